This is an optimization exercise on Yosys and OpenROAD, whose aim is small area and a short achievable clock period, not a production implementation. Where RTL was checked, it was by simulation tests only, not by an equivalence proof against the original. Runs are listed by start time; runs that overlapped did not see each other's results, and the first one shown may already differ from the original design. Some runs may be left out. An edit can pass the tests and still lose a function that they never use. The RTL of runs 5 to 10, 13, 14, 18, 19, 22 and 23 was laid out without a check of its function. No activity file was given, so power comes from the tool's default toggle rates.

File: flow/run.sh
#!/bin/bash
# synth_recipe.tcl (not shown) runs the flow's synth.tcl, then flattens the netlist and writes it again
# the make line also repeats each setting of config.mk as NAME=value (left out here)
make -C /OpenROAD-flow-scripts/flow DESIGN_CONFIG=/design/flow/config.mk WORK_HOME=/design/flow/orfs CLKGATE_MAP_FILE= SYNTH_SCRIPT=/design/flow/synth_recipe.tcl finish
File: flow/config.mk
export PLATFORM = sky130hd
export DESIGN_NAME = axi_stream_insert_header
export DESIGN_NICKNAME = axi_stream_insert_header
export VERILOG_FILES = /design/flow/design.v
export SDC_FILE = /design/flow/constraint.sdc
export NUM_CORES = 4
export LEC_CHECK = 0
export CAP_MARGIN = 20
export CORE_MARGIN = 2
export CORE_UTILIZATION = 30
export SLEW_MARGIN = 20
File: flow/constraint.sdc
create_clock -name core_clock -period 30.0 [get_ports {clk}]
set_input_delay 6.0000 -clock core_clock [delete_from_list [all_inputs] [get_ports {clk}]]
set_output_delay 6.0000 -clock core_clock [all_outputs]
set_load 0.01 [all_outputs]
File: flow/design.v
module axi_stream_insert_header #(
	parameter DATA_WD = 128,
	parameter DATA_BYTE_WD = DATA_WD / 8
) (
	input 							clk,
	input 							rst_n,
	input 							valid_in,
	input      [DATA_WD-1 : 0] 		data_in,
	input 	   [DATA_BYTE_WD-1 : 0] keep_in,
	input 							last_in,
	output reg 						ready_in,
	input 							valid_insert,
	input      [DATA_WD-1 : 0]		header_insert,
	input      [DATA_BYTE_WD-1 : 0] keep_insert,
	output reg 						ready_insert,
	output reg 						valid_out,
	output reg [DATA_WD-1 : 0] 		data_out,
	output reg [DATA_BYTE_WD-1 : 0] keep_out,
	output reg 						last_out,
	input 							ready_out
);
	reg   [DATA_WD-1 : 0] 		data_in_t;					 
	reg   [DATA_BYTE_WD-1 : 0] 	keep_in_t;					 
	reg 						ready_in_t;					 
	reg	  [DATA_BYTE_WD-1:0]	keep_in_count;				 
	reg	  [DATA_BYTE_WD-1:0]	keep_insert_count;			 
	reg   [DATA_BYTE_WD-1:0]	keep_insert_lock;			 
	wire 						ready_in_up; 				 
	wire						ready_in_down;				 
	wire  [DATA_WD*2-1:0]		header_data;				 
	wire  [DATA_WD*2-1:0]		data_2;						 
	integer 					i,j,k;
	assign ready_in_up   = ~ready_in_t && ready_in;    
	assign ready_in_down = ready_in_t && ~ready_in;	 
	assign header_data 	 = {header_insert, data_in};
	assign data_2 		 = {data_in_t, data_in};
	always @(keep_in_t) begin
		keep_in_count = 0;
		for (i = 0; i < DATA_BYTE_WD; i = i+1) begin
			if(keep_in_t[i])
               	keep_in_count = keep_in_count + 1;
		end
	end
	always @(keep_insert) begin
		keep_insert_count = 0;
		for (j = 0; j < DATA_BYTE_WD; j = j+1) begin
			if(keep_insert[j])
                keep_insert_count = keep_insert_count + 1;
		end
	end
	always @(posedge clk or negedge rst_n) begin 
		if(~rst_n) begin
			ready_in <= 0;
		end
		else if (last_in) begin
			ready_in <= 0;
		end
		else if (ready_out && valid_insert && valid_in) begin
			ready_in <= 1; 
		end
		else begin
			ready_in <= ready_in;
		end
	end
	always @(posedge clk or negedge rst_n) begin 
		if(~rst_n) begin
			ready_in_t <= 0;
		end
		else begin
			ready_in_t <= ready_in;
		end
	end
	always @(posedge clk or negedge rst_n) begin 
		if(~rst_n) begin
			ready_insert <= 0;
		end 
		else if (ready_in) begin
			ready_insert <= 0;
		end
		else if (ready_out && valid_insert && valid_in) begin
			ready_insert <= 1;
		end
		else begin
			ready_insert <= ready_insert;
		end
	end
	always @(posedge clk or negedge rst_n) begin 
		if(~rst_n) begin
			data_in_t <= 0;
			keep_in_t <= 0;
		end
		else if (ready_in) begin
			data_in_t <= data_in;
			keep_in_t <= keep_in;
		end
		else begin
			data_in_t <= data_in_t;
			keep_in_t <= keep_in_t;
		end
	end
	always @(posedge clk or negedge rst_n) begin 
		if(~rst_n) begin
			data_out  <= 0;
			keep_out  <= 0;
			last_out  <= 0;
			valid_out <= 0;
			keep_insert_lock <= 0;
		end
		else if (ready_in_up) begin
			data_out <= header_data[DATA_WD*2-1-((DATA_BYTE_WD-keep_insert_count)<<3) -: DATA_WD];
			valid_out <= 1;
			keep_out <= (1<<DATA_BYTE_WD)-1;
			last_out <= 0;
			keep_insert_lock <= keep_insert_count;
		end
		else if (ready_in) begin
			data_out <= data_2[DATA_WD*2-1-((DATA_BYTE_WD-keep_insert_lock)<<3) -: DATA_WD];
			valid_out <= 1;
			keep_out <= (1<<DATA_BYTE_WD)-1;
			last_out <= 0;
			keep_insert_lock <= keep_insert_lock;
		end
		else if (ready_in_down) begin
			data_out <= data_2[DATA_WD*2-1-((DATA_BYTE_WD-keep_insert_lock)<<3) -: DATA_WD];
			valid_out <= 1;
			for(k = 0;k < DATA_BYTE_WD;k=k+1)
				if(k < (DATA_BYTE_WD+DATA_BYTE_WD-keep_insert_lock-keep_in_count))
					keep_out[k] <= 0;
				else
					keep_out[k] <= 1; 
			last_out <= 1;
			keep_insert_lock <= keep_insert_lock;
		end
		else begin
			data_out <= data_out;
			keep_out <= keep_out;
			keep_insert_lock <= keep_insert_lock;
			last_out <= 0;
			valid_out <= 0;
		end
	end
endmodule
==> flow_summary.json, run 1 <==
{
  "areaGrowthSynthToFinish_pct": 19.3,
  "ys_seq_area_share_pct": 17.3,
  "die_x_um": 390,
  "cap_violations": 0,
  "hold_path.class": "reg2reg",
  "arrival_ps": 20030,
  "synth_area_leaders": "mux4_2 23%, dfrtp_1 17%, mux2i_1 9.7%",
  "floorplan.initialDensity_pct": 30.3,
  "drc_errors": 0,
  "clockBufferDepth": 3,
  "synth_area_um2": 44700,
  "drt_wl_total_um": 325000,
  "core_region_area_um2": 148000,
  "hpwl_um": 243000,
  "ys_types": 94,
  "ys_warn_count": 1,
  "cts_hold_buf": 0,
  "crit_type": "in2reg",
  "synth-xor-area-share_pct": 3.22,
  "hp-start": "keep_out[3]",
  "path_clk_slew_ps": 60,
  "synth_top_family_by_area": "multiplexers",
  "setup.worst_path.start_class": "primary input",
  "hold_viol_final": 0,
  "slowest_delay_ps": 860,
  "grt_pass1_vias": 48454,
  "grt_pass1_wl_um": 435000,
  "synth_edf_count": 0,
  "path_common_cell": "ha_1",
  "r2r_start": "keep_in_t[0]",
  "postCtsSetupRepairBufs": 0,
  "htreeDepth": 2,
  "synth_compound_area_share_pct": 19.4,
  "yosysMostFrequentCell": "nor2_1",
  "synth-simple-area-share_pct": 17.2,
  "syn_inst": 5213,
  "cts_resized": 0,
  "clk-insertion-delay-late_ps": 710,
  "min_path_cells": 2,
  "grt_max_degree": 165,
  "tns_ps": 0,
  "setup_viol": 0,
  "vias": 51863,
  "grt-ovfl-total": 0,
  "avgSynthCellArea_um2": 8.58,
  "dominantRegCellSynth": "dfrtp_1",
  "fill_cells": 15276,
  "cpMaxStageDelayCell": "mux2i_1",
  "status": "timing/DRC/antenna clean",
  "die_area_um2": 152000,
  "drtAntennaViolNets": 0,
  "fin_worst_skew_ps": 37.7,
  "drt-pass1-iter-count": 7,
  "ioPinCount": 442,
  "viasPerCell": 7.05,
  "relSlewSlack_pct": 8.24,
  "synthTopCellsByCount": "728 x nor2_1, 544 x nand2_1, 450 x mux4_2",
  "avgRoutedWirePerCell_um": 44.1,
  "gp_congestion": 1.06,
  "final.min_clock_period_ps": 19420,
  "fin_crit_sh_pct": 64.7,
  "yosys_register_bits": 309,
  "synth.mux.area_fraction_pct": 36.4,
  "io_buffers": 441,
  "cts_tree": "done",
  "cts_root_buf": "clkbuf_16",
  "max_freq_ghz": 0.0515,
  "cts_buffers": 48,
  "rsz0062_at_grt": "false",
  "drt_iter0_markers": 7995,
  "core.rowCount": 141,
  "clock_sinks": 309,
  "drive_gt1_share_pct": 18.4,
  "worst-path-max-fanout": 44,
  "rr_worst_depth": 58,
  "die_y_um": 390,
  "synth_top_cell_area_share_pct": 22.7,
  "hold_end": "keep_out[3]",
  "cp.required_ps": 30610,
  "slew_violations": 0,
  "end_kind": "register",
  "grt.total_usage_pct": 41.4,
  "yosys.area.top_type": "mux4_2",
  "r2r-end": "keep_out[6]",
  "synth_adder_area_share_pct": 1.49,
  "nNetsFinal": 5718,
  "async_flop_share_pct": 100,
  "tightest_slew_ps": 1380,
  "grt_antenna_before_repair": 54,
  "r2r_slack_ps": 17280
}
==> through the flow <==
| step | setup WS [ps] | hold WS (ps) | instances | util (%) | area, µm² |
|---|---|---|---|---|---|
| after detailed placement | 10290 | 491 | 7251 | 34.9 | 51600 |
| after global routing | 9590 | 536 | 7345 | 36.1 | 53300 |
| after CTS | 10930 | 504 | 7340 | 36.1 | 53300 |
| final | 10580 | 496 | 7357 | 36.1 | 53400 |
| after global placement | 10170 | 479 | 7248 | 34.9 | 51500 |
| after floorplan | 12620 | 464 | 5222 | - | 44800 |
==> worst max-delay path: cells and delay by family <==
family                     cells  cell delay [ps]
muxes                          6             2160
adders and majority gates     15             4550
buffers and inverters          9             2570
and+or+nand+nor               15             1680
xor gates and xnor gates       3              870
AOI/OAI and AO/OA             13             2020
==> placed cells by master (no fill, tap or decap), types with 39 or more instances in the layout <==
| cell type | n |
|---|---|
| a211oi_1 | 51 |
| a21oi_1 | 271 |
| a22oi_1 | 134 |
| a31oi_1 | 93 |
| and3_1 | 39 |
| buf_4 | 166 |
| clkbuf_16 | 49 |
| clkdlybuf4s50_1 | 440 |
| dfrtp_1 | 306 |
| ha_1 | 49 |
| inv_1 | 51 |
| mux2_2 | 161 |
| mux2i_1 | 432 |
| mux4_2 | 450 |
| nand2_1 | 540 |
| nand3_1 | 126 |
| nor2_1 | 714 |
| nor3_1 | 108 |
| o211ai_1 | 57 |
| o21ai_0 | 275 |
| o221ai_1 | 47 |
| o22ai_1 | 104 |
| or3_1 | 53 |
| xnor2_1 | 56 |
| xor2_1 | 41 |
==> how the worst max path moves through the flow <==
stage | start | end | slack [ps] | cells after the start
finish | keep_insert[0] | data_out[77] | 10580 | 61
global route | keep_insert[0] | data_out[77] | 9590 | 61
CTS | keep_insert[0] | data_out[77] | 10930 | 61
detailed placement | keep_insert[0] | data_out[77] | 10290 | 61
global placement | keep_insert[0] | data_out[77] | 10170 | 61
floorplan | keep_insert[0] | data_out[95] | 12620 | 58
==> cells by family (layout without fill, tap and decap cells) <==
family	Yosys count	in the layout
flops	309	309
buf+inv	579	768
other cells	1	26
xor+xnor	134	134
simple gates	1767	1767
fa+ha+maj	53	53
mux	1044	1044
compound gates	1326	1326
==> layer usage <==
layer  up-vias  global-route usage [%]  routed length, µm
met1     26176                    51.6             121000
met5         -                       0                579
met2      4210                    58.1             130000
met4        80                    30.4              29800
met3      1069                    15.5              43500
li1      20328                       -                  -
==> flip-flops by register name, summed over array words and instances, names as in the netlist <==
| name | count |
|---|---|
| last_out | 1 |
| ready_in | 1 |
| keep_out | 16 |
| ready_insert | 1 |
| ready_in_t | 1 |
| valid_out | 1 |
| keep_in_t | 16 |
| keep_insert_lock | 16 |
| data_out | 128 |
| data_in_t | 128 |
==> final cells by class <==
class | instances | area, µm² | share of cell area, %
clock buffers | 53 | 1260 | 2.36
well taps | 1930 | 2410 | 4.52
multi-input cells | 4334 | 35200 | 66.0
clock inverters | 36 | 472 | 0.884
inverters | 54 | 210 | 0.394
repair buffers | 625 | 6000 | 11.2
diodes | 16 | 40.0 | 0.0750
flip-flops and latches | 309 | 7740 | 14.5
Power of run 1 is left out: the tool's default activity adds up to more than one toggle a clock period on the data nets, which glitch-free logic cannot reach.
==> inputs of run 2 (changes only) <==
==> flow/design.v (replaced) <==
module aish_merge #(
	parameter NB = 16
) (
	input  [8*NB-1:0] a,
	input  [8*NB-1:0] b,
	input  [8*NB-1:0] c,
	input  [NB-1:0]   sa,
	input  [NB-1:0]   sb,
	input  [NB-1:0]   sc,
	output [8*NB-1:0] y
);
	genvar j;
	generate
		for (j = 0; j < NB; j = j + 1) begin : g_byte
			assign y[8*j +: 8] = ~((a[8*j +: 8] & {8{sa[j]}}) |
			                       (b[8*j +: 8] & {8{sb[j]}}) |
			                       (c[8*j +: 8] & {8{sc[j]}}));
		end
	endgenerate
endmodule
module aish_rot #(
	parameter NB  = 16,
	parameter SH  = 1,
	parameter INV = 1
) (
	input  [8*NB-1:0] a,
	input             s,
	output [8*NB-1:0] y
);
	wire [8*NB-1:0] r = {a[8*SH-1:0], a[8*NB-1:8*SH]};
	wire [8*NB-1:0] m = s ? r : a;
	assign y = INV ? ~m : m;
endmodule
module axi_stream_insert_header #(
	parameter DATA_WD = 128,
	parameter DATA_BYTE_WD = DATA_WD / 8
) (
	input                           clk,
	input                           rst_n,
	input                           valid_in,
	input      [DATA_WD-1 : 0]      data_in,
	input      [DATA_BYTE_WD-1 : 0] keep_in,
	input                           last_in,
	output reg                      ready_in,
	input                           valid_insert,
	input      [DATA_WD-1 : 0]      header_insert,
	input      [DATA_BYTE_WD-1 : 0] keep_insert,
	output reg                      ready_insert,
	output                          valid_out,
	output     [DATA_WD-1 : 0]      data_out,
	output     [DATA_BYTE_WD-1 : 0] keep_out,
	output                          last_out,
	input                           ready_out
);
	localparam NB = DATA_BYTE_WD;
	reg               rdy_prev;    
	reg               rdy_prev2;   
	reg [DATA_WD-1:0] data_d;      
	reg [DATA_WD-1:0] merged_n;    
	reg [4:0]         hdr_cnt;     
	reg [5:0]         end_cnt;     
	function [4:0] popcount;
		input [NB-1:0] x;
		integer n;
		begin
			popcount = 0;
			for (n = 0; n < NB; n = n + 1)
				popcount = popcount + x[n];
		end
	endfunction
	wire start = ready_out & valid_insert & valid_in;
	wire up    = ready_in & ~rdy_prev;
	wire [4:0] ins_cnt = popcount(keep_insert);
	wire [4:0] shift   = up ? ins_cnt : hdr_cnt;
	reg [NB-1:0] sel_in, sel_hdr, sel_prev;
	integer j;
	always @(*) begin
		for (j = 0; j < NB; j = j + 1) begin
			sel_in[j]   = (j >= shift);
			sel_hdr[j]  = (j < shift) & up;
			sel_prev[j] = (j < shift) & ~up;
		end
	end
	wire [DATA_WD-1:0] merged_n_d;
	aish_merge #(.NB(NB)) u_merge (
		.a(data_in), .b(header_insert), .c(data_d),
		.sa(sel_in), .sb(sel_hdr), .sc(sel_prev), .y(merged_n_d));
	wire [DATA_WD-1:0] r0, r1, r2;
	aish_rot #(.NB(NB), .SH(1), .INV(1)) u_rot0 (.a(merged_n), .s(hdr_cnt[0]), .y(r0));
	aish_rot #(.NB(NB), .SH(2), .INV(1)) u_rot1 (.a(r0),       .s(hdr_cnt[1]), .y(r1));
	aish_rot #(.NB(NB), .SH(4), .INV(1)) u_rot2 (.a(r1),       .s(hdr_cnt[2]), .y(r2));
	aish_rot #(.NB(NB), .SH(8), .INV(0)) u_rot3 (.a(r2),       .s(hdr_cnt[3]), .y(data_out));
	reg [NB-1:0] last_keep;
	integer k;
	always @(*) begin
		for (k = 0; k < NB; k = k + 1)
			last_keep[k] = (end_cnt >= 2 * NB - k);
	end
	assign valid_out = rdy_prev | rdy_prev2;
	assign last_out  = rdy_prev2 & ~rdy_prev;
	assign keep_out  = rdy_prev ? {NB{1'b1}} : last_keep;
	always @(posedge clk or negedge rst_n) begin
		if (~rst_n) begin
			ready_in     <= 1'b0;
			ready_insert <= 1'b0;
			rdy_prev     <= 1'b0;
			rdy_prev2    <= 1'b0;
		end else begin
			if (last_in)
				ready_in <= 1'b0;
			else if (start)
				ready_in <= 1'b1;
			if (ready_in)
				ready_insert <= 1'b0;
			else if (start)
				ready_insert <= 1'b1;
			rdy_prev  <= ready_in;
			rdy_prev2 <= rdy_prev;
		end
	end
	always @(posedge clk) begin
		data_d   <= data_in;
		merged_n <= merged_n_d;
		if (up)
			hdr_cnt <= ins_cnt;
		if (ready_in)
			end_cnt <= shift + popcount(keep_in);
	end
endmodule
--- a/flow/config.mk
+++ b/flow/config.mk
@@ -9,3 +9,4 @@
 export CORE_MARGIN = 2
 export CORE_UTILIZATION = 30
 export SLEW_MARGIN = 20
+export SYNTH_HIERARCHICAL = 1
==> flow_summary.json, run 2 <==
{
  "gp_congestion": 0.935,
  "relSlewSlack_pct": 25.0,
  "cp.required_ps": 30330,
  "hold_viol_final": 0,
  "vias": 12408,
  "path_clk_slew_ps": 60,
  "status": "timing/DRC/antenna clean",
  "avgRoutedWirePerCell_um": 26.8,
  "setup.worst_path.start_class": "primary input",
  "grt_pass1_vias": 12625,
  "yosys_register_bits": 271,
  "worst-path-max-fanout": 5,
  "grt-ovfl-total": 0,
  "synth_top_cell_area_share_pct": 34.8,
  "reg_top3": "data_d (128), merged_n (128), end_cnt (6)",
  "postCtsSetupRepairBufs": 0,
  "core_region_area_um2": 49800,
  "syn_inst": 1262,
  "viasPerCell": 5.29,
  "final_cell_mix": "441 x clkdlybuf4s50_1, 386 x mux2i_1, 257 x dfxtp_1, 128 x a222oi_1, 128 x mux2_2",
  "clock_sinks": 271,
  "synthTopCellsByCount": "386 x mux2i_1, 261 x dfxtp_1, 128 x a222oi_1, 128 x mux2_2, 62 x inv_1",
  "drive_gt1_share_pct": 13.0,
  "drt_iter0_markers": 1311,
  "yosys.area.top_type": "dfxtp_1",
  "tns_ps": 0,
  "dominantRegCellSynth": "dfxtp_1",
  "async_flop_share_pct": 1.48,
  "end_kind": "register",
  "drtAntennaViolNets": 0,
  "yosysMostFrequentCell": "mux2i_1",
  "setup_viol": 0,
  "ys_types": 57,
  "synth_area_leaders": "dfxtp_1 35%, mux2i_1 26%, mux2_2 9.6%",
  "drt-pass1-iter-count": 9,
  "clockBufferDepth": 3,
  "crit_type": "in2reg",
  "ys_seq_area_share_pct": 36.7,
  "die_area_um2": 51900,
  "cts_resized": 0,
  "cts_tree": "done",
  "fin_crit_sh_pct": 39.5,
  "io_buffers": 441,
  "grt.total_usage_pct": 23.3,
  "arrival_ps": 12160,
  "grt_max_degree": 95,
  "drc_errors": 0,
  "slew_violations": 0,
  "cap_violations": 0,
  "cts_root_buf": "clkbuf_16",
  "areaGrowthSynthToFinish_pct": 34.9,
  "rsz0062_at_grt": "false",
  "core.rowCount": 82,
  "fill_cells": 4830,
  "drt_wl_total_um": 62900,
  "layout_commonest_cell": "clkdlybuf4s50_1",
  "tightest_slew_ps": 1120,
  "cts_buffers": 31,
  "grt_pass1_wl_um": 88600,
  "htreeDepth": 1,
  "synth_area_um2": 15000,
  "fin_worst_skew_ps": 18.1,
  "cts_hold_buf": 0,
  "synth_edf_count": 6,
  "final.min_clock_period_ps": 11840,
  "max_freq_ghz": 0.0845,
  "hold_path.class": "reg2reg",
  "grt_antenna_before_repair": 6,
  "die_x_um": 228,
  "clk-insertion-delay-late_ps": 570,
  "avgSynthCellArea_um2": 11.9,
  "die_y_um": 228,
  "floorplan.initialDensity_pct": 30.2,
  "ioPinCount": 442,
  "ys_warn_count": 7,
  "nNetsFinal": 1977,
  "hpwl_um": 52800
}
[run 2: cell types whose count changed after synthesis, moves of 261 or more]
cell / before / now
clkbuf_1: 361 / 19
dfrtp_1: 309 / 4
dfxtp_1: 0 / 261
mux4_2: 450 / 0
nand2_1: 544 / 13
nor2_1: 728 / 26
o21ai_0: 278 / 16
[run 2: through the flow]
stage / utilization, % / hold slack, ps / setup slack [ps] / instance area [µm²] / instances
after floorplan: - / 393 / 18330 / 15000 / 1262
after global placement: 38.5 / 401 / 17650 / 19200 / 2286
after detailed placement: 38.5 / 402 / 17550 / 19200 / 2286
final: 40.7 / 411 / 18160 / 20300 / 2345
after CTS: 40.6 / 412 / 18160 / 20200 / 2342
after global routing: 40.7 / 417 / 17810 / 20300 / 2344
[run 2: metal layers]
| metal | global-route usage, % | wire length (µm) | vias to the layer above |
|---|---|---|---|
| li1 | - | - | 5619 |
| met1 | 31.4 | 27800 | 6125 |
| met2 | 38.9 | 29500 | 588 |
| met3 | 2.97 | 3930 | 76 |
| met4 | 6.66 | 1690 | 0 |
| met5 | 0 | 0 | - |
[run 2: cell type report]
cell class,instances,area (µm²),share of cell area [%]
clock buffer,45,920,4.54
timing repair buffer,451,4510,22.3
antenna,2,5.00,0.0247
sequential,271,5520,27.3
clock inverter,11,113,0.556
inverter,68,255,1.26
multi-input combinational,825,8090,39.9
tap,672,841,4.15
[run 2: cell families (layout without fill, tap and decap cells)]
family          Yosys count  count (layout)  share of synthesized area (%)
xor+xnor                  7               7                          0.458
flops                   271             271                           36.7
other cells               0               2                              0
mux                     515             515                           35.5
compound gates          199             199                           11.6
fa+ha+maj                35              35                           3.97
buf+inv                 166             575                           9.58
simple gates             69              69                           2.30
[run 2: worst max-delay path, stage by stage]
cell and delay (ps):
clkdlybuf4s50_1 450, inv_1 50, fa_1 550, fa_1 430, fa_1 530, fa_1 400, inv_1 60, ha_1 150
inv_1 60, fa_1 690, nor3b_1 100, a21oi_1 330, inv_2 120, ha_1 300, inv_1 40, fa_1 470
inv_1 50, fa_1 450, ha_1 280, a21o_1 150, a21oi_1 220, o21bai_1 90, a21o_1 170
[run 2: path summary, 6_finish.rpt]
path,startpoint,slack (ps),endpoint,depth (start not counted)
worst max-delay path,keep_insert[11],18160,end_cnt[5],23
worst min-delay path,data_d[33],410,merged_n[33],1
worst max register to register,ready_in,25190,end_cnt[4],13
worst min register to register,data_d[33],410,merged_n[33],1
max in group asynchronous,rst_n,24210,rdy_prev2,1
min in group asynchronous,rst_n,5630,ready_insert,1
Power of run 2 is not shown: the default activity estimate is doubtful for this run.
==> inputs of run 3 (changes only) <==
==> flow/flow/run.sh (new file) <==
#!/bin/bash
# Standard layout, with plain buf_1 cells as the port buffers and timing repair aiming well below the period.
set -euo pipefail
bash standard.sh 'BUFFER_PORTS_ARGS=-buffer_cell sky130_fd_sc_hd__buf_1' SETUP_SLACK_MARGIN=21 finish > make.log 2>&1
==> flow/standard.sh (new file) <==
#!/bin/bash
# synth_recipe.tcl (not shown) runs the flow's synth.tcl, then flattens the netlist and writes it again
# the make line also repeats each setting of config.mk as NAME=value (left out here)
make -C /OpenROAD-flow-scripts/flow DESIGN_CONFIG=/design/flow/config.mk WORK_HOME=/design/flow/orfs CLKGATE_MAP_FILE= SYNTH_SCRIPT=/design/flow/synth_recipe.tcl "${@:-finish}"
removed: flow/run.sh
==> flow_summary.json, run 3 <==
{
  "status": "timing/DRC/antenna clean",
  "relSlewSlack_pct": 28.3,
  "layout_commonest_cell": "buf_1",
  "hold_viol_final": 0,
  "synth_top_cell_area_share_pct": 34.8,
  "cap_violations": 0,
  "ys_types": 57,
  "cpMaxStageDelayCell": "fa_2",
  "drive_gt1_share_pct": 22.3,
  "die_x_um": 228,
  "die_area_um2": 51900,
  "fill_cells": 4883,
  "drt_wl_total_um": 65500,
  "grt_pass1_vias": 12713,
  "setup.worst_path.start_class": "primary input",
  "cp.required_ps": 30290,
  "synthTopCellsByCount": "386 x mux2i_1, 261 x dfxtp_1, 128 x a222oi_1, 128 x mux2_2, 62 x inv_1",
  "htreeDepth": 2,
  "io_buffers": 441,
  "hold_slack_ps": 407,
  "synth_edf_count": 6,
  "regArea_um2": 5520,
  "setup_viol": 0,
  "ys_warn_count": 7,
  "areaGrowthSynthToFinish_pct": 27.9,
  "viasPerCell": 5.29,
  "async_flop_share_pct": 1.48,
  "yosysMostFrequentCell": "mux2i_1",
  "avgRoutedWirePerCell_um": 26.9,
  "crit_type": "in2reg",
  "final.min_clock_period_ps": 11170,
  "end_kind": "register",
  "yosys.area.top_type": "dfxtp_1",
  "arrival_ps": 11460,
  "nNetsFinal": 2069,
  "floorplan.initialDensity_pct": 30.2,
  "ys_seq_area_share_pct": 36.7,
  "final_cell_mix": "440 x buf_1, 364 x mux2i_1, 257 x dfxtp_1, 128 x a222oi_1, 128 x mux2_2",
  "clockBufferDepth": 3,
  "ioPinCount": 442,
  "hpwl_um": 52300,
  "core_region_area_um2": 49800,
  "grt-ovfl-total": 0,
  "synth_area_leaders": "dfxtp_1 35%, mux2i_1 26%, mux2_2 9.6%",
  "cts_buffers": 34,
  "grt_max_degree": 93,
  "stdcell_count": 2439,
  "fin_worst_skew_ps": 19.5,
  "multi_input_area_um2": 8650,
  "tns_ps": 0,
  "hold_path.class": "reg2reg",
  "reg_top3": "data_d (128), merged_n (128), end_cnt (6)",
  "core.rowCount": 82,
  "die_y_um": 228,
  "clock_sinks": 271,
  "drtAntennaViolNets": 0,
  "grt_antenna_before_repair": 3,
  "path_common_cell": "fa_1",
  "drc_errors": 0,
  "cp_cell_sequence": "buf_1 -> inv_1 -> fa_1 -> fa_1 -> fa_1 -> fa_1 -> inv_2 -> ha_4 -> inv_2 -> fa_2 -> nor3b_2 -> a21oi_2 -> inv_2 -> ha_4 -> inv_2 -> fa_1 -> inv_1 -> fa_1 -> ha_1 -> a21o_1 -> a21oi_2 -> o21bai_1 -> a21o_1",
  "path_clk_slew_ps": 60,
  "syn_inst": 1262,
  "rsz0062_at_grt": "true",
  "slew_violations": 0,
  "max_freq_ghz": 0.0895,
  "fin_crit_sh_pct": 37.2,
  "cts_tree": "done",
  "gp_congestion": 0.934,
  "yosys_register_bits": 271,
  "dp.cells": 2287,
  "vias": 12905,
  "synth_area_um2": 15000,
  "drt_iter0_markers": 1454,
  "grt_pass1_wl_um": 90700,
  "tightest_slew_ps": 1080,
  "drt-pass1-iter-count": 9,
  "clk-insertion-delay-late_ps": 540,
  "worst-path-max-fanout": 2,
  "grt.total_usage_pct": 24.0,
  "dominantRegCellSynth": "dfxtp_1",
  "cts_root_buf": "clkbuf_16",
  "avgSynthCellArea_um2": 11.9,
  "slowest_delay_ps": 600
}
==> run 3: cell counts after synthesis <==
No cell type changed its count.
==> run 3: layer usage <==
layer	vias to the layer above	share of wire (%)	GRT usage, %	wire length [µm]
met5	-	0	0	0
met4	0	3.4	7.61	2250
met3	101	6.6	4.11	4300
met2	612	46	39.2	30100
met1	6375	44	32.2	28800
li1	5817	-	-	-
==> run 3: through the flow <==
stage                     area [µm²]  worst slack (ps)  util (%)
final                          19200             18830      38.6
after global routing           19200             18630      38.6
after CTS                      18900             18940      37.9
after detailed placement       16600             18050      33.3
after global placement         16600             18220      33.3
after floorplan                15200             18600         -
==> run 3: area by class of cell <==
class                           count  share of cell area, %
Multi-Input combinational cell    825                   45.0
Sequential cell                   271                   28.7
Timing Repair Buffer              540                   14.3
Clock buffer                       42                   4.85
Tap cell                          672                   4.38
Inverter                           68                   1.43
Clock inverter                     18                   1.18
Antenna cell                        3                 0.0391
==> run 3: worst paths after layout <==
| check | start | to | slack, ps | cells past startpoint |
|---|---|---|---|---|
| max reg2reg | ready_in | end_cnt[4] | 25300 | 15 |
| max | keep_insert[9] | end_cnt[5] | 18830 | 23 |
| min in group asynchronous | rst_n | ready_in | 5290 | 1 |
| max in group asynchronous | rst_n | rdy_prev | 24530 | 1 |
| min reg2reg | data_d[20] | merged_n[20] | 410 | 1 |
| min | data_d[20] | merged_n[20] | 410 | 1 |
==> run 3: what timing repair did <==
| item | in CTS | in global routing |
|---|---|---|
| hold endpoints to repair | 0 | 0 |
| gates cloned | 2 | 1 |
| pin swaps | 48 | 35 |
| endpoints found under the setup margin | 266 | 240 |
| setup buffers | 59 | 27 |
| resized for setup | 116 | 22 |
| hold buffers | 0 | 0 |
==> run 3: logic make-up (layout without fill, tap and decap cells) <==
group,count (synthesis),in the layout,synth area share [%]
buffers and inverters,166,668,9.58
other,0,3,0
DFF,271,271,36.7
and+or+nand+nor,69,69,2.30
muxes,515,515,35.5
AOI/OAI and AO/OA,199,199,11.6
xor gates and xnor gates,7,7,0.458
adders and majority gates,35,35,3.97
==> run 3: critical path: cells and delay by family <==
kind / cells / cell delay (ps)
compound gates: 5 / 820
fa+ha+maj: 10 / 4170
buf+inv: 7 / 410
simple gates: 1 / 70
Power of run 3 is not shown: the default activity estimate is doubtful for this run.
==> inputs of run 4 (changes only) <==
==> flow/flow/run.sh (replaced) <==
#!/bin/bash
# Standard layout, with plain buf_1 cells as the port buffers.
set -euo pipefail
bash standard.sh 'BUFFER_PORTS_ARGS=-buffer_cell sky130_fd_sc_hd__buf_1' finish > make.log 2>&1
==> flow_summary.json, run 4 <==
{
  "cts_resized": 0,
  "syn_inst": 1262,
  "htreeDepth": 2,
  "rsz0062_at_grt": "false",
  "cts_buffers": 34,
  "grt_pass1_wl_um": 88000,
  "core.rowCount": 82,
  "reg_top3": "data_d (128), merged_n (128), end_cnt (6)",
  "fin_worst_skew_ps": 24.3,
  "hp-start": "data_d[119]",
  "hold_path.class": "reg2reg",
  "die_y_um": 228,
  "ys_types": 57,
  "synthTopCellsByCount": "386 x mux2i_1, 261 x dfxtp_1, 128 x a222oi_1, 128 x mux2_2, 62 x inv_1",
  "hold_slack_ps": 405,
  "clockBufferDepth": 3,
  "cts_hold_buf": 0,
  "grt_antenna_before_repair": 8,
  "core_region_area_um2": 49800,
  "synth_top_cell_area_share_pct": 34.8,
  "postCtsSetupRepairBufs": 0,
  "clk-insertion-delay-late_ps": 540,
  "io_buffers": 441,
  "slew_violations": 0,
  "final_cell_mix": "441 x buf_1, 386 x mux2i_1, 257 x dfxtp_1, 128 x a222oi_1, 128 x mux2_2",
  "nNetsFinal": 1978,
  "crit_path_start": "keep_insert[11]",
  "gp_congestion": 0.940,
  "layout_commonest_cell": "buf_1",
  "yosys.area.top_type": "dfxtp_1",
  "grt-ovfl-total": 0,
  "grt_max_degree": 84,
  "setup_viol": 0,
  "path_clk_slew_ps": 60,
  "avgRoutedWirePerCell_um": 26.8,
  "vias": 12472,
  "cts_tree": "done",
  "ys_warn_count": 7,
  "ioPinCount": 442,
  "max_freq_ghz": 0.0865,
  "crit_type": "in2reg",
  "yosys_register_bits": 271,
  "arrival_ps": 11850,
  "grt.total_usage_pct": 23.4,
  "relSlewSlack_pct": 27.0,
  "floorplan.initialDensity_pct": 30.2,
  "drc_errors": 0,
  "drt_wl_total_um": 63000,
  "drt_iter0_markers": 1633,
  "hold_viol_final": 0,
  "cp.required_ps": 30280,
  "ys_seq_area_share_pct": 36.7,
  "synth_edf_count": 6,
  "die_x_um": 228,
  "end_kind": "register",
  "dominantRegCellSynth": "dfxtp_1",
  "drive_gt1_share_pct": 13.2,
  "status": "timing/DRC/antenna clean",
  "tightest_slew_ps": 1090,
  "yosysMostFrequentCell": "mux2i_1",
  "async_flop_share_pct": 1.48,
  "hpwl_um": 52600,
  "final.min_clock_period_ps": 11560,
  "tns_ps": 0,
  "grt_pass1_vias": 12462,
  "drt-pass1-iter-count": 9,
  "cts_root_buf": "clkbuf_16",
  "synth_area_um2": 15000,
  "synth_area_leaders": "dfxtp_1 35%, mux2i_1 26%, mux2_2 9.6%",
  "avgSynthCellArea_um2": 11.9,
  "fin_crit_sh_pct": 38.5,
  "worst-path-max-fanout": 5,
  "clock_sinks": 271,
  "die_area_um2": 51900,
  "r2r_start": "ready_in",
  "setup.worst_path.start_class": "primary input",
  "cap_violations": 0,
  "viasPerCell": 5.31,
  "drtAntennaViolNets": 0,
  "areaGrowthSynthToFinish_pct": 16.9
}
-- run 4: cell families (layout without fill, tap and decap cells) --
family	Yosys count	count (layout)	synth area share, %
compound gates	199	199	11.6
xor+xnor	7	7	0.458
fa+ha+maj	35	35	3.97
buf+inv	166	575	9.58
flops	271	271	36.7
mux	515	515	35.5
other cells	0	7	0
simple gates	69	69	2.30
-- run 4: area by class of cell --
class                           instances  area, µm²
Multi-Input combinational cell        825       8090
Sequential cell                       271       5520
Inverter                               68        255
Clock inverter                         15        180
Tap cell                              672        841
Clock buffer                           43        946
Fill cell                            5075      32200
Timing Repair Buffer                  449       1720
Antenna cell                            7       17.5
-- run 4: per-layer routing --
layer / wire length [µm] / global-route usage, % / part of all wire (%)
met5: 0 / 0 / 0
met4: 2180 / 8.86 / 3.5
met3: 3640 / 3.43 / 5.8
met2: 28600 / 37.8 / 45
met1: 28600 / 31.6 / 45
-- run 4: critical path, stage by stage --
cell	delay, ps
buf_1	70
inv_1	50
fa_1	550
fa_1	430
fa_1	530
fa_1	410
inv_1	70
ha_1	160
inv_1	60
fa_1	690
nor3b_1	110
a21oi_1	330
inv_2	120
ha_1	290
inv_1	40
fa_1	470
inv_1	50
fa_1	460
ha_1	310
a21o_1	170
a21oi_1	210
o21bai_1	90
a21o_1	170
-- run 4: final timing paths --
path / end / slack, ps / depth (start not counted)
max: end_cnt[5] / 18440 / 23
min: merged_n[119] / 410 / 1
max reg2reg: end_cnt[4] / 25220 / 13
min reg2reg: merged_n[119] / 410 / 1
max in group asynchronous: ready_insert / 24530 / 1
min in group asynchronous: rdy_prev2 / 5290 / 1
-- run 4: stage by stage --
step | cells | worst slack [ps] | instance area [µm²] | utilization [%]
floorplan | 1262 | 18330 | 15000 | -
global placement | 2285 | 18030 | 16400 | 33.0
detailed placement | 2285 | 17910 | 16400 | 33.0
CTS | 2343 | 18490 | 17500 | 35.2
global route | 2348 | 18130 | 17600 | 35.3
finish | 2350 | 18440 | 17600 | 35.3
Power of run 4 is not shown: the default activity estimate is doubtful for this run.
==> inputs of run 5 (changes only) <==
--- a/flow/design.v
+++ b/flow/design.v
@@ -31,6 +31,59 @@
 	wire [8*NB-1:0] m = s ? r : a;
 	assign y = INV ? ~m : m;
 endmodule
+module aish_thermo16 (
+	input  [15:0] x,
+	output [15:0] t
+);
+	function [3:0] sort4;
+		input [3:0] v;
+		begin
+			sort4[0] = |v;
+			sort4[1] = (v[0] & v[1]) | (v[0] & v[2]) | (v[0] & v[3]) |
+			           (v[1] & v[2]) | (v[1] & v[3]) | (v[2] & v[3]);
+			sort4[2] = (v[0] & v[1] & v[2]) | (v[0] & v[1] & v[3]) |
+			           (v[0] & v[2] & v[3]) | (v[1] & v[2] & v[3]);
+			sort4[3] = &v;
+		end
+	endfunction
+	function [7:0] add44;
+		input [3:0] a;
+		input [3:0] b;
+		integer m, i;
+		reg [4:0] ae, be;
+		begin
+			ae = {a, 1'b1};
+			be = {b, 1'b1};
+			for (m = 1; m <= 8; m = m + 1) begin
+				add44[m-1] = 1'b0;
+				for (i = 0; i <= 4; i = i + 1)
+					if (m - i >= 0 && m - i <= 4 && i <= 4)
+						add44[m-1] = add44[m-1] | (ae[i] & be[m-i]);
+			end
+		end
+	endfunction
+	function [15:0] add88;
+		input [7:0] a;
+		input [7:0] b;
+		integer m, i;
+		reg [8:0] ae, be;
+		begin
+			ae = {a, 1'b1};
+			be = {b, 1'b1};
+			for (m = 1; m <= 16; m = m + 1) begin
+				add88[m-1] = 1'b0;
+				for (i = 0; i <= 8; i = i + 1)
+					if (m - i >= 0 && m - i <= 8)
+						add88[m-1] = add88[m-1] | (ae[i] & be[m-i]);
+			end
+		end
+	endfunction
+	wire [3:0] n0 = sort4(x[3:0]);
+	wire [3:0] n1 = sort4(x[7:4]);
+	wire [3:0] n2 = sort4(x[11:8]);
+	wire [3:0] n3 = sort4(x[15:12]);
+	assign t = add88(add44(n0, n1), add44(n2, n3));
+endmodule
 module axi_stream_insert_header #(
 	parameter DATA_WD = 128,
 	parameter DATA_BYTE_WD = DATA_WD / 8
@@ -58,27 +111,29 @@
 	reg [DATA_WD-1:0] data_d;      
 	reg [DATA_WD-1:0] merged_n;    
 	reg [4:0]         hdr_cnt;     
-	reg [5:0]         end_cnt;     
-	function [4:0] popcount;
-		input [NB-1:0] x;
-		integer n;
-		begin
-			popcount = 0;
-			for (n = 0; n < NB; n = n + 1)
-				popcount = popcount + x[n];
-		end
-	endfunction
+	reg [4:0]         keep_cnt;    
 	wire start = ready_out & valid_insert & valid_in;
 	wire up    = ready_in & ~rdy_prev;
-	wire [4:0] ins_cnt = popcount(keep_insert);
-	wire [4:0] shift   = up ? ins_cnt : hdr_cnt;
-	reg [NB-1:0] sel_in, sel_hdr, sel_prev;
+	wire [15:0] ins_t;
+	aish_thermo16 u_ins_t (.x(keep_insert), .t(ins_t));
+	wire [4:0] ins_cnt;
+	assign ins_cnt[4] = ins_t[15];
+	assign ins_cnt[3] = ins_t[7] & ~ins_t[15];
+	assign ins_cnt[2] = (ins_t[3] & ~ins_t[7]) | (ins_t[11] & ~ins_t[15]);
+	assign ins_cnt[1] = (ins_t[1] & ~ins_t[3]) | (ins_t[5] & ~ins_t[7]) |
+	                    (ins_t[9] & ~ins_t[11]) | (ins_t[13] & ~ins_t[15]);
+	assign ins_cnt[0] = (ins_t[0] & ~ins_t[1]) | (ins_t[2] & ~ins_t[3]) |
+	                    (ins_t[4] & ~ins_t[5]) | (ins_t[6] & ~ins_t[7]) |
+	                    (ins_t[8] & ~ins_t[9]) | (ins_t[10] & ~ins_t[11]) |
+	                    (ins_t[12] & ~ins_t[13]) | (ins_t[14] & ~ins_t[15]);
+	reg [NB-1:0] low, sel_in, sel_hdr, sel_prev;
 	integer j;
 	always @(*) begin
 		for (j = 0; j < NB; j = j + 1) begin
-			sel_in[j]   = (j >= shift);
-			sel_hdr[j]  = (j < shift) & up;
-			sel_prev[j] = (j < shift) & ~up;
+			low[j]      = up ? ins_t[j] : (hdr_cnt > j);
+			sel_in[j]   = ~low[j];
+			sel_hdr[j]  = low[j] & up;
+			sel_prev[j] = low[j] & ~up;
 		end
 	end
 	wire [DATA_WD-1:0] merged_n_d;
@@ -90,6 +145,7 @@
 	aish_rot #(.NB(NB), .SH(2), .INV(1)) u_rot1 (.a(r0),       .s(hdr_cnt[1]), .y(r1));
 	aish_rot #(.NB(NB), .SH(4), .INV(1)) u_rot2 (.a(r1),       .s(hdr_cnt[2]), .y(r2));
 	aish_rot #(.NB(NB), .SH(8), .INV(0)) u_rot3 (.a(r2),       .s(hdr_cnt[3]), .y(data_out));
+	wire [5:0] end_cnt = hdr_cnt + keep_cnt;
 	reg [NB-1:0] last_keep;
 	integer k;
 	always @(*) begin
@@ -124,6 +180,6 @@
 		if (up)
 			hdr_cnt <= ins_cnt;
 		if (ready_in)
-			end_cnt <= shift + popcount(keep_in);
+			keep_cnt <= $countones(keep_in);
 	end
 endmodule
==> flow_summary.json, run 5 <==
{
  "yosysMostFrequentCell": "mux2i_1",
  "path_clk_slew_ps": 60,
  "yosys.area.top_type": "dfxtp_1",
  "grt.total_usage_pct": 22.8,
  "avgRoutedWirePerCell_um": 26.4,
  "tns_ps": 0,
  "dpl-instance-area_um2": 16900,
  "cap_violations": 0,
  "max_freq_ghz": 0.0947,
  "die_area_um2": 53400,
  "synthTopCellsByCount": "384 x mux2i_1, 256 x dfxtp_1, 137 x a222oi_1",
  "r2r_start": "hdr_cnt[3]",
  "end_kind": "primary output",
  "cp.required_ps": 24000,
  "clockBufferDepth": 3,
  "worst-path-max-fanout": 68,
  "synth_top_cell_area_share_pct": 33.2,
  "fin_worst_skew_ps": 26.2,
  "die_x_um": 231,
  "cts_resized": 0,
  "grt_max_degree": 139,
  "synth_area_leaders": "dfxtp_1 33%, mux2i_1 25%, mux2_2 9.4%",
  "vias": 13121,
  "crit_type": "reg2out",
  "nNetsFinal": 2027,
  "grt_pass1_wl_um": 88500,
  "viasPerCell": 5.43,
  "cp-endpoint": "data_out[59]",
  "core_region_area_um2": 51100,
  "drt-pass1-iter-count": 8,
  "relSlewSlack_pct": 26.7,
  "rsz0062_at_grt": "false",
  "clk-insertion-delay-late_ps": 580,
  "final.min_clock_period_ps": 10550,
  "p_clk_share_pct": 35.1,
  "htreeDepth": 1,
  "arrival_ps": 4550,
  "r2r_slack_ps": 25850,
  "power_frac_seq_pct": 36.1,
  "tightest_slew_ps": 1100,
  "drtAntennaViolNets": 0,
  "postCtsSetupRepairBufs": 0,
  "grt_pass1_vias": 12798,
  "hpwl_um": 52400,
  "leakagePower_nw": 7.59,
  "gp_congestion": 0.942,
  "ioPinCount": 442,
  "combinationalPowerShare_pct": 28.9,
  "die_y_um": 231,
  "status": "timing/DRC/antenna clean",
  "hold_viol_final": 0,
  "drt_iter0_markers": 1668,
  "cts_tree": "done",
  "drc_errors": 0,
  "switching_share_pct": 33.7,
  "clock_sinks": 270,
  "ir_worst_vdd_v": 0.0000392,
  "ys_types": 64,
  "r2r-end": "merged_n[96]",
  "core.rowCount": 83,
  "io_buffers": 441,
  "cts_root_buf": "clkbuf_16",
  "grt-ovfl-total": 0,
  "ys_seq_area_share_pct": 35.7,
  "ys_warn_count": 8,
  "areaGrowthSynthToFinish_pct": 16.4,
  "power_density_nw_per_um2": 64.9,
  "grt_antenna_before_repair": 4,
  "final_area_um2": 18000,
  "crit_path_start": "hdr_cnt[0]",
  "setup.worst_path.start_class": "register",
  "syn_inst": 1328,
  "internal_power_w": 0.000774,
  "dominantRegCellSynth": "dfxtp_1",
  "rr_worst_depth": 6,
  "hold_path.class": "reg2reg",
  "async_flop_share_pct": 1.48,
  "cts_buffers": 31,
  "drt_wl_total_um": 63900,
  "final_cell_mix": "441 x buf_1, 384 x mux2i_1, 256 x dfxtp_1, 137 x a222oi_1, 129 x mux2_2",
  "synth_edf_count": 10,
  "yosys_register_bits": 270,
  "cts_hold_buf": 0,
  "layout_commonest_cell": "buf_1",
  "floorplan.initialDensity_pct": 30.3,
  "avgSynthCellArea_um2": 11.6,
  "fin_crit_sh_pct": 35.2,
  "drive_gt1_share_pct": 12.6,
  "setup_viol": 0,
  "slew_violations": 0,
  "reg_top3": "data_d (128), merged_n (128)",
  "switchingPower_w": 0.000393,
  "synth_area_um2": 15500
}
run 5: cell types whose count changed after synthesis, sizes merged, moves of 6 or more:
cell	delta
and2	+13
o211ai	+15
nand2	+6
a21oi	-12
nand3	+6
nor2	+9
inv	-24
nand4	+9
a22oi	+14
o21a	+6
a222oi	+9
fa	-10
run 5: cell families (layout without fill, tap and decap cells):
kind of cell / after synthesis / count (layout) / share of synthesized area [%]
flip-flops: 270 / 270 / 35.7
buffers and inverters: 149 / 556 / 9.00
adder cells (fa/ha/maj): 25 / 25 / 2.51
other: 0 / 1 / 0
multiplexers: 513 / 513 / 34.3
AND/OR/NAND/NOR: 121 / 121 / 4.32
AO/OA/AOI/OAI: 247 / 247 / 14.0
XOR/XNOR: 3 / 3 / 0.170
run 5: stage by stage:
step / utilization, % / power, W / cells / worst slack [ps] / hold WS (ps)
after floorplan: - / 0.000635 / 1328 / 20990 / 393
final: 35.2 / 0.00117 / 2416 / 19450 / 407
after global routing: 35.2 / 0.00122 / 2415 / 19210 / 416
after detailed placement: 33.0 / 0.000761 / 2358 / 20050 / 402
after global placement: 33.0 / 0.000756 / 2358 / 20090 / 402
after CTS: 35.2 / 0.00117 / 2414 / 19460 / 407
run 5: how the worst min path moves through the flow:
stage | startpoint | endpoint | slack, ps | cells past startpoint
final | data_d[120] | merged_n[120] | 410 | 1
after global routing | data_d[108] | merged_n[108] | 420 | 1
after CTS | data_d[120] | merged_n[120] | 410 | 1
after detailed placement | data_d[91] | merged_n[91] | 400 | 1
after global placement | data_d[104] | merged_n[104] | 400 | 1
after floorplan | data_d[0] | merged_n[0] | 390 | 1
run 5: per-layer routing:
layer | up-vias | track usage (%) | wire length, µm
met2 | 573 | 40.4 | 31600
met4 | 4 | 7.88 | 2110
met3 | 86 | 3.32 | 3550
li1 | 6001 | - | -
met1 | 6457 | 28.2 | 26600
met5 | - | 0 | 27
run 5: worst max-delay path, cell delays in order, from the launching register on:
cell	delay [ps]
edfxtp_1	620
buf_4	910
buf_4	920
mux2i_1	240
mux2i_1	590
mux2i_1	210
mux2_2	310
buf_1	130
run 5: modules after synthesis (local to each module, per instance), excerpt:
module / flip-flops and latches / cells / times used / cell area, µm²
aish_thermo16: 0 / 131 / 1 / 951
axi_stream_insert_header: 270 / 469 / 1 / 6810
run 5: power by group through the flow:
stage	logic [W]	clock network [W]	registers, W
2_1_floorplan	0.000224	0	0.000411
3_3_place_gp	0.000328	0	0.000428
3_5_place_dp	0.000332	0	0.000428
4_1_cts	0.000335	0.000419	0.000420
5_1_grt	0.000362	0.000432	0.000422
6_report	0.000337	0.000409	0.000421
run 5: cell type report:
class                           instances  area [µm²]
Antenna cell                            1        2.50
Clock buffer                           38         873
Clock inverter                         18         238
Fill cell                            5190       33100
Inverter                               44         165
Multi-Input combinational cell        909        8550
Sequential cell                       270        5530
Tap cell                              680         851
Timing Repair Buffer                  456        1780
==> inputs of run 6 (changes only) <==
==> flow/flow/run.sh (replaced) <==
#!/bin/bash
# Standard layout, with plain buf_1 cells as the port buffers and timing repair aiming well below the period.
set -euo pipefail
bash standard.sh 'BUFFER_PORTS_ARGS=-buffer_cell sky130_fd_sc_hd__buf_1' SETUP_SLACK_MARGIN=20 finish > make.log 2>&1
==> flow_summary.json, run 6 <==
{
  "cts_buffers": 31,
  "die_x_um": 231,
  "async_flop_share_pct": 1.48,
  "yosys.area.top_type": "dfxtp_1",
  "postCtsSetupRepairBufs": 0,
  "cts_tree": "done",
  "drc_errors": 0,
  "drt_iter0_markers": 1723,
  "rr_worst_depth": 6,
  "fin_worst_skew_ps": 27.0,
  "final_cell_mix": "441 x buf_1, 384 x mux2i_1, 256 x dfxtp_1, 137 x a222oi_1, 129 x mux2_2",
  "reg_top3": "data_d (128), merged_n (128)",
  "grt-ovfl-total": 0,
  "end_kind": "primary output",
  "avgRoutedWirePerCell_um": 26.7,
  "clockBufferDepth": 3,
  "ys_warn_count": 8,
  "die_y_um": 231,
  "power_frac_seq_pct": 36.0,
  "power_density_nw_per_um2": 64.8,
  "avgSynthCellArea_um2": 11.6,
  "r2r_slack_ps": 25830,
  "drive_gt1_share_pct": 12.7,
  "fin_crit_sh_pct": 32.3,
  "combinationalPowerShare_pct": 28.9,
  "grt_max_degree": 139,
  "final.min_clock_period_ps": 9700,
  "relSlewSlack_pct": 26.1,
  "cts_root_buf": "clkbuf_16",
  "ir_worst_vdd_v": 0.0000392,
  "hold_viol_final": 0,
  "switching_share_pct": 33.8,
  "hp-start": "data_d[120]",
  "max_freq_ghz": 0.103,
  "ys_types": 64,
  "core_region_area_um2": 51100,
  "drt_wl_total_um": 64700,
  "synth_area_um2": 15500,
  "io_buffers": 441,
  "rsz0062_at_grt": "false",
  "ys_seq_area_share_pct": 35.7,
  "syn_inst": 1328,
  "cp_cell_sequence": "clkbuf_16 -> inv_1 -> fa_1 -> nand2b_1 -> a21oi_1 -> nand3_1 -> a31oi_1 -> o21ai_0 -> buf_1",
  "hold_path.class": "reg2reg",
  "status": "timing/DRC/antenna clean",
  "grt_pass1_vias": 12797,
  "layout_commonest_cell": "buf_1",
  "floorplan.initialDensity_pct": 30.3,
  "cap_violations": 0,
  "hold_slack_ps": 406,
  "clk-insertion-delay-late_ps": 580,
  "slew_violations": 0,
  "synth_top_cell_area_share_pct": 33.2,
  "leakagePower_nw": 7.61,
  "min_path_cells": 1,
  "synth_area_leaders": "dfxtp_1 33%, mux2i_1 25%, mux2_2 9.4%",
  "vias": 13166,
  "p_clk_share_pct": 35.1,
  "synthTopCellsByCount": "384 x mux2i_1, 256 x dfxtp_1, 137 x a222oi_1",
  "dominantRegCellSynth": "dfxtp_1",
  "htreeDepth": 1,
  "cpMaxStageDelayCell": "edfxtp_1",
  "gp_congestion": 0.942,
  "hpwl_um": 52400,
  "arrival_ps": 3700,
  "die_area_um2": 53400,
  "synth_edf_count": 10,
  "grt_antenna_before_repair": 4,
  "hold_end": "merged_n[120]",
  "setup_viol": 0,
  "tns_ps": 0,
  "cp.required_ps": 24000,
  "setup.worst_path.start_class": "register",
  "r2r-end": "merged_n[96]",
  "r2r_start": "hdr_cnt[3]",
  "crit_type": "reg2out",
  "path_clk_slew_ps": 60,
  "areaGrowthSynthToFinish_pct": 16.7,
  "clock_sinks": 270,
  "grt.total_usage_pct": 22.8,
  "nNetsFinal": 2029,
  "drt-pass1-iter-count": 11,
  "core.rowCount": 83,
  "yosysMostFrequentCell": "mux2i_1",
  "internal_power_w": 0.000774,
  "tightest_slew_ps": 1110,
  "slowest_delay_ps": 590,
  "worst-path-max-fanout": 35,
  "drtAntennaViolNets": 0,
  "switchingPower_w": 0.000394,
  "grt_pass1_wl_um": 88500,
  "viasPerCell": 5.44,
  "yosys_register_bits": 270,
  "ioPinCount": 442
}
[run 6: cell counts after synthesis]
Identical to the previous run, type by type.
[run 6: logic make-up after synthesis]
family                     after synthesis  share of synthesized area [%]
AOI/OAI and AO/OA                      247                           14.0
xor gates and xnor gates                 3                          0.170
adders and majority gates               25                           2.51
buffers and inverters                  149                           9.00
DFF                                    270                           35.7
muxes                                  513                           34.3
and+or+nand+nor                        121                           4.32
[run 6: how the worst max path moves through the flow]
| stage | startpoint | to | slack, ps | depth (start not counted) |
|---|---|---|---|---|
| floorplan | keep_in[11] | keep_cnt[2] | 20990 | 10 |
| global placement | hdr_cnt[0] | data_out[27] | 20090 | 7 |
| detailed placement | hdr_cnt[0] | data_out[27] | 20050 | 7 |
| CTS | hdr_cnt[1] | keep_out[15] | 20020 | 9 |
| global route | hdr_cnt[1] | keep_out[13] | 20000 | 9 |
| finish | hdr_cnt[1] | keep_out[15] | 20300 | 9 |
[run 6: power groups by stage]
stage / Sequential (W) / Combinational [W] / Clock (W)
6_report: 0.000421 / 0.000338 / 0.000410
5_1_grt: 0.000423 / 0.000363 / 0.000432
4_1_cts: 0.000420 / 0.000335 / 0.000419
3_5_place_dp: 0.000428 / 0.000332 / 0
3_3_place_gp: 0.000428 / 0.000328 / 0
2_1_floorplan: 0.000411 / 0.000224 / 0
[run 6: metal layers]
metal / track usage (%) / up-vias / wire, µm
li1: - / 6004 / -
met1: 28.2 / 6468 / 26900
met2: 40.4 / 596 / 31800
met3: 3.32 / 94 / 3680
met4: 7.88 / 4 / 2220
met5: 0 / - / 32
[run 6: modules after synthesis (local to each module, per instance), a selection]
module                    cell area [µm²]  copies in the design
axi_stream_insert_header             6810                     1
aish_thermo16                         951                     1
[run 6: through the flow]
| stage | cell area, µm² | power (W) | worst slack, ps | std cells | util, % |
|---|---|---|---|---|---|
| final | 18000 | 0.00117 | 20300 | 2418 | 35.3 |
| after global routing | 18000 | 0.00122 | 20000 | 2417 | 35.3 |
| after CTS | 18000 | 0.00117 | 20020 | 2414 | 35.2 |
| after detailed placement | 16900 | 0.000761 | 20050 | 2358 | 33.0 |
| after global placement | 16900 | 0.000756 | 20090 | 2358 | 33.0 |
| after floorplan | 15500 | 0.000635 | 20990 | 1328 | - |
[run 6: worst max-delay path: cells and delay by family, from the launching register on]
| kind | cells | cell delay [ps] |
|---|---|---|
| AOI/OAI and AO/OA | 3 | 980 |
| adders and majority gates | 1 | 470 |
| buffers and inverters | 3 | 750 |
| DFF | 1 | 590 |
| and+or+nand+nor | 2 | 360 |
[run 6: timing repair]
action / in CTS / in global routing
cloned: 0 / 2
hold buffers: 0 / 0
endpoints found under the hold margin: 0 / 0
gates resized for setup: 3 / 5
endpoints found under the setup margin: 96 / 27
[run 6: final cells by class]
type                            count  area (µm²)
Antenna cell                        1        2.50
Clock buffer                       38         873
Clock inverter                     18         238
Fill cell                        5189       33100
Inverter                           44         165
Multi-Input combinational cell    909        8550
Sequential cell                   270        5530
Tap cell                          680         851
Timing Repair Buffer              458        1830
==> inputs of run 7 (changes only) <==
--- a/flow/design.v
+++ b/flow/design.v
@@ -112,8 +112,10 @@
 	reg [DATA_WD-1:0] merged_n;    
 	reg [4:0]         hdr_cnt;     
 	reg [4:0]         keep_cnt;    
+	reg [3:0]         rot;         
 	wire start = ready_out & valid_insert & valid_in;
 	wire up    = ready_in & ~rdy_prev;
+	wire [4:0] shift;
 	wire [15:0] ins_t;
 	aish_thermo16 u_ins_t (.x(keep_insert), .t(ins_t));
 	wire [4:0] ins_cnt;
@@ -126,6 +128,7 @@
 	                    (ins_t[4] & ~ins_t[5]) | (ins_t[6] & ~ins_t[7]) |
 	                    (ins_t[8] & ~ins_t[9]) | (ins_t[10] & ~ins_t[11]) |
 	                    (ins_t[12] & ~ins_t[13]) | (ins_t[14] & ~ins_t[15]);
+	assign shift = up ? ins_cnt : hdr_cnt;
 	reg [NB-1:0] low, sel_in, sel_hdr, sel_prev;
 	integer j;
 	always @(*) begin
@@ -141,10 +144,10 @@
 		.a(data_in), .b(header_insert), .c(data_d),
 		.sa(sel_in), .sb(sel_hdr), .sc(sel_prev), .y(merged_n_d));
 	wire [DATA_WD-1:0] r0, r1, r2;
-	aish_rot #(.NB(NB), .SH(1), .INV(1)) u_rot0 (.a(merged_n), .s(hdr_cnt[0]), .y(r0));
-	aish_rot #(.NB(NB), .SH(2), .INV(1)) u_rot1 (.a(r0),       .s(hdr_cnt[1]), .y(r1));
-	aish_rot #(.NB(NB), .SH(4), .INV(1)) u_rot2 (.a(r1),       .s(hdr_cnt[2]), .y(r2));
-	aish_rot #(.NB(NB), .SH(8), .INV(0)) u_rot3 (.a(r2),       .s(hdr_cnt[3]), .y(data_out));
+	aish_rot #(.NB(NB), .SH(1), .INV(1)) u_rot0 (.a(merged_n), .s(rot[0]), .y(r0));
+	aish_rot #(.NB(NB), .SH(2), .INV(1)) u_rot1 (.a(r0),       .s(rot[1]), .y(r1));
+	aish_rot #(.NB(NB), .SH(4), .INV(1)) u_rot2 (.a(r1),       .s(rot[2]), .y(r2));
+	aish_rot #(.NB(NB), .SH(8), .INV(0)) u_rot3 (.a(r2),       .s(rot[3]), .y(data_out));
 	wire [5:0] end_cnt = hdr_cnt + keep_cnt;
 	reg [NB-1:0] last_keep;
 	integer k;
@@ -177,6 +180,7 @@
 	always @(posedge clk) begin
 		data_d   <= data_in;
 		merged_n <= merged_n_d;
+		rot      <= shift[3:0];
 		if (up)
 			hdr_cnt <= ins_cnt;
 		if (ready_in)
==> flow/flow/run.sh (replaced) <==
#!/bin/bash
# Standard layout, with plain buf_1 cells as the port buffers and timing repair aiming well below the period.
set -euo pipefail
bash standard.sh 'BUFFER_PORTS_ARGS=-buffer_cell sky130_fd_sc_hd__buf_1' SETUP_SLACK_MARGIN=22 finish > make.log 2>&1
--- a/flow/config.mk
+++ b/flow/config.mk
@@ -7,6 +7,6 @@
 export LEC_CHECK = 0
 export CAP_MARGIN = 20
 export CORE_MARGIN = 2
-export CORE_UTILIZATION = 30
+export CORE_UTILIZATION = 50
 export SLEW_MARGIN = 20
 export SYNTH_HIERARCHICAL = 1
==> flow_summary.json, run 7 <==
{
  "rsz0062_at_grt": "true",
  "gp_congestion": 0.972,
  "setup_ws_ps": 21100,
  "r2r_start": "ready_in",
  "clockBufferDepth": 3,
  "power_density_nw_per_um2": 55.1,
  "ys_types": 67,
  "switching_share_pct": 33.7,
  "core.rowCount": 64,
  "yosys.area.top_type": "dfxtp_1",
  "io_buffers": 441,
  "die_x_um": 180,
  "ioPinCount": 442,
  "drt_iter0_markers": 2022,
  "grt_antenna_before_repair": 2,
  "final.min_clock_period_ps": 8910,
  "grt.total_usage_pct": 34.0,
  "syn_inst": 1332,
  "async_flop_share_pct": 1.48,
  "leakagePower_nw": 9.02,
  "multi_input_area_um2": 11000,
  "internal_power_w": 0.000791,
  "avgSynthCellArea_um2": 11.6,
  "drt-pass1-iter-count": 9,
  "crit_type": "reg2out",
  "drive_gt1_share_pct": 42.1,
  "drc_errors": 0,
  "regArea_um2": 5530,
  "arrival_ps": 2900,
  "vias": 14469,
  "diodes": 0,
  "clk-insertion-delay-late_ps": 550,
  "fin_worst_skew_ps": 9.67,
  "status": "timing/DRC/antenna clean",
  "tns_ps": 0,
  "relSlewSlack_pct": 19.4,
  "die_area_um2": 32400,
  "rr_worst_depth": 7,
  "yosysMostFrequentCell": "mux2i_1",
  "hold_slack_ps": 407,
  "ys_seq_area_share_pct": 35.7,
  "ys_warn_count": 8,
  "hpwl_um": 43200,
  "cts_buffers": 28,
  "areaGrowthSynthToFinish_pct": 40.0,
  "place_ws_ps": 20620,
  "htreeDepth": 1,
  "drtAntennaViolNets": 0,
  "reg_top3": "data_d (128), merged_n (128), keep_cnt (5)",
  "grt_pass1_vias": 13503,
  "core_region_area_um2": 30500,
  "cp.required_ps": 24000,
  "p_total_w": 0.00119,
  "grt_max_degree": 78,
  "end_kind": "primary output",
  "layout_commonest_cell": "buf_1",
  "fill_cells": 2205,
  "hold_path.class": "reg2reg",
  "final_cell_mix": "304 x buf_1, 256 x dfxtp_1, 190 x mux2i_1, 137 x a222oi_1, 117 x mux2i_2",
  "cap_violations": 0,
  "nNetsFinal": 2138,
  "cts_root_buf": "clkbuf_16",
  "viasPerCell": 6.46,
  "synthTopCellsByCount": "384 x mux2i_1, 256 x dfxtp_1, 137 x a222oi_1",
  "tightest_slew_ps": 1210,
  "synth_area_leaders": "dfxtp_1 33%, mux2i_1 25%, mux2_2 9.4%",
  "clock_sinks": 270,
  "ir_worst_vdd_v": 0.0000444,
  "power_frac_seq_pct": 36.0,
  "path_clk_slew_ps": 60,
  "drt_wl_total_um": 62200,
  "cts_tree": "done",
  "slew_violations": 0,
  "synth_top_cell_area_share_pct": 33.1,
  "crit_path_start": "rot[0]",
  "worst-path-max-fanout": 8,
  "die_y_um": 180,
  "min_path_cells": 1,
  "switchingPower_w": 0.000402,
  "setup.worst_path.start_class": "register",
  "dominantRegCellSynth": "dfxtp_1",
  "hold_viol_final": 0,
  "setup_viol": 0,
  "grt-ovfl-total": 0,
  "avgRoutedWirePerCell_um": 27.7,
  "yosys_register_bits": 270,
  "max_freq_ghz": 0.112,
  "synth_edf_count": 10,
  "fin_crit_sh_pct": 29.7,
  "grt_pass1_wl_um": 83800,
  "cts_hold_buf": 0,
  "p_clk_share_pct": 29.7,
  "combinationalPowerShare_pct": 34.3,
  "floorplan.initialDensity_pct": 50.7,
  "hp-start": "data_d[124]",
  "synth_area_um2": 15500
}
==> run 7: cell count changes after synthesis, sizes merged, moves of 4 or more <==
cell   change
a22oi      -5
and2       -5
nor2       +7
o22ai      +4
==> run 7: worst paths after layout <==
kind,to,slack [ps]
max reg2reg,merged_n[33],26140
max,data_out[25],21100
min in group asynchronous,rdy_prev2,5270
max in group asynchronous,ready_insert,24550
min,merged_n[124],410
min reg2reg,merged_n[124],410
==> run 7: layout make-up <==
| cell class | instances | area share [%] |
|---|---|---|
| Sequential cell | 270 | 25.5 |
| Timing Repair Buffer | 562 | 16.1 |
| Multi-Input combinational cell | 916 | 50.9 |
| Clock buffer | 38 | 3.74 |
| Clock inverter | 14 | 0.711 |
| Tap cell | 396 | 2.29 |
| Inverter | 45 | 0.815 |
==> run 7: critical path, cell delays in order, from the launching register on <==
cell	delay, ps
edfxtp_1	420
buf_4	160
buf_6	140
buf_12	160
buf_16	170
mux2i_2	180
mux2i_2	450
mux2i_1	230
mux2_2	310
clkbuf_2	130
==> run 7: cell families after synthesis <==
| family | Yosys count | share of synthesized area (%) |
|---|---|---|
| multiplexers | 513 | 34.2 |
| flip-flops | 270 | 35.7 |
| AO/OA/AOI/OAI | 247 | 13.9 |
| buffers and inverters | 151 | 9.04 |
| AND/OR/NAND/NOR | 123 | 4.37 |
| adder cells (fa/ha/maj) | 25 | 2.51 |
| XOR/XNOR | 3 | 0.170 |
==> run 7: modules after synthesis, one instance, submodules excluded, a selection <==
module,flops+latches,cells
axi_stream_insert_header,270,473
aish_thermo16,0,131
==> run 7: stage by stage <==
| stage | utilization [%] | std cells | cell area (µm²) |
|---|---|---|---|
| after floorplan | - | 1332 | 15900 |
| after global placement | 55.1 | 2071 | 16800 |
| after detailed placement | 55.1 | 2071 | 16800 |
| after CTS | 64.8 | 2188 | 19800 |
| after global routing | 71.0 | 2241 | 21700 |
| final | 71.0 | 2241 | 21700 |
==> run 7: timing repair <==
item                                    4_1_cts  5_1_grt
pin swaps                                    55       89
buffers inserted                             51       42
cloned                                       14       11
endpoints found under the setup margin      267      270
gates resized for setup                     277      406
==> run 7: per-layer routing <==
metal	part of all wire, %	global-route usage (%)	vias up
met1	38	42.9	6942
li1	-	-	6298
met3	8.8	4.48	234
met2	47	57.1	991
met4	6.2	17.4	4
met5	0.042	0	-
==> run 7: power groups by stage <==
stage               Clock (W)  Sequential (W)  Combinational [W]
floorplan                   0        0.000410           0.000214
global placement            0        0.000423           0.000302
detailed placement          0        0.000423           0.000305
CTS                  0.000357        0.000422           0.000346
global route         0.000372        0.000430           0.000429
finish               0.000354        0.000429           0.000410
==> inputs of run 8 (changes only) <==
--- a/flow/config.mk
+++ b/flow/config.mk
@@ -8,5 +8,6 @@
 export CAP_MARGIN = 20
 export CORE_MARGIN = 2
 export CORE_UTILIZATION = 50
+export CTS_BUF_LIST = sky130_fd_sc_hd__clkbuf_4
 export SLEW_MARGIN = 20
 export SYNTH_HIERARCHICAL = 1
==> flow_summary.json, run 8 <==
{
  "synthTopCellsByCount": "384 x mux2i_1, 256 x dfxtp_1, 137 x a222oi_1",
  "dominantRegCellSynth": "dfxtp_1",
  "layout_commonest_cell": "buf_1",
  "die_x_um": 180,
  "viasPerCell": 6.34,
  "path_clk_slew_ps": 80,
  "path_common_cell": "buf_12",
  "slowest_delay_ps": 430,
  "reg_top3": "data_d (128), merged_n (128), keep_cnt (5)",
  "synth_area_leaders": "dfxtp_1 33%, mux2i_1 25%, mux2_2 9.4%",
  "grt-ovfl-total": 0,
  "relSlewSlack_pct": 18.0,
  "io_buffers": 441,
  "hp-start": "data_d[127]",
  "grt_max_degree": 78,
  "cts_root_buf": "clkbuf_4",
  "hold_end": "merged_n[127]",
  "ys_types": 67,
  "drtAntennaViolNets": 0,
  "synth_top_cell_area_share_pct": 33.1,
  "tightest_slew_ps": 1230,
  "wl_met2_um": 29000,
  "setup_ws_ps": 20960,
  "yosysMostFrequentCell": "mux2i_1",
  "combinationalPowerShare_pct": 34.5,
  "async_flop_share_pct": 1.48,
  "drt_wl_total_um": 61300,
  "cts_buffers": 71,
  "drive_gt1_share_pct": 39.2,
  "switching_share_pct": 35.5,
  "leakagePower_nw": 8.68,
  "floorplan.initialDensity_pct": 50.7,
  "yosys.area.top_type": "dfxtp_1",
  "clockBufferDepth": 3,
  "drt_iter0_markers": 2042,
  "gp_congestion": 0.972,
  "final_cell_mix": "320 x buf_1, 256 x dfxtp_1, 211 x mux2i_1, 137 x a222oi_1, 107 x mux2i_2",
  "cts_tree": "done",
  "switchingPower_w": 0.000404,
  "synth_area_um2": 15500,
  "yosys_register_bits": 270,
  "place_ws_ps": 20620,
  "worst-path-max-fanout": 8,
  "clock_sinks": 270,
  "drt-pass1-iter-count": 11,
  "core_region_area_um2": 30500,
  "grt_antenna_before_repair": 3,
  "setup.worst_path.start_class": "register",
  "cp.required_ps": 24000,
  "status": "timing/DRC/antenna clean",
  "arrival_ps": 3040,
  "tns_ps": 0,
  "synth_edf_count": 10,
  "p_clk_share_pct": 28.0,
  "max_freq_ghz": 0.111,
  "die_area_um2": 32400,
  "min_path_cells": 1,
  "cp_cell_sequence": "buf_4 -> buf_6 -> buf_12 -> buf_12 -> buf_16 -> mux2i_4 -> mux2i_2 -> mux2i_1 -> mux2_2 -> clkbuf_2",
  "ys_seq_area_share_pct": 35.7,
  "drc_errors": 0,
  "clk-insertion-delay-late_ps": 730,
  "r2r-end": "merged_n[33]",
  "areaGrowthSynthToFinish_pct": 33.6,
  "syn_inst": 1332,
  "rsz0062_at_grt": "true",
  "cap_violations": 0,
  "end_kind": "primary output",
  "nNetsFinal": 2130,
  "avgSynthCellArea_um2": 11.6,
  "r2r_slack_ps": 26240,
  "vias": 14340,
  "final.min_clock_period_ps": 9040,
  "power_density_nw_per_um2": 55.0,
  "grt.total_usage_pct": 34.0,
  "ir_worst_vdd_v": 0.0000423,
  "cpMaxStageDelayCell": "edfxtp_1",
  "met3_length_um": 5950,
  "setup_viol": 0,
  "ioPinCount": 442,
  "core.rowCount": 64,
  "met1_length_um": 22700,
  "power_frac_seq_pct": 37.6,
  "r2r_start": "ready_in",
  "slew_violations": 0,
  "fin_worst_skew_ps": 70.0,
  "rr_worst_depth": 7,
  "htreeDepth": 3,
  "fin_crit_sh_pct": 30.1,
  "grt_pass1_wl_um": 83100,
  "highest_layer": "met5",
  "hpwl_um": 43200,
  "internal_power_w": 0.000733,
  "hold_viol_final": 0,
  "hold_path.class": "reg2reg",
  "ys_warn_count": 8,
  "grt_pass1_vias": 13625,
  "avgRoutedWirePerCell_um": 27.1,
  "crit_type": "reg2out",
  "die_y_um": 180
}
## run 8: cell count changes in the layout (fill, tap and decap cells not counted), moves of 12 or more
cell       change
clkbuf_16     -29
clkbuf_4      +99
buf_1         +16
buf_6         -16
clkbuf_2      -12
mux2i_1       +21
buf_4         -30
clkinv_1      +14
## run 8: timing repair
item,CTS,global route
gates resized for setup,182,378
setup buffers,24,22
hold buffers,0,0
setup endpoints to repair,251,268
pin swaps,31,51
gates cloned,11,10
## run 8: power by group through the flow
stage               Clock [W]  Combinational, W  Sequential [W]
finish               0.000318          0.000392        0.000428
global placement            0          0.000302        0.000423
detailed placement          0          0.000305        0.000423
CTS                  0.000322          0.000333        0.000420
global route         0.000342          0.000411        0.000428
floorplan                   0          0.000214        0.000410
## run 8: area by class of cell
type | instances | area (µm²)
inverter | 45 | 176
fill | 2410 | 9840
timing repair buffer | 512 | 2920
tap | 396 | 495
sequential | 270 | 5530
clock buffer | 100 | 751
clock inverter | 23 | 128
multi-input combinational | 915 | 10700
antenna | 2 | 5.00
## run 8: worst max-delay path: cells and delay by family, from the launching register on
kind | cells | cell delay (ps)
multiplexers | 4 | 1030
buffers and inverters | 6 | 900
flip-flops | 1 | 430
## run 8: per-layer routing
| metal | global-route usage (%) | vias to the layer above |
|---|---|---|
| met5 | 0 | - |
| met4 | 20.3 | 2 |
| met3 | 5.23 | 228 |
| met2 | 55.7 | 1060 |
| met1 | 42.4 | 6742 |
| li1 | - | 6308 |
## run 8: stage by stage
step           util, %  total power (W)  hold WS (ps)  instances  cell area, µm²
6_report          67.7          0.00114           368       2263           20700
5_1_grt           67.7          0.00118           375       2263           20700
4_1_cts           62.2          0.00108           373       2229           19000
3_5_place_dp      55.1         0.000728           397       2071           16800
3_3_place_gp      55.1         0.000725           396       2071           16800
2_1_floorplan        -         0.000624           393       1332           15900
## run 8: modules after synthesis (local to each module, per instance), a selection
module	cells inside	area, µm²
aish_thermo16	131	951
axi_stream_insert_header	473	6820
## run 8: worst max path at each step
stage                    start       endpoint  slack [ps]  depth (start not counted)
floorplan           keep_in[2]    keep_cnt[1]       20940                         12
CTS                     rot[0]    keep_out[7]       21070                         10
global route            rot[0]  data_out[116]       20940                         10
finish                  rot[0]   data_out[37]       20960                         10
detailed placement  keep_in[2]    keep_cnt[1]       20620                         13
global placement    keep_in[2]    keep_cnt[1]       20640                         13
## run 8: logic make-up after synthesis
kind of cell             after synthesis  share of synthesized area [%]
AO/OA/AOI/OAI                        247                           13.9
multiplexers                         513                           34.2
buffers and inverters                151                           9.04
adder cells (fa/ha/maj)               25                           2.51
AND/OR/NAND/NOR                      123                           4.37
flip-flops                           270                           35.7
XOR/XNOR                               3                          0.170
==> inputs of run 9 (changes only) <==
--- a/flow/design.v
+++ b/flow/design.v
@@ -109,10 +109,10 @@
 	reg               rdy_prev;    
 	reg               rdy_prev2;   
 	reg [DATA_WD-1:0] data_d;      
-	reg [DATA_WD-1:0] merged_n;    
+	reg [DATA_WD-1:0] merged;      
 	reg [4:0]         hdr_cnt;     
 	reg [4:0]         keep_cnt;    
-	reg [3:0]         rot;         
+	reg [2:0]         rot;         
 	wire start = ready_out & valid_insert & valid_in;
 	wire up    = ready_in & ~rdy_prev;
 	wire [4:0] shift;
@@ -139,15 +139,15 @@
 			sel_prev[j] = low[j] & ~up;
 		end
 	end
-	wire [DATA_WD-1:0] merged_n_d;
+	wire [DATA_WD-1:0] merged_n_d, merged_d;
 	aish_merge #(.NB(NB)) u_merge (
 		.a(data_in), .b(header_insert), .c(data_d),
 		.sa(sel_in), .sb(sel_hdr), .sc(sel_prev), .y(merged_n_d));
-	wire [DATA_WD-1:0] r0, r1, r2;
-	aish_rot #(.NB(NB), .SH(1), .INV(1)) u_rot0 (.a(merged_n), .s(rot[0]), .y(r0));
-	aish_rot #(.NB(NB), .SH(2), .INV(1)) u_rot1 (.a(r0),       .s(rot[1]), .y(r1));
-	aish_rot #(.NB(NB), .SH(4), .INV(1)) u_rot2 (.a(r1),       .s(rot[2]), .y(r2));
-	aish_rot #(.NB(NB), .SH(8), .INV(0)) u_rot3 (.a(r2),       .s(rot[3]), .y(data_out));
+	aish_rot #(.NB(NB), .SH(8), .INV(1)) u_rot3 (.a(merged_n_d), .s(shift[3]), .y(merged_d));
+	wire [DATA_WD-1:0] r0, r1;
+	aish_rot #(.NB(NB), .SH(1), .INV(1)) u_rot0 (.a(merged), .s(rot[0]), .y(r0));
+	aish_rot #(.NB(NB), .SH(2), .INV(1)) u_rot1 (.a(r0),     .s(rot[1]), .y(r1));
+	aish_rot #(.NB(NB), .SH(4), .INV(0)) u_rot2 (.a(r1),     .s(rot[2]), .y(data_out));
 	wire [5:0] end_cnt = hdr_cnt + keep_cnt;
 	reg [NB-1:0] last_keep;
 	integer k;
@@ -179,8 +179,8 @@
 	end
 	always @(posedge clk) begin
 		data_d   <= data_in;
-		merged_n <= merged_n_d;
-		rot      <= shift[3:0];
+		merged   <= merged_d;
+		rot      <= shift[2:0];
 		if (up)
 			hdr_cnt <= ins_cnt;
 		if (ready_in)
==> flow/flow/run.sh (replaced) <==
#!/bin/bash
# Standard layout, with plain buf_1 cells as the port buffers and timing repair aiming well below the period.
set -euo pipefail
bash standard.sh 'BUFFER_PORTS_ARGS=-buffer_cell sky130_fd_sc_hd__buf_1' SETUP_SLACK_MARGIN=20 finish > make.log 2>&1
--- a/flow/config.mk
+++ b/flow/config.mk
@@ -7,7 +7,6 @@
 export LEC_CHECK = 0
 export CAP_MARGIN = 20
 export CORE_MARGIN = 2
-export CORE_UTILIZATION = 50
-export CTS_BUF_LIST = sky130_fd_sc_hd__clkbuf_4
+export CORE_UTILIZATION = 30
 export SLEW_MARGIN = 20
 export SYNTH_HIERARCHICAL = 1
==> flow_summary.json, run 9 <==
{
  "status": "timing/DRC/antenna clean",
  "synth_area_um2": 15500,
  "syn_inst": 1338,
  "setup_viol": 0,
  "drc_errors": 0,
  "postCtsSetupRepairBufs": 0,
  "hold_viol_final": 0,
  "viasPerCell": 5.40,
  "rr_worst_depth": 8,
  "leakagePower_nw": 7.67,
  "synth_edf_count": 9,
  "worst-path-max-fanout": 139,
  "cts_buffers": 34,
  "fin_crit_sh_pct": 32.2,
  "fin_worst_skew_ps": 14.0,
  "ir_worst_vdd_v": 0.0000282,
  "yosys_register_bits": 270,
  "hp-start": "rdy_prev",
  "grt_antenna_before_repair": 10,
  "tns_ps": 0,
  "dominantRegCellSynth": "dfxtp_1",
  "rsz0062_at_grt": "false",
  "hold_path.class": "reg2reg",
  "synth_area_leaders": "dfxtp_1 33%, mux2i_1 25%, mux2_2 9.3%",
  "synth-xor-area-share_pct": 0.283,
  "crit_type": "reg2out",
  "cp.required_ps": 24000,
  "hold_end": "rdy_prev2",
  "max_freq_ghz": 0.103,
  "tightest_slew_ps": 1180,
  "dp.cells": 2381,
  "path_clk_slew_ps": 60,
  "min_path_cells": 0,
  "synth_compound_area_share_pct": 14.1,
  "grt_max_degree": 140,
  "cts_tree": "done",
  "avgSynthCellArea_um2": 11.6,
  "hpwl_um": 51000,
  "cts_resized": 0,
  "cts_root_buf": "clkbuf_16",
  "clk-insertion-delay-late_ps": 540,
  "drtAntennaViolNets": 0,
  "ys_types": 64,
  "cap_violations": 0,
  "clockBufferDepth": 3,
  "setup.worst_path.start_class": "register",
  "synth_adder_area_share_pct": 2.51,
  "synth.mux.area_fraction_pct": 34.2,
  "synthTopCellsByCount": "384 x mux2i_1, 257 x dfxtp_1, 137 x a222oi_1",
  "core_region_area_um2": 51100,
  "synth_top_family_by_area": "multiplexers",
  "drive_gt1_share_pct": 13.0,
  "dpl-instance-area_um2": 17000,
  "areaGrowthSynthToFinish_pct": 17.2,
  "ys_warn_count": 8,
  "layout_commonest_cell": "buf_1",
  "end_kind": "primary output",
  "drt_iter0_markers": 1600,
  "stdcell_count": 2447,
  "htreeDepth": 2,
  "ioPinCount": 442,
  "grt.total_usage_pct": 22.7,
  "core.rowCount": 83,
  "yosysMostFrequentCell": "mux2i_1",
  "vias": 13215,
  "final_cell_mix": "441 x buf_1, 384 x mux2i_1, 257 x dfxtp_1, 137 x a222oi_1, 128 x mux2_2",
  "cts_hold_buf": 0,
  "async_flop_share_pct": 1.48,
  "grt_pass1_vias": 13149,
  "synth_top_cell_area_share_pct": 33.3,
  "final_area_um2": 18100,
  "io_buffers": 441,
  "reg_top3": "data_d (128), merged (128), keep_cnt (5)",
  "die_x_um": 231,
  "die_y_um": 231,
  "nNetsFinal": 2053,
  "grt-ovfl-total": 0,
  "grt_pass1_wl_um": 88700,
  "drt_wl_total_um": 62800,
  "arrival_ps": 3660,
  "yosys.area.top_type": "dfxtp_1",
  "r2r_start": "ready_in",
  "floorplan.initialDensity_pct": 30.3,
  "slew_violations": 0,
  "gp_congestion": 0.908,
  "clock_sinks": 270,
  "utilization_pct": 35.5,
  "relSlewSlack_pct": 21.0,
  "final.min_clock_period_ps": 9660,
  "avgRoutedWirePerCell_um": 25.7,
  "ys_seq_area_share_pct": 35.7,
  "power_density_nw_per_um2": 75.4,
  "synth-simple-area-share_pct": 4.26,
  "r2r_slack_ps": 26640,
  "die_area_um2": 53400,
  "drt-pass1-iter-count": 10,
  "r2r-end": "merged[32]"
}
run 9: cell count changes in the layout (fill, tap and decap cells not counted), moves of 19 or more:
cell / change
mux2_2: +52
mux2i_4: -66
clkbuf_4: -100
nor2_1: +24
clkbuf_16: +28
mux2_4: -53
buf_1: +121
mux2i_2: -107
mux2i_1: +173
clkbuf_2: -91
buf_2: -19
run 9: stage by stage:
step / setup slack, ps / power (W) / hold WS, ps
CTS: 20160 / 0.00138 / 494
detailed placement: 20230 / 0.000959 / 491
floorplan: 20900 / 0.000785 / 400
global route: 20060 / 0.00143 / 506
global placement: 20230 / 0.000952 / 479
finish: 20340 / 0.00137 / 486
run 9: layer usage:
metal  wire length, µm  vias to the layer above  GRT usage [%]
met5                68                        -              0
met4              2460                       10           9.48
met3              5000                      114           5.02
met2             29700                      634           38.4
met1             25600                     6376           27.9
li1                  -                     6081              -
run 9: cell families after synthesis:
family | after synthesis
adder cells (fa/ha/maj) | 25
flip-flops | 270
XOR/XNOR | 5
AND/OR/NAND/NOR | 126
buffers and inverters | 148
AO/OA/AOI/OAI | 252
multiplexers | 512
run 9: how the worst max path moves through the flow:
stage                          startpoint          end  slack, ps  cells after the start
after global placement    keep_insert[13]   merged[47]      20230                     11
after global routing               rot[1]  keep_out[9]      20060                      9
after floorplan                keep_in[2]  keep_cnt[2]      20900                     12
final                              rot[1]  keep_out[9]      20340                      9
after detailed placement  keep_insert[13]   merged[47]      20230                     11
after CTS                          rot[1]  keep_out[9]      20160                      9
run 9: Yosys stat by module (local to each module, per instance), excerpt:
module / cell area, µm² / times used / cells inside
aish_thermo16: 951 / 1 / 131
axi_stream_insert_header: 6810 / 1 / 479
run 9: report_power, final:
part           internal, W  switching (W)
combinational     0.000193       0.000285
clock             0.000247       0.000166
sequential        0.000421      0.0000548
run 9: area by class of cell:
type,count,area (µm²)
diodes,4,10.0
clock buffers,48,985
clock inverters,13,128
fillers,5180,33000
inverters,43,161
multi-input cells,920,8580
flip-flops and latches,270,5520
well taps,680,851
repair buffers,469,1900
run 9: worst max-delay path: stages, from the launching register on:
cell,delay (ps)
edfxtp_1,370
buf_12,420
inv_1,260
fa_1,540
nand2b_1,170
a21o_1,210
or3_4,360
a31oi_2,290
o21ai_0,190
buf_1,160
==> inputs of run 10 (changes only) <==
==> flow/flow/run.sh (replaced) <==
#!/bin/bash
# Standard layout, with plain buf_1 cells as the port buffers and timing repair aiming well below the period.
set -euo pipefail
bash standard.sh 'BUFFER_PORTS_ARGS=-buffer_cell sky130_fd_sc_hd__buf_1' SETUP_SLACK_MARGIN=21 finish > make.log 2>&1
==> flow_summary.json, run 10 <==
{
  "yosys.area.top_type": "dfxtp_1",
  "relSlewSlack_pct": 28.7,
  "viasPerCell": 5.44,
  "cp_cell_sequence": "buf_1 -> maj3_1 -> o21ai_1 -> o221ai_2 -> a222oi_1 -> nand3_1 -> inv_1 -> nor2_1 -> buf_4 -> a222oi_1 -> mux2i_1",
  "nNetsFinal": 2104,
  "io_buffers": 441,
  "hp-start": "rdy_prev",
  "path_common_cell": "a222oi_1",
  "avgSynthCellArea_um2": 11.6,
  "core.rowCount": 83,
  "p_clk_share_pct": 30.9,
  "path_clk_slew_ps": 60,
  "yosys_register_bits": 270,
  "fin_crit_sh_pct": 29.7,
  "arrival_ps": 9270,
  "layout_commonest_cell": "buf_1",
  "cts_buffers": 34,
  "slew_violations": 0,
  "clk-insertion-delay-late_ps": 550,
  "dominantRegCellSynth": "dfxtp_1",
  "drtAntennaViolNets": 0,
  "combinationalPowerShare_pct": 35.9,
  "yosysMostFrequentCell": "mux2i_1",
  "synth_area_leaders": "dfxtp_1 33%, mux2i_1 25%, mux2_2 9.3%",
  "crit_path_start": "keep_insert[15]",
  "grt-ovfl-total": 0,
  "clock_sinks": 270,
  "ys_warn_count": 8,
  "die_y_um": 231,
  "end_kind": "register",
  "areaGrowthSynthToFinish_pct": 22.0,
  "status": "timing/DRC/antenna clean",
  "setup_viol": 0,
  "r2r_start": "hdr_cnt[4]",
  "max_freq_ghz": 0.112,
  "leakagePower_nw": 8.01,
  "tightest_slew_ps": 1070,
  "slowest_delay_ps": 560,
  "synthTopCellsByCount": "384 x mux2i_1, 257 x dfxtp_1, 137 x a222oi_1",
  "grt.total_usage_pct": 23.4,
  "syn_inst": 1338,
  "cts_hold_buf": 0,
  "rsz0062_at_grt": "false",
  "drive_gt1_share_pct": 17.3,
  "floorplan.initialDensity_pct": 30.3,
  "synth_top_cell_area_share_pct": 33.3,
  "gp_congestion": 0.947,
  "die_x_um": 231,
  "final.min_clock_period_ps": 8920,
  "switching_share_pct": 36.6,
  "internal_power_w": 0.000891,
  "ys_types": 64,
  "cpMaxStageDelayCell": "a222oi_1",
  "grt_pass1_vias": 13379,
  "core_region_area_um2": 51100,
  "worst-path-max-fanout": 9,
  "critPathTopFamily": "compound AO/OA/AOI/OAI gates",
  "ioPinCount": 442,
  "fin_worst_skew_ps": 15.7,
  "synth_area_um2": 15500,
  "synth_edf_count": 9,
  "final_cell_mix": "440 x buf_1, 384 x mux2i_1, 257 x dfxtp_1, 137 x a222oi_1, 128 x mux2_2",
  "die_area_um2": 53400,
  "hold_path.class": "reg2reg",
  "cts_root_buf": "clkbuf_16",
  "ys_seq_area_share_pct": 35.7,
  "power_frac_seq_pct": 33.2,
  "switchingPower_w": 0.000514,
  "drt-pass1-iter-count": 10,
  "drt_wl_total_um": 65200,
  "r2r_slack_ps": 26190,
  "drt_iter0_markers": 1396,
  "hold_viol_final": 0,
  "hpwl_um": 51400,
  "grt_max_degree": 83,
  "cts_tree": "done",
  "fill_cells": 5168,
  "crit_type": "in2reg",
  "ir_worst_vdd_v": 0.0000312,
  "async_flop_share_pct": 1.48,
  "cp.required_ps": 30340,
  "tns_ps": 0,
  "hold_slack_ps": 502,
  "grt_antenna_before_repair": 2,
  "power_density_nw_per_um2": 74.5,
  "htreeDepth": 2,
  "crit_buf_inv": 3,
  "clockBufferDepth": 3,
  "drc_errors": 0,
  "grt_pass1_wl_um": 91200,
  "setup.worst_path.start_class": "primary input",
  "cap_violations": 0,
  "reg_top3": "data_d (128), merged (128), keep_cnt (5)",
  "avgRoutedWirePerCell_um": 26.2,
  "diodes": 0,
  "vias": 13577
}
[run 10: cell types whose count changed in the layout (fill, tap and decap cells not counted), sizes merged]
cell,change
clkinv,-1
bufbuf,+3
bufinv,+1
clkbuf,+1
inv,+1
diode,-4
buf,+46
[run 10: routing by layer]
layer	track usage [%]	share of wire, %	vias to the layer above
li1	-	-	6185
met1	29.3	42	6693
met2	40.3	48	606
met3	4.22	6.7	89
met4	7.68	3.2	4
met5	0	0.046	-
[run 10: final timing paths]
kind,cells after the start,endpoint
setup / recovery,11,merged[127]
hold / removal,0,rdy_prev2
setup reg to reg,6,merged[68]
hold reg to reg,0,rdy_prev2
max in group asynchronous,1,rdy_prev
min in group asynchronous,1,rdy_prev2
[run 10: worst reg2reg max path: cells and delay by family (launching register included)]
family / cells / cell delay, ps
mux: 1 / 220
flops: 1 / 670
compound gates: 3 / 2230
simple gates: 2 / 500
[run 10: logic make-up (layout without fill, tap and decap cells)]
kind of cell	after synthesis	count (layout)	synth area share (%)
adder cells (fa/ha/maj)	25	25	2.51
XOR/XNOR	5	5	0.283
flip-flops	270	270	35.7
AND/OR/NAND/NOR	126	126	4.26
buffers and inverters	148	624	8.97
multiplexers	512	512	34.2
AO/OA/AOI/OAI	252	252	14.1
[run 10: timing repair]
action	in CTS	in global routing
resized for setup	30	23
pin swaps	25	20
gates cloned	3	1
buffers inserted	30	18
endpoints found under the setup margin	179	119
[run 10: modules after synthesis (local to each module, per instance), a selection]
| module | cells | cell area (µm²) |
|---|---|---|
| aish_thermo16 | 131 | 951 |
| axi_stream_insert_header | 479 | 6810 |
[run 10: cell type report]
| cell class | instances | area (µm²) | area share [%] |
|---|---|---|---|
| clock buffer | 47 | 1020 | 5.43 |
| clock inverter | 14 | 161 | 0.855 |
| inverter | 43 | 169 | 0.895 |
| multi-input combinational | 920 | 8740 | 46.3 |
| sequential | 270 | 5520 | 29.2 |
| tap | 680 | 851 | 4.51 |
| timing repair buffer | 520 | 2410 | 12.8 |
[run 10: stage by stage]
step	cell area, µm²	power [W]	cells	utilization, %	worst slack (ps)
3_5_place_dp	17000	0.000956	2381	33.3	19580
4_1_cts	18600	0.00141	2475	36.5	20950
3_3_place_gp	17000	0.000948	2381	33.3	19710
2_1_floorplan	15500	0.000786	1338	-	20920
5_1_grt	18900	0.00147	2494	36.9	21000
6_report	18900	0.00141	2494	36.9	21080
[run 10: power groups by stage]
stage	Sequential (W)	Clock, W	Combinational, W
finish	0.000466	0.000435	0.000504
global route	0.000471	0.000458	0.000541
CTS	0.000466	0.000445	0.000496
detailed placement	0.000474	0	0.000482
global placement	0.000475	0	0.000474
floorplan	0.000447	0	0.000338
==> inputs of run 11 (changes only) <==
--- a/flow/design.v
+++ b/flow/design.v
@@ -113,6 +113,22 @@
 	reg [4:0]         hdr_cnt;     
 	reg [4:0]         keep_cnt;    
 	reg [2:0]         rot;         
+	wire [1:0] in_c2 [0:7];
+	wire [2:0] in_c4 [0:3];
+	wire [3:0] in_c8 [0:1];
+	genvar g;
+	generate
+		for (g = 0; g < 8; g = g + 1) begin : g_c2
+			assign in_c2[g] = keep_in[2*g] + keep_in[2*g+1];
+		end
+		for (g = 0; g < 4; g = g + 1) begin : g_c4
+			assign in_c4[g] = in_c2[2*g] + in_c2[2*g+1];
+		end
+		for (g = 0; g < 2; g = g + 1) begin : g_c8
+			assign in_c8[g] = in_c4[2*g] + in_c4[2*g+1];
+		end
+	endgenerate
+	wire [4:0] in_cnt = in_c8[0] + in_c8[1];
 	wire start = ready_out & valid_insert & valid_in;
 	wire up    = ready_in & ~rdy_prev;
 	wire [4:0] shift;
@@ -184,6 +200,6 @@
 		if (up)
 			hdr_cnt <= ins_cnt;
 		if (ready_in)
-			keep_cnt <= $countones(keep_in);
-	end
-endmodule
+			keep_cnt <= in_cnt;
+	end
+endmodule
==> flow_summary.json, run 11 <==
{
  "ys_types": 65,
  "tightest_slew_ps": 996,
  "arrival_ps": 2880,
  "grt_max_degree": 134,
  "max_freq_ghz": 0.113,
  "setup.worst_path.start_class": "register",
  "avgRoutedWirePerCell_um": 25.7,
  "cts_root_buf": "clkbuf_16",
  "status": "timing/DRC/antenna clean",
  "ys_seq_area_share_pct": 35.6,
  "drt-pass1-iter-count": 9,
  "ys_warn_count": 8,
  "internal_power_w": 0.000870,
  "cp.required_ps": 24000,
  "path_clk_slew_ps": 60,
  "setup_ws_ps": 21120,
  "yosys.area.top_type": "dfxtp_1",
  "cts_tree": "done",
  "vias": 13390,
  "clockBufferDepth": 3,
  "nNetsFinal": 2087,
  "drc_errors": 0,
  "switching_share_pct": 37.5,
  "r2r_start": "hdr_cnt[2]",
  "hold_path.class": "reg2reg",
  "rsz0062_at_grt": "true",
  "worst-path-max-fanout": 133,
  "relSlewSlack_pct": 33.6,
  "final_area_um2": 18600,
  "hold_slack_ps": 506,
  "die_area_um2": 53500,
  "core.rowCount": 83,
  "tns_ps": 0,
  "cap_violations": 0,
  "grt_pass1_vias": 13394,
  "grt-ovfl-total": 0,
  "grt.total_usage_pct": 22.9,
  "cts_buffers": 35,
  "combinationalPowerShare_pct": 36.0,
  "fin_crit_sh_pct": 29.6,
  "hold_viol_final": 0,
  "synthTopCellsByCount": "384 x mux2i_1, 257 x dfxtp_1, 137 x a222oi_1",
  "slew_violations": 0,
  "drive_gt1_share_pct": 16.2,
  "switchingPower_w": 0.000522,
  "drtAntennaViolNets": 0,
  "ioPinCount": 442,
  "async_flop_share_pct": 1.48,
  "gp_congestion": 0.954,
  "grt_antenna_before_repair": 4,
  "synth_edf_count": 9,
  "p_clk_share_pct": 29.6,
  "synth_area_um2": 15500,
  "place_ws_ps": 20170,
  "io_buffers": 441,
  "fin_worst_skew_ps": 24.2,
  "drt_wl_total_um": 63800,
  "reg_top3": "data_d (128), merged (128), keep_cnt (5)",
  "power_frac_seq_pct": 34.4,
  "dominantRegCellSynth": "dfxtp_1",
  "leakagePower_nw": 7.84,
  "yosysMostFrequentCell": "mux2i_1",
  "grt_pass1_wl_um": 89500,
  "avgSynthCellArea_um2": 11.5,
  "viasPerCell": 5.40,
  "die_x_um": 231,
  "crit_type": "reg2out",
  "end_kind": "primary output",
  "areaGrowthSynthToFinish_pct": 19.9,
  "hp-start": "ready_insert",
  "synth_top_cell_area_share_pct": 33.2,
  "syn_inst": 1342,
  "final.min_clock_period_ps": 8880,
  "clock_sinks": 270,
  "htreeDepth": 2,
  "hpwl_um": 51900,
  "synth_area_leaders": "dfxtp_1 33%, mux2i_1 25%, mux2_2 9.3%",
  "clk-insertion-delay-late_ps": 550,
  "power_density_nw_per_um2": 75.0,
  "core_region_area_um2": 51200,
  "final_cell_mix": "440 x buf_1, 384 x mux2i_1, 256 x dfxtp_1, 137 x a222oi_1, 128 x mux2_2",
  "setup_viol": 0,
  "layout_commonest_cell": "buf_1",
  "dpl-instance-area_um2": 17100,
  "ir_worst_vdd_v": 0.0000436,
  "floorplan.initialDensity_pct": 30.3,
  "crit_path_start": "rot[0]",
  "die_y_um": 231,
  "drt_iter0_markers": 1540,
  "yosys_register_bits": 270
}
## run 11: changes by cell type after synthesis, moves of 3 or more
| cell | delta |
|---|---|
| a21boi_2 | +3 |
| a21o_1 | -3 |
| a21oi_1 | +3 |
| buf_2 | +3 |
| clkbuf_1 | -3 |
| o21ai_0 | -7 |
| o21ai_1 | +4 |
| o21bai_1 | -3 |
## run 11: per-layer routing
layer / wire (µm) / track usage [%]
met4: 2500 / 9.94
met3: 4430 / 4.58
met5: 13 / 0
met2: 30300 / 38.2
met1: 26600 / 28.6
## run 11: repair_timing
action                                  in CTS  in global routing
gates cloned                                 1                  0
pin swaps                                   11                 15
buffers inserted                            13                 13
hold endpoints to repair                     0                  0
endpoints found under the setup margin     129                132
resized for setup                           11                 30
hold buffers                                 0                  0
## run 11: cells by family (layout without fill, tap and decap cells)
family | after synthesis | count (layout) | synth area share [%]
AO/OA/AOI/OAI | 250 | 250 | 14.1
flip-flops | 270 | 270 | 35.6
adder cells (fa/ha/maj) | 25 | 25 | 2.50
AND/OR/NAND/NOR | 130 | 130 | 4.39
multiplexers | 512 | 512 | 34.1
XOR/XNOR | 7 | 7 | 0.396
other | 0 | 2 | 0
buffers and inverters | 148 | 604 | 8.97
## run 11: worst paths after layout
kind | slack [ps] | end | cells after the start
worst max-delay path | 21120 | data_out[84] | 5
max in group asynchronous | 24530 | rdy_prev2 | 1
worst max register to register | 26430 | merged[79] | 6
worst min-delay path | 510 | ready_insert | 2
worst min register to register | 510 | ready_insert | 2
min in group asynchronous | 5290 | rdy_prev | 1
## run 11: worst max-delay path, stage by stage (launching register included)
cell and delay, ps:
edfxtp_1 450, buf_12 570, mux2i_1 450, mux2i_1 170, mux2_2 310, buf_1 130
## run 11: final cells by class
type / instances / area, µm²
Antenna cell: 2 / 5.00
Clock buffer: 50 / 1010
Clock inverter: 13 / 123
Fill cell: 5204 / 32600
Inverter: 42 / 161
Multi-Input combinational cell: 924 / 8740
Sequential cell: 270 / 5520
Tap cell: 680 / 851
Timing Repair Buffer: 499 / 2170
## run 11: through the flow
step | cells | utilization, % | power (W)
2_1_floorplan | 1342 | - | 0.000791
3_3_place_gp | 2387 | 33.3 | 0.000962
3_5_place_dp | 2388 | 33.3 | 0.000969
4_1_cts | 2465 | 35.9 | 0.00140
5_1_grt | 2478 | 36.3 | 0.00146
6_report | 2480 | 36.3 | 0.00139
## run 11: modules after synthesis, one instance, submodules excluded, a selection
module                    flops+latches  cell area (µm²)  copies in the design  cells
aish_thermo16                         0              951                     1    131
axi_stream_insert_header            270             6850                     1    483
## run 11: power by group through the flow
stage | clock (W) | combinational, W | sequential [W]
after CTS | 0.000425 | 0.000491 | 0.000480
after floorplan | 0 | 0.000343 | 0.000448
after detailed placement | 0 | 0.000481 | 0.000488
final | 0.000413 | 0.000501 | 0.000479
after global placement | 0 | 0.000475 | 0.000488
after global routing | 0.000436 | 0.000538 | 0.000483
==> inputs of run 12 (changes only) <==
--- a/flow/config.mk
+++ b/flow/config.mk
@@ -8,5 +8,7 @@
 export CAP_MARGIN = 20
 export CORE_MARGIN = 2
 export CORE_UTILIZATION = 30
+export CTS_CLUSTER_DIAMETER = 90
+export CTS_CLUSTER_SIZE = 24
 export SLEW_MARGIN = 20
 export SYNTH_HIERARCHICAL = 1
==> flow_summary.json, run 12 <==
{
  "drtAntennaViolNets": 0,
  "cp_cell_sequence": "buf_4 -> buf_12 -> ha_1 -> a21o_1 -> a211oi_4 -> buf_4 -> nor3b_2 -> a2bb2oi_1 -> o21ai_1 -> buf_1",
  "reg_top3": "data_d (128), merged (128), keep_cnt (5)",
  "slowest_delay_ps": 400,
  "die_x_um": 231,
  "tns_ps": 0,
  "ioPinCount": 442,
  "path_clk_slew_ps": 100,
  "ys_seq_area_share_pct": 35.6,
  "arrival_ps": 2880,
  "synth_area_um2": 15500,
  "ys_types": 65,
  "gp_congestion": 0.954,
  "final.min_clock_period_ps": 8880,
  "cp.required_ps": 24000,
  "core.rowCount": 83,
  "avgSynthCellArea_um2": 11.5,
  "io_buffers": 441,
  "fin_crit_sh_pct": 29.6,
  "grt_pass1_wl_um": 89100,
  "async_flop_share_pct": 1.48,
  "fill_cells": 5238,
  "status": "timing/DRC/antenna clean",
  "synth_top_cell_area_share_pct": 33.2,
  "drt-pass1-iter-count": 8,
  "hold_path.class": "reg2reg",
  "die_y_um": 231,
  "switching_share_pct": 40.3,
  "synth_area_leaders": "dfxtp_1 33%, mux2i_1 25%, mux2_2 9.3%",
  "die_area_um2": 53500,
  "viasPerCell": 5.47,
  "synthTopCellsByCount": "384 x mux2i_1, 257 x dfxtp_1, 137 x a222oi_1",
  "drc_errors": 0,
  "areaGrowthSynthToFinish_pct": 16.1,
  "dp.cells": 2388,
  "clock_sinks": 270,
  "clockBufferDepth": 3,
  "switchingPower_w": 0.000496,
  "setup_viol": 0,
  "htreeDepth": 1,
  "crit_type": "reg2out",
  "grt_pass1_vias": 13113,
  "dominantRegCellSynth": "dfxtp_1",
  "syn_inst": 1342,
  "tightest_slew_ps": 1010,
  "final_cell_mix": "438 x buf_1, 384 x mux2i_1, 256 x dfxtp_1, 137 x a222oi_1, 128 x mux2_2",
  "drt_iter0_markers": 1466,
  "stdcell_count": 2447,
  "nNetsFinal": 2071,
  "slew_violations": 0,
  "vias": 13375,
  "cts_buffers": 17,
  "place_ws_ps": 20170,
  "path_common_cell": "buf_4",
  "drive_gt1_share_pct": 15.2,
  "rsz0062_at_grt": "true",
  "cap_violations": 0,
  "cts_tree": "done",
  "core_region_area_um2": 51200,
  "relSlewSlack_pct": 32.8,
  "drt_wl_total_um": 63900,
  "hold_viol_final": 0,
  "cts_hold_buf": 0,
  "ir_worst_vdd_v": 0.0000334,
  "power_frac_seq_pct": 38.8,
  "synth_edf_count": 9,
  "avgRoutedWirePerCell_um": 26.1,
  "grt.total_usage_pct": 22.6,
  "p_total_w": 0.00123,
  "cts_root_buf": "clkbuf_16",
  "hpwl_um": 51900,
  "crit_path_start": "rot[1]",
  "internal_power_w": 0.000735,
  "grt_antenna_before_repair": 2,
  "worst-path-max-fanout": 19,
  "r2r_start": "hdr_cnt[2]",
  "ys_warn_count": 8,
  "layout_commonest_cell": "buf_1",
  "fin_worst_skew_ps": 27.7,
  "floorplan.initialDensity_pct": 30.3,
  "setup_ws_ps": 21120,
  "power_density_nw_per_um2": 68.4,
  "max_freq_ghz": 0.113,
  "p_clk_share_pct": 20.3,
  "combinationalPowerShare_pct": 40.9,
  "clk-insertion-delay-late_ps": 530,
  "setup.worst_path.start_class": "register",
  "end_kind": "primary output",
  "grt-ovfl-total": 0,
  "yosys_register_bits": 270,
  "hp-start": "rdy_prev",
  "cpMaxStageDelayCell": "edfxtp_1",
  "leakagePower_nw": 7.56,
  "yosysMostFrequentCell": "mux2i_1",
  "grt_max_degree": 134,
  "yosys.area.top_type": "dfxtp_1"
}
run 12: power groups by stage:
stage          Clock, W  Combinational (W)  Sequential, W
2_1_floorplan         0           0.000343       0.000448
3_3_place_gp          0           0.000475       0.000488
3_5_place_dp          0           0.000481       0.000488
4_1_cts        0.000258           0.000491       0.000479
5_1_grt        0.000272           0.000540       0.000482
6_report       0.000250           0.000503       0.000478
run 12: worst paths after layout:
path / cells after the start / slack, ps / end
min in group asynchronous: 1 / 5300 / rdy_prev
worst max register to register: 6 / 26350 / merged[8]
worst min-delay path: 0 / 500 / rdy_prev2
worst min register to register: 0 / 500 / rdy_prev2
worst max-delay path: 10 / 21120 / keep_out[14]
max in group asynchronous: 1 / 24520 / rdy_prev2
run 12: critical path, delay by kind of cell (launching register included):
kind                       cells  cell delay [ps]
DFF                            1              400
AOI/OAI and AO/OA              4              750
buffers and inverters          4              700
and+or+nand+nor                1              190
adders and majority gates      1              320
run 12: timing repair:
action,CTS,global route
cloned,1,1
endpoints found under the setup margin,128,111
endpoints found under the hold margin,0,0
gates resized for setup,13,29
setup buffers,14,13
pin swaps,12,14
run 12: through the flow:
stage                     cell area, µm²  hold WS [ps]  util [%]
final                              18000           497      35.1
after global routing               18000           547      35.1
after CTS                          17800           517      34.7
after detailed placement           17100           499      33.3
after global placement             17000           484      33.3
after floorplan                    15500           400         -
run 12: cell families after synthesis:
group	Yosys count	share of synthesized area [%]
muxes	512	34.1
DFF	270	35.6
AOI/OAI and AO/OA	250	14.1
buffers and inverters	148	8.97
and+or+nand+nor	130	4.39
adders and majority gates	25	2.50
xor gates and xnor gates	7	0.396
run 12: per-module statistics from Yosys, one instance, submodules excluded, a selection:
module	cells	times used
aish_thermo16	131	1
axi_stream_insert_header	483	1
run 12: metal layers:
| metal | vias up | track usage, % | wire length, µm |
|---|---|---|---|
| li1 | 6099 | - | - |
| met1 | 6663 | 29.6 | 27700 |
| met3 | 53 | 2.33 | 3360 |
| met2 | 560 | 39.8 | 31600 |
| met4 | 0 | 5.28 | 1280 |
| met5 | - | 0 | 0 |
run 12: area by class of cell:
| cell class | count | area [µm²] | area share, % |
|---|---|---|---|
| timing repair buffer | 501 | 2190 | 12.1 |
| multi-input combinational | 924 | 8740 | 48.6 |
| clock inverter | 8 | 85.1 | 0.473 |
| sequential | 270 | 5520 | 30.7 |
| antenna | 2 | 5.00 | 0.0278 |
| tap | 680 | 851 | 4.73 |
| inverter | 42 | 161 | 0.897 |
| clock buffer | 20 | 447 | 2.48 |
==> inputs of run 13 (changes only) <==
--- a/flow/design.v
+++ b/flow/design.v
@@ -21,14 +21,15 @@
 module aish_rot #(
 	parameter NB  = 16,
 	parameter SH  = 1,
-	parameter INV = 1
+	parameter INV = 1,
+	parameter SN  = 0
 ) (
 	input  [8*NB-1:0] a,
 	input             s,
 	output [8*NB-1:0] y
 );
 	wire [8*NB-1:0] r = {a[8*SH-1:0], a[8*NB-1:8*SH]};
-	wire [8*NB-1:0] m = s ? r : a;
+	wire [8*NB-1:0] m = (SN ? ~s : s) ? r : a;
 	assign y = INV ? ~m : m;
 endmodule
 module aish_thermo16 (
@@ -112,7 +113,8 @@
 	reg [DATA_WD-1:0] merged;      
 	reg [4:0]         hdr_cnt;     
 	reg [4:0]         keep_cnt;    
-	reg [2:0]         rot;         
+	reg [5:0]         end_cnt;     
+	reg [2:0]         rot_n;       
 	wire [1:0] in_c2 [0:7];
 	wire [2:0] in_c4 [0:3];
 	wire [3:0] in_c8 [0:1];
@@ -161,10 +163,9 @@
 		.sa(sel_in), .sb(sel_hdr), .sc(sel_prev), .y(merged_n_d));
 	aish_rot #(.NB(NB), .SH(8), .INV(1)) u_rot3 (.a(merged_n_d), .s(shift[3]), .y(merged_d));
 	wire [DATA_WD-1:0] r0, r1;
-	aish_rot #(.NB(NB), .SH(1), .INV(1)) u_rot0 (.a(merged), .s(rot[0]), .y(r0));
-	aish_rot #(.NB(NB), .SH(2), .INV(1)) u_rot1 (.a(r0),     .s(rot[1]), .y(r1));
-	aish_rot #(.NB(NB), .SH(4), .INV(0)) u_rot2 (.a(r1),     .s(rot[2]), .y(data_out));
-	wire [5:0] end_cnt = hdr_cnt + keep_cnt;
+	aish_rot #(.NB(NB), .SH(1), .INV(1), .SN(1)) u_rot0 (.a(merged), .s(rot_n[0]), .y(r0));
+	aish_rot #(.NB(NB), .SH(2), .INV(1), .SN(1)) u_rot1 (.a(r0),     .s(rot_n[1]), .y(r1));
+	aish_rot #(.NB(NB), .SH(4), .INV(0), .SN(1)) u_rot2 (.a(r1),     .s(rot_n[2]), .y(data_out));
 	reg [NB-1:0] last_keep;
 	integer k;
 	always @(*) begin
@@ -196,10 +197,10 @@
 	always @(posedge clk) begin
 		data_d   <= data_in;
 		merged   <= merged_d;
-		rot      <= shift[2:0];
+		rot_n    <= ~shift[2:0];
 		if (up)
 			hdr_cnt <= ins_cnt;
-		if (ready_in)
-			keep_cnt <= in_cnt;
-	end
-endmodule
+		keep_cnt <= in_cnt;
+		end_cnt  <= hdr_cnt + keep_cnt;
+	end
+endmodule
--- a/flow/config.mk
+++ b/flow/config.mk
@@ -7,7 +7,7 @@
 export LEC_CHECK = 0
 export CAP_MARGIN = 20
 export CORE_MARGIN = 2
-export CORE_UTILIZATION = 30
+export CORE_UTILIZATION = 45
 export CTS_CLUSTER_DIAMETER = 90
 export CTS_CLUSTER_SIZE = 24
 export SLEW_MARGIN = 20
==> flow_summary.json, run 13 <==
{
  "grt_antenna_before_repair": 1,
  "r2r_start": "rdy_prev",
  "fill_cells": 3300,
  "core.rowCount": 68,
  "hpwl_um": 43500,
  "crit_path_start": "rot_n[0]",
  "diodes": 0,
  "hp-start": "keep_cnt[0]",
  "vias": 13104,
  "core_region_area_um2": 34500,
  "fin_worst_skew_ps": 19.1,
  "yosysMostFrequentCell": "mux2i_1",
  "areaGrowthSynthToFinish_pct": 11.4,
  "final_cell_mix": "441 x buf_1, 384 x mux2i_1, 271 x dfxtp_1, 137 x a222oi_1, 128 x mux2_2",
  "clk-insertion-delay-late_ps": 520,
  "yosys_register_bits": 279,
  "yosys.area.top_type": "dfxtp_1",
  "synthTopCellsByCount": "384 x mux2i_1, 274 x dfxtp_1, 137 x a222oi_1",
  "leakagePower_nw": 7.13,
  "layout_commonest_cell": "buf_1",
  "arrival_ps": 2890,
  "cts_tree": "done",
  "hold_viol_final": 0,
  "syn_inst": 1369,
  "grt_pass1_wl_um": 77500,
  "nNetsFinal": 2059,
  "async_flop_share_pct": 1.43,
  "place_ws_ps": 20210,
  "max_freq_ghz": 0.112,
  "p_total_w": 0.00168,
  "fin_crit_sh_pct": 29.6,
  "utilization_pct": 50.7,
  "path_common_cell": "mux2i_1",
  "power_density_nw_per_um2": 96.4,
  "setup_ws_ps": 21110,
  "multi_input_area_um2": 8680,
  "htreeDepth": 1,
  "setup.worst_path.start_class": "register",
  "grt-ovfl-total": 0,
  "hold_path.class": "reg2reg",
  "gp_congestion": 0.910,
  "synth_area_leaders": "dfxtp_1 35%, mux2i_1 25%, mux2_2 9.2%",
  "drt_iter0_markers": 1509,
  "drt_wl_total_um": 54800,
  "dominantRegCellSynth": "dfxtp_1",
  "floorplan.initialDensity_pct": 45.5,
  "ys_seq_area_share_pct": 35.8,
  "critPathTopFamily": "multiplexers",
  "tns_ps": 0,
  "ir_worst_vdd_v": 0.0000631,
  "regArea_um2": 5630,
  "drc_errors": 0,
  "grt.total_usage_pct": 28.4,
  "avgRoutedWirePerCell_um": 24.8,
  "clockBufferDepth": 3,
  "setup_viol": 0,
  "slew_violations": 0,
  "grt_pass1_vias": 12715,
  "synth-xor-area-share_pct": 0.223,
  "rsz0062_at_grt": "true",
  "cts_root_buf": "clkbuf_16",
  "viasPerCell": 5.94,
  "avgSynthCellArea_um2": 11.5,
  "worst-path-max-fanout": 64,
  "relSlewSlack_pct": 26.3,
  "synth.mux.area_fraction_pct": 33.7,
  "drtAntennaViolNets": 0,
  "final.min_clock_period_ps": 8890,
  "grt_max_degree": 130,
  "path_clk_slew_ps": 90,
  "reg_top3": "data_d (128), merged (128), end_cnt (6)",
  "cap_violations": 0,
  "cts_buffers": 16,
  "ys_warn_count": 8,
  "synth_top_family_by_area": "multiplexers",
  "synth_adder_area_share_pct": 2.47,
  "cp.required_ps": 24000,
  "synth_compound_area_share_pct": 14.1,
  "die_area_um2": 36400,
  "end_kind": "primary output",
  "synth_area_um2": 15700,
  "synth-simple-area-share_pct": 4.33,
  "die_y_um": 191,
  "io_buffers": 441,
  "hold_slack_ps": 456,
  "synth_edf_count": 1,
  "drt-pass1-iter-count": 10,
  "ys_types": 66,
  "die_x_um": 191,
  "cts_hold_buf": 0,
  "crit_buf_inv": 2,
  "ioPinCount": 442,
  "drive_gt1_share_pct": 12.2,
  "cpMaxStageDelayCell": "dfxtp_4",
  "synth_top_cell_area_share_pct": 35.0,
  "slowest_delay_ps": 760,
  "tightest_slew_ps": 1100,
  "clock_sinks": 279,
  "crit_type": "reg2out",
  "status": "timing/DRC/antenna clean",
  "cp_cell_sequence": "buf_8 -> mux2i_1 -> mux2i_1 -> mux2_2 -> buf_1"
}
[run 13: cell count changes in the layout (fill, tap and decap cells not counted), sizes merged, moves of 7 or more]
cell,change
buf,-27
dfxtp,+17
edfxtp,-8
nand2,+10
nor2,-7
o21ai,+14
[run 13: cell families (layout without fill, tap and decap cells)]
logic type      after synthesis  after routing
mux                         512            512
flops                       279            279
compound gates              261            261
buf+inv                     158            539
simple gates                130            130
fa+ha+maj                    25             25
xor+xnor                      4              4
[run 13: what timing repair did]
action / 4_1_cts / 5_1_grt
setup buffers: 3 / 14
pin swaps: 1 / 15
gates cloned: 0 / 1
gates resized for setup: 5 / 14
setup endpoints to repair: 107 / 162
[run 13: power by group]
group / total, W / internal, W / switching (W) / leakage [nW]
clock: 0.000243 / 0.000115 / 0.000129 / 0.241
sequential: 0.000533 / 0.000443 / 0.0000896 / 2.37
combinational: 0.000908 / 0.000392 / 0.000516 / 4.52
[run 13: final timing paths]
kind	slack (ps)	endpoint	cells past startpoint
worst max-delay path	21110	data_out[100]	5
max in group asynchronous	24490	rdy_prev2	1
worst min-delay path	460	end_cnt[0]	1
worst max register to register	26290	merged[6]	8
worst min register to register	460	end_cnt[0]	1
min in group asynchronous	5300	rdy_prev	1
[run 13: cell type report]
| type | instances | area share, % |
|---|---|---|
| clock buffer | 20 | 2.50 |
| sequential | 279 | 32.2 |
| tap | 455 | 3.26 |
| inverter | 45 | 0.967 |
| clock inverter | 4 | 0.379 |
| timing repair buffer | 470 | 11.0 |
| multi-input combinational | 932 | 49.7 |
[run 13: metrics by stage]
stage / std cells / instance area [µm²]
after floorplan: 1369 / 15700
after global placement: 2162 / 16700
after detailed placement: 2162 / 16700
after CTS: 2189 / 17300
after global routing: 2205 / 17500
final: 2205 / 17500
[run 13: per-module statistics from Yosys, one instance, submodules excluded, excerpt]
| module | cell area (µm²) | cells | flip-flops and latches | copies in the design |
|---|---|---|---|---|
| aish_thermo16 | 951 | 131 | 0 | 1 |
| axi_stream_insert_header | 7030 | 510 | 279 | 1 |
[run 13: metal layers]
metal / wire [µm] / up-vias / part of all wire, % / GRT usage (%)
met1: 22900 / 6319 / 42 / 36.5
li1: - / 6095 / - / -
met3: 4630 / 73 / 8.5 / 6.16
met5: 0 / - / 0 / 0
met2: 25700 / 617 / 47 / 47.5
met4: 1580 / 0 / 2.9 / 8.50
==> inputs of run 14 (changes only) <==
--- a/flow/config.mk
+++ b/flow/config.mk
@@ -7,7 +7,7 @@
 export LEC_CHECK = 0
 export CAP_MARGIN = 20
 export CORE_MARGIN = 2
-export CORE_UTILIZATION = 45
+export CORE_UTILIZATION = 30
 export CTS_CLUSTER_DIAMETER = 90
 export CTS_CLUSTER_SIZE = 24
 export SLEW_MARGIN = 20
==> flow_summary.json, run 14 <==
{
  "status": "timing/DRC/antenna clean",
  "setup_viol": 0,
  "floorplan.initialDensity_pct": 30.4,
  "synth_edf_count": 1,
  "clk-insertion-delay-late_ps": 560,
  "hold_path.class": "reg2reg",
  "final_cell_mix": "441 x buf_1, 384 x mux2i_1, 271 x dfxtp_1, 137 x a222oi_1, 128 x mux2_2",
  "yosys.area.top_type": "dfxtp_1",
  "arrival_ps": 9300,
  "hpwl_um": 51300,
  "path_clk_slew_ps": 80,
  "die_y_um": 233,
  "synthTopCellsByCount": "384 x mux2i_1, 274 x dfxtp_1, 137 x a222oi_1",
  "async_flop_share_pct": 1.43,
  "power_density_nw_per_um2": 99.0,
  "cap_violations": 0,
  "fin_worst_skew_ps": 24.7,
  "viasPerCell": 5.43,
  "grt_antenna_before_repair": 6,
  "ys_seq_area_share_pct": 35.8,
  "slew_violations": 0,
  "p_total_w": 0.00177,
  "cpMaxStageDelayCell": "a222oi_1",
  "die_area_um2": 54100,
  "io_buffers": 441,
  "clockBufferDepth": 3,
  "drive_gt1_share_pct": 12.4,
  "leakagePower_nw": 7.17,
  "hold_viol_final": 0,
  "cts_hold_buf": 0,
  "grt_max_degree": 130,
  "cp.required_ps": 30380,
  "cts_buffers": 20,
  "avgSynthCellArea_um2": 11.5,
  "areaGrowthSynthToFinish_pct": 14.0,
  "crit_type": "in2reg",
  "reg_top3": "data_d (128), merged (128), end_cnt (6)",
  "grt.total_usage_pct": 21.9,
  "synth_top_cell_area_share_pct": 35.0,
  "slowest_delay_ps": 620,
  "cts_tree": "done",
  "drtAntennaViolNets": 0,
  "worst-path-max-fanout": 9,
  "ys_types": 66,
  "path_common_cell": "a222oi_1",
  "tns_ps": 0,
  "fin_crit_sh_pct": 29.7,
  "tightest_slew_ps": 1060,
  "vias": 13226,
  "nNetsFinal": 2053,
  "grt_pass1_vias": 12724,
  "die_x_um": 233,
  "drc_errors": 0,
  "gp_congestion": 0.947,
  "syn_inst": 1369,
  "setup.worst_path.start_class": "primary input",
  "cp_cell_sequence": "buf_1 -> maj3_2 -> o21ai_0 -> o211ai_1 -> a222oi_1 -> nand3_1 -> and2_1 -> a222oi_1 -> mux2i_1",
  "synth_area_leaders": "dfxtp_1 35%, mux2i_1 25%, mux2_2 9.2%",
  "relSlewSlack_pct": 28.7,
  "rr_worst_depth": 8,
  "ir_worst_vdd_v": 0.0000471,
  "drt_iter0_markers": 1493,
  "ys_warn_count": 8,
  "rsz0062_at_grt": "false",
  "yosys_register_bits": 279,
  "grt-ovfl-total": 0,
  "synth_area_um2": 15700,
  "min_path_cells": 1,
  "yosysMostFrequentCell": "mux2i_1",
  "end_kind": "register",
  "grt_pass1_wl_um": 86300,
  "fill_cells": 5326,
  "final.min_clock_period_ps": 8920,
  "layout_commonest_cell": "buf_1",
  "max_freq_ghz": 0.112,
  "clock_sinks": 279,
  "htreeDepth": 1,
  "dominantRegCellSynth": "dfxtp_1",
  "avgRoutedWirePerCell_um": 26.0,
  "drt-pass1-iter-count": 10,
  "core_region_area_um2": 51500,
  "ioPinCount": 442,
  "hold_slack_ps": 455,
  "cts_root_buf": "clkbuf_16",
  "drt_wl_total_um": 63400,
  "core.rowCount": 83
}
run 14: cell families after synthesis:
| logic type | count (synthesis) | share of synthesized area, % |
|---|---|---|
| flops | 279 | 35.8 |
| xor+xnor | 4 | 0.223 |
| compound gates | 261 | 14.1 |
| simple gates | 130 | 4.33 |
| mux | 512 | 33.7 |
| fa+ha+maj | 25 | 2.47 |
| buf+inv | 158 | 9.32 |
run 14: per-stage QoR:
stage | util (%) | instances | cell area (µm²) | worst slack (ps)
2_1_floorplan | - | 1369 | 15700 | 21010
3_3_place_gp | 33.0 | 2387 | 17000 | 20130
3_5_place_dp | 33.0 | 2387 | 17000 | 20100
4_1_cts | 34.5 | 2422 | 17800 | 21010
5_1_grt | 34.7 | 2435 | 17900 | 21010
6_report | 34.7 | 2435 | 17900 | 21080
run 14: cell type report:
cell class              instances  area (µm²)  area share (%)
diodes                          6        15.0          0.0840
clock buffers                  21         504            2.82
clock inverters                12         163           0.910
inverters                      45         169           0.945
multi-input cells             932        8680            48.5
flip-flops and latches        279        5630            31.5
well taps                     680         851            4.76
repair buffers                460        1870            10.4
run 14: what timing repair did:
item,CTS,global route
resized for setup,10,14
setup endpoints to repair,116,111
pin swaps,0,6
cloned,0,1
buffers inserted,2,6
run 14: Yosys stat by module (local to each module, per instance), excerpt:
module,copies in the design,area [µm²],cells,flip-flops and latches
axi_stream_insert_header,1,7030,510,279
aish_thermo16,1,951,131,0
run 14: worst paths after layout:
check	from	end	slack, ps
worst max-delay path	keep_insert[2]	merged[75]	21080
worst min-delay path	keep_cnt[0]	end_cnt[0]	450
worst max register to register	rdy_prev	merged[69]	26190
worst min register to register	keep_cnt[0]	end_cnt[0]	450
max in group asynchronous	rst_n	ready_in	24540
min in group asynchronous	rst_n	rdy_prev2	5280
run 14: power by group:
part | internal (W) | total [W] | switching (W)
Sequential | 0.000443 | 0.000549 | 0.000106
Clock | 0.000133 | 0.000293 | 0.000160
Combinational | 0.000391 | 0.000927 | 0.000536
Total | 0.000968 | 0.00177 | 0.000802
run 14: layer usage:
layer  vias up  track usage (%)  share of wire, %
met1      6489             28.7                44
met3        66             3.19               6.2
met2       573             36.6                47
li1       6098                -                 -
met4         0             7.30               2.9
met5         -                0                 0
run 14: worst max-delay path, delay by kind of cell:
kind / cells / cell delay [ps]
AO/OA/AOI/OAI: 4 / 1850
buffers and inverters: 1 / 150
AND/OR/NAND/NOR: 2 / 740
multiplexers: 1 / 200
adder cells (fa/ha/maj): 1 / 360
==> inputs of run 15 (changes only) <==
--- a/flow/design.v
+++ b/flow/design.v
@@ -32,58 +32,67 @@
 	wire [8*NB-1:0] m = (SN ? ~s : s) ? r : a;
 	assign y = INV ? ~m : m;
 endmodule
+module aish_sort4 (
+	input  [3:0] v,
+	output [3:0] t
+);
+	assign t[0] = |v;
+	assign t[1] = (v[0] & v[1]) | (v[0] & v[2]) | (v[0] & v[3]) |
+	              (v[1] & v[2]) | (v[1] & v[3]) | (v[2] & v[3]);
+	assign t[2] = (v[0] & v[1] & v[2]) | (v[0] & v[1] & v[3]) |
+	              (v[0] & v[2] & v[3]) | (v[1] & v[2] & v[3]);
+	assign t[3] = &v;
+endmodule
+module aish_tadd #(
+	parameter N = 4
+) (
+	input  [N-1:0]   a,
+	input  [N-1:0]   b,
+	output [2*N-1:0] c
+);
+	wire [N:0] ae = {a, 1'b1};
+	wire [N:0] be = {b, 1'b1};
+	genvar m, i;
+	generate
+		for (m = 1; m <= 2 * N; m = m + 1) begin : g_m
+			wire [N:0] term;
+			for (i = 0; i <= N; i = i + 1) begin : g_i
+				if (m - i >= 0 && m - i <= N)
+					assign term[i] = ae[i] & be[m-i];
+				else
+					assign term[i] = 1'b0;
+			end
+			assign c[m-1] = |term;
+		end
+	endgenerate
+endmodule
 module aish_thermo16 (
 	input  [15:0] x,
 	output [15:0] t
 );
-	function [3:0] sort4;
-		input [3:0] v;
-		begin
-			sort4[0] = |v;
-			sort4[1] = (v[0] & v[1]) | (v[0] & v[2]) | (v[0] & v[3]) |
-			           (v[1] & v[2]) | (v[1] & v[3]) | (v[2] & v[3]);
-			sort4[2] = (v[0] & v[1] & v[2]) | (v[0] & v[1] & v[3]) |
-			           (v[0] & v[2] & v[3]) | (v[1] & v[2] & v[3]);
-			sort4[3] = &v;
-		end
-	endfunction
-	function [7:0] add44;
-		input [3:0] a;
-		input [3:0] b;
-		integer m, i;
-		reg [4:0] ae, be;
-		begin
-			ae = {a, 1'b1};
-			be = {b, 1'b1};
-			for (m = 1; m <= 8; m = m + 1) begin
-				add44[m-1] = 1'b0;
-				for (i = 0; i <= 4; i = i + 1)
-					if (m - i >= 0 && m - i <= 4 && i <= 4)
-						add44[m-1] = add44[m-1] | (ae[i] & be[m-i]);
-			end
-		end
-	endfunction
-	function [15:0] add88;
-		input [7:0] a;
-		input [7:0] b;
-		integer m, i;
-		reg [8:0] ae, be;
-		begin
-			ae = {a, 1'b1};
-			be = {b, 1'b1};
-			for (m = 1; m <= 16; m = m + 1) begin
-				add88[m-1] = 1'b0;
-				for (i = 0; i <= 8; i = i + 1)
-					if (m - i >= 0 && m - i <= 8)
-						add88[m-1] = add88[m-1] | (ae[i] & be[m-i]);
-			end
-		end
-	endfunction
-	wire [3:0] n0 = sort4(x[3:0]);
-	wire [3:0] n1 = sort4(x[7:4]);
-	wire [3:0] n2 = sort4(x[11:8]);
-	wire [3:0] n3 = sort4(x[15:12]);
-	assign t = add88(add44(n0, n1), add44(n2, n3));
+	wire [3:0] n0, n1, n2, n3;
+	wire [7:0] h0, h1;
+	aish_sort4 u_n0 (.v(x[3:0]),   .t(n0));
+	aish_sort4 u_n1 (.v(x[7:4]),   .t(n1));
+	aish_sort4 u_n2 (.v(x[11:8]),  .t(n2));
+	aish_sort4 u_n3 (.v(x[15:12]), .t(n3));
+	aish_tadd #(.N(4)) u_h0 (.a(n0), .b(n1), .c(h0));
+	aish_tadd #(.N(4)) u_h1 (.a(n2), .b(n3), .c(h1));
+	aish_tadd #(.N(8)) u_t  (.a(h0), .b(h1), .c(t));
+endmodule
+module aish_sel #(
+	parameter NB = 16
+) (
+	input  [NB-1:0] t,
+	input  [NB-1:0] h,
+	input           up,
+	output [NB-1:0] sa,
+	output [NB-1:0] sb,
+	output [NB-1:0] sc
+);
+	assign sa = up ? ~t : ~h;
+	assign sb = {NB{up}} & t;
+	assign sc = {NB{~up}} & h;
 endmodule
 module axi_stream_insert_header #(
 	parameter DATA_WD = 128,
@@ -147,16 +156,16 @@
 	                    (ins_t[8] & ~ins_t[9]) | (ins_t[10] & ~ins_t[11]) |
 	                    (ins_t[12] & ~ins_t[13]) | (ins_t[14] & ~ins_t[15]);
 	assign shift = up ? ins_cnt : hdr_cnt;
-	reg [NB-1:0] low, sel_in, sel_hdr, sel_prev;
+	reg [NB-1:0] hdr_low;
 	integer j;
 	always @(*) begin
-		for (j = 0; j < NB; j = j + 1) begin
-			low[j]      = up ? ins_t[j] : (hdr_cnt > j);
-			sel_in[j]   = ~low[j];
-			sel_hdr[j]  = low[j] & up;
-			sel_prev[j] = low[j] & ~up;
-		end
-	end
+		for (j = 0; j < NB; j = j + 1)
+			hdr_low[j] = (hdr_cnt > j);
+	end
+	wire [NB-1:0] sel_in, sel_hdr, sel_prev;
+	aish_sel #(.NB(NB)) u_sel (
+		.t(ins_t), .h(hdr_low), .up(up),
+		.sa(sel_in), .sb(sel_hdr), .sc(sel_prev));
 	wire [DATA_WD-1:0] merged_n_d, merged_d;
 	aish_merge #(.NB(NB)) u_merge (
 		.a(data_in), .b(header_insert), .c(data_d),
==> flow_summary.json, run 15 <==
{
  "drtAntennaViolNets": 0,
  "utilization_pct": 34.5,
  "drt_iter0_markers": 1513,
  "relSlewSlack_pct": 27.0,
  "synth_area_um2": 15700,
  "cts_tree": "done",
  "end_kind": "primary output",
  "clockBufferDepth": 3,
  "tightest_slew_ps": 1090,
  "dominantRegCellSynth": "dfxtp_1",
  "crit_type": "reg2out",
  "stdcell_count": 2410,
  "synth_area_leaders": "dfxtp_1 35%, mux2i_1 26%, mux2_2 9.2%",
  "grt_antenna_before_repair": 0,
  "diodes": 0,
  "hpwl_um": 50100,
  "rr_worst_depth": 6,
  "floorplan.initialDensity_pct": 30.4,
  "tns_ps": 0,
  "reg_top3": "data_d (128), merged (128), end_cnt (6)",
  "vias": 13002,
  "grt_max_degree": 130,
  "met3_usage_pct": 3.32,
  "max_freq_ghz": 0.113,
  "drt-pass1-iter-count": 10,
  "cts_hold_buf": 0,
  "clk-insertion-delay-late_ps": 550,
  "drt_wl_total_um": 61300,
  "drc_errors": 0,
  "cts_root_buf": "clkbuf_16",
  "layout_commonest_cell": "buf_1",
  "hold_path.class": "reg2reg",
  "slew_violations": 0,
  "fin_worst_skew_ps": 21.4,
  "nNetsFinal": 2032,
  "die_x_um": 233,
  "viasPerCell": 5.40,
  "drive_gt1_share_pct": 11.4,
  "min_path_cells": 0,
  "avgRoutedWirePerCell_um": 25.4,
  "path_clk_slew_ps": 80,
  "cap_violations": 0,
  "die_area_um2": 54100,
  "yosysMostFrequentCell": "mux2i_1",
  "cp.required_ps": 24000,
  "final_cell_mix": "441 x buf_1, 397 x mux2i_1, 271 x dfxtp_1, 135 x a222oi_1, 128 x mux2_2",
  "grtUsageMet1_pct": 27.8,
  "setup.worst_path.start_class": "register",
  "ys_seq_area_share_pct": 35.8,
  "ioPinCount": 442,
  "ir_worst_vdd_v": 0.0000512,
  "areaGrowthSynthToFinish_pct": 13.3,
  "synth_edf_count": 1,
  "worst-path-max-fanout": 76,
  "top_usage_layer": "met2",
  "hold_viol_final": 0,
  "synth_top_cell_area_share_pct": 35.0,
  "arrival_ps": 2870,
  "avgSynthCellArea_um2": 11.5,
  "ys_warn_count": 7,
  "fin_crit_sh_pct": 29.6,
  "grt_pass1_wl_um": 86000,
  "setup_viol": 0,
  "grt_pass1_vias": 12775,
  "htreeDepth": 1,
  "grt_util_met2_pct": 38.1,
  "cts_buffers": 20,
  "clock_sinks": 279,
  "status": "timing/DRC/antenna clean",
  "gp_congestion": 0.948,
  "synthTopCellsByCount": "400 x mux2i_1, 274 x dfxtp_1, 135 x a222oi_1",
  "dp.cells": 2371,
  "core_region_area_um2": 51500,
  "core.rowCount": 83,
  "die_y_um": 233,
  "io_buffers": 441,
  "ys_types": 47,
  "final.min_clock_period_ps": 8870,
  "yosys_register_bits": 279,
  "yosys.area.top_type": "dfxtp_1",
  "grt.total_usage_pct": 21.6,
  "async_flop_share_pct": 1.43,
  "grt-ovfl-total": 0,
  "rsz0062_at_grt": "false",
  "syn_inst": 1358,
  "leakagePower_nw": 7.83,
  "power_density_nw_per_um2": 99.5
}
run 15: cell count changes after synthesis, moves of 12 or more:
cell and delta:
nor2b_1 +16, mux2i_1 +16, a22oi_1 +20, a211oi_1 +13, a21oi_1 -12, nor2_1 -25
run 15: metrics by stage:
step                power, W  setup WS, ps  hold slack (ps)  cell area [µm²]
finish               0.00177         21130              458            17800
global route         0.00187         21000              487            17800
CTS                  0.00177         21070              463            17700
detailed placement   0.00145         20570              443            17000
global placement     0.00144         20590              425            17000
floorplan            0.00120         21010              400            15700
run 15: per-module statistics from Yosys, one instance, submodules excluded, excerpt:
module / cell area, µm² / copies in the design
aish_sort4: 55.1 / 4
axi_stream_insert_header: 6730 / 1
run 15: cell families (layout without fill, tap and decap cells):
logic type / Yosys count / in the layout / share of synthesized area [%]
muxes: 528 / 528 / 34.7
xor gates and xnor gates: 4 / 4 / 0.223
adders and majority gates: 21 / 21 / 2.20
AOI/OAI and AO/OA: 240 / 240 / 13.3
buffers and inverters: 165 / 537 / 9.62
and+or+nand+nor: 121 / 121 / 4.16
DFF: 279 / 279 / 35.8
run 15: cell type report:
type	instances	area (µm²)
tap	680	851
timing repair buffer	456	1810
inverter	46	173
clock inverter	13	185
clock buffer	22	529
sequential	279	5630
multi-input combinational	914	8580
fill	5265	33700
run 15: final timing paths:
kind | slack [ps] | startpoint | end
worst max register to register | 26370 | rdy_prev | merged[93]
min in group asynchronous | 5280 | rst_n | ready_insert
worst max-delay path | 21130 | rot_n[2] | data_out[33]
worst min-delay path | 460 | rdy_prev | rdy_prev2
max in group asynchronous | 24500 | rst_n | ready_in
worst min register to register | 460 | rdy_prev | rdy_prev2
run 15: worst max-delay path, cell delays in order (launching register included):
cell and delay, ps:
dfxtp_4 790, buf_4 810, mux2_2 440, buf_1 190
run 15: power breakdown:
group	leakage (nW)	total [W]	internal, W	switching [W]
combinational	5.11	0.000927	0.000385	0.000541
sequential	2.37	0.000536	0.000444	0.0000919
clock	0.345	0.000305	0.000146	0.000159
run 15: timing repair:
item / in CTS / in global routing
resized for setup: 3 / 3
buffers inserted: 1 / 3
pin swaps: 0 / 3
setup endpoints to repair: 103 / 72
run 15: metal layers:
metal  vias up  routed length (µm)
li1       5992                   -
met1      6337               26000
met2       616               30000
met3        57                4360
met4         0                 973
met5         -                   0
==> inputs of run 16 (changes only) <==
--- a/flow/design.v
+++ b/flow/design.v
@@ -79,6 +79,21 @@
 	aish_tadd #(.N(4)) u_h0 (.a(n0), .b(n1), .c(h0));
 	aish_tadd #(.N(4)) u_h1 (.a(n2), .b(n3), .c(h1));
 	aish_tadd #(.N(8)) u_t  (.a(h0), .b(h1), .c(t));
+endmodule
+module aish_rot2 #(
+	parameter NB  = 16,
+	parameter SH  = 1,
+	parameter INV = 1
+) (
+	input  [8*NB-1:0] a,
+	input             s_n,
+	input             s_p,
+	output [8*NB-1:0] y
+);
+	localparam HB = 4 * NB;
+	wire [8*NB-1:0] r = {a[8*SH-1:0], a[8*NB-1:8*SH]};
+	wire [8*NB-1:0] m = {s_p ? r[8*NB-1:HB] : a[8*NB-1:HB], ~s_n ? r[HB-1:0] : a[HB-1:0]};
+	assign y = INV ? ~m : m;
 endmodule
 module aish_sel #(
 	parameter NB = 16
@@ -119,11 +134,12 @@
 	reg               rdy_prev;    
 	reg               rdy_prev2;   
 	reg [DATA_WD-1:0] data_d;      
-	reg [DATA_WD-1:0] merged;      
+	reg [DATA_WD-1:0] merged_n;    
 	reg [4:0]         hdr_cnt;     
 	reg [4:0]         keep_cnt;    
 	reg [5:0]         end_cnt;     
 	reg [2:0]         rot_n;       
+	reg [2:0]         rot_p;       
 	wire [1:0] in_c2 [0:7];
 	wire [2:0] in_c4 [0:3];
 	wire [3:0] in_c8 [0:1];
@@ -166,15 +182,15 @@
 	aish_sel #(.NB(NB)) u_sel (
 		.t(ins_t), .h(hdr_low), .up(up),
 		.sa(sel_in), .sb(sel_hdr), .sc(sel_prev));
-	wire [DATA_WD-1:0] merged_n_d, merged_d;
+	wire [DATA_WD-1:0] merged_n_d, merged_n_d8;
 	aish_merge #(.NB(NB)) u_merge (
 		.a(data_in), .b(header_insert), .c(data_d),
 		.sa(sel_in), .sb(sel_hdr), .sc(sel_prev), .y(merged_n_d));
-	aish_rot #(.NB(NB), .SH(8), .INV(1)) u_rot3 (.a(merged_n_d), .s(shift[3]), .y(merged_d));
+	aish_rot #(.NB(NB), .SH(8), .INV(0)) u_rot3 (.a(merged_n_d), .s(shift[3]), .y(merged_n_d8));
 	wire [DATA_WD-1:0] r0, r1;
-	aish_rot #(.NB(NB), .SH(1), .INV(1), .SN(1)) u_rot0 (.a(merged), .s(rot_n[0]), .y(r0));
-	aish_rot #(.NB(NB), .SH(2), .INV(1), .SN(1)) u_rot1 (.a(r0),     .s(rot_n[1]), .y(r1));
-	aish_rot #(.NB(NB), .SH(4), .INV(0), .SN(1)) u_rot2 (.a(r1),     .s(rot_n[2]), .y(data_out));
+	aish_rot2 #(.NB(NB), .SH(1), .INV(1)) u_rot0 (.a(merged_n), .s_n(rot_n[0]), .s_p(rot_p[0]), .y(r0));
+	aish_rot2 #(.NB(NB), .SH(2), .INV(1)) u_rot1 (.a(r0),       .s_n(rot_n[1]), .s_p(rot_p[1]), .y(r1));
+	aish_rot2 #(.NB(NB), .SH(4), .INV(1)) u_rot2 (.a(r1),       .s_n(rot_n[2]), .s_p(rot_p[2]), .y(data_out));
 	reg [NB-1:0] last_keep;
 	integer k;
 	always @(*) begin
@@ -205,8 +221,9 @@
 	end
 	always @(posedge clk) begin
 		data_d   <= data_in;
-		merged   <= merged_d;
+		merged_n <= merged_n_d8;
 		rot_n    <= ~shift[2:0];
+		rot_p    <= shift[2:0];
 		if (up)
 			hdr_cnt <= ins_cnt;
 		keep_cnt <= in_cnt;
--- a/flow/config.mk
+++ b/flow/config.mk
@@ -7,7 +7,7 @@
 export LEC_CHECK = 0
 export CAP_MARGIN = 20
 export CORE_MARGIN = 2
-export CORE_UTILIZATION = 30
+export CORE_UTILIZATION = 45
 export CTS_CLUSTER_DIAMETER = 90
 export CTS_CLUSTER_SIZE = 24
 export SLEW_MARGIN = 20
==> flow_summary.json, run 16 <==
{
  "leakagePower_nw": 7.35,
  "areaGrowthSynthToFinish_pct": 11.0,
  "drt_iter0_markers": 1488,
  "synth_edf_count": 1,
  "yosysMostFrequentCell": "mux2i_1",
  "rsz0062_at_grt": "false",
  "arrival_ps": 9410,
  "rr_worst_depth": 6,
  "yosys.area.top_type": "dfxtp_1",
  "nNetsFinal": 2015,
  "status": "timing/DRC/antenna clean",
  "fin_crit_sh_pct": 29.9,
  "drt-pass1-iter-count": 9,
  "setup_viol": 0,
  "cts_hold_buf": 0,
  "vias": 12904,
  "cpMaxStageDelayCell": "a222oi_1",
  "tns_ps": 0,
  "grt-ovfl-total": 0,
  "tightest_slew_ps": 1140,
  "grt_pass1_vias": 12458,
  "fill_cells": 3196,
  "synth_area_um2": 15500,
  "die_area_um2": 35900,
  "io_buffers": 441,
  "slew_violations": 0,
  "power_density_nw_per_um2": 95.4,
  "floorplan.initialDensity_pct": 45.9,
  "setup.worst_path.start_class": "primary input",
  "cp_cell_sequence": "buf_1 -> or4_1 -> a211oi_1 -> nand2_1 -> a22oi_1 -> nand4_1 -> and2_1 -> a222oi_1 -> mux2_2",
  "hold_viol_final": 0,
  "fin_worst_skew_ps": 21.3,
  "gp_congestion": 0.955,
  "async_flop_share_pct": 1.43,
  "critPathTopFamily": "compound AO/OA/AOI/OAI gates",
  "path_clk_slew_ps": 90,
  "clockBufferDepth": 3,
  "reg_top3": "data_d (128), merged_n (128), end_cnt (6)",
  "final_cell_mix": "441 x buf_1, 396 x mux2i_1, 268 x dfxtp_1, 135 x a222oi_1, 128 x mux2_2",
  "ioPinCount": 442,
  "layout_commonest_cell": "buf_1",
  "cap_violations": 0,
  "drc_errors": 0,
  "relSlewSlack_pct": 24.1,
  "cts_buffers": 16,
  "synthTopCellsByCount": "400 x mux2i_1, 274 x dfxtp_1, 135 x a222oi_1",
  "ys_seq_area_share_pct": 36.3,
  "htreeDepth": 1,
  "ir_worst_vdd_v": 0.0000492,
  "grt_max_degree": 96,
  "final.min_clock_period_ps": 8960,
  "dpl-instance-area_um2": 16600,
  "cp.depth": 9,
  "regArea_um2": 5640,
  "syn_inst": 1352,
  "drtAntennaViolNets": 0,
  "die_y_um": 189,
  "utilization_pct": 51.0,
  "yosys_register_bits": 279,
  "max_freq_ghz": 0.112,
  "final_area_um2": 17200,
  "worst-path-max-fanout": 9,
  "core.rowCount": 67,
  "multi_input_area_um2": 8580,
  "viasPerCell": 5.99,
  "crit_buf_inv": 1,
  "clk-insertion-delay-late_ps": 510,
  "end_kind": "register",
  "grt_antenna_before_repair": 4,
  "ys_types": 50,
  "ys_warn_count": 7,
  "avgSynthCellArea_um2": 11.4,
  "hold_path.class": "reg2reg",
  "grt_pass1_wl_um": 78400,
  "core_region_area_um2": 33700,
  "clock_sinks": 279,
  "drt_wl_total_um": 54300,
  "synth_area_leaders": "dfxtp_1 35%, mux2i_1 26%, mux2_2 9.3%",
  "hpwl_um": 43600,
  "avgRoutedWirePerCell_um": 25.2,
  "synth_top_cell_area_share_pct": 35.5,
  "cts_tree": "done",
  "grt.total_usage_pct": 28.9,
  "cp.required_ps": 30460,
  "dominantRegCellSynth": "dfxtp_1",
  "drive_gt1_share_pct": 10.7,
  "cts_root_buf": "clkbuf_16",
  "die_x_um": 189,
  "min_path_cells": 1,
  "slowest_delay_ps": 980,
  "crit_type": "in2reg"
}
==> run 16: cell families after synthesis <==
group	Yosys count	share of synthesized area, %
simple gates	114	3.99
buf+inv	163	8.44
mux	528	35.2
xor+xnor	4	0.226
flops	279	36.3
fa+ha+maj	21	2.23
compound gates	243	13.6
==> run 16: worst register-to-register path, delay by kind of cell, from the launching register on <==
kind                   cells  cell delay, ps
buffers and inverters      2            1100
AO/OA/AOI/OAI              1            1060
multiplexers               2             660
flip-flops                 1             440
AND/OR/NAND/NOR            1             390
==> run 16: path summary, 6_finish.rpt <==
kind / startpoint / to / slack, ps
max: keep_insert[9] / merged_n[4] / 21040
min: keep_cnt[0] / end_cnt[0] / 450
max reg2reg: rdy_prev / merged_n[36] / 26300
min reg2reg: keep_cnt[0] / end_cnt[0] / 450
max in group asynchronous: rst_n / ready_in / 24470
min in group asynchronous: rst_n / rdy_prev2 / 5330
==> run 16: routing by layer <==
layer  routed length [µm]  up-vias  global-route usage [%]
met5                   27        -                       0
met4                 1900        4                    10.3
met3                 4120       83                    3.67
met2                24800      673                    47.0
met1                23500     6208                    39.4
li1                     -     5936                       -
==> run 16: modules after synthesis (local to each module, per instance), a selection <==
module / flip-flops and latches / cell area, µm²
aish_sort4: 0 / 55.1
axi_stream_insert_header: 279 / 6720
==> run 16: report_power, final <==
part	total, W	switching, W	internal (W)	leakage, nW
sequential	0.000559	0.000115	0.000443	2.37
combinational	0.000841	0.000494	0.000347	4.73
clock	0.000239	0.000127	0.000112	0.247
==> run 16: through the flow <==
step                hold slack (ps)  total power (W)  cells  setup slack [ps]
finish                          448          0.00164   2154             21040
global route                    471          0.00173   2153             21020
CTS                             453          0.00164   2151             21010
detailed placement              433          0.00140   2129             20580
global placement                436          0.00139   2129             20610
floorplan                       400          0.00114   1352             21010
==> run 16: layout make-up <==
| class | instances | area share [%] |
|---|---|---|
| multi-input combinational | 910 | 50.0 |
| sequential | 279 | 32.8 |
| timing repair buffer | 448 | 10.0 |
| tap | 448 | 3.26 |
| clock buffer | 19 | 2.70 |
| inverter | 45 | 0.984 |
| clock inverter | 3 | 0.219 |
| antenna | 2 | 0.0291 |
==> run 16: timing repair <==
action,CTS,global route
setup endpoints to repair,0,44
buffers inserted,0,1
gates resized for setup,0,5
==> inputs of run 17 (changes only) <==
==> flow/design.v: back to that of run 15 <==
==> flow/flow/run.sh (replaced) <==
#!/bin/bash
# Standard layout, with plain buf_1 cells as the port buffers and timing repair aiming well below the period.
set -euo pipefail
bash standard.sh 'BUFFER_PORTS_ARGS=-buffer_cell sky130_fd_sc_hd__buf_1' SETUP_SLACK_MARGIN=21.5 finish > make.log 2>&1
==> flow_summary.json, run 17 <==
{
  "fill_cells": 3248,
  "core.rowCount": 68,
  "cts_buffers": 17,
  "final.min_clock_period_ps": 8540,
  "synth_top_family_by_area": "multiplexers",
  "synth-simple-area-share_pct": 4.16,
  "dominantRegCellSynth": "dfxtp_1",
  "drt_wl_total_um": 54600,
  "relSlewSlack_pct": 33.5,
  "drt_iter0_markers": 1599,
  "power_frac_seq_pct": 29.9,
  "reg_top3": "data_d (128), merged (128), end_cnt (6)",
  "setup_viol": 0,
  "final_area_um2": 18100,
  "nNetsFinal": 2091,
  "synth_area_um2": 15700,
  "areaGrowthSynthToFinish_pct": 15.5,
  "avgSynthCellArea_um2": 11.5,
  "setup.worst_path.start_class": "primary input",
  "die_area_um2": 36400,
  "ys_types": 47,
  "synth_area_leaders": "dfxtp_1 35%, mux2i_1 26%, mux2_2 9.2%",
  "gp_congestion": 0.928,
  "switchingPower_w": 0.000752,
  "grt_max_degree": 81,
  "yosys_register_bits": 279,
  "ioPinCount": 442,
  "syn_inst": 1358,
  "synth.mux.area_fraction_pct": 34.7,
  "yosysMostFrequentCell": "mux2i_1",
  "yosys.area.top_type": "dfxtp_1",
  "synth_compound_area_share_pct": 13.3,
  "cts_tree": "done",
  "final_cell_mix": "439 x buf_1, 387 x mux2i_1, 271 x dfxtp_1, 135 x a222oi_1, 128 x mux2_2",
  "hpwl_um": 43000,
  "tns_ps": 0,
  "grt.total_usage_pct": 28.3,
  "avgRoutedWirePerCell_um": 24.4,
  "drive_gt1_share_pct": 16.5,
  "grt_antenna_before_repair": 1,
  "grt-ovfl-total": 0,
  "clock_sinks": 279,
  "arrival_ps": 8980,
  "die_x_um": 191,
  "io_buffers": 441,
  "synthTopCellsByCount": "400 x mux2i_1, 274 x dfxtp_1, 135 x a222oi_1",
  "cp.required_ps": 30440,
  "end_kind": "register",
  "diodes": 0,
  "crit_type": "in2reg",
  "fin_worst_skew_ps": 30.8,
  "power_density_nw_per_um2": 95.6,
  "switching_share_pct": 43.5,
  "async_flop_share_pct": 1.43,
  "clk-insertion-delay-late_ps": 520,
  "worst-path-max-fanout": 2,
  "clockBufferDepth": 3,
  "ir_worst_vdd_v": 0.0000542,
  "synth_top_cell_area_share_pct": 35.0,
  "slew_violations": 0,
  "synth_adder_area_share_pct": 2.20,
  "rsz0062_at_grt": "true",
  "drtAntennaViolNets": 0,
  "dpl-instance-area_um2": 16700,
  "fin_crit_sh_pct": 28.5,
  "grt_pass1_wl_um": 77200,
  "hold_path.class": "reg2reg",
  "die_y_um": 191,
  "max_freq_ghz": 0.117,
  "ys_warn_count": 7,
  "ys_seq_area_share_pct": 35.8,
  "layout_commonest_cell": "buf_1",
  "drc_errors": 0,
  "core_region_area_um2": 34500,
  "cap_violations": 0,
  "hold_viol_final": 0,
  "cts_root_buf": "clkbuf_16",
  "viasPerCell": 5.88,
  "grt_pass1_vias": 12605,
  "path_clk_slew_ps": 70,
  "floorplan.initialDensity_pct": 45.5,
  "p_clk_share_pct": 14.7,
  "vias": 13166,
  "combinationalPowerShare_pct": 55.4,
  "tightest_slew_ps": 998,
  "drt-pass1-iter-count": 10,
  "internal_power_w": 0.000979,
  "leakagePower_nw": 8.13,
  "synth-xor-area-share_pct": 0.223,
  "htreeDepth": 1,
  "status": "timing/DRC/antenna clean",
  "synth_edf_count": 1
}
[run 17: power by group through the flow]
stage	Clock, W	Combinational (W)	Sequential [W]
floorplan	0	0.000725	0.000477
global placement	0	0.000862	0.000549
detailed placement	0	0.000871	0.000549
CTS	0.000259	0.000927	0.000522
global route	0.000273	0.00103	0.000524
finish	0.000254	0.000959	0.000518
[run 17: kinds of logic (layout without fill, tap and decap cells)]
family,after synthesis,after routing
mux,528,528
flops,279,279
compound gates,240,240
buf+inv,165,590
simple gates,121,121
fa+ha+maj,21,21
xor+xnor,4,4
[run 17: worst max-delay path, stage by stage]
cell and delay (ps):
buf_1 90, inv_2 40, fa_1 530, inv_2 50, fa_2 540, fa_1 400
inv_1 80, fa_2 430, inv_2 70, ha_4 130, inv_2 30, fa_2 340
nor2b_1 130, o21a_1 120
[run 17: repair_timing]
action | in CTS | in global routing
hold buffers | 0 | 0
pin swaps | 35 | 47
buffers inserted | 32 | 35
gates resized for setup | 26 | 48
gates cloned | 1 | 0
endpoints found under the setup margin | 222 | 205
[run 17: layout make-up]
class	count	area, µm²	share of cell area, %
multi-input combinational	914	8770	48.4
sequential	279	5630	31.1
clock inverter	6	98.8	0.546
inverter	46	180	0.995
timing repair buffer	518	2430	13.4
clock buffer	20	437	2.41
tap	455	569	3.14
[run 17: per-module statistics from Yosys, one instance, submodules excluded, excerpt]
module                    area (µm²)  times used  cells
axi_stream_insert_header        6730           1    452
aish_sort4                      55.1           4      8
[run 17: worst paths after layout]
check | cells past startpoint | startpoint | slack, ps | endpoint
hold reg to reg | 1 | keep_cnt[0] | 450 | end_cnt[0]
max in group asynchronous | 1 | rst_n | 24520 | rdy_prev
min in group asynchronous | 1 | rst_n | 5290 | rdy_prev2
setup reg to reg | 6 | rdy_prev | 26210 | merged[127]
setup / recovery | 14 | keep_in[1] | 21460 | keep_cnt[4]
hold / removal | 1 | keep_cnt[0] | 450 | end_cnt[0]
[run 17: metal layers]
metal  GRT usage, %  vias up  part of all wire, %
li1               -     6104                    -
met1           36.4     6366                   42
met2           46.3      597                   46
met3           5.94       99                  8.3
met4           11.1        0                  4.0
met5              0        -                    0
[run 17: metrics by stage]
step                power [W]  worst slack, ps  hold slack, ps  util (%)  instances
finish                0.00173            21460             451      52.6       2238
global route          0.00183            21320             494      52.6       2238
CTS                   0.00171            21380             462      51.2       2202
detailed placement    0.00142            20600             444      48.4       2143
global placement      0.00141            20620             435      48.4       2143
floorplan             0.00120            21060             400         -       1358
==> inputs of run 18 (changes only) <==
--- a/flow/design.v
+++ b/flow/design.v
@@ -79,6 +79,21 @@
 	aish_tadd #(.N(4)) u_h0 (.a(n0), .b(n1), .c(h0));
 	aish_tadd #(.N(4)) u_h1 (.a(n2), .b(n3), .c(h1));
 	aish_tadd #(.N(8)) u_t  (.a(h0), .b(h1), .c(t));
+endmodule
+module aish_rot2 #(
+	parameter NB  = 16,
+	parameter SH  = 1,
+	parameter INV = 1
+) (
+	input  [8*NB-1:0] a,
+	input             s_n,
+	input             s_p,
+	output [8*NB-1:0] y
+);
+	localparam HB = 4 * NB;
+	wire [8*NB-1:0] r = {a[8*SH-1:0], a[8*NB-1:8*SH]};
+	wire [8*NB-1:0] m = {s_p ? r[8*NB-1:HB] : a[8*NB-1:HB], ~s_n ? r[HB-1:0] : a[HB-1:0]};
+	assign y = INV ? ~m : m;
 endmodule
 module aish_sel #(
 	parameter NB = 16
@@ -119,11 +134,12 @@
 	reg               rdy_prev;    
 	reg               rdy_prev2;   
 	reg [DATA_WD-1:0] data_d;      
-	reg [DATA_WD-1:0] merged;      
+	reg [DATA_WD-1:0] merged_n;    
 	reg [4:0]         hdr_cnt;     
 	reg [4:0]         keep_cnt;    
 	reg [5:0]         end_cnt;     
 	reg [2:0]         rot_n;       
+	reg [2:0]         rot_p;       
 	wire [1:0] in_c2 [0:7];
 	wire [2:0] in_c4 [0:3];
 	wire [3:0] in_c8 [0:1];
@@ -166,15 +182,15 @@
 	aish_sel #(.NB(NB)) u_sel (
 		.t(ins_t), .h(hdr_low), .up(up),
 		.sa(sel_in), .sb(sel_hdr), .sc(sel_prev));
-	wire [DATA_WD-1:0] merged_n_d, merged_d;
+	wire [DATA_WD-1:0] merged_n_d, merged_n_d8;
 	aish_merge #(.NB(NB)) u_merge (
 		.a(data_in), .b(header_insert), .c(data_d),
 		.sa(sel_in), .sb(sel_hdr), .sc(sel_prev), .y(merged_n_d));
-	aish_rot #(.NB(NB), .SH(8), .INV(1)) u_rot3 (.a(merged_n_d), .s(shift[3]), .y(merged_d));
+	aish_rot #(.NB(NB), .SH(1), .INV(0)) u_rot0 (.a(merged_n_d), .s(shift[0]), .y(merged_n_d8));
 	wire [DATA_WD-1:0] r0, r1;
-	aish_rot #(.NB(NB), .SH(1), .INV(1), .SN(1)) u_rot0 (.a(merged), .s(rot_n[0]), .y(r0));
-	aish_rot #(.NB(NB), .SH(2), .INV(1), .SN(1)) u_rot1 (.a(r0),     .s(rot_n[1]), .y(r1));
-	aish_rot #(.NB(NB), .SH(4), .INV(0), .SN(1)) u_rot2 (.a(r1),     .s(rot_n[2]), .y(data_out));
+	aish_rot2 #(.NB(NB), .SH(2), .INV(1)) u_rot1 (.a(merged_n), .s_n(rot_n[0]), .s_p(rot_p[0]), .y(r0));
+	aish_rot2 #(.NB(NB), .SH(4), .INV(1)) u_rot2 (.a(r0),       .s_n(rot_n[1]), .s_p(rot_p[1]), .y(r1));
+	aish_rot2 #(.NB(NB), .SH(8), .INV(1)) u_rot3 (.a(r1),       .s_n(rot_n[2]), .s_p(rot_p[2]), .y(data_out));
 	reg [NB-1:0] last_keep;
 	integer k;
 	always @(*) begin
@@ -205,8 +221,9 @@
 	end
 	always @(posedge clk) begin
 		data_d   <= data_in;
-		merged   <= merged_d;
-		rot_n    <= ~shift[2:0];
+		merged_n <= merged_n_d8;
+		rot_n    <= ~shift[3:1];
+		rot_p    <= shift[3:1];
 		if (up)
 			hdr_cnt <= ins_cnt;
 		keep_cnt <= in_cnt;
==> flow/flow/run.sh (replaced) <==
#!/bin/bash
# Standard layout, with plain buf_1 cells as the port buffers and timing repair aiming well below the period.
set -euo pipefail
bash standard.sh 'BUFFER_PORTS_ARGS=-buffer_cell sky130_fd_sc_hd__buf_1' SETUP_SLACK_MARGIN=21 finish > make.log 2>&1
==> flow_summary.json, run 18 <==
{
  "dominantRegCellSynth": "dfxtp_1",
  "avgSynthCellArea_um2": 11.4,
  "p_total_w": 0.00171,
  "grt_pass1_vias": 12483,
  "yosysMostFrequentCell": "mux2i_1",
  "clk-insertion-delay-late_ps": 520,
  "fin_crit_sh_pct": 29.9,
  "end_kind": "register",
  "setup_viol": 0,
  "max_freq_ghz": 0.111,
  "ys_types": 48,
  "diodes": 0,
  "grt-ovfl-total": 0,
  "hold_end": "end_cnt[0]",
  "crit_type": "in2reg",
  "rsz0062_at_grt": "false",
  "min_path_cells": 1,
  "cap_violations": 0,
  "rr_worst_depth": 6,
  "tns_ps": 0,
  "power_density_nw_per_um2": 98.2,
  "gp_congestion": 0.935,
  "hp-start": "keep_cnt[0]",
  "floorplan.initialDensity_pct": 45.9,
  "die_x_um": 189,
  "ys_warn_count": 7,
  "status": "timing/DRC/antenna clean",
  "nNetsFinal": 2028,
  "relSlewSlack_pct": 20.3,
  "die_y_um": 189,
  "slowest_delay_ps": 840,
  "cp.required_ps": 30400,
  "grt.total_usage_pct": 30.3,
  "fill_cells": 3157,
  "worst-path-max-fanout": 9,
  "async_flop_share_pct": 1.43,
  "drive_gt1_share_pct": 11.4,
  "stdcell_count": 2167,
  "cts_buffers": 16,
  "drtAntennaViolNets": 0,
  "cpMaxStageDelayCell": "mux2i_1",
  "r2r_slack_ps": 26270,
  "synth_top_cell_area_share_pct": 35.5,
  "cts_tree": "done",
  "leakagePower_nw": 7.50,
  "core.rowCount": 67,
  "io_buffers": 441,
  "path_clk_slew_ps": 100,
  "core_region_area_um2": 33700,
  "tightest_slew_ps": 1190,
  "r2r-end": "merged_n[38]",
  "ys_seq_area_share_pct": 36.3,
  "r2r_start": "rdy_prev",
  "arrival_ps": 9370,
  "grt_max_degree": 65,
  "dp.cells": 2133,
  "clockBufferDepth": 3,
  "ioPinCount": 442,
  "grt_antenna_before_repair": 5,
  "final.min_clock_period_ps": 8970,
  "vias": 13306,
  "htreeDepth": 1,
  "areaGrowthSynthToFinish_pct": 12.5,
  "syn_inst": 1352,
  "yosys_register_bits": 279,
  "synth_area_leaders": "dfxtp_1 35%, mux2i_1 26%, mux2_2 9.3%",
  "hold_path.class": "reg2reg",
  "ir_worst_vdd_v": 0.0000539,
  "path_common_cell": "nand2_1",
  "avgRoutedWirePerCell_um": 26.6,
  "die_area_um2": 35900,
  "drc_errors": 0,
  "drt_wl_total_um": 57700,
  "synth_edf_count": 1,
  "hpwl_um": 45600,
  "cp_cell_sequence": "buf_1 -> or4_1 -> a211oi_1 -> nand2_1 -> a22oi_1 -> nand2_1 -> mux2i_1 -> a222oi_1 -> mux2_2",
  "setup.worst_path.start_class": "primary input",
  "reg_top3": "data_d (128), merged_n (128), end_cnt (6)",
  "viasPerCell": 6.14,
  "hold_viol_final": 0,
  "final_cell_mix": "441 x buf_1, 396 x mux2i_1, 268 x dfxtp_1, 135 x a222oi_1, 128 x mux2_2",
  "clock_sinks": 279,
  "layout_commonest_cell": "buf_1",
  "synth_area_um2": 15500,
  "synthTopCellsByCount": "400 x mux2i_1, 274 x dfxtp_1, 135 x a222oi_1",
  "crit_buf_inv": 1,
  "drt-pass1-iter-count": 10,
  "yosys.area.top_type": "dfxtp_1",
  "cts_root_buf": "clkbuf_16",
  "slew_violations": 0,
  "critPathTopFamily": "multiplexers",
  "cts_hold_buf": 0,
  "fin_worst_skew_ps": 24.6,
  "grt_pass1_wl_um": 81500,
  "drt_iter0_markers": 1764
}
-- run 18: changes by cell type after synthesis, sizes merged, moves of 2 or more --
cell | before | now
o21bai | 0 | 3
nor2 | 17 | 13
a22oi | 30 | 28
o31ai | 2 | 0
clkbuf | 45 | 42
buf | 74 | 76
-- run 18: layout make-up --
type,instances,area [µm²],area share [%]
sequential,279,5640,32.4
tap,448,561,3.22
clock inverter,2,36.3,0.209
timing repair buffer,461,1940,11.1
multi-input combinational,909,8600,49.4
inverter,46,173,0.993
clock buffer,22,454,2.61
-- run 18: how the worst max path moves through the flow --
stage,start,end,cells after the start
CTS,rot_p[0],data_out[50],5
global route,keep_insert[1],merged_n[124],12
finish,keep_insert[9],merged_n[16],9
global placement,keep_insert[1],merged_n[63],12
detailed placement,keep_insert[1],merged_n[108],12
floorplan,keep_in[11],keep_cnt[4],13
-- run 18: timing repair --
action                                  4_1_cts  5_1_grt
cloned                                        1        4
pin swaps                                     0        6
gates resized for setup                      10        8
endpoints found under the hold margin         0        0
buffers inserted                              0        5
endpoints found under the setup margin       88      102
-- run 18: cell families after synthesis --
group / after synthesis / share of synthesized area [%]
xor+xnor: 4 / 0.226
simple gates: 114 / 4.00
fa+ha+maj: 21 / 2.23
flops: 279 / 36.3
buf+inv: 164 / 8.42
compound gates: 242 / 13.6
mux: 528 / 35.2
-- run 18: per-module statistics from Yosys (local to each module, per instance), excerpt --
module                    cell area, µm²  copies in the design  cells  flops+latches
axi_stream_insert_header            6720                     1    446            279
aish_sort4                          55.1                     4      8              0
-- run 18: where the power goes --
group / internal (W) / total [W] / leakage (nW) / switching (W)
Sequential: 0.000452 / 0.000544 / 2.37 / 0.0000923
Clock: 0.000109 / 0.000242 / 0.238 / 0.000132
Combinational: 0.000374 / 0.000921 / 4.88 / 0.000547
-- run 18: metrics by stage --
stage	area, µm²	setup slack, ps	util [%]	hold WS, ps
detailed placement	16700	19650	49.5	419
finish	17400	21030	51.6	437
global route	17400	20990	51.6	444
CTS	17200	21010	51.1	442
global placement	16700	19780	49.5	417
floorplan	15500	21010	-	394
-- run 18: layer usage --
layer | up-vias | GRT usage [%] | routed length, µm
met4 | 4 | 6.77 | 1270
li1 | 5981 | - | -
met3 | 84 | 3.80 | 4880
met1 | 6527 | 41.0 | 23800
met2 | 710 | 51.5 | 27700
met5 | - | 0 | 23
==> inputs of run 19 (changes only) <==
--- a/flow/config.mk
+++ b/flow/config.mk
@@ -7,7 +7,7 @@
 export LEC_CHECK = 0
 export CAP_MARGIN = 20
 export CORE_MARGIN = 2
-export CORE_UTILIZATION = 45
+export CORE_UTILIZATION = 60
 export CTS_CLUSTER_DIAMETER = 90
 export CTS_CLUSTER_SIZE = 24
 export SLEW_MARGIN = 20
==> flow_summary.json, run 19 <==
{
  "status": "timing/DRC/antenna clean",
  "avgRoutedWirePerCell_um": 25.7,
  "path_clk_slew_ps": 90,
  "setup_ws_ps": 21110,
  "synthTopCellsByCount": "400 x mux2i_1, 274 x dfxtp_1, 135 x a222oi_1",
  "max_freq_ghz": 0.113,
  "grt_max_degree": 68,
  "internal_power_w": 0.000926,
  "nNetsFinal": 2022,
  "drc_errors": 0,
  "viasPerCell": 6.49,
  "leakagePower_nw": 7.46,
  "regArea_um2": 5640,
  "slew_violations": 0,
  "layout_commonest_cell": "buf_1",
  "synth-xor-area-share_pct": 0.227,
  "die_y_um": 165,
  "dp.cells": 2011,
  "cts_buffers": 15,
  "avgSynthCellArea_um2": 11.4,
  "yosys.area.top_type": "dfxtp_1",
  "setup_viol": 0,
  "floorplan.initialDensity_pct": 61.2,
  "hpwl_um": 41700,
  "dominantRegCellSynth": "dfxtp_1",
  "synth_adder_area_share_pct": 2.23,
  "clock_sinks": 279,
  "htreeDepth": 1,
  "relSlewSlack_pct": 22.7,
  "synth_area_leaders": "dfxtp_1 35%, mux2i_1 26%, mux2_2 9.3%",
  "synth.mux.area_fraction_pct": 35.2,
  "drt-pass1-iter-count": 13,
  "diodes": 0,
  "worst-path-max-fanout": 37,
  "gp_congestion": 0.980,
  "clockBufferDepth": 3,
  "drive_gt1_share_pct": 11.6,
  "ir_worst_vdd_v": 0.0000573,
  "drtAntennaViolNets": 0,
  "final_cell_mix": "441 x buf_1, 396 x mux2i_1, 268 x dfxtp_1, 135 x a222oi_1, 128 x mux2_2",
  "grt_antenna_before_repair": 1,
  "tns_ps": 0,
  "power_density_nw_per_um2": 97.3,
  "yosysMostFrequentCell": "mux2i_1",
  "fin_worst_skew_ps": 24.4,
  "cts_hold_buf": 0,
  "yosys_register_bits": 279,
  "core_region_area_um2": 25300,
  "crit_type": "in2reg",
  "synth_top_family_by_area": "multiplexers",
  "syn_inst": 1352,
  "die_area_um2": 27100,
  "grt-ovfl-total": 0,
  "hold_viol_final": 0,
  "async_flop_share_pct": 1.43,
  "ys_warn_count": 7,
  "final.min_clock_period_ps": 8890,
  "areaGrowthSynthToFinish_pct": 10.9,
  "grt_pass1_vias": 12327,
  "setup.worst_path.start_class": "primary input",
  "drt_iter0_markers": 1952,
  "place_ws_ps": 19640,
  "synth-simple-area-share_pct": 4.00,
  "switching_share_pct": 44.5,
  "die_x_um": 165,
  "fin_crit_sh_pct": 29.6,
  "grt.total_usage_pct": 37.0,
  "synth_area_um2": 15500,
  "synth_compound_area_share_pct": 13.6,
  "switchingPower_w": 0.000743,
  "cp.required_ps": 30410,
  "synth_edf_count": 1,
  "core.rowCount": 58,
  "ys_seq_area_share_pct": 36.3,
  "vias": 13237,
  "combinationalPowerShare_pct": 52.1,
  "fill_cells": 2086,
  "tightest_slew_ps": 1160,
  "cts_root_buf": "clkbuf_16",
  "io_buffers": 441,
  "rsz0062_at_grt": "false",
  "hold_path.class": "reg2reg",
  "arrival_ps": 9300,
  "p_clk_share_pct": 13.1,
  "cts_tree": "done",
  "drt_wl_total_um": 52400,
  "clk-insertion-delay-late_ps": 520,
  "grt_pass1_wl_um": 74700,
  "multi_input_area_um2": 8630,
  "ioPinCount": 442,
  "reg_top3": "data_d (128), merged_n (128), end_cnt (6)",
  "cap_violations": 0,
  "power_frac_seq_pct": 34.7,
  "ys_types": 48,
  "synth_top_cell_area_share_pct": 35.5,
  "end_kind": "register",
  "stdcell_count": 2040
}
[run 19: cell counts after synthesis]
Identical to the previous run, type by type.
[run 19: area by class of cell]
class                           instances  share of cell area [%]
Multi-Input combinational cell        909                    50.3
Timing Repair Buffer                  456                    11.0
Tap cell                              330                    2.41
Inverter                               46                    1.01
Clock inverter                          2                  0.0875
Clock buffer                           18                    2.38
Sequential cell                       279                    32.9
[run 19: critical path, cell delays in order]
cell and delay, ps:
buf_1 130, or4_1 630, a22oi_1 260, nand2_2 170
a222oi_1 430, nand3_2 250, a22oi_1 340, a41oi_4 190
buf_12 250, bufbuf_16 330, mux2_2 290
[run 19: path summary, 6_finish.rpt]
path	cells after the start	to	from	slack, ps
setup reg to reg	6	merged_n[28]	rdy_prev	26320
max in group asynchronous	1	rdy_prev	rst_n	24510
hold reg to reg	0	rdy_prev2	rdy_prev	460
hold / removal	0	rdy_prev2	rdy_prev	460
setup / recovery	11	merged_n[108]	keep_insert[5]	21110
min in group asynchronous	1	ready_insert	rst_n	5310
[run 19: Yosys stat by module (local to each module, per instance), a selection]
| module | area, µm² | flops+latches | cells inside | times used |
|---|---|---|---|---|
| aish_sort4 | 55.1 | 0 | 8 | 4 |
| axi_stream_insert_header | 6720 | 279 | 446 | 1 |
[run 19: layer usage]
layer  routed length (µm)  up-vias  global-route usage (%)
met5                    0        -                       0
met4                 2450        0                    15.5
met3                 4810      100                    6.65
met2                23600      806                    58.9
met1                21500     6380                    49.7
li1                     -     5951                       -
[run 19: stage by stage]
stage	hold WS, ps	util (%)	instance area [µm²]	power, W
4_1_cts	442	67.5	17100	0.00165
3_3_place_gp	424	65.3	16500	0.00140
3_5_place_dp	424	65.3	16500	0.00141
2_1_floorplan	394	-	15500	0.00117
6_report	455	67.9	17200	0.00167
5_1_grt	482	67.9	17200	0.00175
[run 19: logic make-up after synthesis]
group | Yosys count
XOR/XNOR | 4
flip-flops | 279
buffers and inverters | 164
AO/OA/AOI/OAI | 242
multiplexers | 528
adder cells (fa/ha/maj) | 21
AND/OR/NAND/NOR | 114
[run 19: power by group through the flow]
stage / registers (W) / logic (W) / clock network (W)
after floorplan: 0.000487 / 0.000679 / 0
after global placement: 0.000582 / 0.000819 / 0
after detailed placement: 0.000583 / 0.000831 / 0
after global routing: 0.000584 / 0.000935 / 0.000233
after CTS: 0.000574 / 0.000855 / 0.000220
final: 0.000579 / 0.000870 / 0.000219
[run 19: timing repair]
action	4_1_cts	5_1_grt
pin swaps	2	5
gates resized for setup	9	16
setup buffers	0	6
gates cloned	3	0
endpoints found under the setup margin	124	146
==> inputs of run 20 (changes only) <==
--- a/flow/design.v
+++ b/flow/design.v
@@ -186,11 +186,11 @@
 	aish_merge #(.NB(NB)) u_merge (
 		.a(data_in), .b(header_insert), .c(data_d),
 		.sa(sel_in), .sb(sel_hdr), .sc(sel_prev), .y(merged_n_d));
-	aish_rot #(.NB(NB), .SH(1), .INV(0)) u_rot0 (.a(merged_n_d), .s(shift[0]), .y(merged_n_d8));
+	aish_rot #(.NB(NB), .SH(8), .INV(0)) u_rot3 (.a(merged_n_d), .s(shift[3]), .y(merged_n_d8));
 	wire [DATA_WD-1:0] r0, r1;
-	aish_rot2 #(.NB(NB), .SH(2), .INV(1)) u_rot1 (.a(merged_n), .s_n(rot_n[0]), .s_p(rot_p[0]), .y(r0));
-	aish_rot2 #(.NB(NB), .SH(4), .INV(1)) u_rot2 (.a(r0),       .s_n(rot_n[1]), .s_p(rot_p[1]), .y(r1));
-	aish_rot2 #(.NB(NB), .SH(8), .INV(1)) u_rot3 (.a(r1),       .s_n(rot_n[2]), .s_p(rot_p[2]), .y(data_out));
+	aish_rot2 #(.NB(NB), .SH(1), .INV(1)) u_rot0 (.a(merged_n), .s_n(rot_n[0]), .s_p(rot_p[0]), .y(r0));
+	aish_rot2 #(.NB(NB), .SH(2), .INV(1)) u_rot1 (.a(r0),       .s_n(rot_n[1]), .s_p(rot_p[1]), .y(r1));
+	aish_rot2 #(.NB(NB), .SH(4), .INV(1)) u_rot2 (.a(r1),       .s_n(rot_n[2]), .s_p(rot_p[2]), .y(data_out));
 	reg [NB-1:0] last_keep;
 	integer k;
 	always @(*) begin
@@ -222,8 +222,8 @@
 	always @(posedge clk) begin
 		data_d   <= data_in;
 		merged_n <= merged_n_d8;
-		rot_n    <= ~shift[3:1];
-		rot_p    <= shift[3:1];
+		rot_n    <= ~shift[2:0];
+		rot_p    <= shift[2:0];
 		if (up)
 			hdr_cnt <= ins_cnt;
 		keep_cnt <= in_cnt;
==> flow/flow/run.sh (replaced) <==
#!/bin/bash
# Standard layout, with plain buf_1 cells as the port buffers and timing repair aiming well below the period.
set -euo pipefail
bash standard.sh 'BUFFER_PORTS_ARGS=-buffer_cell sky130_fd_sc_hd__buf_1' SETUP_SLACK_MARGIN=21.5 finish > make.log 2>&1
--- a/flow/config.mk
+++ b/flow/config.mk
@@ -7,7 +7,7 @@
 export LEC_CHECK = 0
 export CAP_MARGIN = 20
 export CORE_MARGIN = 2
-export CORE_UTILIZATION = 60
+export CORE_UTILIZATION = 45
 export CTS_CLUSTER_DIAMETER = 90
 export CTS_CLUSTER_SIZE = 24
 export SLEW_MARGIN = 20
==> flow_summary.json, run 20 <==
{
  "hold_path.class": "reg2reg",
  "grt.total_usage_pct": 29.3,
  "synth_top_family_by_area": "multiplexers",
  "end_kind": "register",
  "crit_type": "in2reg",
  "utilization_pct": 53.3,
  "grt_max_degree": 81,
  "hp-start": "ready_in",
  "clock_sinks": 279,
  "hold_end": "rdy_prev",
  "p_total_w": 0.00169,
  "final_cell_mix": "440 x buf_1, 385 x mux2i_1, 268 x dfxtp_1, 135 x a222oi_1, 128 x mux2_2",
  "tightest_slew_ps": 958,
  "grt_pass1_wl_um": 79200,
  "synth-xor-area-share_pct": 0.226,
  "status": "timing/DRC/antenna clean",
  "switching_share_pct": 44.9,
  "yosys_register_bits": 279,
  "synth_edf_count": 1,
  "drtAntennaViolNets": 0,
  "setup_ws_ps": 21470,
  "avgRoutedWirePerCell_um": 25.3,
  "ir_worst_vdd_v": 0.0000442,
  "relSlewSlack_pct": 36.1,
  "synthTopCellsByCount": "400 x mux2i_1, 274 x dfxtp_1, 135 x a222oi_1",
  "setup.worst_path.start_class": "primary input",
  "combinationalPowerShare_pct": 53.7,
  "slowest_delay_ps": 530,
  "fin_worst_skew_ps": 29.1,
  "grt_antenna_before_repair": 0,
  "drt_iter0_markers": 1728,
  "yosys.area.top_type": "dfxtp_1",
  "core_region_area_um2": 33700,
  "die_x_um": 189,
  "yosysMostFrequentCell": "mux2i_1",
  "cap_violations": 0,
  "max_freq_ghz": 0.117,
  "vias": 13241,
  "die_area_um2": 35900,
  "areaGrowthSynthToFinish_pct": 16.2,
  "p_clk_share_pct": 14.9,
  "async_flop_share_pct": 1.43,
  "dp.cells": 2129,
  "crit_buf_inv": 6,
  "switchingPower_w": 0.000761,
  "drt_wl_total_um": 55900,
  "ys_warn_count": 7,
  "cts_buffers": 17,
  "ys_types": 50,
  "syn_inst": 1352,
  "place_ws_ps": 20620,
  "min_path_cells": 0,
  "cts_tree": "done",
  "synth_compound_area_share_pct": 13.6,
  "synth_adder_area_share_pct": 2.23,
  "cp.required_ps": 30440,
  "drc_errors": 0,
  "hold_viol_final": 0,
  "r2r_start": "rdy_prev",
  "clk-insertion-delay-late_ps": 520,
  "drt-pass1-iter-count": 10,
  "synth.mux.area_fraction_pct": 35.2,
  "ys_seq_area_share_pct": 36.3,
  "floorplan.initialDensity_pct": 45.9,
  "htreeDepth": 1,
  "slew_violations": 0,
  "cpMaxStageDelayCell": "fa_2",
  "grt_pass1_vias": 12633,
  "worst-path-max-fanout": 2,
  "setup_viol": 0,
  "drive_gt1_share_pct": 15.8,
  "r2r_slack_ps": 26670,
  "tns_ps": 0,
  "synth_top_cell_area_share_pct": 35.5,
  "internal_power_w": 0.000933,
  "grt-ovfl-total": 0,
  "synth_area_leaders": "dfxtp_1 35%, mux2i_1 26%, mux2_2 9.3%",
  "gp_congestion": 0.968,
  "viasPerCell": 5.99,
  "arrival_ps": 8970,
  "critPathTopFamily": "adder cells",
  "cts_root_buf": "clkbuf_16",
  "synth-simple-area-share_pct": 3.99,
  "path_clk_slew_ps": 90,
  "io_buffers": 441,
  "power_frac_seq_pct": 31.4,
  "power_density_nw_per_um2": 94.3,
  "dominantRegCellSynth": "dfxtp_1",
  "hpwl_um": 43200,
  "die_y_um": 189,
  "fill_cells": 3103,
  "rr_worst_depth": 6,
  "fin_crit_sh_pct": 28.4,
  "final.min_clock_period_ps": 8530,
  "synth_area_um2": 15500,
  "reg_top3": "data_d (128), merged_n (128), end_cnt (6)",
  "avgSynthCellArea_um2": 11.4,
  "layout_commonest_cell": "buf_1",
  "leakagePower_nw": 7.69,
  "r2r-end": "merged_n[60]",
  "cp_cell_sequence": "buf_1 -> inv_1 -> fa_1 -> inv_1 -> fa_2 -> fa_1 -> inv_2 -> fa_1 -> inv_1 -> ha_2 -> inv_2 -> fa_2 -> nor2b_1 -> o21a_1",
  "stdcell_count": 2210,
  "rsz0062_at_grt": "true",
  "core.rowCount": 67,
  "ioPinCount": 442,
  "nNetsFinal": 2067,
  "clockBufferDepth": 3
}
## run 20: metal layers
layer	track usage [%]	share of wire, %
met5	0	0
met1	39.0	42
met3	3.69	7.8
met2	48.9	47
met4	10.4	3.5
## run 20: logic make-up (layout without fill, tap and decap cells)
group,count (synthesis),after routing
AOI/OAI and AO/OA,243,243
xor gates and xnor gates,4,4
adders and majority gates,21,21
buffers and inverters,163,570
DFF,279,279
muxes,528,528
other,0,3
and+or+nand+nor,114,114
## run 20: how the worst max path moves through the flow
stage	startpoint	to	slack [ps]	cells after the start
after floorplan	keep_in[11]	keep_cnt[1]	21060	12
after global placement	keep_insert[9]	merged_n[83]	20740	9
after detailed placement	keep_insert[9]	merged_n[83]	20620	9
after CTS	keep_insert[9]	merged_n[4]	21380	9
after global routing	keep_in[0]	keep_cnt[4]	21310	14
final	keep_in[0]	keep_cnt[4]	21470	14
## run 20: repair_timing
action | in CTS | in global routing
setup endpoints to repair | 256 | 146
hold buffers | 0 | 0
resized for setup | 23 | 51
gates cloned | 0 | 1
pin swaps | 27 | 37
setup buffers | 24 | 26
## run 20: area by class of cell
| cell class | count | area [µm²] | area share, % |
|---|---|---|---|
| diodes | 3 | 7.51 | 0.0418 |
| clock buffers | 21 | 472 | 2.62 |
| clock inverters | 5 | 67.6 | 0.376 |
| inverters | 45 | 176 | 0.981 |
| multi-input cells | 910 | 8800 | 49.0 |
| flip-flops and latches | 279 | 5640 | 31.4 |
| well taps | 448 | 561 | 3.12 |
| repair buffers | 499 | 2250 | 12.5 |
## run 20: per-stage QoR
step	hold WS (ps)	area (µm²)
after floorplan	400	15500
after global placement	427	16700
after detailed placement	434	16700
after CTS	445	17500
after global routing	470	18000
final	448	18000
## run 20: modules after synthesis (local to each module, per instance), a selection
module	cell area (µm²)	times used	flops+latches	cells inside
aish_sort4	55.1	4	0	8
axi_stream_insert_header	6720	1	279	446
## run 20: power groups by stage
stage	Sequential, W	Combinational, W	Clock [W]
6_report	0.000532	0.000909	0.000253
5_1_grt	0.000538	0.000970	0.000271
4_1_cts	0.000540	0.000868	0.000257
3_5_place_dp	0.000568	0.000824	0
3_3_place_gp	0.000567	0.000815	0
2_1_floorplan	0.000475	0.000665	0
==> inputs of run 21 (changes only) <==
--- a/flow/config.mk
+++ b/flow/config.mk
@@ -7,7 +7,7 @@
 export LEC_CHECK = 0
 export CAP_MARGIN = 20
 export CORE_MARGIN = 2
-export CORE_UTILIZATION = 45
+export CORE_UTILIZATION = 60
 export CTS_CLUSTER_DIAMETER = 90
 export CTS_CLUSTER_SIZE = 24
 export SLEW_MARGIN = 20
==> flow_summary.json, run 21 <==
{
  "cts_root_buf": "clkbuf_16",
  "core_region_area_um2": 25300,
  "die_x_um": 165,
  "synth_edf_count": 1,
  "yosysMostFrequentCell": "mux2i_1",
  "drtAntennaViolNets": 0,
  "die_y_um": 165,
  "viasPerCell": 6.50,
  "drive_gt1_share_pct": 14.9,
  "r2r-end": "merged_n[126]",
  "path_clk_slew_ps": 90,
  "ys_seq_area_share_pct": 36.3,
  "fin_crit_sh_pct": 28.7,
  "status": "timing/DRC/antenna clean",
  "synth_top_family_by_area": "multiplexers",
  "hold_viol_final": 0,
  "tns_ps": 0,
  "fill_cells": 1997,
  "hold_path.class": "reg2reg",
  "synth_area_leaders": "dfxtp_1 35%, mux2i_1 26%, mux2_2 9.3%",
  "final_cell_mix": "440 x buf_1, 386 x mux2i_1, 268 x dfxtp_1, 135 x a222oi_1, 127 x mux2_2",
  "clockBufferDepth": 3,
  "async_flop_share_pct": 1.43,
  "vias": 13417,
  "ioPinCount": 442,
  "die_area_um2": 27100,
  "grt_pass1_wl_um": 73800,
  "grt.total_usage_pct": 36.1,
  "drt-pass1-iter-count": 10,
  "cts_hold_buf": 0,
  "synth_adder_area_share_pct": 2.23,
  "leakagePower_nw": 7.56,
  "power_density_nw_per_um2": 94.5,
  "grt_antenna_before_repair": 3,
  "setup_viol": 0,
  "core.rowCount": 58,
  "r2r_slack_ps": 26780,
  "grt_max_degree": 70,
  "drt_wl_total_um": 52500,
  "setup_ws_ps": 21380,
  "slew_violations": 0,
  "cp-endpoint": "keep_cnt[4]",
  "synth-simple-area-share_pct": 3.99,
  "grt-ovfl-total": 0,
  "io_buffers": 441,
  "end_kind": "register",
  "synthTopCellsByCount": "400 x mux2i_1, 274 x dfxtp_1, 135 x a222oi_1",
  "synth_compound_area_share_pct": 13.6,
  "cts_buffers": 16,
  "cp.required_ps": 30450,
  "setup.worst_path.start_class": "primary input",
  "dp.cells": 2011,
  "synth_area_um2": 15500,
  "htreeDepth": 1,
  "yosys_register_bits": 279,
  "crit_path_start": "keep_in[0]",
  "synth.mux.area_fraction_pct": 35.2,
  "floorplan.initialDensity_pct": 61.3,
  "relSlewSlack_pct": 22.4,
  "clock_sinks": 279,
  "max_freq_ghz": 0.116,
  "worst-path-max-fanout": 2,
  "ir_worst_vdd_v": 0.0000569,
  "avgSynthCellArea_um2": 11.4,
  "rr_worst_depth": 6,
  "rsz0062_at_grt": "true",
  "cts_tree": "done",
  "drt_iter0_markers": 2013,
  "r2r_start": "rdy_prev",
  "ys_warn_count": 7,
  "hold_slack_ps": 455,
  "grt_pass1_vias": 12635,
  "dominantRegCellSynth": "dfxtp_1",
  "cap_violations": 0,
  "hpwl_um": 40200,
  "clk-insertion-delay-late_ps": 520,
  "drc_errors": 0,
  "synth_top_cell_area_share_pct": 35.5,
  "diodes": 0,
  "avgRoutedWirePerCell_um": 25.4,
  "yosys.area.top_type": "dfxtp_1",
  "nNetsFinal": 2046,
  "arrival_ps": 9070,
  "fin_worst_skew_ps": 37.1,
  "place_ws_ps": 20730,
  "gp_congestion": 0.964,
  "stdcell_count": 2065,
  "final.min_clock_period_ps": 8620,
  "layout_commonest_cell": "buf_1",
  "areaGrowthSynthToFinish_pct": 13.6,
  "syn_inst": 1352,
  "tightest_slew_ps": 1160,
  "crit_type": "in2reg",
  "reg_top3": "data_d (128), merged_n (128), end_cnt (6)",
  "synth-xor-area-share_pct": 0.226,
  "ys_types": 50
}
## run 21: cell counts after synthesis
Identical to the previous run, type by type.
## run 21: kinds of logic after synthesis
kind of cell,Yosys count
adder cells (fa/ha/maj),21
buffers and inverters,163
AO/OA/AOI/OAI,243
XOR/XNOR,4
AND/OR/NAND/NOR,114
flip-flops,279
multiplexers,528
## run 21: worst min path at each step
stage | from | endpoint | slack (ps) | cells after the start
CTS | keep_cnt[0] | end_cnt[0] | 460 | 1
detailed placement | keep_cnt[0] | end_cnt[0] | 440 | 1
floorplan | rdy_prev | rdy_prev2 | 400 | 0
finish | keep_cnt[0] | end_cnt[0] | 460 | 1
global placement | rdy_prev | rdy_prev2 | 420 | 0
global route | keep_cnt[0] | end_cnt[0] | 460 | 1
## run 21: power breakdown
part           total [W]  leakage (nW)  internal [W]  switching (W)
registers       0.000543          2.37      0.000443      0.0000999
logic           0.000886          4.95      0.000369       0.000517
clock network   0.000233         0.231      0.000106       0.000127
## run 21: layout make-up
| class | count | area, µm² | area share (%) |
|---|---|---|---|
| clock buffer | 20 | 437 | 2.48 |
| clock inverter | 2 | 46.3 | 0.263 |
| inverter | 45 | 176 | 1.00 |
| multi-input combinational | 911 | 8800 | 50.1 |
| sequential | 279 | 5640 | 32.1 |
| tap | 330 | 413 | 2.35 |
| timing repair buffer | 478 | 2070 | 11.8 |
## run 21: critical path, stage by stage
cell     delay [ps]
buf_1            80
inv_2            40
fa_1            540
inv_2            40
fa_2            540
fa_1            430
inv_2            80
fa_2            440
inv_2            60
ha_2            180
inv_2            40
fa_2            350
nor2b_1         120
o21a_1          140
## run 21: timing repair
action	in CTS	in global routing
endpoints found under the setup margin	254	218
gates resized for setup	25	53
cloned	0	3
setup buffers	8	21
pin swaps	14	35
## run 21: layer usage
layer	up-vias	track usage, %	part of all wire, %
met5	-	0	0
met4	0	14.3	4.8
met3	115	5.80	9.2
met2	825	60.6	46
met1	6462	46.5	40
li1	6015	-	-
## run 21: Yosys stat by module (local to each module, per instance), excerpt
module / flops+latches / cell area, µm² / cells inside
aish_sort4: 0 / 55.1 / 8
axi_stream_insert_header: 279 / 6720 / 446
## run 21: stage by stage
stage	utilization, %	total power (W)	cell area, µm²
floorplan	-	0.00114	15500
global placement	65.3	0.00136	16500
detailed placement	65.3	0.00138	16500
CTS	67.9	0.00161	17200
global route	69.6	0.00174	17600
finish	69.6	0.00166	17600
==> inputs of run 22 (changes only) <==
--- a/flow/design.v
+++ b/flow/design.v
@@ -186,11 +186,11 @@
 	aish_merge #(.NB(NB)) u_merge (
 		.a(data_in), .b(header_insert), .c(data_d),
 		.sa(sel_in), .sb(sel_hdr), .sc(sel_prev), .y(merged_n_d));
-	aish_rot #(.NB(NB), .SH(8), .INV(0)) u_rot3 (.a(merged_n_d), .s(shift[3]), .y(merged_n_d8));
+	aish_rot #(.NB(NB), .SH(1), .INV(0)) u_rot0 (.a(merged_n_d), .s(shift[0]), .y(merged_n_d8));
 	wire [DATA_WD-1:0] r0, r1;
-	aish_rot2 #(.NB(NB), .SH(1), .INV(1)) u_rot0 (.a(merged_n), .s_n(rot_n[0]), .s_p(rot_p[0]), .y(r0));
-	aish_rot2 #(.NB(NB), .SH(2), .INV(1)) u_rot1 (.a(r0),       .s_n(rot_n[1]), .s_p(rot_p[1]), .y(r1));
-	aish_rot2 #(.NB(NB), .SH(4), .INV(1)) u_rot2 (.a(r1),       .s_n(rot_n[2]), .s_p(rot_p[2]), .y(data_out));
+	aish_rot2 #(.NB(NB), .SH(2), .INV(1)) u_rot1 (.a(merged_n), .s_n(rot_n[0]), .s_p(rot_p[0]), .y(r0));
+	aish_rot2 #(.NB(NB), .SH(4), .INV(1)) u_rot2 (.a(r0),       .s_n(rot_n[1]), .s_p(rot_p[1]), .y(r1));
+	aish_rot2 #(.NB(NB), .SH(8), .INV(1)) u_rot3 (.a(r1),       .s_n(rot_n[2]), .s_p(rot_p[2]), .y(data_out));
 	reg [NB-1:0] last_keep;
 	integer k;
 	always @(*) begin
@@ -222,8 +222,8 @@
 	always @(posedge clk) begin
 		data_d   <= data_in;
 		merged_n <= merged_n_d8;
-		rot_n    <= ~shift[2:0];
-		rot_p    <= shift[2:0];
+		rot_n    <= ~shift[3:1];
+		rot_p    <= shift[3:1];
 		if (up)
 			hdr_cnt <= ins_cnt;
 		keep_cnt <= in_cnt;
==> flow_summary.json, run 22 <==
{
  "status": "timing/DRC/antenna clean",
  "place_ws_ps": 19300,
  "reg_top3": "data_d (128), merged_n (128), end_cnt (6)",
  "tightest_slew_ps": 1150,
  "hold_viol_final": 0,
  "rsz0062_at_grt": "true",
  "grt-ovfl-total": 0,
  "async_flop_share_pct": 1.43,
  "synthTopCellsByCount": "400 x mux2i_1, 274 x dfxtp_1, 135 x a222oi_1",
  "ys_seq_area_share_pct": 36.3,
  "relSlewSlack_pct": 23.5,
  "utilization_pct": 74.3,
  "layout_commonest_cell": "buf_1",
  "core_region_area_um2": 25300,
  "fin_crit_sh_pct": 28.9,
  "grt.total_usage_pct": 40.5,
  "min_path_cells": 0,
  "grt_pass1_vias": 13107,
  "fill_cells": 1832,
  "hold_path.class": "reg2reg",
  "ir_worst_vdd_v": 0.0000641,
  "setup_ws_ps": 21330,
  "arrival_ps": 9120,
  "r2r_slack_ps": 26850,
  "grt_pass1_wl_um": 80900,
  "vias": 14079,
  "power_density_nw_per_um2": 97.7,
  "fin_worst_skew_ps": 10.2,
  "setup.worst_path.start_class": "primary input",
  "cts_root_buf": "clkbuf_16",
  "dpl-instance-area_um2": 17000,
  "cts_tree": "done",
  "slew_violations": 0,
  "gp_congestion": 1.08,
  "drive_gt1_share_pct": 17.9,
  "drc_errors": 0,
  "yosysMostFrequentCell": "mux2i_1",
  "die_x_um": 165,
  "clockBufferDepth": 3,
  "end_kind": "register",
  "ys_types": 48,
  "cts_hold_buf": 0,
  "areaGrowthSynthToFinish_pct": 21.3,
  "htreeDepth": 1,
  "dp.cells": 2012,
  "drt_wl_total_um": 59200,
  "synth_top_cell_area_share_pct": 35.5,
  "final_cell_mix": "433 x buf_1, 379 x mux2i_1, 268 x dfxtp_1, 135 x a222oi_1, 120 x mux2_4",
  "yosys_register_bits": 279,
  "syn_inst": 1352,
  "io_buffers": 441,
  "die_area_um2": 27100,
  "avgSynthCellArea_um2": 11.4,
  "yosys.area.top_type": "dfxtp_1",
  "cp.required_ps": 30440,
  "final.min_clock_period_ps": 8670,
  "synth_area_um2": 15500,
  "worst-path-max-fanout": 8,
  "final_area_um2": 18800,
  "grt_antenna_before_repair": 1,
  "rr_worst_depth": 6,
  "floorplan.initialDensity_pct": 61.2,
  "synth_edf_count": 1,
  "dominantRegCellSynth": "dfxtp_1",
  "avgRoutedWirePerCell_um": 28.1,
  "crit_type": "in2reg",
  "synth_area_leaders": "dfxtp_1 35%, mux2i_1 26%, mux2_2 9.3%",
  "hpwl_um": 43100,
  "cap_violations": 0,
  "path_clk_slew_ps": 100,
  "leakagePower_nw": 8.54,
  "grt_max_degree": 66,
  "cts_buffers": 15,
  "nNetsFinal": 2087,
  "setup_viol": 0,
  "tns_ps": 0,
  "viasPerCell": 6.69,
  "drt_iter0_markers": 2224,
  "drtAntennaViolNets": 0,
  "stdcell_count": 2106,
  "core.rowCount": 58,
  "max_freq_ghz": 0.115,
  "clk-insertion-delay-late_ps": 500,
  "die_y_um": 165,
  "ys_warn_count": 7,
  "drt-pass1-iter-count": 12,
  "clock_sinks": 279,
  "ioPinCount": 442
}
run 22: changes by cell type in the layout (fill, tap and decap cells not counted), moves of 9 or more:
cell	previous run	this run
mux2_2	127	8
mux2_4	1	120
buf_4	27	42
mux2i_2	4	18
a22oi_1	29	18
buf_16	2	12
a22oi_2	1	10
run 22: final cells by class:
cell class              count  area, µm²  area share [%]
well taps                 330        413            2.20
clock inverters             1       8.76          0.0467
clock buffers              18        397            2.12
repair buffers            518       2790            14.9
flip-flops and latches    279       5640            30.1
diodes                      2       5.00          0.0267
repair inverters            1       5.00          0.0267
inverters                  46        180           0.961
multi-input cells         911       9320            49.7
run 22: worst paths after layout:
kind | from | endpoint
max in group asynchronous | rst_n | rdy_prev
max reg2reg | rdy_prev | merged_n[4]
max | keep_insert[9] | merged_n[82]
min in group asynchronous | rst_n | ready_in
min reg2reg | rdy_prev | rdy_prev2
min | rdy_prev | rdy_prev2
run 22: per-stage QoR:
step	hold WS, ps	total power, W
floorplan	394	0.00123
global route	474	0.00190
finish	442	0.00183
CTS	449	0.00176
global placement	426	0.00146
detailed placement	429	0.00148
run 22: cells by family (layout without fill, tap and decap cells):
| logic type | after synthesis | count (layout) | synth area share, % |
|---|---|---|---|
| muxes | 528 | 528 | 35.2 |
| xor gates and xnor gates | 4 | 4 | 0.226 |
| other | 0 | 2 | 0 |
| and+or+nand+nor | 114 | 115 | 4.00 |
| AOI/OAI and AO/OA | 242 | 243 | 13.6 |
| adders and majority gates | 21 | 21 | 2.23 |
| DFF | 279 | 279 | 36.3 |
| buffers and inverters | 164 | 584 | 8.42 |
run 22: what timing repair did:
item,CTS,global route
gates resized for setup,79,33
setup buffers,41,13
setup endpoints to repair,261,156
gates cloned,11,8
pin swaps,40,17
run 22: modules after synthesis (local to each module, per instance), a selection:
module	area [µm²]	flops+latches	copies in the design
axi_stream_insert_header	6720	279	1
aish_sort4	55.1	0	4
run 22: critical path, stage by stage:
cell	delay, ps
buf_8	100
or4_4	600
a22oi_2	220
nand2_2	140
buf_6	150
buf_4	120
a22oi_1	140
nand3_1	230
and2_1	330
a222oi_1	770
mux2_4	310
run 22: report_power, final:
part           total, W  internal [W]  switching, W
Clock          0.000215     0.0000947      0.000120
Combinational   0.00107      0.000470      0.000602
Sequential     0.000545      0.000452     0.0000928
run 22: layer usage:
| layer | wire length (µm) | GRT usage (%) |
|---|---|---|
| met1 | 22200 | 50.9 |
| met2 | 27500 | 66.0 |
| met3 | 5730 | 6.71 |
| met4 | 3820 | 23.1 |
| met5 | 0 | 0 |
==> inputs of run 23 (changes only) <==
==> flow/flow/run.sh (replaced) <==
#!/bin/bash
# Standard layout, with plain buf_1 cells as the port buffers and timing repair aiming well below the period.
set -euo pipefail
bash standard.sh 'BUFFER_PORTS_ARGS=-buffer_cell sky130_fd_sc_hd__buf_1' SETUP_SLACK_MARGIN=22 finish > make.log 2>&1
==> flow_summary.json, run 23 <==
{
  "status": "timing/DRC/antenna clean",
  "die_x_um": 165,
  "cp.required_ps": 30460,
  "fin_crit_sh_pct": 29.2,
  "drive_gt1_share_pct": 40.4,
  "gp_congestion": 0.966,
  "viasPerCell": 7.64,
  "r2r_slack_ps": 26480,
  "synth_top_cell_area_share_pct": 35.5,
  "synth_area_leaders": "dfxtp_1 35%, mux2i_1 26%, mux2_2 9.3%",
  "tightest_slew_ps": 1070,
  "io_buffers": 441,
  "end_kind": "register",
  "fill_cells": 1125,
  "slew_violations": 0,
  "max_freq_ghz": 0.114,
  "synth_adder_area_share_pct": 2.23,
  "syn_inst": 1352,
  "utilization_pct": 87.6,
  "core_region_area_um2": 25300,
  "die_area_um2": 27100,
  "rr_worst_depth": 6,
  "reg_top3": "data_d (128), merged_n (128), end_cnt (6)",
  "drt-pass1-iter-count": 17,
  "grt_max_degree": 64,
  "synth_edf_count": 1,
  "synth.mux.area_fraction_pct": 35.2,
  "yosysMostFrequentCell": "mux2i_1",
  "drc_errors": 0,
  "drt_iter0_markers": 3999,
  "ys_seq_area_share_pct": 36.3,
  "layout_commonest_cell": "buf_1",
  "grt_pass1_wl_um": 88700,
  "floorplan.initialDensity_pct": 61.2,
  "power_density_nw_per_um2": 109,
  "clockBufferDepth": 3,
  "final_cell_mix": "301 x buf_1, 268 x dfxtp_1, 190 x mux2i_1, 135 x a222oi_1, 128 x mux2_4",
  "regArea_um2": 5640,
  "rsz0062_at_grt": "true",
  "worst-path-max-fanout": 8,
  "final.min_clock_period_ps": 8770,
  "setup.worst_path.start_class": "primary input",
  "synthTopCellsByCount": "400 x mux2i_1, 274 x dfxtp_1, 135 x a222oi_1",
  "hold_slack_ps": 452,
  "core.rowCount": 58,
  "avgSynthCellArea_um2": 11.4,
  "ys_warn_count": 7,
  "crit_path_start": "keep_insert[5]",
  "grt_pass1_vias": 14020,
  "multi_input_area_um2": 11200,
  "hold_viol_final": 0,
  "cts_root_buf": "clkbuf_16",
  "htreeDepth": 1,
  "cts_buffers": 15,
  "cts_tree": "done",
  "yosys.area.top_type": "dfxtp_1",
  "path_clk_slew_ps": 110,
  "r2r_start": "rdy_prev",
  "cp_cell_sequence": "buf_6 -> or4_4 -> a211o_4 -> a22oi_2 -> nand4_1 -> buf_4 -> buf_4 -> and2_1 -> a222oi_1 -> mux2_4",
  "synth_compound_area_share_pct": 13.6,
  "yosys_register_bits": 279,
  "clock_sinks": 279,
  "synth_top_family_by_area": "multiplexers",
  "async_flop_share_pct": 1.43,
  "hold_path.class": "reg2reg",
  "die_y_um": 165,
  "cap_violations": 0,
  "grtUsageMet1_pct": 53.0,
  "synth-simple-area-share_pct": 4.00,
  "dominantRegCellSynth": "dfxtp_1",
  "top_usage_layer": "met2",
  "avgRoutedWirePerCell_um": 36.5,
  "areaGrowthSynthToFinish_pct": 43.0,
  "synth_area_um2": 15500,
  "grt-ovfl-total": 0,
  "cts_hold_buf": 0,
  "arrival_ps": 9230,
  "nNetsFinal": 2179,
  "tns_ps": 0,
  "clk-insertion-delay-late_ps": 530,
  "cp-endpoint": "merged_n[66]",
  "relSlewSlack_pct": 28.6,
  "grt_antenna_before_repair": 10,
  "path_common_cell": "buf_4",
  "crit_type": "in2reg",
  "hpwl_um": 42100,
  "fin_worst_skew_ps": 33.2,
  "drt_wl_total_um": 80500,
  "cpMaxStageDelayCell": "a222oi_1",
  "r2r-end": "merged_n[127]",
  "ioPinCount": 442,
  "leakagePower_nw": 9.44,
  "slowest_delay_ps": 780,
  "setup_viol": 0,
  "grt_util_met2_pct": 69.6,
  "vias": 16830,
  "ys_types": 48,
  "grt.total_usage_pct": 44.8,
  "ir_worst_vdd_v": 0.0000735,
  "met3_usage_pct": 13.7,
  "drtAntennaViolNets": 0,
  "synth-xor-area-share_pct": 0.227
}
[run 23: cell counts after synthesis]
No cell type changed its count.
[run 23: area by class of cell]
cell class,instances,area share [%]
clock buffers,16,1.71
multi-input cells,911,50.4
clock inverters,2,0.0622
flip-flops and latches,279,25.5
diodes,9,0.102
well taps,330,1.87
repair buffers,611,19.5
inverters,46,0.814
[run 23: worst max-delay path: cells and delay by family]
kind / cells / cell delay, ps
buffers and inverters: 3 / 440
AND/OR/NAND/NOR: 3 / 1100
multiplexers: 1 / 290
AO/OA/AOI/OAI: 3 / 1390
[run 23: repair_timing]
action	in CTS	in global routing
gates cloned	28	4
gates resized for setup	266	460
endpoints found under the hold margin	0	0
endpoints found under the setup margin	264	265
buffers inserted	87	48
pin swaps	59	62
[run 23: worst min-delay path by stage]
stage	from	endpoint	slack (ps)	depth (start not counted)
4_1_cts	keep_cnt[0]	end_cnt[0]	460	1
3_3_place_gp	keep_cnt[0]	end_cnt[0]	440	1
6_report	keep_cnt[0]	end_cnt[0]	450	1
5_1_grt	keep_cnt[0]	end_cnt[0]	490	1
2_1_floorplan	rdy_prev	rdy_prev2	390	0
3_5_place_dp	keep_cnt[0]	end_cnt[0]	430	1
[run 23: stage by stage]
stage | setup WS (ps) | total power (W) | instances | instance area [µm²]
final | 21230 | 0.00241 | 2204 | 22100
after detailed placement | 20470 | 0.00147 | 2010 | 17000
after floorplan | 21080 | 0.00123 | 1352 | 16100
after CTS | 21450 | 0.00194 | 2143 | 20000
after global routing | 21190 | 0.00242 | 2197 | 22100
after global placement | 20530 | 0.00146 | 2010 | 17000
[run 23: routing by layer]
layer,up-vias,routed length [µm]
met2,2016,32500
met1,7742,24700
met5,-,301
met4,10,9010
met3,762,14000
li1,6300,-
[run 23: where the power goes]
part	switching, W	internal, W	total, W
Clock	0.000127	0.0000918	0.000219
Sequential	0.000178	0.000452	0.000630
Combinational	0.000821	0.000741	0.00156
[run 23: cell families (layout without fill, tap and decap cells)]
family | count (synthesis) | count (layout)
flip-flops | 279 | 279
AO/OA/AOI/OAI | 242 | 242
other | 0 | 9
AND/OR/NAND/NOR | 114 | 116
adder cells (fa/ha/maj) | 21 | 21
multiplexers | 528 | 528
buffers and inverters | 164 | 675
XOR/XNOR | 4 | 4
[run 23: Yosys stat by module, one instance, submodules excluded, a selection]
module | cells | copies in the design | flops+latches
axi_stream_insert_header | 446 | 1 | 279
aish_sort4 | 8 | 4 | 0
==> inputs of run 24 (changes only) <==
--- a/flow/design.v
+++ b/flow/design.v
@@ -186,11 +186,11 @@
 	aish_merge #(.NB(NB)) u_merge (
 		.a(data_in), .b(header_insert), .c(data_d),
 		.sa(sel_in), .sb(sel_hdr), .sc(sel_prev), .y(merged_n_d));
-	aish_rot #(.NB(NB), .SH(1), .INV(0)) u_rot0 (.a(merged_n_d), .s(shift[0]), .y(merged_n_d8));
+	aish_rot #(.NB(NB), .SH(8), .INV(0)) u_rot3 (.a(merged_n_d), .s(shift[3]), .y(merged_n_d8));
 	wire [DATA_WD-1:0] r0, r1;
-	aish_rot2 #(.NB(NB), .SH(2), .INV(1)) u_rot1 (.a(merged_n), .s_n(rot_n[0]), .s_p(rot_p[0]), .y(r0));
-	aish_rot2 #(.NB(NB), .SH(4), .INV(1)) u_rot2 (.a(r0),       .s_n(rot_n[1]), .s_p(rot_p[1]), .y(r1));
-	aish_rot2 #(.NB(NB), .SH(8), .INV(1)) u_rot3 (.a(r1),       .s_n(rot_n[2]), .s_p(rot_p[2]), .y(data_out));
+	aish_rot2 #(.NB(NB), .SH(1), .INV(1)) u_rot0 (.a(merged_n), .s_n(rot_n[0]), .s_p(rot_p[0]), .y(r0));
+	aish_rot2 #(.NB(NB), .SH(2), .INV(1)) u_rot1 (.a(r0),       .s_n(rot_n[1]), .s_p(rot_p[1]), .y(r1));
+	aish_rot2 #(.NB(NB), .SH(4), .INV(1)) u_rot2 (.a(r1),       .s_n(rot_n[2]), .s_p(rot_p[2]), .y(data_out));
 	reg [NB-1:0] last_keep;
 	integer k;
 	always @(*) begin
@@ -222,8 +222,8 @@
 	always @(posedge clk) begin
 		data_d   <= data_in;
 		merged_n <= merged_n_d8;
-		rot_n    <= ~shift[3:1];
-		rot_p    <= shift[3:1];
+		rot_n    <= ~shift[2:0];
+		rot_p    <= shift[2:0];
 		if (up)
 			hdr_cnt <= ins_cnt;
 		keep_cnt <= in_cnt;
==> flow/flow/run.sh (replaced) <==
#!/bin/bash
# Standard layout, with plain buf_1 cells as the port buffers and timing repair aiming well below the period.
set -euo pipefail
bash standard.sh 'BUFFER_PORTS_ARGS=-buffer_cell sky130_fd_sc_hd__buf_1' SETUP_SLACK_MARGIN=21.5 finish > make.log 2>&1
--- a/flow/config.mk
+++ b/flow/config.mk
@@ -8,7 +8,8 @@
 export CAP_MARGIN = 20
 export CORE_MARGIN = 2
 export CORE_UTILIZATION = 60
-export CTS_CLUSTER_DIAMETER = 90
-export CTS_CLUSTER_SIZE = 24
+export CTS_BUF_LIST = sky130_fd_sc_hd__clkbuf_8
+export CTS_CLUSTER_DIAMETER = 60
+export CTS_CLUSTER_SIZE = 12
 export SLEW_MARGIN = 20
 export SYNTH_HIERARCHICAL = 1
==> flow_summary.json, run 24 <==
{
  "status": "timing/DRC/antenna clean",
  "crit_type": "in2reg",
  "cts_root_buf": "clkbuf_8",
  "layout_commonest_cell": "buf_1",
  "grt_pass1_wl_um": 74200,
  "io_buffers": 441,
  "gp_congestion": 0.964,
  "tightest_slew_ps": 1140,
  "syn_inst": 1352,
  "floorplan.initialDensity_pct": 61.3,
  "areaGrowthSynthToFinish_pct": 13.2,
  "grt_pass1_vias": 12744,
  "slowest_delay_ps": 540,
  "final.min_clock_period_ps": 8520,
  "hold_end": "end_cnt[0]",
  "cts_buffers": 28,
  "met3_length_um": 4910,
  "cp_cell_sequence": "buf_1 -> inv_1 -> fa_1 -> inv_2 -> fa_1 -> fa_1 -> inv_2 -> fa_1 -> inv_1 -> ha_2 -> inv_2 -> fa_2 -> nor2b_1 -> o21a_1",
  "ys_seq_area_share_pct": 36.3,
  "drive_gt1_share_pct": 14.9,
  "relSlewSlack_pct": 23.7,
  "cap_violations": 0,
  "yosys.area.top_type": "dfxtp_1",
  "setup_viol": 0,
  "fin_crit_sh_pct": 28.4,
  "die_y_um": 165,
  "combinationalPowerShare_pct": 53.5,
  "ir_worst_vdd_v": 0.0000604,
  "r2r-end": "merged_n[126]",
  "synth_area_leaders": "dfxtp_1 35%, mux2i_1 26%, mux2_2 9.3%",
  "yosys_register_bits": 279,
  "rr_worst_depth": 6,
  "r2r_slack_ps": 26850,
  "yosysMostFrequentCell": "mux2i_1",
  "hold_path.class": "reg2reg",
  "path_clk_slew_ps": 80,
  "viasPerCell": 6.43,
  "cts_tree": "done",
  "clk-insertion-delay-late_ps": 580,
  "grt_max_degree": 70,
  "setup.worst_path.start_class": "primary input",
  "met1_length_um": 20600,
  "switchingPower_w": 0.000738,
  "setup_ws_ps": 21480,
  "fin_worst_skew_ps": 16.8,
  "hp-start": "keep_cnt[0]",
  "tns_ps": 0,
  "min_path_cells": 1,
  "fill_cells": 2025,
  "core.rowCount": 58,
  "core_region_area_um2": 25300,
  "internal_power_w": 0.000903,
  "ioPinCount": 442,
  "ys_warn_count": 7,
  "arrival_ps": 9040,
  "worst-path-max-fanout": 2,
  "reg_top3": "data_d (128), merged_n (128), end_cnt (6)",
  "slew_violations": 0,
  "end_kind": "register",
  "grt_antenna_before_repair": 4,
  "cpMaxStageDelayCell": "fa_1",
  "async_flop_share_pct": 1.43,
  "diodes": 0,
  "drtAntennaViolNets": 0,
  "synth_top_cell_area_share_pct": 35.5,
  "leakagePower_nw": 7.57,
  "grt.total_usage_pct": 36.3,
  "final_cell_mix": "440 x buf_1, 386 x mux2i_1, 268 x dfxtp_1, 135 x a222oi_1, 128 x mux2_2",
  "synth_area_um2": 15500,
  "drc_errors": 0,
  "grt-ovfl-total": 0,
  "highest_layer": "met4",
  "vias": 13371,
  "cp.required_ps": 30520,
  "ys_types": 50,
  "die_area_um2": 27100,
  "synth_edf_count": 1,
  "rsz0062_at_grt": "true",
  "avgSynthCellArea_um2": 11.4,
  "p_clk_share_pct": 13.4,
  "drt_iter0_markers": 1999,
  "max_freq_ghz": 0.117,
  "drt-pass1-iter-count": 9,
  "cts_hold_buf": 0,
  "hpwl_um": 40200,
  "switching_share_pct": 45.0,
  "p_total_w": 0.00164,
  "path_common_cell": "fa_1",
  "place_ws_ps": 20730,
  "drt_wl_total_um": 52100,
  "power_frac_seq_pct": 33.2,
  "avgRoutedWirePerCell_um": 25.0,
  "clockBufferDepth": 3,
  "r2r_start": "rdy_prev",
  "dominantRegCellSynth": "dfxtp_1",
  "clock_sinks": 279,
  "nNetsFinal": 2055,
  "synthTopCellsByCount": "400 x mux2i_1, 274 x dfxtp_1, 135 x a222oi_1",
  "power_density_nw_per_um2": 93.7,
  "die_x_um": 165,
  "hold_viol_final": 0,
  "htreeDepth": 1,
  "wl_met2_um": 24000
}
[run 24: changes by cell type after synthesis, moves of 2 or more]
cell      change
o21bai_1      +2
inv_1         -2
nor2_1        -2
buf_2         -2
a22oi_1       +2
[run 24: worst max-delay path: cells and delay by family]
family	cells	cell delay, ps
adders and majority gates	6	2470
buffers and inverters	6	310
AOI/OAI and AO/OA	1	140
and+or+nand+nor	1	130
[run 24: worst max path at each step]
stage                    from           end  slack, ps
3_3_place_gp   keep_insert[1]  merged_n[12]      20780
3_5_place_dp      keep_in[11]   keep_cnt[4]      20730
2_1_floorplan     keep_in[11]   keep_cnt[1]      21060
4_1_cts            keep_in[0]   keep_cnt[4]      21490
6_report          keep_in[15]   keep_cnt[4]      21480
5_1_grt            keep_in[0]   keep_cnt[4]      21380
[run 24: metrics by stage]
stage	area (µm²)	util, %	instances	hold slack [ps]
CTS	17100	67.7	2053	450
detailed placement	16500	65.3	2011	436
floorplan	15500	-	1352	400
global placement	16500	65.3	2011	416
global route	17500	69.3	2079	458
finish	17500	69.3	2079	445
[run 24: power groups by stage]
stage | sequential [W] | combinational [W] | clock, W
2_1_floorplan | 0.000475 | 0.000665 | 0
6_report | 0.000544 | 0.000877 | 0.000219
3_3_place_gp | 0.000562 | 0.000802 | 0
5_1_grt | 0.000547 | 0.000940 | 0.000235
4_1_cts | 0.000539 | 0.000844 | 0.000221
3_5_place_dp | 0.000563 | 0.000814 | 0
[run 24: layout make-up]
cell class / instances / area [µm²] / area share (%)
Sequential cell: 279 / 5640 / 32.2
Clock buffer: 31 / 427 / 2.44
Multi-Input combinational cell: 910 / 8770 / 50.1
Inverter: 45 / 176 / 1.01
Tap cell: 330 / 413 / 2.36
Clock inverter: 8 / 40.0 / 0.229
Timing Repair Buffer: 476 / 2050 / 11.7
[run 24: Yosys stat by module, one instance, submodules excluded, excerpt]
module	flops+latches	cells	copies in the design	cell area (µm²)
aish_sort4	0	8	4	55.1
axi_stream_insert_header	279	446	1	6720
[run 24: cells by family after synthesis]
| group | count (synthesis) | share of synthesized area (%) |
|---|---|---|
| mux | 528 | 35.2 |
| buf+inv | 163 | 8.44 |
| xor+xnor | 4 | 0.226 |
| simple gates | 114 | 3.99 |
| flops | 279 | 36.3 |
| fa+ha+maj | 21 | 2.23 |
| compound gates | 243 | 13.6 |
[run 24: routing by layer]
| metal | up-vias | GRT usage [%] |
|---|---|---|
| met2 | 826 | 60.7 |
| met3 | 116 | 5.47 |
| met1 | 6395 | 47.1 |
| met4 | 0 | 14.7 |
| li1 | 6034 | - |
| met5 | - | 0 |
[run 24: what timing repair did]
action                     CTS  global route
cloned                       0             2
gates resized for setup     18            48
buffers inserted             3            24
pin swaps                    5            44
setup endpoints to repair  237           136
==> inputs of run 25 (changes only) <==
--- a/flow/config.mk
+++ b/flow/config.mk
@@ -8,8 +8,8 @@
 export CAP_MARGIN = 20
 export CORE_MARGIN = 2
 export CORE_UTILIZATION = 60
-export CTS_BUF_LIST = sky130_fd_sc_hd__clkbuf_8
-export CTS_CLUSTER_DIAMETER = 60
-export CTS_CLUSTER_SIZE = 12
+export CTS_CLUSTER_DIAMETER = 90
+export CTS_CLUSTER_SIZE = 24
+export PLACE_DENSITY = 0.8
 export SLEW_MARGIN = 20
 export SYNTH_HIERARCHICAL = 1
==> flow_summary.json, run 25 <==
{
  "status": "timing/DRC/antenna clean",
  "regArea_um2": 5640,
  "diodes": 0,
  "gp_congestion": 0.932,
  "stdcell_count": 2090,
  "crit_type": "in2reg",
  "rr_worst_depth": 6,
  "async_flop_share_pct": 1.43,
  "cts_tree": "done",
  "ir_worst_vdd_v": 0.0000525,
  "clk-insertion-delay-late_ps": 490,
  "r2r_start": "rdy_prev",
  "areaGrowthSynthToFinish_pct": 15.1,
  "core_region_area_um2": 25300,
  "drc_errors": 0,
  "grt.total_usage_pct": 36.1,
  "yosysMostFrequentCell": "mux2i_1",
  "ys_seq_area_share_pct": 36.3,
  "cts_hold_buf": 0,
  "synthTopCellsByCount": "400 x mux2i_1, 274 x dfxtp_1, 135 x a222oi_1",
  "max_freq_ghz": 0.117,
  "ys_types": 50,
  "floorplan.initialDensity_pct": 61.3,
  "drt-pass1-iter-count": 10,
  "io_buffers": 441,
  "viasPerCell": 6.58,
  "r2r_slack_ps": 26090,
  "ys_warn_count": 7,
  "multi_input_area_um2": 8860,
  "yosys.area.top_type": "dfxtp_1",
  "hold_viol_final": 0,
  "crit_buf_inv": 7,
  "grt-ovfl-total": 0,
  "arrival_ps": 8960,
  "drt_wl_total_um": 53400,
  "final_cell_mix": "440 x buf_1, 386 x mux2i_1, 268 x dfxtp_1, 135 x a222oi_1, 128 x mux2_2",
  "die_y_um": 165,
  "r2r-end": "merged_n[52]",
  "cts_root_buf": "clkbuf_16",
  "drt_iter0_markers": 2153,
  "nNetsFinal": 2072,
  "worst-path-max-fanout": 2,
  "avgRoutedWirePerCell_um": 25.6,
  "reg_top3": "data_d (128), merged_n (128), end_cnt (6)",
  "synth_edf_count": 1,
  "power_density_nw_per_um2": 93.6,
  "synth_top_cell_area_share_pct": 35.5,
  "hold_end": "rdy_prev2",
  "fill_cells": 1970,
  "path_common_cell": "inv_2",
  "grt_pass1_vias": 12814,
  "die_area_um2": 27100,
  "relSlewSlack_pct": 24.2,
  "layout_commonest_cell": "buf_1",
  "cts_buffers": 15,
  "clockBufferDepth": 3,
  "ioPinCount": 442,
  "setup_viol": 0,
  "tns_ps": 0,
  "htreeDepth": 1,
  "min_path_cells": 0,
  "synth_area_um2": 15500,
  "cp.required_ps": 30400,
  "grt_antenna_before_repair": 1,
  "drive_gt1_share_pct": 16.6,
  "end_kind": "register",
  "slew_violations": 0,
  "core.rowCount": 58,
  "rsz0062_at_grt": "true",
  "hpwl_um": 40300,
  "fin_crit_sh_pct": 28.5,
  "utilization_pct": 70.5,
  "leakagePower_nw": 7.67,
  "slowest_delay_ps": 530,
  "grt_max_degree": 77,
  "cp_cell_sequence": "buf_1 -> inv_2 -> fa_1 -> inv_1 -> fa_2 -> fa_1 -> inv_2 -> fa_2 -> inv_2 -> ha_4 -> inv_2 -> fa_2 -> inv_1",
  "final.min_clock_period_ps": 8560,
  "syn_inst": 1352,
  "synth_area_leaders": "dfxtp_1 35%, mux2i_1 26%, mux2_2 9.3%",
  "critPathTopFamily": "adder cells",
  "tightest_slew_ps": 1140,
  "fin_worst_skew_ps": 11.8,
  "drtAntennaViolNets": 0,
  "setup.worst_path.start_class": "primary input",
  "avgSynthCellArea_um2": 11.4,
  "hp-start": "rdy_prev",
  "crit_path_start": "keep_in[0]",
  "clock_sinks": 279,
  "dominantRegCellSynth": "dfxtp_1",
  "die_x_um": 165,
  "dp.cells": 2011,
  "cap_violations": 0,
  "grt_pass1_wl_um": 74000,
  "hold_path.class": "reg2reg",
  "vias": 13743,
  "path_clk_slew_ps": 90,
  "yosys_register_bits": 279,
  "cpMaxStageDelayCell": "fa_1"
}
## run 25: cell counts after synthesis
No cell type changed its count.
## run 25: modules after synthesis (local to each module, per instance), a selection
module	cell area, µm²	cells
aish_sort4	55.1	8
axi_stream_insert_header	6720	446
## run 25: what timing repair did
item,CTS,global route
cloned,0,2
endpoints found under the setup margin,254,216
gates resized for setup,30,56
pin swaps,31,40
setup buffers,28,29
endpoints found under the hold margin,0,0
## run 25: area by class of cell
| cell class | count | area share (%) |
|---|---|---|
| repair buffers | 505 | 12.8 |
| inverters | 45 | 0.991 |
| clock inverters | 2 | 0.337 |
| well taps | 330 | 2.32 |
| clock buffers | 18 | 2.17 |
| multi-input cells | 911 | 49.8 |
| flip-flops and latches | 279 | 31.7 |
## run 25: per-layer routing
| layer | routed length, µm | global-route usage, % |
|---|---|---|
| met1 | 20700 | 46.7 |
| met5 | 0 | 0 |
| met3 | 5430 | 5.68 |
| met2 | 24700 | 60.6 |
| met4 | 2610 | 14.5 |
## run 25: cell families (layout without fill, tap and decap cells)
group           after synthesis  after routing  synth area share [%]
xor+xnor                      4              4                 0.226
mux                         528            528                  35.2
fa+ha+maj                    21             21                  2.23
buf+inv                     163            570                  8.44
simple gates                114            115                  3.99
compound gates              243            243                  13.6
flops                       279            279                  36.3
## run 25: power breakdown
part           leakage [nW]  internal, W  switching (W)  total (W)
registers              2.37     0.000443      0.0000834   0.000527
logic                  5.08     0.000376       0.000535   0.000911
clock network         0.217     0.000109       0.000120   0.000229
total                  7.67     0.000929       0.000738    0.00167
## run 25: worst max-delay path by stage
stage / end / cells after the start
final: keep_cnt[1] / 13
after global placement: merged_n[108] / 12
after floorplan: keep_cnt[1] / 12
after global routing: keep_cnt[4] / 14
after detailed placement: merged_n[117] / 12
after CTS: keep_cnt[1] / 13
## run 25: per-stage QoR
stage	worst slack [ps]	power, W	area (µm²)	hold WS [ps]
2_1_floorplan	21060	0.00114	15500	400
3_3_place_gp	20560	0.00136	16500	425
3_5_place_dp	20360	0.00137	16500	422
4_1_cts	21440	0.00162	17300	443
5_1_grt	21360	0.00174	17800	497
6_report	21440	0.00167	17800	443
==> inputs of run 26 (changes only) <==
--- a/flow/config.mk
+++ b/flow/config.mk
@@ -7,9 +7,9 @@
 export LEC_CHECK = 0
 export CAP_MARGIN = 20
 export CORE_MARGIN = 2
-export CORE_UTILIZATION = 60
-export CTS_CLUSTER_DIAMETER = 90
-export CTS_CLUSTER_SIZE = 24
-export PLACE_DENSITY = 0.8
+export CORE_UTILIZATION = 70
+export CTS_BUF_LIST = sky130_fd_sc_hd__clkbuf_8
+export CTS_CLUSTER_DIAMETER = 60
+export CTS_CLUSTER_SIZE = 12
 export SLEW_MARGIN = 20
 export SYNTH_HIERARCHICAL = 1
==> flow_summary.json, run 26 <==
{
  "clockBufferDepth": 3,
  "clock_sinks": 279,
  "status": "timing/DRC/antenna clean",
  "syn_inst": 1352,
  "viasPerCell": 6.72,
  "drt_iter0_markers": 2224,
  "path_clk_slew_ps": 80,
  "end_kind": "register",
  "cts_tree": "done",
  "drc_errors": 0,
  "synth_top_cell_area_share_pct": 35.5,
  "cts_buffers": 28,
  "synth_edf_count": 1,
  "cap_violations": 0,
  "fin_crit_sh_pct": 28.4,
  "htreeDepth": 1,
  "final_cell_mix": "440 x buf_1, 387 x mux2i_1, 268 x dfxtp_1, 135 x a222oi_1, 128 x mux2_2",
  "ys_types": 50,
  "grt-ovfl-total": 0,
  "min_path_cells": 0,
  "worst-path-max-fanout": 9,
  "cts_root_buf": "clkbuf_8",
  "vias": 13622,
  "tightest_slew_ps": 1130,
  "yosys_register_bits": 279,
  "setup_viol": 0,
  "avgRoutedWirePerCell_um": 25.2,
  "grt_max_degree": 66,
  "ir_worst_vdd_v": 0.0000486,
  "drtAntennaViolNets": 0,
  "grt_pass1_vias": 13079,
  "leakagePower_nw": 7.55,
  "yosysMostFrequentCell": "mux2i_1",
  "relSlewSlack_pct": 24.4,
  "areaGrowthSynthToFinish_pct": 12.6,
  "rsz0062_at_grt": "true",
  "cp_cell_sequence": "buf_1 -> or4_1 -> a22oi_1 -> nand2_2 -> a222oi_1 -> nand2_2 -> and2_2 -> a222oi_1 -> mux2_2",
  "dominantRegCellSynth": "dfxtp_1",
  "clk-insertion-delay-late_ps": 580,
  "io_buffers": 441,
  "hp-start": "rdy_prev",
  "r2r-end": "merged_n[125]",
  "die_area_um2": 23300,
  "arrival_ps": 9040,
  "drt_wl_total_um": 51200,
  "floorplan.initialDensity_pct": 71.1,
  "ys_warn_count": 7,
  "crit_buf_inv": 1,
  "grt_pass1_wl_um": 75400,
  "slowest_delay_ps": 650,
  "hpwl_um": 38600,
  "hold_end": "rdy_prev2",
  "hold_viol_final": 0,
  "ioPinCount": 442,
  "tns_ps": 0,
  "drt-pass1-iter-count": 10,
  "r2r_slack_ps": 26930,
  "synthTopCellsByCount": "400 x mux2i_1, 274 x dfxtp_1, 135 x a222oi_1",
  "synth_area_leaders": "dfxtp_1 35%, mux2i_1 26%, mux2_2 9.3%",
  "hold_path.class": "reg2reg",
  "crit_type": "in2reg",
  "core_region_area_um2": 21800,
  "r2r_start": "rdy_prev",
  "drive_gt1_share_pct": 14.9,
  "grt.total_usage_pct": 41.2,
  "setup.worst_path.start_class": "primary input",
  "fin_worst_skew_ps": 21.3,
  "critPathTopFamily": "simple AND/OR/NAND/NOR gates",
  "ys_seq_area_share_pct": 36.3,
  "layout_commonest_cell": "buf_1",
  "core.rowCount": 54,
  "cts_hold_buf": 0,
  "diodes": 0,
  "die_y_um": 153,
  "cp.required_ps": 30500,
  "gp_congestion": 0.986,
  "yosys.area.top_type": "dfxtp_1",
  "die_x_um": 153,
  "grt_antenna_before_repair": 2,
  "final.min_clock_period_ps": 8530,
  "cpMaxStageDelayCell": "or4_1",
  "nNetsFinal": 2057,
  "slew_violations": 0,
  "async_flop_share_pct": 1.43,
  "avgSynthCellArea_um2": 11.4,
  "synth_area_um2": 15500,
  "max_freq_ghz": 0.117,
  "rr_worst_depth": 6,
  "reg_top3": "data_d (128), merged_n (128), end_cnt (6)",
  "power_density_nw_per_um2": 94.0,
  "p_total_w": 0.00164
}
## run 26: cell count changes in the layout (fill, tap and decap cells not counted), moves of 6 or more
cell       delta
buf_4        -28
clkbuf_16    -16
clkbuf_8     +29
inv_1         +9
inv_2         -6
## run 26: area by class of cell
type,count,area [µm²]
clock inverters,7,41.3
clock buffers,29,399
repair buffers,478,2070
flip-flops and latches,279,5640
inverters,45,176
multi-input cells,910,8740
well taps,280,350
fillers,1468,4340
## run 26: logic make-up (layout without fill, tap and decap cells)
family | count (synthesis) | after routing | synth area share [%]
AO/OA/AOI/OAI | 243 | 243 | 13.6
XOR/XNOR | 4 | 4 | 0.226
adder cells (fa/ha/maj) | 21 | 21 | 2.23
buffers and inverters | 163 | 559 | 8.44
flip-flops | 279 | 279 | 36.3
multiplexers | 528 | 528 | 35.2
AND/OR/NAND/NOR | 114 | 114 | 3.99
## run 26: metal layers
| metal | vias up | global-route usage, % | part of all wire (%) |
|---|---|---|---|
| met4 | 0 | 22.1 | 6.7 |
| met1 | 6447 | 52.1 | 38 |
| met5 | - | 0 | 0 |
| met2 | 960 | 67.1 | 46 |
| li1 | 6035 | - | - |
| met3 | 180 | 7.45 | 10 |
## run 26: where the power goes
part / switching [W] / internal, W / total [W]
Clock: 0.000126 / 0.0000880 / 0.000214
Combinational: 0.000504 / 0.000367 / 0.000871
Sequential: 0.000108 / 0.000443 / 0.000552
Total: 0.000738 / 0.000898 / 0.00164
## run 26: Yosys stat by module, one instance, submodules excluded, a selection
| module | copies in the design | flops+latches | cells |
|---|---|---|---|
| aish_sort4 | 4 | 0 | 8 |
| axi_stream_insert_header | 1 | 279 | 446 |
## run 26: how the worst max path moves through the flow
| stage | start | to | slack [ps] | depth (start not counted) |
|---|---|---|---|---|
| 2_1_floorplan | keep_in[11] | keep_cnt[1] | 21060 | 12 |
| 3_3_place_gp | keep_insert[6] | merged_n[13] | 20570 | 12 |
| 3_5_place_dp | keep_insert[12] | merged_n[92] | 20370 | 12 |
| 4_1_cts | keep_in[0] | keep_cnt[4] | 21490 | 14 |
| 5_1_grt | keep_in[0] | keep_cnt[4] | 21370 | 14 |
| 6_report | keep_insert[9] | merged_n[90] | 21470 | 9 |
## run 26: what timing repair did
action | CTS | global route
hold endpoints to repair | 0 | 0
pin swaps | 9 | 38
gates resized for setup | 20 | 34
buffers inserted | 10 | 22
setup endpoints to repair | 237 | 189
cloned | 0 | 1
## run 26: through the flow
| step | instances | hold WS, ps | setup WS (ps) | util (%) | area [µm²] |
|---|---|---|---|---|---|
| final | 2028 | 446 | 21470 | 80.0 | 17400 |
| after CTS | 2005 | 451 | 21490 | 78.5 | 17100 |
| after detailed placement | 1959 | 439 | 20370 | 75.5 | 16400 |
| after floorplan | 1352 | 400 | 21060 | - | 15500 |
| after global placement | 1959 | 440 | 20570 | 75.5 | 16400 |
| after global routing | 2028 | 473 | 21370 | 80.0 | 17400 |
==> inputs of run 27 (changes only) <==
==> flow/flow/run.sh (replaced) <==
#!/bin/bash
# Standard layout, with plain buf_1 cells as the port buffers and timing repair aiming well below the period.
set -euo pipefail
bash standard.sh 'BUFFER_PORTS_ARGS=-buffer_cell sky130_fd_sc_hd__buf_1' SETUP_SLACK_MARGIN=21.8 finish > make.log 2>&1
--- a/flow/config.mk
+++ b/flow/config.mk
@@ -7,7 +7,7 @@
 export LEC_CHECK = 0
 export CAP_MARGIN = 20
 export CORE_MARGIN = 2
-export CORE_UTILIZATION = 70
+export CORE_UTILIZATION = 60
 export CTS_BUF_LIST = sky130_fd_sc_hd__clkbuf_8
 export CTS_CLUSTER_DIAMETER = 60
 export CTS_CLUSTER_SIZE = 12
==> flow_summary.json, run 27 <==
{
  "status": "timing/DRC/antenna clean",
  "synth_top_family_by_area": "multiplexers",
  "drt_iter0_markers": 2767,
  "ioPinCount": 442,
  "ys_seq_area_share_pct": 36.3,
  "setup.worst_path.start_class": "primary input",
  "yosys_register_bits": 279,
  "async_flop_share_pct": 1.43,
  "leakagePower_nw": 8.83,
  "fin_worst_skew_ps": 17.3,
  "cts_buffers": 28,
  "clk-insertion-delay-late_ps": 580,
  "min_path_cells": 0,
  "slew_violations": 0,
  "synth_adder_area_share_pct": 2.23,
  "fill_cells": 1712,
  "r2r_slack_ps": 26280,
  "grt_antenna_before_repair": 2,
  "yosys.area.top_type": "dfxtp_1",
  "drt_wl_total_um": 58800,
  "utilization_pct": 78.9,
  "end_kind": "register",
  "ys_types": 50,
  "cts_root_buf": "clkbuf_8",
  "hpwl_um": 40400,
  "final.min_clock_period_ps": 8500,
  "grt-ovfl-total": 0,
  "power_frac_seq_pct": 28.8,
  "max_freq_ghz": 0.118,
  "synth_edf_count": 1,
  "die_y_um": 165,
  "core_region_area_um2": 25300,
  "grt_pass1_wl_um": 77300,
  "synth_compound_area_share_pct": 13.6,
  "switching_share_pct": 43.7,
  "rsz0062_at_grt": "true",
  "p_clk_share_pct": 12.8,
  "switchingPower_w": 0.000800,
  "hp-start": "rdy_prev",
  "grt.total_usage_pct": 38.0,
  "hold_end": "rdy_prev2",
  "drc_errors": 0,
  "tns_ps": 0,
  "rr_worst_depth": 6,
  "synth_area_um2": 15500,
  "arrival_ps": 8990,
  "synth_top_cell_area_share_pct": 35.5,
  "internal_power_w": 0.00103,
  "drive_gt1_share_pct": 27.2,
  "synth.mux.area_fraction_pct": 35.2,
  "relSlewSlack_pct": 27.0,
  "stdcell_count": 2221,
  "p_total_w": 0.00183,
  "areaGrowthSynthToFinish_pct": 28.8,
  "crit_type": "in2reg",
  "vias": 14658,
  "combinationalPowerShare_pct": 58.4,
  "io_buffers": 441,
  "synthTopCellsByCount": "400 x mux2i_1, 274 x dfxtp_1, 135 x a222oi_1",
  "reg_top3": "data_d (128), merged_n (128), end_cnt (6)",
  "core.rowCount": 58,
  "cts_tree": "done",
  "cts_hold_buf": 0,
  "synth_area_leaders": "dfxtp_1 35%, mux2i_1 26%, mux2_2 9.3%",
  "avgSynthCellArea_um2": 11.4,
  "cap_violations": 0,
  "synth-xor-area-share_pct": 0.226,
  "clockBufferDepth": 3,
  "dpl-instance-area_um2": 16600,
  "gp_congestion": 0.945,
  "ys_warn_count": 7,
  "r2r_start": "rdy_prev",
  "setup_viol": 0,
  "synth-simple-area-share_pct": 3.99,
  "clock_sinks": 279,
  "path_clk_slew_ps": 90,
  "worst-path-max-fanout": 2,
  "htreeDepth": 1,
  "hold_path.class": "reg2reg",
  "dominantRegCellSynth": "dfxtp_1",
  "final_area_um2": 19900,
  "r2r-end": "merged_n[28]",
  "fin_crit_sh_pct": 28.3,
  "yosysMostFrequentCell": "mux2i_1",
  "drt-pass1-iter-count": 10,
  "floorplan.initialDensity_pct": 61.3,
  "grt_max_degree": 69,
  "grt_pass1_vias": 13238,
  "hold_viol_final": 0,
  "power_density_nw_per_um2": 91.9,
  "die_x_um": 165,
  "viasPerCell": 6.60,
  "final_cell_mix": "413 x buf_1, 350 x mux2i_1, 268 x dfxtp_1, 135 x a222oi_1, 112 x buf_4",
  "tightest_slew_ps": 1090,
  "dp.cells": 2011,
  "drtAntennaViolNets": 0,
  "layout_commonest_cell": "buf_1",
  "syn_inst": 1352,
  "cp.required_ps": 30490,
  "avgRoutedWirePerCell_um": 26.5,
  "die_area_um2": 27100,
  "ir_worst_vdd_v": 0.0000599,
  "nNetsFinal": 2196
}
-- run 27: through the flow --
step,hold slack (ps),worst slack [ps]
after floorplan,400,21080
after global placement,459,20440
after detailed placement,450,20320
after CTS,471,21460
after global routing,489,21430
final,459,21500
-- run 27: repair_timing --
item,in CTS,in global routing
cloned,4,20
resized for setup,68,232
pin swaps,67,101
setup buffers,80,66
setup endpoints to repair,260,242
-- run 27: how the worst max path moves through the flow --
| stage | to | slack [ps] | depth (start not counted) | startpoint |
|---|---|---|---|---|
| 6_report | keep_cnt[1] | 21500 | 13 | keep_in[11] |
| 5_1_grt | keep_cnt[1] | 21430 | 13 | keep_in[11] |
| 4_1_cts | keep_cnt[1] | 21460 | 13 | keep_in[15] |
| 3_5_place_dp | merged_n[106] | 20320 | 12 | keep_insert[15] |
| 3_3_place_gp | merged_n[59] | 20440 | 12 | keep_insert[6] |
| 2_1_floorplan | keep_cnt[1] | 21080 | 12 | keep_in[11] |
-- run 27: critical path: stages --
cell and delay (ps):
buf_8 80, inv_8 30, fa_1 550, inv_1 50
fa_1 480, fa_1 550, inv_2 40, fa_2 420
inv_2 80, ha_4 130, inv_2 40, fa_2 520
inv_2 30
-- run 27: metal layers --
metal / vias up / part of all wire [%] / track usage [%]
li1: 6309 / - / -
met1: 7035 / 38 / 48.5
met5: - / 0 / 0
met2: 1126 / 46 / 61.8
met4: 0 / 5.1 / 17.2
met3: 188 / 11 / 8.19
-- run 27: logic make-up (layout without fill, tap and decap cells) --
group,Yosys count,after routing
simple gates,114,115
fa+ha+maj,21,21
other cells,0,2
compound gates,243,243
xor+xnor,4,4
flops,279,279
mux,528,528
buf+inv,163,699
-- run 27: cell type report --
type	count	area [µm²]	share of cell area [%]
multi-input cells	911	9420	47.3
inverters	45	180	0.904
flip-flops and latches	279	5640	28.3
diodes	2	5.00	0.0251
clock buffers	30	413	2.07
repair buffers	616	3770	18.9
well taps	330	413	2.07
clock inverters	8	91.3	0.458
-- run 27: power by group through the flow --
stage / clock (W) / combinational [W] / sequential (W)
after global routing: 0.000250 / 0.00112 / 0.000528
after detailed placement: 0 / 0.000832 / 0.000547
after CTS: 0.000234 / 0.000919 / 0.000516
after global placement: 0 / 0.000819 / 0.000546
after floorplan: 0 / 0.000675 / 0.000475
final: 0.000234 / 0.00107 / 0.000527
-- run 27: Yosys stat by module (local to each module, per instance), a selection --
module / flops+latches / area, µm² / times used
aish_sort4: 0 / 55.1 / 4
axi_stream_insert_header: 279 / 6720 / 1
==> inputs of run 28 (changes only) <==
==> flow/flow/run.sh (replaced) <==
#!/bin/bash
# Standard layout, with plain buf_1 cells as the port buffers and timing repair aiming well below the period.
set -euo pipefail
bash standard.sh 'BUFFER_PORTS_ARGS=-buffer_cell sky130_fd_sc_hd__buf_1' SETUP_SLACK_MARGIN=21.65 finish > make.log 2>&1
==> flow_summary.json, run 28 <==
{
  "status": "timing/DRC/antenna clean",
  "grt.total_usage_pct": 36.7,
  "cts_root_buf": "clkbuf_8",
  "leakagePower_nw": 7.87,
  "drive_gt1_share_pct": 19.3,
  "grt_pass1_wl_um": 74800,
  "arrival_ps": 8890,
  "fin_crit_sh_pct": 28.0,
  "critPathTopFamily": "adder cells",
  "end_kind": "register",
  "drtAntennaViolNets": 0,
  "clk-insertion-delay-late_ps": 590,
  "max_freq_ghz": 0.119,
  "die_area_um2": 27100,
  "avgRoutedWirePerCell_um": 25.0,
  "cts_tree": "done",
  "htreeDepth": 1,
  "layout_commonest_cell": "buf_1",
  "setup.worst_path.start_class": "primary input",
  "hold_viol_final": 0,
  "grt_antenna_before_repair": 3,
  "ys_types": 50,
  "synthTopCellsByCount": "400 x mux2i_1, 274 x dfxtp_1, 135 x a222oi_1",
  "grt-ovfl-total": 0,
  "drc_errors": 0,
  "rsz0062_at_grt": "true",
  "relSlewSlack_pct": 22.6,
  "power_density_nw_per_um2": 92.5,
  "worst-path-max-fanout": 2,
  "ioPinCount": 442,
  "hpwl_um": 39800,
  "viasPerCell": 6.45,
  "path_clk_slew_ps": 70,
  "fill_cells": 2005,
  "clockBufferDepth": 3,
  "cp_cell_sequence": "buf_8 -> inv_8 -> fa_1 -> inv_2 -> fa_1 -> fa_1 -> inv_2 -> fa_2 -> inv_2 -> ha_4 -> inv_2 -> fa_2 -> inv_2",
  "io_buffers": 441,
  "r2r_slack_ps": 26850,
  "grt_max_degree": 75,
  "setup_viol": 0,
  "core_region_area_um2": 25300,
  "cpMaxStageDelayCell": "fa_1",
  "floorplan.initialDensity_pct": 61.3,
  "yosysMostFrequentCell": "mux2i_1",
  "yosys.area.top_type": "dfxtp_1",
  "ys_warn_count": 7,
  "die_y_um": 165,
  "tightest_slew_ps": 1160,
  "async_flop_share_pct": 1.43,
  "yosys_register_bits": 279,
  "drt-pass1-iter-count": 8,
  "synth_edf_count": 1,
  "fin_worst_skew_ps": 18.8,
  "grt_pass1_vias": 12948,
  "cts_hold_buf": 0,
  "cp.required_ps": 30490,
  "syn_inst": 1352,
  "clock_sinks": 279,
  "synth_top_cell_area_share_pct": 35.5,
  "cts_buffers": 28,
  "path_common_cell": "inv_2",
  "slew_violations": 0,
  "drt_iter0_markers": 1996,
  "drt_wl_total_um": 53300,
  "utilization_pct": 72.0,
  "tns_ps": 0,
  "reg_top3": "data_d (128), merged_n (128), end_cnt (6)",
  "place_ws_ps": 20350,
  "ys_seq_area_share_pct": 36.3,
  "crit_type": "in2reg",
  "ir_worst_vdd_v": 0.0000577,
  "areaGrowthSynthToFinish_pct": 17.5,
  "core.rowCount": 58,
  "dominantRegCellSynth": "dfxtp_1",
  "avgSynthCellArea_um2": 11.4,
  "hold_path.class": "reg2reg",
  "nNetsFinal": 2107,
  "vias": 13753,
  "gp_congestion": 0.960,
  "final.min_clock_period_ps": 8410,
  "slowest_delay_ps": 540,
  "cap_violations": 0,
  "setup_ws_ps": 21590,
  "synth_area_um2": 15500,
  "synth_area_leaders": "dfxtp_1 35%, mux2i_1 26%, mux2_2 9.3%",
  "die_x_um": 165,
  "final_cell_mix": "431 x buf_1, 379 x mux2i_1, 268 x dfxtp_1, 135 x a222oi_1, 128 x mux2_2",
  "crit_buf_inv": 7
}
==> run 28: per-module statistics from Yosys, one instance, submodules excluded, a selection <==
module                    cells  cell area, µm²
aish_sort4                    8            55.1
axi_stream_insert_header    446            6720
==> run 28: report_power, final <==
group | internal (W) | total (W) | switching (W)
Combinational | 0.000391 | 0.000929 | 0.000537
Clock | 0.0000947 | 0.000223 | 0.000128
Sequential | 0.000443 | 0.000530 | 0.0000866
Total | 0.000930 | 0.00168 | 0.000752
==> run 28: cells by family after synthesis <==
kind of cell,synth area share [%]
multiplexers,35.2
flip-flops,36.3
AND/OR/NAND/NOR,3.99
buffers and inverters,8.44
adder cells (fa/ha/maj),2.23
AO/OA/AOI/OAI,13.6
XOR/XNOR,0.226
==> run 28: final cells by class <==
type | count | area, µm² | area share (%)
Antenna cell | 3 | 7.51 | 0.0413
Clock buffer | 28 | 385 | 2.12
Clock inverter | 8 | 80.1 | 0.440
Inverter | 45 | 176 | 0.970
Multi-Input combinational cell | 913 | 8930 | 49.1
Sequential cell | 279 | 5640 | 31.0
Tap cell | 330 | 413 | 2.27
Timing Repair Buffer | 524 | 2550 | 14.0
Timing Repair inverter | 1 | 5.00 | 0.0275
==> run 28: timing repair <==
| item | CTS | global route |
|---|---|---|
| pin swaps | 25 | 63 |
| gates resized for setup | 34 | 86 |
| endpoints found under the setup margin | 251 | 214 |
| buffers inserted | 27 | 45 |
| cloned | 1 | 8 |
==> run 28: metal layers <==
| metal | wire length (µm) | vias up | GRT usage (%) |
|---|---|---|---|
| met5 | 0 | - | 0 |
| met4 | 2860 | 0 | 17.9 |
| met3 | 5300 | 153 | 5.68 |
| met2 | 24200 | 902 | 60.1 |
| met1 | 20900 | 6553 | 47.4 |
| li1 | - | 6145 | - |
==> run 28: worst paths after layout <==
kind,start,end,cells after the start
setup / recovery,keep_in[11],keep_cnt[1],13
hold / removal,rdy_prev,rdy_prev2,0
hold reg to reg,rdy_prev,rdy_prev2,0
setup reg to reg,rdy_prev,merged_n[113],6
min in group asynchronous,rst_n,ready_insert,1
max in group asynchronous,rst_n,rdy_prev2,1
==> run 28: metrics by stage <==
stage,instance area [µm²],total power [W],cells,hold slack (ps)
3_5_place_dp,16500,0.00138,2011,432
3_3_place_gp,16500,0.00136,2011,428
6_report,18200,0.00168,2131,440
5_1_grt,18200,0.00176,2129,483
4_1_cts,17500,0.00163,2075,448
2_1_floorplan,15500,0.00114,1352,400
==> inputs of run 29 (changes only) <==
==> flow/flow/run.sh (replaced) <==
#!/bin/bash
# Standard layout, with plain buf_1 cells as the port buffers and timing repair aiming well below the period.
set -euo pipefail
bash standard.sh 'BUFFER_PORTS_ARGS=-buffer_cell sky130_fd_sc_hd__buf_1' SETUP_SLACK_MARGIN=21.3 finish > make.log 2>&1
==> flow_summary.json, run 29 <==
{
  "dp.cells": 2011,
  "floorplan.initialDensity_pct": 61.3,
  "worst-path-max-fanout": 9,
  "drt-pass1-iter-count": 7,
  "tightest_slew_ps": 1140,
  "path_clk_slew_ps": 80,
  "drc_errors": 0,
  "combinationalPowerShare_pct": 52.5,
  "grt_max_degree": 70,
  "viasPerCell": 6.46,
  "grt_pass1_wl_um": 73300,
  "arrival_ps": 9090,
  "clk-insertion-delay-late_ps": 580,
  "die_y_um": 165,
  "drive_gt1_share_pct": 12.5,
  "max_freq_ghz": 0.116,
  "diodes": 0,
  "stdcell_count": 2056,
  "grt-ovfl-total": 0,
  "synthTopCellsByCount": "400 x mux2i_1, 274 x dfxtp_1, 135 x a222oi_1",
  "slowest_delay_ps": 810,
  "ys_seq_area_share_pct": 36.3,
  "internal_power_w": 0.000889,
  "switching_share_pct": 45.0,
  "cts_hold_buf": 0,
  "core_region_area_um2": 25300,
  "yosys_register_bits": 279,
  "ir_worst_vdd_v": 0.0000605,
  "tns_ps": 0,
  "async_flop_share_pct": 1.43,
  "core.rowCount": 58,
  "power_frac_seq_pct": 33.9,
  "cp.required_ps": 30470,
  "grt_antenna_before_repair": 6,
  "grt_pass1_vias": 12651,
  "synth_area_leaders": "dfxtp_1 35%, mux2i_1 26%, mux2_2 9.3%",
  "avgRoutedWirePerCell_um": 24.9,
  "syn_inst": 1352,
  "setup.worst_path.start_class": "primary input",
  "yosys.area.top_type": "dfxtp_1",
  "clockBufferDepth": 3,
  "die_area_um2": 27100,
  "slew_violations": 0,
  "clock_sinks": 279,
  "vias": 13283,
  "drt_wl_total_um": 51200,
  "gp_congestion": 0.964,
  "drt_iter0_markers": 1964,
  "ioPinCount": 442,
  "layout_commonest_cell": "buf_1",
  "drtAntennaViolNets": 0,
  "p_clk_share_pct": 13.5,
  "switchingPower_w": 0.000728,
  "rsz0062_at_grt": "false",
  "nNetsFinal": 2032,
  "ys_types": 50,
  "place_ws_ps": 20730,
  "reg_top3": "data_d (128), merged_n (128), end_cnt (6)",
  "leakagePower_nw": 7.42,
  "power_density_nw_per_um2": 94.4,
  "die_x_um": 165,
  "synth_edf_count": 1,
  "cts_tree": "done",
  "cts_buffers": 28,
  "cap_violations": 0,
  "relSlewSlack_pct": 24.0,
  "fin_worst_skew_ps": 13.7,
  "setup_ws_ps": 21380,
  "dominantRegCellSynth": "dfxtp_1",
  "cp_cell_sequence": "buf_1 -> or4_1 -> or2_2 -> or2_2 -> mux2i_1 -> a222oi_1 -> mux2_2",
  "status": "timing/DRC/antenna clean",
  "fin_crit_sh_pct": 28.7,
  "areaGrowthSynthToFinish_pct": 10.7,
  "synth_top_cell_area_share_pct": 35.5,
  "cpMaxStageDelayCell": "mux2i_1",
  "path_common_cell": "or2_2",
  "avgSynthCellArea_um2": 11.4,
  "final.min_clock_period_ps": 8620,
  "grt.total_usage_pct": 36.0,
  "htreeDepth": 1,
  "synth_area_um2": 15500,
  "utilization_pct": 67.8,
  "setup_viol": 0,
  "p_total_w": 0.00162,
  "crit_type": "in2reg",
  "hold_path.class": "reg2reg",
  "hpwl_um": 40200,
  "hold_viol_final": 0,
  "io_buffers": 441,
  "ys_warn_count": 7,
  "end_kind": "register",
  "final_cell_mix": "440 x buf_1, 388 x mux2i_1, 268 x dfxtp_1, 135 x a222oi_1, 128 x mux2_2",
  "cts_root_buf": "clkbuf_8",
  "yosysMostFrequentCell": "mux2i_1"
}
==> run 29: worst max-delay path: cells and delay by family <==
family          cells  cell delay (ps)
compound gates      1              360
buf+inv             1              130
mux                 2             1160
simple gates        3             1430
==> run 29: layer usage <==
layer	vias up	track usage, %	share of wire, %
met5	-	0	0.025
li1	5976	-	-
met4	2	15.7	4.9
met1	6422	46.6	40
met2	770	59.5	46
met3	113	5.73	9.1
==> run 29: power by group through the flow <==
stage	logic, W	clock network (W)	registers [W]
floorplan	0.000665	0	0.000475
global placement	0.000802	0	0.000562
detailed placement	0.000814	0	0.000563
CTS	0.000827	0.000221	0.000548
global route	0.000912	0.000235	0.000553
finish	0.000850	0.000219	0.000549
==> run 29: final timing paths <==
check                      slack [ps]      endpoint  depth (start not counted)           start
max in group asynchronous       24550      rdy_prev                          1           rst_n
hold / removal                    450    end_cnt[0]                          1     keep_cnt[0]
min in group asynchronous        5250     rdy_prev2                          1           rst_n
hold reg to reg                   450    end_cnt[0]                          1     keep_cnt[0]
setup reg to reg                26770  merged_n[71]                          6        rdy_prev
setup / recovery                21380  merged_n[71]                          7  keep_insert[9]
==> run 29: cell type report <==
type,instances,area [µm²]
clock inverters,8,40.0
multi-input cells,910,8650
inverters,45,176
clock buffers,31,427
fillers,2079,8120
flip-flops and latches,279,5640
well taps,330,413
repair buffers,453,1790
==> run 29: logic make-up (layout without fill, tap and decap cells) <==
logic type               Yosys count  after routing  synth area share (%)
multiplexers                     528            528                  35.2
buffers and inverters            163            537                  8.44
adder cells (fa/ha/maj)           21             21                  2.23
AND/OR/NAND/NOR                  114            114                  3.99
XOR/XNOR                           4              4                 0.226
AO/OA/AOI/OAI                    243            243                  13.6
flip-flops                       279            279                  36.3
==> run 29: Yosys stat by module, one instance, submodules excluded, a selection <==
| module | times used | cells | flops+latches | area (µm²) |
|---|---|---|---|---|
| axi_stream_insert_header | 1 | 446 | 279 | 6720 |
| aish_sort4 | 4 | 8 | 0 | 55.1 |
==> run 29: what timing repair did <==
item | 4_1_cts | 5_1_grt
setup endpoints to repair | 82 | 150
gates resized for setup | 1 | 24
buffers inserted | 1 | 5
pin swaps | 0 | 8
hold endpoints to repair | 0 | 0
==> run 29: stage by stage <==
stage	instance area [µm²]	hold WS [ps]
2_1_floorplan	15500	400
3_3_place_gp	16500	416
3_5_place_dp	16500	436
4_1_cts	17000	450
5_1_grt	17100	458
6_report	17100	446
==> inputs of run 30 (changes only) <==
--- a/flow/config.mk
+++ b/flow/config.mk
@@ -7,7 +7,7 @@
 export LEC_CHECK = 0
 export CAP_MARGIN = 20
 export CORE_MARGIN = 2
-export CORE_UTILIZATION = 60
+export CORE_UTILIZATION = 70
 export CTS_BUF_LIST = sky130_fd_sc_hd__clkbuf_8
 export CTS_CLUSTER_DIAMETER = 60
 export CTS_CLUSTER_SIZE = 12
==> flow_summary.json, run 30 <==
{
  "status": "timing/DRC/antenna clean",
  "yosys_register_bits": 279,
  "die_x_um": 153,
  "worst-path-max-fanout": 9,
  "max_freq_ghz": 0.115,
  "clockBufferDepth": 3,
  "cts_buffers": 28,
  "htreeDepth": 1,
  "final.min_clock_period_ps": 8720,
  "relSlewSlack_pct": 23.7,
  "r2r_start": "rdy_prev",
  "drc_errors": 0,
  "cpMaxStageDelayCell": "or4_1",
  "slew_violations": 0,
  "ioPinCount": 442,
  "drt_wl_total_um": 49800,
  "tightest_slew_ps": 1140,
  "synth_top_cell_area_share_pct": 35.5,
  "crit_type": "in2reg",
  "grt_max_degree": 75,
  "dpl-instance-area_um2": 16400,
  "place_ws_ps": 20370,
  "die_area_um2": 23300,
  "grt_antenna_before_repair": 3,
  "core.rowCount": 54,
  "fin_crit_sh_pct": 29.1,
  "slowest_delay_ps": 620,
  "final_area_um2": 17100,
  "areaGrowthSynthToFinish_pct": 10.5,
  "ys_warn_count": 7,
  "cp.required_ps": 30510,
  "path_clk_slew_ps": 90,
  "drt_iter0_markers": 2044,
  "end_kind": "register",
  "dominantRegCellSynth": "dfxtp_1",
  "gp_congestion": 0.986,
  "reg_top3": "data_d (128), merged_n (128), end_cnt (6)",
  "grt.total_usage_pct": 40.5,
  "rsz0062_at_grt": "true",
  "setup_viol": 0,
  "grt-ovfl-total": 0,
  "setup.worst_path.start_class": "primary input",
  "cap_violations": 0,
  "avgRoutedWirePerCell_um": 24.8,
  "tns_ps": 0,
  "ys_seq_area_share_pct": 36.3,
  "cts_tree": "done",
  "ys_types": 50,
  "yosys.area.top_type": "dfxtp_1",
  "power_density_nw_per_um2": 94.4,
  "async_flop_share_pct": 1.43,
  "drive_gt1_share_pct": 12.5,
  "hold_path.class": "reg2reg",
  "drt-pass1-iter-count": 20,
  "io_buffers": 441,
  "yosysMostFrequentCell": "mux2i_1",
  "synth_edf_count": 1,
  "ir_worst_vdd_v": 0.0000487,
  "path_common_cell": "a222oi_1",
  "synthTopCellsByCount": "400 x mux2i_1, 274 x dfxtp_1, 135 x a222oi_1",
  "vias": 13372,
  "syn_inst": 1352,
  "core_region_area_um2": 21800,
  "avgSynthCellArea_um2": 11.4,
  "clk-insertion-delay-late_ps": 580,
  "final_cell_mix": "440 x buf_1, 389 x mux2i_1, 268 x dfxtp_1, 135 x a222oi_1, 128 x mux2_2",
  "hold_viol_final": 0,
  "grt_pass1_vias": 13024,
  "viasPerCell": 6.66,
  "clock_sinks": 279,
  "hpwl_um": 38600,
  "crit_path_start": "keep_insert[1]",
  "nNetsFinal": 2034,
  "hp-start": "rdy_prev",
  "fin_worst_skew_ps": 26.9,
  "cp_cell_sequence": "buf_1 -> or4_1 -> a211oi_1 -> nand2_1 -> a222oi_1 -> nand3_1 -> and2_1 -> a222oi_1 -> mux2_2",
  "synth_area_leaders": "dfxtp_1 35%, mux2i_1 26%, mux2_2 9.3%",
  "cts_hold_buf": 0,
  "drtAntennaViolNets": 0,
  "die_y_um": 153,
  "arrival_ps": 9230,
  "multi_input_area_um2": 8640,
  "fill_cells": 1516,
  "synth_area_um2": 15500,
  "layout_commonest_cell": "buf_1",
  "regArea_um2": 5640,
  "grt_pass1_wl_um": 74400,
  "p_total_w": 0.00161,
  "setup_ws_ps": 21280,
  "floorplan.initialDensity_pct": 71.1,
  "leakagePower_nw": 7.41,
  "cts_root_buf": "clkbuf_8"
}
==> run 30: area by class of cell <==
type	count	area share (%)
clock buffer	29	2.33
inverter	45	1.03
tap	280	2.05
sequential	279	33.0
timing repair buffer	455	10.8
multi-input combinational	910	50.5
clock inverter	7	0.242
antenna	2	0.0293
==> run 30: path summary, 6_finish.rpt <==
path                                      to  slack (ps)  cells past startpoint
worst max-delay path            merged_n[74]       21280                      9
worst min-delay path               rdy_prev2         450                      0
worst max register to register  merged_n[76]       26880                      6
worst min register to register     rdy_prev2         450                      0
max in group asynchronous           ready_in       24540                      1
min in group asynchronous          rdy_prev2        5240                      1
==> run 30: what timing repair did <==
item	CTS	global route
setup endpoints to repair	89	113
setup buffers	2	7
gates cloned	0	0
resized for setup	4	21
pin swaps	0	10
==> run 30: power by group <==
group | switching (W) | internal [W]
Combinational | 0.000487 | 0.000357
Clock | 0.000126 | 0.0000880
Sequential | 0.000113 | 0.000443
==> run 30: cells by family (layout without fill, tap and decap cells) <==
group	count (synthesis)	count (layout)	share of synthesized area [%]
and+or+nand+nor	114	114	3.99
muxes	528	528	35.2
xor gates and xnor gates	4	4	0.226
adders and majority gates	21	21	2.23
other	0	2	0
buffers and inverters	163	536	8.44
AOI/OAI and AO/OA	243	243	13.6
DFF	279	279	36.3
==> run 30: per-module statistics from Yosys (local to each module, per instance), a selection <==
module                    copies in the design  flip-flops and latches
aish_sort4                                   4                       0
axi_stream_insert_header                     1                     279
==> run 30: critical path: cells and delay by family <==
kind,cells,cell delay [ps]
AND/OR/NAND/NOR,4,1600
multiplexers,1,250
buffers and inverters,1,130
AO/OA/AOI/OAI,3,1250
==> run 30: per-layer routing <==
metal	up-vias	routed length [µm]	GRT usage, %
met1	6266	18600	50.8
met4	0	3010	21.3
met3	165	5430	8.53
met2	954	22800	66.0
met5	-	0	0
li1	5987	-	-
==> run 30: stage by stage <==
| step | hold WS [ps] | utilization, % | std cells |
|---|---|---|---|
| final | 448 | 78.6 | 2007 |
| after global routing | 473 | 78.5 | 2005 |
| after CTS | 451 | 77.8 | 1997 |
| after detailed placement | 439 | 75.5 | 1959 |
| after global placement | 440 | 75.5 | 1959 |
| after floorplan | 400 | - | 1352 |

-- what the ideal ports hide --
How much do the figures lean on ideal ports? The routed layouts below were timed once more, with nothing changed but the port constraints.
Step 1, drivers: a clkbuf_16 drives clk and a buf_2 each remaining input, both assumed.
Step 2 moves the port delays by t, midway between the first and last clock arrival at a register: inputs arrive t later, outputs are due t later. That takes back most of the time a late clock gives input paths.
Three values: ideal ports, drivers, drivers and shift; two values: the first two.
run | shift t [ns] | setup WS [ns] | worst hold slack (ns) | worst slew at a driven data input, ns | pins driven straight from the clock port
run 1 | 0.774 | 10.576 / 10.633 / 9.859 | 0.496 / 0.496 / 0.496 | 0.17 | 1
run 2 | 0.619 | 18.163 / 18.198 / 17.579 | 0.411 / 0.411 / 0.411 | 0.08 | 1
run 3 | 0.589 | 18.831 / 18.837 / 18.248 | 0.407 / 0.407 / 0.407 | 0.08 | 1
run 4 | 0.593 | 18.435 / 18.470 / 17.878 | 0.405 / 0.405 / 0.405 | 0.09 | 1
run 5 | 0.615 | 19.445 / 19.393 / 20.008 | 0.407 / 0.407 / 0.407 | 0.07 | 1
run 6 | 0.616 | 20.301 / 20.248 / 20.123 | 0.406 / 0.406 / 0.406 | 0.07 | 1
run 7 | 0.597 | 21.095 / 21.042 / 20.807 | 0.407 / 0.407 / 0.407 | 0.07 | 1
run 8 | 0.746 | 20.956 / 20.907 / 20.810 | 0.368 / 0.368 / 0.368 | 0.07 | 1
run 9 | 0.593 | 20.335 / 20.280 / 20.103 | 0.486 / 0.486 / 0.486 | 0.12 | 1
run 10 | 0.585 | 21.078 / 21.052 / 20.521 | 0.502 / 0.502 / 0.502 | 0.08 | 1
run 11 | 0.587 | 21.119 / 21.065 / 20.607 | 0.506 / 0.506 / 0.506 | 0.07 | 1
run 12 | 0.575 | 21.117 / 21.060 / 20.635 | 0.497 / 0.497 / 0.497 | 0.06 | 1
run 13 | 0.558 | 21.111 / 21.059 / 20.585 | 0.456 / 0.456 / 0.456 | 0.08 | 1
run 14 | 0.595 | 21.081 / 21.057 / 20.510 | 0.455 / 0.455 / 0.455 | 0.10 | 1
run 15 | 0.587 | 21.134 / 21.087 / 20.593 | 0.458 / 0.458 / 0.458 | 0.08 | 1
run 16 | 0.555 | 21.045 / 21.078 / 20.523 | 0.448 / 0.448 / 0.448 | 0.09 | 1
run 17 | 0.562 | 21.459 / 21.477 / 20.915 | 0.451 / 0.451 / 0.451 | 0.07 | 1
run 18 | 0.555 | 21.029 / 21.026 / 20.506 | 0.437 / 0.437 / 0.437 | 0.07 | 1
run 19 | 0.546 | 21.112 / 21.123 / 20.589 | 0.455 / 0.455 / 0.455 | 0.07 | 1
run 20 | 0.558 | 21.471 / 21.481 / 20.923 | 0.448 / 0.448 / 0.448 | 0.07 | 1
run 21 | 0.544 | 21.377 / 21.394 / 20.850 | 0.455 / 0.455 / 0.455 | 0.09 | 1
run 22 | 0.540 | 21.325 / 21.338 / 20.798 | 0.442 / 0.442 / 0.442 | 0.08 | 1
run 23 | 0.567 | 21.235 / 21.191 / 20.694 | 0.452 / 0.452 / 0.452 | 0.12 | 1
run 24 | 0.617 | 21.479 / 21.498 / 20.881 | 0.445 / 0.445 / 0.445 | 0.08 | 1
run 25 | 0.537 | 21.437 / 21.417 / 20.926 | 0.443 / 0.443 / 0.443 | 0.08 | 1
run 26 | 0.613 | 21.466 / 21.493 / 20.880 | 0.446 / 0.446 / 0.446 | 0.07 | 1
run 27 | 0.619 | 21.500 / 21.484 / 20.865 | 0.459 / 0.459 / 0.459 | 0.10 | 1
run 28 | 0.629 | 21.592 / 21.580 / 20.952 | 0.440 / 0.440 / 0.440 | 0.10 | 1
run 29 | 0.615 | 21.375 / 21.372 / 20.783 | 0.446 / 0.446 / 0.446 | 0.09 | 1
run 30 | 0.613 | 21.278 / 21.304 / 20.691 | 0.448 / 0.448 / 0.448 | 0.07 | 1
After both steps setup and hold are still met in every run listed. For run 1, which loses most, drivers alone change the setup slack by +0.057 ns; drivers and shift together by -0.717 ns.
